From an optimization exercise on the open Yosys and OpenROAD flow, aimed at small area and a short achievable clock period; shortcuts taken in it are not production practice.
Only simulation tests tie the RTL to the original design; equivalence was not proved.
Order is by start time. A run may have started before the one above it ended, and the first run may already hold edits.
The series may have gaps, and a smaller design here may also do less where the tests do not look.
Power figures rest on the tool's default switching activity, not on a simulated workload.

==> design.v <==
module id_decoder(
  instr,
  alu_op,
  imm,
  alu_a_src,
  alu_b_src,
  mem_op,
  branch_op,
  dest_src
);
  parameter INSTR_W = 32;
  parameter ALU_OP_W = (4);
  parameter WORD_W = 32;
  input [INSTR_W - 1:0] instr;
  output reg [ALU_OP_W - 1:0] alu_op;
  output reg [WORD_W - 1:0] imm;
  output reg [(2) - 1:0] alu_a_src;
  output reg [(2) - 1:0] alu_b_src;
  output reg [(4) - 1:0] mem_op;
  output reg branch_op;
  output reg [(2) - 1:0] dest_src;
  wire [6:0] opcode = (instr[6:0]);
  wire [2:0] funct3 = (instr[14:12]);
  wire [6:0] funct7 = (instr[31:25]);
  wire [16:0] opcode_rtype = 
({(instr[31:25]), (instr[14:12]), (instr[6:0])});
  wire [16:0] opcode_itype = 
({7'b0, (instr[14:12]), (instr[6:0])});
  wire [16:0] opcode_stype = 
({7'b0, (instr[14:12]), (instr[6:0])});
  wire [16:0] opcode_btype = 
({7'b0, (instr[14:12]), (instr[6:0])});
  reg [16:0] opcode_complete;
  wire [11:0] itype_imm12 = (instr[31:20]);
  wire [11:0] stype_imm12 = ({instr[31:25], instr[11:7]});
  wire [11:0] btype_imm12 = 
({instr[31], instr[7], instr[30:25], instr[11:8], 1'b0});
  always@(*) begin
    case(opcode)
      (7'b0110011): opcode_complete = opcode_rtype;
      (7'b0010011): opcode_complete = opcode_itype;
      (7'b0000011): opcode_complete = opcode_stype;
      (7'b0100011): opcode_complete = opcode_stype;
      (7'b1100011): opcode_complete = opcode_btype;
      (7'b0110111): opcode_complete = ({10'b0, (7'b0110111)});
      (7'b0010111): opcode_complete = ({10'b0, (7'b0010111)});
      (7'b1101111): opcode_complete = ({10'b0, (7'b1101111)});
      (7'b1100111): opcode_complete = ({10'b0, (7'b1100111)});
      default: opcode_complete = 0;
    endcase
  end
  always@(*) begin
    mem_op = (0);
    branch_op = 0;
    case(opcode)
      (7'b0110011): begin
        imm = {32{1'b0}};
        alu_a_src = (0);
        alu_b_src = (0);
        dest_src = (1);
      end
      (7'b0010011): begin
        imm = $signed(itype_imm12);
        alu_a_src = (0);
        alu_b_src = (1);
        dest_src = (1);
      end
      (7'b0000011): begin
        imm = $signed(itype_imm12);
        alu_a_src = (0);
        alu_b_src = (1);
        dest_src = (2);
        case(funct3)
          (3'b000): mem_op = (6);
          (3'b001): mem_op = (5);
          (3'b010): mem_op = (4);
          (3'b100): mem_op = (7);
          (3'b101): mem_op = (8);
          default: mem_op = (0);
        endcase
      end
      (7'b0100011): begin
        imm = $signed(stype_imm12);
        alu_a_src = (0);
        alu_b_src = (0);
        dest_src = (0);
        case(funct3)
          (3'b000): mem_op = (3);
          (3'b001): mem_op = (2);
          (3'b010): mem_op = (1);
          default: mem_op = (0);
        endcase
      end
      (7'b1100011): begin
        imm = $signed(btype_imm12);
        alu_a_src = (0);
        alu_b_src = (0);
        dest_src = (0);
        branch_op = 1;
      end
      (7'b0110111): begin
        imm = ({instr[31:12], 12'b0});
        alu_a_src = (2);
        alu_b_src = (1);
        dest_src = (1);
      end
      (7'b0010111): begin
        imm = ({instr[31:12], 12'b0});
        alu_a_src = (1);
        alu_b_src = (1);
        dest_src = (1);
      end
      (7'b1101111): begin
        imm = ({instr[31], instr[19:12], instr[20], instr[30:21], 
12'b0});
        alu_a_src = (2);
        alu_b_src = (3);
        dest_src = (0);
        branch_op = 1;
      end
      (7'b1100111): begin
        imm = ($signed(instr[31:20]));
        alu_a_src = (2);
        alu_b_src = (3);
        dest_src = (3);
        branch_op = 1;
      end
      default: begin
        imm = 0;
        alu_a_src = (0);
        alu_b_src = (0);
        dest_src = (0);
      end
    endcase
  end
  always@(*) begin
    case(opcode_complete)
      ({(7'b0000000), (3'b000), (7'b0110011)}), ({7'b0000000, (3'b000), (7'b0010011)}): alu_op = (0);
      ({(7'b0100000), (3'b000), (7'b0110011)}): alu_op = (6);
      ({(7'b0000000), (3'b010), (7'b0110011)}), ({7'b0000000, (3'b010), (7'b0010011)}): alu_op = (4);
      ({(7'b0000000), (3'b010), (7'b0110011)}), ({7'b0000000, (3'b011), (7'b0010011)}): alu_op = (5);
      ({(7'b0000000), (3'b100), (7'b0110011)}), ({7'b0000000, (3'b100), (7'b0010011)}): alu_op = (3);
      ({(7'b0000000), (3'b110), (7'b0110011)}), ({7'b0000000, (3'b110), (7'b0010011)}): alu_op = (2);
      ({(7'b0000000), (3'b111), (7'b0110011)}), ({7'b0000000, (3'b111), (7'b0010011)}): alu_op = (1);
      ({7'h00, (3'b000), (7'b1100011)}): alu_op = (3);
      ({7'h00, (3'b001), (7'b1100011)}): alu_op = (12);
      ({7'h00, (3'b100), (7'b1100011)}): alu_op = (10);
      ({7'h00, (3'b101), (7'b1100011)}): alu_op = (4);
      ({7'h00, (3'b110), (7'b1100011)}): alu_op = (10);
      ({7'h00, (3'b111), (7'b1100011)}): alu_op = (11);
      ({10'b0, (7'b0110111)}): alu_op = (0);
      ({10'b0, (7'b0010111)}): alu_op = (0);
      ({10'b0, (7'b1101111)}): alu_op = (0);
      ({10'b0, (7'b1100111)}): alu_op = (0);
      default: alu_op = (0);
    endcase
  end
endmodule
module alu(
  opp_a,
  opp_b,
  op,
  eval,
  zero
);
  parameter DATA_W = 32;
  localparam ALU_OP_W = (4);
  input [DATA_W - 1:0] opp_a;
  input [DATA_W - 1:0] opp_b;
  input [ALU_OP_W - 1:0] op;
  output reg [DATA_W - 1:0] eval;
  output zero;
  assign zero = (eval == 0);
  always@(*) begin
    case(op)
      (0): eval = opp_a + opp_b;
      (6): eval = opp_a - opp_b;
      (1): eval = opp_a & opp_b;
      (2): eval = opp_a | opp_b;
      (3): eval = opp_a ^ opp_b;
      (4): eval = $signed(opp_a) < $signed(opp_b);
      (5): eval = opp_a < opp_b;
      (10): eval = $signed(opp_a) >= $signed(opp_b);
      (11): eval = opp_a >= opp_b;
      (12): eval = opp_a != opp_b;
      default: eval = 0;
    endcase
  end
endmodule
module register_file(
  clk,
  aresetn,
  rd_reg_a,
  rd_reg_b,
  rd_data_a,
  rd_data_b,
  wr_en,
  wr_reg,
  wr_data
);
  parameter REG_COUNT = 32;
  parameter REG_W = 32;
  parameter REG_IDX_W = $clog2(REG_COUNT);
  input clk;
  input aresetn;
  input [REG_IDX_W - 1:0] rd_reg_a;
  input [REG_IDX_W - 1:0] rd_reg_b;
  output [REG_W - 1:0] rd_data_a;
  output [REG_W - 1:0] rd_data_b;
  input wr_en;
  input [REG_IDX_W - 1:0] wr_reg;
  input [REG_W - 1:0] wr_data;
  reg [REG_W - 1:0] registers [0:REG_COUNT - 1];
  integer i;
  always@(posedge clk) begin
    if(aresetn == 0) begin
      for(i = 0; i < REG_COUNT; i = i + 1) begin
        registers[i] <= 0;
      end
    end else if(wr_en == 1 && wr_reg != 0) begin
      registers[wr_reg] <= wr_data;
    end
  end
  assign rd_data_a = registers[rd_reg_a];
  assign rd_data_b = registers[rd_reg_b];
endmodule
module fe(
  clk,
  clr,
  stall,
  i_branch,
  i_branch_addr,
  o_pc,
  o_instr_req
);
  input clk;
  input clr;
  input stall;
  input i_branch;
  input [32 - 1:0] i_branch_addr;
  output [32 -1:0] o_pc;
  output o_instr_req;
  reg [32 - 1:0] r_pc;
  always@(posedge clk) begin
    if(clr == 1) begin
      r_pc <= 0;
    end else if(stall == 0) begin
      if (i_branch == 1) begin
        r_pc <= i_branch_addr + 32 / 8;
      end else begin
        r_pc <= r_pc + 32 / 8;
      end
    end
  end
  assign o_pc = i_branch ? i_branch_addr : r_pc;
  assign o_instr_req = ~clr;
endmodule
module id(
  clk,
  clr,
  stall,
  rf_reset,
  i_pc,
  i_instr,
  i_ex_alu_eval,
  i_ex_dest_reg,
  i_ex_dest_src,
  i_me_dest_reg,
  i_me_dest_src,
  i_me_dest_data,
  i_wb_dest_en,
  i_wb_dest_reg,
  i_wb_dest_data,
  o_pc,
  o_instr,
  o_alu_op,
  o_alu_data_a,
  o_alu_data_b,
  o_imm,
  o_mem_op,
  o_dest_src,
  o_dest_reg,
  o_branch_op,
  o_mem_hazard
);
  input clk;
  input clr;
  input stall;
  input rf_reset;
  input [32 - 1:0] i_pc;
  input [32 - 1:0] i_instr;
  wire [32 - 1:0] s_instr;
  input [$clog2(32) - 1:0] i_ex_dest_reg;
  input [(2) - 1:0] i_ex_dest_src;
  input [32 - 1:0] i_ex_alu_eval;
  input [$clog2(32) - 1:0] i_me_dest_reg;
  input [(2) - 1:0] i_me_dest_src;
  input [32 - 1:0] i_me_dest_data;
  input i_wb_dest_en;
  input [$clog2(32) - 1:0] i_wb_dest_reg;
  input [32 - 1:0] i_wb_dest_data;
  output [32 - 1:0] o_pc;
  output [32 - 1:0] o_instr;
  reg [32 - 1:0] r_pc;
  reg [32 - 1:0] r_instr;
  output [(4) - 1:0] o_alu_op;
  output reg[32 - 1:0] o_alu_data_a;
  output reg[32 - 1:0] o_alu_data_b;
  output [32 - 1:0] o_imm;
  output [(4) - 1:0] o_mem_op;
  output o_branch_op;
  output [(2) - 1:0] o_dest_src;
  output [$clog2(32) - 1:0] o_dest_reg;
  assign o_dest_reg = (s_instr[11:7]);
  output o_mem_hazard;
  wire [(2) - 1:0] s_alu_src_a;
  wire [(2) - 1:0] s_alu_src_b;
  wire [(4) - 1:0] s_mem_op;
  wire [(2) - 1:0] s_dest_src;
  wire s_branch_op;
  wire [$clog2(32) - 1:0] s_reg_a = (s_instr[19:15]);
  wire [32 - 1:0] s_reg_data_a;
  wire [$clog2(32) - 1:0] s_reg_b = (s_instr[24:20]);
  wire [32 - 1:0] s_reg_data_b;
  reg s_mem_hazard_reg_a;
  reg s_mem_hazard_reg_b;
  reg [32 - 1:0] r_temp_pc;
  reg [32 - 1:0] r_temp_instr;
  reg r_temp_valid;
  always@(posedge clk) begin
    if(clr == 1) begin
      r_pc <= 0;
      r_instr <= 0;
      r_temp_valid <= 0;
    end else begin
      if(r_temp_valid == 0) begin
        r_pc <= i_pc;
        r_instr <= i_instr;
      end
      if(stall == 1) begin
        r_temp_pc <= r_pc;
        r_temp_instr <= r_instr;
      end
      r_temp_valid <= stall;
    end
  end
  assign o_pc = r_temp_valid ? r_temp_pc : r_pc;
  assign o_instr = r_temp_valid ? r_temp_instr : r_instr;
  assign s_instr = o_instr;
  assign o_mem_hazard = s_mem_hazard_reg_a | s_mem_hazard_reg_b;
  assign o_mem_op = stall ? (0) : s_mem_op;
  assign o_dest_src = stall ? (0) : s_dest_src;
  assign o_branch_op = ~stall & s_branch_op;
  id_decoder dec(
    .instr(s_instr),
    .alu_op(o_alu_op),
    .imm(o_imm),
    .mem_op(s_mem_op),
    .alu_a_src(s_alu_src_a),
    .alu_b_src(s_alu_src_b),
    .dest_src(s_dest_src),
    .branch_op(s_branch_op)
  );
  register_file rf(
    .clk(clk),
    .aresetn(rf_reset),
    .rd_reg_a(s_reg_a),
    .rd_reg_b(s_reg_b),
    .rd_data_a(s_reg_data_a),
    .rd_data_b(s_reg_data_b),
    .wr_en(i_wb_dest_en),
    .wr_reg(i_wb_dest_reg),
    .wr_data(i_wb_dest_data)
  );
  function [32 - 1:0] fwd_alu_data;
    input [$clog2(32) - 1:0] reg_num;
    input [32 - 1:0] reg_data;
  begin
    if(reg_num != 0 && reg_num == i_ex_dest_reg &&
      i_ex_dest_src == (1)) begin
      fwd_alu_data = i_ex_alu_eval;
    end else if(reg_num != 0 && reg_num == i_me_dest_reg &&
      i_me_dest_src != (0)) begin
      fwd_alu_data = i_me_dest_data;
    end else if(reg_num != 0 && reg_num == i_wb_dest_reg &&
      i_wb_dest_en == 1) begin
      fwd_alu_data = i_wb_dest_data;
    end else begin
      fwd_alu_data = reg_data;
    end
  end
  endfunction
  function mem_hazard_stall;
    input [$clog2(32) - 1:0] reg_num;
  begin
    if(reg_num != 0 && reg_num == i_ex_dest_reg &&
      i_ex_dest_src == (2)) begin
      mem_hazard_stall = 1;
    end else begin
      mem_hazard_stall = 0;
    end
  end
  endfunction
  always@(*) begin
    s_mem_hazard_reg_a = 0;
    case(s_alu_src_a)
      (0): begin
        o_alu_data_a = fwd_alu_data(s_reg_a, s_reg_data_a);
        s_mem_hazard_reg_a = mem_hazard_stall(s_reg_a);
      end
      (1): o_alu_data_a = r_pc;
      (2): o_alu_data_a = 0;
      default: o_alu_data_a = 0;
    endcase
    s_mem_hazard_reg_b = 0;
    case(s_alu_src_b)
      (0): begin
        o_alu_data_b = fwd_alu_data(s_reg_b, s_reg_data_b);
        s_mem_hazard_reg_b = mem_hazard_stall(s_reg_b);
      end
      (1): o_alu_data_b = o_imm;
      (2): o_alu_data_b = 32 / 8;
      (3): o_alu_data_b = 0;
      default: o_alu_data_b = 0;
    endcase
  end
endmodule
module ex(
  clk,
  clr,
  stall,
  i_pc,
  i_instr,
  i_alu_op,
  i_alu_data_a,
  i_alu_data_b,
  i_imm,
  i_mem_op,
  i_dest_src,
  i_dest_reg,
  i_branch_op,
  o_pc,
  o_instr,
  o_dest_src,
  o_dest_reg,
  o_alu_eval,
  o_mem_op,
  o_mem_req_addr,
  o_mem_req_wr_data,
  o_mem_req_wr_en,
  o_mem_req_count,
  o_branch,
  o_branch_addr
);
  input clk;
  input clr;
  input stall;
  input [32 - 1:0] i_pc;
  input [32 - 1:0] i_instr;
  input [(4) - 1:0] i_alu_op;
  input [32 - 1:0] i_alu_data_a;
  input [32 - 1:0] i_alu_data_b;
  input [32 - 1:0] i_imm;
  input [(4) - 1:0] i_mem_op;
  input [(2) - 1:0] i_dest_src;
  input [$clog2(32) - 1:0] i_dest_reg;
  input i_branch_op;
  reg [32 - 1:0] r_pc;
  reg [32 - 1:0] r_instr;
  reg [(4) - 1:0] r_alu_op;
  reg [32 - 1:0] r_alu_data_a;
  reg [32 - 1:0] r_alu_data_b;
  reg [32 - 1:0] r_imm;
  reg [(4) - 1:0] r_mem_op;
  reg [(2) - 1:0] r_dest_src;
  reg [$clog2(32) - 1:0] r_dest_reg;
  reg r_branch_op;
  wire [32 - 1:0] s_alu_eval;
  wire s_alu_zero;
  output [32 - 1:0] o_pc;
  output [32 - 1:0] o_instr;
  output [(2) - 1:0] o_dest_src;
  output [$clog2(32) - 1:0] o_dest_reg;
  output [32 - 1:0] o_alu_eval;
  output [(4) - 1:0] o_mem_op;
  output [32 - 1:0] o_mem_req_addr;
  output [32 - 1:0] o_mem_req_wr_data;
  output reg o_mem_req_wr_en;
  output reg [(2) - 1:0] o_mem_req_count;
  output o_branch;
  output [32 - 1:0] o_branch_addr;
  assign o_pc = r_pc;
  assign o_instr = r_instr;
  assign o_dest_src = r_dest_src;
  assign o_dest_reg = r_dest_reg;
  assign o_alu_eval = s_alu_eval;
  assign o_mem_op = r_mem_op;
  assign o_branch = s_alu_zero & r_branch_op;
  assign o_branch_addr = r_pc + r_imm;
  always@(posedge clk) begin
    if(clr == 1) begin
      r_pc <= 0;
      r_instr <= 0;
      r_alu_op <= (0);
      r_alu_data_a <= 0;
      r_alu_data_b <= 0;
      r_imm <= 0;
      r_mem_op <= (0);
      r_dest_src <= (0);
      r_dest_reg <= 0;
      r_branch_op <= 0;
    end else if(stall == 0) begin
      r_pc <= i_pc;
      r_instr <= i_instr;
      r_alu_op <= i_alu_op;
      r_mem_op <= i_mem_op;
      r_alu_data_a <= i_alu_data_a;
      r_alu_data_b <= i_alu_data_b;
      r_imm <= i_imm;
      r_dest_src <= i_dest_src;
      r_dest_reg <= i_dest_reg;
      r_branch_op <= i_branch_op;
    end
  end
  alu comp(
    .opp_a(r_alu_data_a),
    .opp_b(r_alu_data_b),
    .op(r_alu_op),
    .eval(s_alu_eval),
    .zero(s_alu_zero)
  );
  assign o_mem_req_addr = r_imm + r_alu_data_a;
  assign o_mem_req_wr_data = r_alu_data_b;
  always@(*) begin
    case(r_mem_op)
      (1): begin
        o_mem_req_count = (3);
        o_mem_req_wr_en = 1;
      end
      (2): begin
        o_mem_req_count = (2);
        o_mem_req_wr_en = 1;
      end
      (3): begin
        o_mem_req_count = (1);
        o_mem_req_wr_en = 1;
      end
      (4): begin
        o_mem_req_count = (3);
        o_mem_req_wr_en = 0;
      end
      (5): begin
        o_mem_req_count = (2);
        o_mem_req_wr_en = 0;
      end
      (6): begin
        o_mem_req_count = (1);
        o_mem_req_wr_en = 0;
      end
      (8): begin
        o_mem_req_count = (2);
        o_mem_req_wr_en = 0;
      end
      (7): begin
        o_mem_req_count = (1);
        o_mem_req_wr_en = 0;
      end
      default: begin
        o_mem_req_count = (0);
        o_mem_req_wr_en = 0;
      end
    endcase
  end
endmodule
module me(
  clk,
  clr,
  stall,
  i_pc,
  i_instr,
  i_dest_src,
  i_dest_reg,
  i_alu_eval,
  i_mem_read,
  i_mem_op,
  o_pc,
  o_instr,
  o_dest_src,
  o_dest_reg,
  o_dest_data
);
  input clk;
  input clr;
  input stall;
  input [32 - 1:0] i_pc;
  input [32 - 1:0] i_instr;
  input [(2) - 1:0] i_dest_src;
  input [$clog2(32) - 1:0] i_dest_reg;
  input [32 - 1:0] i_alu_eval;
  input [32 - 1:0] i_mem_read;
  input [(4) -1:0] i_mem_op;
  reg [32 - 1:0] r_pc;
  reg [32 - 1:0] r_instr;
  reg [(2) - 1:0] r_dest_src;
  reg [$clog2(32) - 1:0] r_dest_reg;
  reg [32 - 1:0] r_alu_eval;
  reg [32 - 1:0] r_mem_read;
  reg [32 - 1:0] s_final_mem_read;
  output [32 - 1:0] o_pc;
  output [32 - 1:0] o_instr;
  output [(2) - 1:0] o_dest_src;
  output [$clog2(32) - 1:0] o_dest_reg;
  output reg [32 - 1:0] o_dest_data;
  assign o_pc = r_pc;
  assign o_instr = r_instr;
  assign o_dest_src = r_dest_src;
  assign o_dest_reg = r_dest_reg;
  always@(posedge clk) begin
    if(clr == 1) begin
      r_pc <= 0;
      r_instr <= 0;
      r_dest_src <= 0;
      r_dest_reg <= 0;
      r_alu_eval <= 0;
      r_mem_read <= 0;
    end else if(stall == 0) begin
      r_pc <= i_pc;
      r_instr <= i_instr;
      r_dest_src <= i_dest_src;
      r_dest_reg <= i_dest_reg;
      r_alu_eval <= i_alu_eval;
      r_mem_read <= i_mem_read;
    end
  end
  always@(*) begin
    if(i_mem_op == (7) || i_mem_op == (8)) begin
      s_final_mem_read = i_mem_read;
    end else begin
      s_final_mem_read = $signed(i_mem_read);
    end
    case(r_dest_src)
      (0): o_dest_data = 0;
      (1): o_dest_data = r_alu_eval;
      (2): o_dest_data = s_final_mem_read;
      (3): o_dest_data = r_pc + 32 / 8;
      default: o_dest_data = 0;
    endcase
  end
endmodule
module wb(
  clk,
  clr,
  i_pc,
  i_instr,
  i_dest_src,
  i_dest_reg,
  i_dest_data,
  o_pc,
  o_instr,
  o_dest_en,
  o_dest_reg,
  o_dest_data
);
  input clk;
  input clr;
  input [32 - 1:0] i_pc;
  input [32 - 1:0] i_instr;
  input [(2) - 1:0] i_dest_src;
  input [$clog2(32) - 1:0] i_dest_reg;
  input [32 - 1:0] i_dest_data;
  reg [32 - 1:0] r_pc;
  reg [32 - 1:0] r_instr;
  reg [(2) - 1:0] r_dest_src;
  reg [$clog2(32) - 1:0] r_dest_reg;
  reg [32 - 1:0] r_dest_data;
  output [32 - 1:0] o_pc;
  output [32 - 1:0] o_instr;
  output o_dest_en;
  output [$clog2(32) - 1:0] o_dest_reg;
  output [32 - 1:0] o_dest_data;
  assign o_pc = r_pc;
  assign o_instr = r_instr;
  assign o_dest_en = r_dest_src != (0);
  assign o_dest_reg = r_dest_reg;
  assign o_dest_data = r_dest_data;
  always@(posedge clk) begin
    if(clr == 1) begin
      r_pc <= 0;
      r_instr <= 0;
      r_dest_src <= (0);
      r_dest_reg <= 0;
      r_dest_data <= 0;
    end else begin
      r_pc <= i_pc;
      r_instr <= i_instr;
      r_dest_src <= i_dest_src;
      r_dest_reg <= i_dest_reg;
      r_dest_data <= i_dest_data;
    end
  end
endmodule
module pipeline(
  clk,
  resetn,
  o_instr_req_addr,
  o_instr_req_en,
  i_instr_res_data,
  o_mem_req_addr,
  o_mem_req_wr_data,
  o_mem_req_wr_en,
  o_mem_req_count,
  i_mem_res_rd_data,
  i_mem_res_code
);
  input clk;
  input resetn;
  output [32 - 1:0] o_instr_req_addr;
  output o_instr_req_en;
  input [32 - 1:0] i_instr_res_data;
  output [32 - 1:0] o_mem_req_addr;
  output [32 - 1:0] o_mem_req_wr_data;
  output o_mem_req_wr_en;
  output [(2) - 1:0] o_mem_req_count;
  input [32 - 1:0] i_mem_res_rd_data;
  input [(3) - 1:0] i_mem_res_code;
  wire fe_clr;
  wire fe_stall;
  wire fe_branch;
  wire [32 - 1:0] fe_branch_addr;
  wire [32 - 1:0] fe_pc;
  wire id_clr;
  wire id_stall;
  wire [32 - 1:0] id_pc;
  wire [32 - 1:0] id_instr;
  wire [(4) - 1:0] id_alu_op;
  wire [32 - 1:0] id_alu_data_a;
  wire [32 - 1:0] id_alu_data_b;
  wire [32 - 1:0] id_imm;
  wire [(4) - 1:0] id_mem_op;
  wire [(2) - 1:0] id_dest_src;
  wire [$clog2(32) - 1:0] id_dest_reg;
  wire id_branch_op;
  wire id_mem_hazard;
  wire ex_clr;
  wire ex_stall;
  wire [32 - 1:0] ex_pc;
  wire [32 - 1:0] ex_instr;
  wire [32 - 1:0] ex_alu_eval;
  wire [(2) - 1:0] ex_dest_src;
  wire [$clog2(32) - 1:0] ex_dest_reg;
  wire [(4) - 1:0] ex_mem_op;
  wire me_clr;
  wire me_stall;
  wire [32 - 1:0] me_pc;
  wire [32 - 1:0] me_instr;
  wire [(2) - 1:0] me_dest_src;
  wire [$clog2(32) - 1:0] me_dest_reg;
  wire [32 - 1:0] me_dest_data;
  wire wb_clr;
  wire wb_stall;
  wire wb_dest_en;
  wire [$clog2(32) - 1:0] wb_dest_reg;
  wire [32 - 1:0] wb_dest_data;
  assign fe_clr = ~resetn;
  assign id_clr = ~resetn | fe_branch;
  assign ex_clr = ~resetn | fe_branch;
  assign me_clr = ~resetn;
  assign wb_clr = ~resetn;
  assign fe_stall = id_mem_hazard;
  assign id_stall = id_mem_hazard;
  assign ex_stall = 0;
  assign me_stall = 0;
  assign wb_stall = 0;
  assign o_instr_req_addr = fe_pc;
  fe p0(
    .clk(clk),
    .clr(fe_clr),
    .stall(fe_stall),
    .i_branch(fe_branch),
    .i_branch_addr(fe_branch_addr),
    .o_pc(fe_pc),
    .o_instr_req(o_instr_req_en)
  );
  reg [32 - 1:0] fe_pc_delay;
  always@(posedge clk) begin
    fe_pc_delay <= fe_pc;
  end
  id p1(
    .clk(clk),
    .clr(id_clr),
    .stall(id_stall),
    .rf_reset(resetn),
    .i_pc(fe_pc_delay),
    .i_instr(i_instr_res_data),
    .i_ex_dest_reg(ex_dest_reg),
    .i_ex_dest_src(ex_dest_src),
    .i_ex_alu_eval(ex_alu_eval),
    .i_me_dest_reg(me_dest_reg),
    .i_me_dest_src(me_dest_src),
    .i_me_dest_data(me_dest_data),
    .i_wb_dest_en(wb_dest_en),
    .i_wb_dest_reg(wb_dest_reg),
    .i_wb_dest_data(wb_dest_data),
    .o_pc(id_pc),
    .o_instr(id_instr),
    .o_alu_op(id_alu_op),
    .o_alu_data_a(id_alu_data_a),
    .o_alu_data_b(id_alu_data_b),
    .o_imm(id_imm),
    .o_mem_op(id_mem_op),
    .o_dest_src(id_dest_src),
    .o_dest_reg(id_dest_reg),
    .o_branch_op(id_branch_op),
    .o_mem_hazard(id_mem_hazard)
  );
  ex p2(
    .clk(clk),
    .clr(ex_clr),
    .stall(ex_stall),
    .i_pc(id_pc),
    .i_instr(id_instr),
    .i_alu_op(id_alu_op),
    .i_alu_data_a(id_alu_data_a),
    .i_alu_data_b(id_alu_data_b),
    .i_imm(id_imm),
    .i_mem_op(id_mem_op),
    .i_dest_src(id_dest_src),
    .i_dest_reg(id_dest_reg),
    .i_branch_op(id_branch_op),
    .o_pc(ex_pc),
    .o_instr(ex_instr),
    .o_dest_src(ex_dest_src),
    .o_dest_reg(ex_dest_reg),
    .o_alu_eval(ex_alu_eval),
    .o_mem_op(ex_mem_op),
    .o_mem_req_addr(o_mem_req_addr),
    .o_mem_req_wr_data(o_mem_req_wr_data),
    .o_mem_req_wr_en(o_mem_req_wr_en),
    .o_mem_req_count(o_mem_req_count),
    .o_branch(fe_branch),
    .o_branch_addr(fe_branch_addr)
  );
  me p3(
    .clk(clk),
    .clr(me_clr),
    .stall(me_stall),
    .i_pc(ex_pc),
    .i_instr(ex_instr),
    .i_dest_src(ex_dest_src),
    .i_dest_reg(ex_dest_reg),
    .i_alu_eval(ex_alu_eval),
    .i_mem_read(i_mem_res_rd_data),
    .i_mem_op(ex_mem_op),
    .o_pc(me_pc),
    .o_instr(me_instr),
    .o_dest_src(me_dest_src),
    .o_dest_reg(me_dest_reg),
    .o_dest_data(me_dest_data)
  );
  wb p4(
    .clk(clk),
    .clr(wb_clr),
    .i_pc(me_pc),
    .i_instr(me_instr),
    .i_dest_src(me_dest_src),
    .i_dest_reg(me_dest_reg),
    .i_dest_data(me_dest_data),
    .o_dest_en(wb_dest_en),
    .o_dest_reg(wb_dest_reg),
    .o_dest_data(wb_dest_data)
  );
endmodule
==> run.sh <==
#!/bin/bash
# synth_recipe.tcl (not shown) runs the flow's synth.tcl, then flattens the netlist and writes it again
# the make line also repeats each setting of config.mk as NAME=value (left out here)
make -C /OpenROAD-flow-scripts/flow DESIGN_CONFIG=/design/flow/config.mk WORK_HOME=/design/flow/orfs CLKGATE_MAP_FILE= SYNTH_SCRIPT=/design/flow/synth_recipe.tcl finish
==> config.mk <==
export PLATFORM = sky130hd
export DESIGN_NAME = pipeline
export DESIGN_NICKNAME = pipeline
export VERILOG_FILES = /design/flow/design.v
export SDC_FILE = /design/flow/constraint.sdc
export NUM_CORES = 4
export LEC_CHECK = 0
export CAP_MARGIN = 20
export CORE_MARGIN = 2
export CORE_UTILIZATION = 40
export SLEW_MARGIN = 20
==> constraint.sdc <==
create_clock -name core_clock -period 10.5 [get_ports {clk}]
set_input_delay 2.1000 -clock core_clock [delete_from_list [all_inputs] [get_ports {clk}]]
set_output_delay 2.1000 -clock core_clock [all_outputs]
set_load 0.01 [all_outputs]
==> results.toml, run 1 <==
[job]
max-cap-violations = 0

[finish]
multi_input_area_um2 = 41830
fin_cells = 12430
largest_reg_flops = 1024
final_common_cell = "nand2_1"
post-route-util_pct = 44.87
final_cell_mix = "2337 x nand2_1, 1088 x edfxtp_1, 1058 x and2_1, 856 x nand3_1, 422 x nor2_1"
drive_gt1_share_pct = 6.286
fin_nets = 9691
fillers = 20090
syn_to_final_growth_pct = 11.76
seq_area_um2 = 40340
top_register = "p1.rf.registers"

[timing]
slew_viol_final = 0
slew_headroom_pct = 13.15
max_freq_mhz = 97.94
finalHoldViolations = 0
finalSetupTns_ps = 0
finalHoldWorstSlack_ps = 436.9
fin_crit_ps = 10210
clock-skew-final_ps = 46.58
period_share_pct = 97.24
rsz0062_at_grt = "no"
setup_viol = 0
worst-slew-pin-transition_ps = 1294

[clock_tree]
cts_setup_buffers = 0
clk_latency_ps = 860
clock_sinks = 1470
cts-buffers-inserted = 166
htree_levels = 4
clock_path_buffers = 3
cts_tree = "built"
root_buffer = "clkbuf_16"
holdBufCountCts = 0
cts_resized = 0
clkTransAtPathRegs_ps = 60

[power_and_ir_drop]
power_density_nw_per_um2 = 153.0
intPower_uw = 10300
switching_share_pct = 29.05
power_leakage_uw = 0.03483
share_seq_of_total_power_pct = 45.3
p_clk_share_pct = 39.9
peakVddDrop_uv = 111.8
power_frac_comb_pct = 14.8
switchingPower_uw = 4218

[synthesis]
synth_area_leaders = "edfxtp_1 38%, nand2_1 10%, dfxtp_1 9.0%"
synth_top_area_share_pct = 38.48
synth_compound_area_share_pct = 13.01
synth_top_flop_cell = "edfxtp_1"
synth_edf_count = 1088
syn_area_um2 = 84900
seq_area_frac_synth_pct = 47.49
synthCells = 9748
synth-simple-area-share_pct = 28.92
syn_avg_cell_area_um2 = 8.709
synth.distinct_cells = 88
synthXorXnorAreaFrac_pct = 1.444
synthAdderAreaFrac_pct = 2.482
synth_top_family_by_area = "simple AND/OR/NAND/NOR gates"
yosys_warnings = 9
synthMuxAreaShare_pct = 2.233
synth_seq_cells = 1470
async_flop_share_pct = 0
synth_area_leader_cell = "edfxtp_1"

[worst_setup_path]
worstPathMaxFanout = 35
crit_type = "register to output port"
start_kind = "register"
r2r_cells = 24
worstReg2RegEnd = "p0.r_pc[28]"
endpoint_kind = "output port"
ff2ff_setup_slack_ps = 1340
r2r-start = "p2.r_alu_data_a[8]"
arrival_ps = 8110
crit_required_ps = 8400

[floorplan]
initial_core_util_pct = 40.15
die_w_um = 464.7
die_h_um = 464.7
rows = 169
fp.dieArea_um2 = 215900
ioPinCount = 169
core_um2 = 211500

[global_route]
grt_overflow_total = 0
grt_pass1_wl_mm = 509.9
antenna_found_initial = 27
grt_max_degree = 168
grt_pass1_vias = 72030
globalRouteTotalUtil_pct = 32.07

[routing]
drc = 0
drtPass1Iterations = 9
ant_nets = 0
drt_iter0_markers = 12630
vias_per_cell = 6.247
wire_per_inst_um = 28.90
vias = 77620
drt-total-wl_mm = 359.1

[place]
gp_congestion = 0.9952
io_buffer_count = 165
dp_hpwl_mm = 218.0
dp_cells = 12110

[worst_hold_path]
hp-start = "p1.r_instr[28]"
whs_path_depth = 0
worstHoldEndpoint = "p1.r_temp_instr[28]"
hold_path_class = "register to register"

[run_status]
outcome = "finished clean"
power by group through the flow:
| stage | clock network, uW | logic [uW] | registers, uW |
|---|---|---|---|
| floorplan | 0 | 1220 | 6650 |
| global placement | 0 | 2050 | 6680 |
| detailed placement | 0 | 2070 | 6680 |
| CTS | 5830 | 2080 | 6560 |
| global route | 6050 | 2250 | 6590 |
| finish | 5790 | 2150 | 6570 |
layer usage:
layer	track usage (%)	share of wire, %	vias to the layer above
li1	-	-	33680
met1	41.51	38	37650
met5	0	0.029	-
met3	7.223	12	1076
met4	18.13	6.2	10
met2	49.37	44	5208
per-stage QoR:
step / total power (uW) / instance area, um2 / setup WS (ps)
6_report: 14520 / 94880 / 289.7
2_1_floorplan: 7869 / 85010 / 3333
4_1_cts: 14460 / 94840 / 531.1
3_3_place_gp: 8728 / 89500 / 1439
5_1_grt: 14890 / 94860 / 20.08
3_5_place_dp: 8753 / 89530 / 1492
critical path, cell delays in order (launching register included):
cell,delay (ps)
dfxtp_1,480
inv_1,80
ha_1,450
and2_1,230
o21ai_0,480
o21ai_0,160
a21oi_1,620
o21ai_0,570
a31oi_1,550
nor4_1,120
a311oi_1,830
nand4_2,690
nor2_4,970
buf_4,280
nand2_1,60
nand2_1,110
clkdlybuf4s50_1,540
cell type report:
type | count | share of cell area (%)
Antenna cell | 11 | 0.02901
Clock buffer | 219 | 4.776
Inverter | 135 | 0.5367
Timing Repair Buffer | 356 | 3.512
Sequential cell | 1470 | 42.52
Tap cell | 2821 | 3.720
Clock inverter | 86 | 0.8202
Multi-Input combinational cell | 7327 | 44.09
synth_stat cells (all sizes together), types with 7 or more instances:
master	n
o211ai	119
and2	1058
nor3	50
nor3b	9
a21boi	8
clkbuf	759
a221o	8
mux2	35
a311oi	356
edfxtp	1088
nor4	26
or4	7
nand3	857
o21bai	14
or2	13
nand2b	47
nand3b	9
o311ai	8
o2bb2ai	31
nand4	38
xnor2	91
inv	135
a22oi	70
a221oi	16
and3	222
o22ai	28
a31oi	120
o31ai	21
a211oi	63
nand2	2339
a211o	14
a21oi	357
buf	88
ha	162
o21ai	245
a21o	45
mux2i	150
o21a	23
and4	7
or3	11
xor2	49
dfxtp	382
nor2b	23
nor2	459
kinds of logic after synthesis:
family / count (synthesis)
mux: 185
other cells: 1
fa+ha+maj: 166
xor+xnor: 140
compound gates: 1605
simple gates: 5199
flops: 1470
buf+inv: 982
how the worst max path moves through the flow:
stage / startpoint / endpoint / slack, ps / depth (start not counted)
6_report: p2.r_alu_data_a[8] / o_instr_req_addr[9] / 290 / 16
5_1_grt: p2.r_alu_data_a[6] / o_instr_req_addr[19] / 20 / 15
3_3_place_gp: p2.r_alu_data_a[5] / o_instr_req_addr[28] / 1440 / 15
3_5_place_dp: p2.r_alu_data_a[6] / o_instr_req_addr[2] / 1490 / 14
4_1_cts: p2.r_alu_data_a[6] / o_instr_req_addr[9] / 530 / 16
2_1_floorplan: p2.r_alu_data_b[5] / p1.r_temp_instr[0] / 3330 / 19
==> run 2: changes to the inputs <==
==> design.v (replaced) <==
module pipeline(
  clk,
  resetn,
  o_instr_req_addr,
  o_instr_req_en,
  i_instr_res_data,
  o_mem_req_addr,
  o_mem_req_wr_data,
  o_mem_req_wr_en,
  o_mem_req_count,
  i_mem_res_rd_data,
  i_mem_res_code
);
  input clk;
  input resetn;
  output [31:0] o_instr_req_addr;
  output o_instr_req_en;
  input [31:0] i_instr_res_data;
  output [31:0] o_mem_req_addr;
  output [31:0] o_mem_req_wr_data;
  output o_mem_req_wr_en;
  output [1:0] o_mem_req_count;
  input [31:0] i_mem_res_rd_data;
  input [2:0] i_mem_res_code;
  wire rst = ~resetn;
  assign o_instr_req_en = resetn;
  reg [31:0] pcd;
  reg rst_q;
  reg stall_q;
  reg [31:0] id_instr;
  reg [31:0] id_pc;
  reg [31:0] hold_instr;    
  reg id_v;                 
  reg id_replay;            
  reg [31:0] ex_a;
  reg [31:0] ex_b;
  reg [31:0] ex_t;          
  reg ex_cin;
  reg ex_op_and, ex_op_or, ex_op_xor, ex_op_lts, ex_op_ltu;
  reg ex_wr_alu, ex_wr_pc4, ex_wr_mem;
  reg [4:0] ex_rd;
  reg [1:0] ex_cnt;
  reg ex_we;
  reg ex_jump, ex_beq, ex_bs0, ex_blt, ex_bge, ex_bltu;
  reg [31:0] me_res;
  reg me_wr;
  reg me_ld;
  reg [4:0] me_rd;
  wire [32:0] ex_sum = {1'b0, ex_a} + {1'b0, ex_b} + {32'd0, ex_cin};
  wire [31:0] sum = ex_sum[31:0];
  wire lt_u = ~ex_sum[32];
  wire lt_s = (ex_a[31] == ex_b[31]) ? ex_a[31] : lt_u;
  wire eq = &(ex_a ^ ex_b);
  wire s0 = ((ex_a ^ ex_b) == {ex_a[30:0] | ex_b[30:0], 1'b0});
  wire branch = ex_jump | (ex_beq & eq) | (ex_bs0 & s0) |
                (ex_blt & lt_s) | (ex_bge & ~lt_s) | (ex_bltu & lt_u);
  reg [31:0] ex_res;
  always @(*) begin
    if (ex_op_and) ex_res = ex_a & ex_b;
    else if (ex_op_or) ex_res = ex_a | ex_b;
    else if (ex_op_xor) ex_res = ex_a ^ ex_b;
    else if (ex_op_lts) ex_res = {31'd0, lt_s};
    else if (ex_op_ltu) ex_res = {31'd0, lt_u};
    else ex_res = sum;
  end
  assign o_mem_req_addr = sum;
  assign o_mem_req_wr_data = ex_t;
  assign o_mem_req_wr_en = ex_we;
  assign o_mem_req_count = ex_cnt;
  wire [31:0] f_pc = rst_q ? 32'd0 : stall_q ? pcd : pcd + 32'd4;
  wire [31:0] o_pc = branch ? ex_t : f_pc;
  assign o_instr_req_addr = o_pc;
  wire [31:0] me_data = me_ld ? i_mem_res_rd_data : me_res;
  wire [32*32-1:0] rf_flat;
  assign rf_flat[31:0] = 32'd0;
  genvar g;
  generate
    for (g = 1; g < 32; g = g + 1) begin : rf
      reg [31:0] q;
      always @(posedge clk) begin
        if (rst | (me_wr && me_rd == g)) q <= rst ? 32'd0 : me_data;
      end
      assign rf_flat[g*32 +: 32] = q;
    end
  endgenerate
  wire [6:0] opc = id_instr[6:0];
  wire [2:0] f3 = id_instr[14:12];
  wire [6:0] f7 = id_instr[31:25];
  wire [4:0] rs1 = id_instr[19:15];
  wire [4:0] rs2 = id_instr[24:20];
  wire [4:0] rd = id_instr[11:7];
  wire is_r = opc == 7'b0110011;
  wire is_i = opc == 7'b0010011;
  wire is_ld = opc == 7'b0000011;
  wire is_st = opc == 7'b0100011;
  wire is_br = opc == 7'b1100011;
  wire is_lui = opc == 7'b0110111;
  wire is_auipc = opc == 7'b0010111;
  wire is_jal = opc == 7'b1101111;
  wire is_jalr = opc == 7'b1100111;
  wire reads_a = ~(is_lui | is_auipc | is_jal | is_jalr);
  wire reads_b = ~(is_i | is_ld | is_lui | is_auipc | is_jal | is_jalr);
  reg [31:0] rf_a, rf_b;
  integer i;
  always @(*) begin
    rf_a = 32'd0;
    rf_b = 32'd0;
    for (i = 1; i < 32; i = i + 1) begin
      rf_a = rf_a | ({32{rs1 == i}} & rf_flat[i*32 +: 32]);
      rf_b = rf_b | ({32{rs2 == i}} & rf_flat[i*32 +: 32]);
    end
  end
  wire fa_ex = (rs1 != 5'd0) & (rs1 == ex_rd) & ex_wr_alu;
  wire fa_me = (rs1 != 5'd0) & (rs1 == me_rd) & me_wr;
  wire fb_ex = (rs2 != 5'd0) & (rs2 == ex_rd) & ex_wr_alu;
  wire fb_me = (rs2 != 5'd0) & (rs2 == me_rd) & me_wr;
  wire [31:0] va = fa_ex ? ex_res : fa_me ? me_data : rf_a;
  wire [31:0] vb = fb_ex ? ex_res : fb_me ? me_data : rf_b;
  wire haz_a = reads_a & (rs1 != 5'd0) & (rs1 == ex_rd) & ex_wr_mem;
  wire haz_b = reads_b & (rs2 != 5'd0) & (rs2 == ex_rd) & ex_wr_mem;
  wire stall = id_v & (haz_a | haz_b);
  wire [31:0] imm_i = {{20{id_instr[31]}}, id_instr[31:20]};
  wire [31:0] imm_s = {{20{id_instr[31]}}, id_instr[31:25], id_instr[11:7]};
  wire [31:0] imm_b = {{20{id_instr[7]}}, id_instr[7], id_instr[30:25],
                       id_instr[11:8], 1'b0};
  wire [31:0] imm_u = {id_instr[31:12], 12'd0};
  wire [31:0] imm_j = {id_instr[31], id_instr[19:12], id_instr[20],
                       id_instr[30:21], 12'd0};
  wire [31:0] target = id_pc + (is_br ? imm_b : is_jal ? imm_j : imm_i);
  wire f7z = f7 == 7'd0;
  wire r_sub = is_r & (f7 == 7'b0100000) & (f3 == 3'd0);
  wire r_lo = is_r & f7z;           
  wire op_and = (r_lo | is_i) & (f3 == 3'd7);
  wire op_or = (r_lo | is_i) & (f3 == 3'd6);
  wire op_xor = (r_lo | is_i) & (f3 == 3'd4);
  wire op_lts = (r_lo | is_i) & (f3 == 3'd2);
  wire op_ltu = is_i & (f3 == 3'd3);
  wire b_inv = r_sub | op_lts | op_ltu | (is_br & (f3[2:1] != 2'b01));
  wire [31:0] a_val = reads_a ? va : (is_auipc | is_jalr) ? id_pc : 32'd0;
  wire [31:0] b_sel = (is_i | is_ld) ? imm_i :
                      is_st ? imm_s :
                      (is_lui | is_auipc) ? imm_u :
                      is_jalr ? 32'd4 : vb;
  wire [31:0] b_val = b_inv ? ~b_sel : b_sel;
  reg [1:0] cnt;
  always @(*) begin
    cnt = 2'd0;
    if (is_ld) begin
      case (f3)
        3'd0, 3'd4: cnt = 2'd1;
        3'd1, 3'd5: cnt = 2'd2;
        3'd2: cnt = 2'd3;
        default: cnt = 2'd0;
      endcase
    end else if (is_st) begin
      case (f3)
        3'd0: cnt = 2'd1;
        3'd1: cnt = 2'd2;
        3'd2: cnt = 2'd3;
        default: cnt = 2'd0;
      endcase
    end
  end
  wire flush = rst | branch;
  wire ok = id_v & ~stall & ~flush;
  always @(posedge clk) begin
    pcd <= o_pc;
    rst_q <= rst;
    stall_q <= stall;
    id_v <= ~flush;
    id_replay <= ~flush & stall;
    if (stall) begin
      hold_instr <= i_instr_res_data;
    end else begin
      id_instr <= id_replay ? hold_instr : i_instr_res_data;
      id_pc <= id_replay ? pcd - 32'd4 : pcd;
    end
    ex_a <= a_val;
    ex_b <= b_val;
    ex_t <= is_st ? vb : target;
    ex_cin <= b_inv;
    ex_op_and <= op_and;
    ex_op_or <= op_or;
    ex_op_xor <= op_xor;
    ex_op_lts <= op_lts;
    ex_op_ltu <= op_ltu;
    ex_rd <= rd;
    ex_we <= is_st;
    ex_wr_alu <= ok & (is_r | is_i | is_lui | is_auipc);
    ex_wr_pc4 <= ok & is_jalr;
    ex_wr_mem <= ok & is_ld;
    ex_cnt <= ok ? cnt : 2'd0;
    ex_jump <= ok & (is_jal | is_jalr);
    ex_beq <= ok & is_br & (f3[2:1] == 2'b00);
    ex_bs0 <= ok & is_br & (f3[2:1] == 2'b01);
    ex_blt <= ok & is_br & ((f3 == 3'd4) | (f3 == 3'd6));
    ex_bge <= ok & is_br & (f3 == 3'd5);
    ex_bltu <= ok & is_br & (f3 == 3'd7);
    me_res <= ex_res;
    me_wr <= ~rst & (ex_wr_alu | ex_wr_pc4 | ex_wr_mem);
    me_ld <= ex_wr_mem;
    me_rd <= ex_rd;
  end
endmodule
==> run 2 against run 1 <==
  * Still clean
  * Worst setup slack improved by 3000 ps
  * Flip-flop and latch count fell by 188
  * Area after synthesis down 30%
  * Core utilization is 1.6 points higher
  * Wire length decreased by 21%
  * Power up 4.4%
  * Clock skew is 1.5 ps higher
  * Clock power is 17% lower
==> results.toml, run 2 <==
[routing]
drt_iter0_markers = 11620
drc = 0
drt-total-wl_mm = 285.3
drtPass1Iterations = 10
highest_layer = "met5"
ant_nets = 0
wire_per_inst_um = 40.37
met2_length_mm = 117.0
wl_met1_mm = 96.67
met3_length_mm = 46.53
vias_per_cell = 7.200
vias = 50890

[power_and_ir_drop]
power_leakage_uw = 0.02486
peakVddDrop_uv = 170.3
p_total_uw = 15160
power_density_nw_per_um2 = 220.2

[finish]
final_common_cell = "edfxtp_1"
syn_to_final_growth_pct = 15.22
largest_reg_flops = 992
fin_cells = 7068
fin_nets = 5193
top_register = "rf.q"
drive_gt1_share_pct = 11.48
final_cell_mix = "1088 x edfxtp_1, 893 x a22oi_1, 353 x nand2_1, 192 x dfxtp_1, 190 x nor2_1"

[worst_setup_path]
r2r-start = "id_instr[23]"
crit_required_ps = 8400
endpoint_kind = "output port"
ff2ff_setup_slack_ps = 4510
crit_type = "register to output port"
arrival_ps = 5060
start_kind = "register"
r2r_cells = 10
worstReg2RegEnd = "ex_b[7]"
worstPathMaxFanout = 36

[clock_tree]
holdBufCountCts = 0
root_buffer = "clkbuf_16"
cts_tree = "built"
htree_levels = 4
clock_sinks = 1282
clock_path_buffers = 3
cts_setup_buffers = 0
clk_latency_ps = 800
cts_resized = 0
clkTransAtPathRegs_ps = 60
cts-buffers-inserted = 136

[timing]
setup_viol = 0
worst-slew-pin-transition_ps = 1268
fin_crit_ps = 7161
finalSetupTns_ps = 0
max_freq_mhz = 139.7
rsz0062_at_grt = "no"
slew_viol_final = 0
finalHoldViolations = 0
slew_headroom_pct = 15.23
period_share_pct = 68.20
clock-skew-final_ps = 48.12

[floorplan]
die_w_um = 390.5
core_um2 = 148000
rows = 141
initial_core_util_pct = 40.37
ioPinCount = 169
fp.dieArea_um2 = 152500
die_h_um = 390.5

[synthesis]
synthCells = 4908
yosys_warnings = 1
async_flop_share_pct = 0
synth_area_leaders = "edfxtp_1 55%, a22oi_1 11%, dfxtp_1 6.5%"
synth_area_leader_cell = "edfxtp_1"
seq_area_frac_synth_pct = 61.18
syn_area_um2 = 59750
synth_commonest_cells = "1088 x edfxtp_1, 893 x a22oi_1, 355 x nand2_1"
synth_seq_cells = 1282
syn_avg_cell_area_um2 = 12.17
synth_top_area_share_pct = 54.68
synth.distinct_cells = 88
yosysMostFrequentCell = "edfxtp_1"
synth_top_flop_cell = "edfxtp_1"
synth_edf_count = 1088

[global_route]
grt_pass1_vias = 46630
globalRouteTotalUtil_pct = 36.08
antenna_found_initial = 11
grt_overflow_total = 0
grt_pass1_wl_mm = 380.3
grt_max_degree = 66

[worst_hold_path]
whs_path_depth = 0
worstHoldEndpoint = "me_ld"
hp-start = "ex_wr_mem"
hold_path_class = "register to register"

[place]
io_buffer_count = 165
dp_hpwl_mm = 164.9
dp_cells = 6813
gp_congestion = 0.9697

[run_status]
outcome = "finished clean"

[job]
max-cap-violations = 0
## run 2: cell count changes in the layout (fill, tap and decap cells not counted), sizes merged, moves of 96 or more
cell and delta:
a21oi -227, a22oi +823, a311oi -356, a31oi -100
and2 -1005, and3 -187, dfxtp -188, mux2i -121
nand2 -1984, nand3 -712, nor2 -225, nor3 +96
o211ai -97
## run 2: worst max path at each step
| stage | cells past startpoint | slack (ps) | startpoint | to |
|---|---|---|---|---|
| after floorplan | 12 | 5040 | ex_a[0] | o_instr_req_addr[10] |
| after global placement | 13 | 4190 | ex_a[0] | o_instr_req_addr[12] |
| after detailed placement | 13 | 4140 | ex_a[0] | o_instr_req_addr[12] |
| after CTS | 13 | 3300 | ex_b[0] | o_instr_req_addr[13] |
| after global routing | 13 | 3150 | ex_a[0] | o_instr_req_addr[12] |
| final | 13 | 3340 | ex_b[0] | o_instr_req_addr[12] |
## run 2: cell type report
class	count	area [um2]
Antenna cell	9	22.52
Inverter	113	424.2
Timing Repair Buffer	330	2898
Fill cell	13200	79180
Tap cell	1930	2415
Clock buffer	167	3603
Multi-Input combinational cell	3161	22160
Sequential cell	1282	36560
Clock inverter	76	763.2
## run 2: worst max-delay path: stages, from the launching register on
cell and delay [ps]:
dfxtp_1 390, fa_1 250, inv_1 70, fa_1 440, nand2b_1 230, a21oi_4 220, o21ba_4 230, o21ai_2 120
o211a_4 330, mux2_4 320, a221oi_4 230, buf_4 470, mux2_2 420, clkdlybuf4s50_1 500
## run 2: cells by family (layout without fill, tap and decap cells)
family,after synthesis,in the layout,synth area share (%)
AOI/OAI and AO/OA,1548,1548,18.95
xor gates and xnor gates,188,188,2.756
adders and majority gates,100,100,2.132
buffers and inverters,465,686,3.024
DFF,1282,1282,61.18
muxes,119,119,2.188
other,0,9,0
and+or+nand+nor,1206,1206,9.769
## run 2: report_power, final
group / internal (uW) / switching (uW) / total, uW
registers: 6710 / 515 / 7230
clock network: 2690 / 2130 / 4810
logic: 967 / 2150 / 3120
total: 10400 / 4790 / 15200
## run 2: metrics by stage
step           setup WS (ps)  cell area, um2  hold slack, ps  util (%)
2_1_floorplan           5040           59750           351.3         -
3_3_place_gp            4187           64410           357.0     43.52
3_5_place_dp            4139           64410           359.8     43.52
4_1_cts                 3302           68780           365.3     46.47
5_1_grt                 3154           68820           375.9     46.49
6_report                3339           68840           366.4     46.51
## run 2: layer usage
layer / GRT usage, % / up-vias
met5: 0.3190 / -
met4: 24.18 / 16
met3: 15.21 / 1489
met2: 51.67 / 5208
met1: 44.15 / 24500
li1: - / 19670
==> run 3: changes to the inputs <==
--- a/design.v
+++ b/design.v
@@ -24,52 +24,30 @@
   input [2:0] i_mem_res_code;
   wire rst = ~resetn;
   assign o_instr_req_en = resetn;
-  reg [31:0] pcd;
-  reg rst_q;
-  reg stall_q;
+  reg [31:0] f_pc;          
+  reg [31:0] pcd;           
   reg [31:0] id_instr;
   reg [31:0] id_pc;
   reg [31:0] hold_instr;    
   reg id_v;                 
   reg id_replay;            
-  reg [31:0] ex_a;
-  reg [31:0] ex_b;
+  reg [31:0] ex_res;        
   reg [31:0] ex_t;          
-  reg ex_cin;
-  reg ex_op_and, ex_op_or, ex_op_xor, ex_op_lts, ex_op_ltu;
+  reg ex_br;                
   reg ex_wr_alu, ex_wr_pc4, ex_wr_mem;
   reg [4:0] ex_rd;
   reg [1:0] ex_cnt;
   reg ex_we;
-  reg ex_jump, ex_beq, ex_bs0, ex_blt, ex_bge, ex_bltu;
   reg [31:0] me_res;
   reg me_wr;
   reg me_ld;
   reg [4:0] me_rd;
-  wire [32:0] ex_sum = {1'b0, ex_a} + {1'b0, ex_b} + {32'd0, ex_cin};
-  wire [31:0] sum = ex_sum[31:0];
-  wire lt_u = ~ex_sum[32];
-  wire lt_s = (ex_a[31] == ex_b[31]) ? ex_a[31] : lt_u;
-  wire eq = &(ex_a ^ ex_b);
-  wire s0 = ((ex_a ^ ex_b) == {ex_a[30:0] | ex_b[30:0], 1'b0});
-  wire branch = ex_jump | (ex_beq & eq) | (ex_bs0 & s0) |
-                (ex_blt & lt_s) | (ex_bge & ~lt_s) | (ex_bltu & lt_u);
-  reg [31:0] ex_res;
-  always @(*) begin
-    if (ex_op_and) ex_res = ex_a & ex_b;
-    else if (ex_op_or) ex_res = ex_a | ex_b;
-    else if (ex_op_xor) ex_res = ex_a ^ ex_b;
-    else if (ex_op_lts) ex_res = {31'd0, lt_s};
-    else if (ex_op_ltu) ex_res = {31'd0, lt_u};
-    else ex_res = sum;
-  end
-  assign o_mem_req_addr = sum;
+  wire [31:0] o_pc = ex_br ? ex_t : f_pc;
+  assign o_instr_req_addr = o_pc;
+  assign o_mem_req_addr = ex_res;
   assign o_mem_req_wr_data = ex_t;
   assign o_mem_req_wr_en = ex_we;
   assign o_mem_req_count = ex_cnt;
-  wire [31:0] f_pc = rst_q ? 32'd0 : stall_q ? pcd : pcd + 32'd4;
-  wire [31:0] o_pc = branch ? ex_t : f_pc;
-  assign o_instr_req_addr = o_pc;
   wire [31:0] me_data = me_ld ? i_mem_res_rd_data : me_res;
   wire [32*32-1:0] rf_flat;
   assign rf_flat[31:0] = 32'd0;
@@ -114,8 +92,12 @@
   wire fa_me = (rs1 != 5'd0) & (rs1 == me_rd) & me_wr;
   wire fb_ex = (rs2 != 5'd0) & (rs2 == ex_rd) & ex_wr_alu;
   wire fb_me = (rs2 != 5'd0) & (rs2 == me_rd) & me_wr;
-  wire [31:0] va = fa_ex ? ex_res : fa_me ? me_data : rf_a;
-  wire [31:0] vb = fb_ex ? ex_res : fb_me ? me_data : rf_b;
+  wire fa_ld = ~fa_ex & fa_me & me_ld;
+  wire fb_ld = ~fb_ex & fb_me & me_ld;
+  wire [31:0] va_r = fa_ex ? ex_res : fa_me ? me_res : rf_a;
+  wire [31:0] vb_r = fb_ex ? ex_res : fb_me ? me_res : rf_b;
+  wire [31:0] va = fa_ld ? i_mem_res_rd_data : va_r;
+  wire [31:0] vb = fb_ld ? i_mem_res_rd_data : vb_r;
   wire haz_a = reads_a & (rs1 != 5'd0) & (rs1 == ex_rd) & ex_wr_mem;
   wire haz_b = reads_b & (rs2 != 5'd0) & (rs2 == ex_rd) & ex_wr_mem;
   wire stall = id_v & (haz_a | haz_b);
@@ -127,21 +109,48 @@
   wire [31:0] imm_j = {id_instr[31], id_instr[19:12], id_instr[20],
                        id_instr[30:21], 12'd0};
   wire [31:0] target = id_pc + (is_br ? imm_b : is_jal ? imm_j : imm_i);
-  wire f7z = f7 == 7'd0;
   wire r_sub = is_r & (f7 == 7'b0100000) & (f3 == 3'd0);
-  wire r_lo = is_r & f7z;           
+  wire r_lo = is_r & (f7 == 7'd0);   
   wire op_and = (r_lo | is_i) & (f3 == 3'd7);
   wire op_or = (r_lo | is_i) & (f3 == 3'd6);
   wire op_xor = (r_lo | is_i) & (f3 == 3'd4);
   wire op_lts = (r_lo | is_i) & (f3 == 3'd2);
   wire op_ltu = is_i & (f3 == 3'd3);
-  wire b_inv = r_sub | op_lts | op_ltu | (is_br & (f3[2:1] != 2'b01));
-  wire [31:0] a_val = reads_a ? va : (is_auipc | is_jalr) ? id_pc : 32'd0;
-  wire [31:0] b_sel = (is_i | is_ld) ? imm_i :
+  wire [31:0] a_oth = (is_auipc | is_jalr) ? id_pc : 32'd0;
+  wire [31:0] b_oth = (is_i | is_ld) ? imm_i :
                       is_st ? imm_s :
-                      (is_lui | is_auipc) ? imm_u :
-                      is_jalr ? 32'd4 : vb;
-  wire [31:0] b_val = b_inv ? ~b_sel : b_sel;
+                      (is_lui | is_auipc) ? imm_u : 32'd4;
+  wire [31:0] a_val = ~reads_a ? a_oth : fa_ld ? i_mem_res_rd_data : va_r;
+  wire [31:0] b_val = (~reads_b | is_st) ? b_oth : fb_ld ? i_mem_res_rd_data : vb_r;
+  wire sub = r_sub | op_lts | op_ltu | (is_br & (f3[2:1] != 2'b01));
+  wire sflip = op_lts | (is_br & f3[2] & (f3 != 3'd7));
+  wire [31:0] a_op = a_val ^ {sflip, 31'd0};
+  wire [31:0] b_op = b_val ^ {32{sub}} ^ {sflip, 31'd0};
+  wire [33:0] add = {1'b0, a_op, 1'b1} + {1'b0, b_op, sub};
+  wire [31:0] sum = add[32:1];
+  wire lt = ~add[33];
+  wire [31:0] p = a_op ^ b_op;
+  wire eq = &p;
+  wire s0 = (p == {p[30:0] | (a_op[30:0] & b_op[30:0]), 1'b0});
+  reg [31:0] result;
+  always @(*) begin
+    if (op_and) result = a_val & b_val;
+    else if (op_or) result = a_val | b_val;
+    else if (op_xor) result = a_val ^ b_val;
+    else if (op_lts | op_ltu) result = {31'd0, lt};
+    else result = sum;
+  end
+  reg taken;
+  always @(*) begin
+    case (f3)
+      3'd0, 3'd1: taken = eq;
+      3'd2, 3'd3: taken = s0;
+      3'd5: taken = ~lt;
+      default: taken = lt;
+    endcase
+    if (is_jal | is_jalr) taken = 1'b1;
+    else if (~is_br) taken = 1'b0;
+  end
   reg [1:0] cnt;
   always @(*) begin
     cnt = 2'd0;
@@ -161,12 +170,11 @@
       endcase
     end
   end
-  wire flush = rst | branch;
+  wire flush = rst | ex_br;
   wire ok = id_v & ~stall & ~flush;
   always @(posedge clk) begin
+    f_pc <= rst ? 32'd0 : stall ? f_pc : o_pc + 32'd4;
     pcd <= o_pc;
-    rst_q <= rst;
-    stall_q <= stall;
     id_v <= ~flush;
     id_replay <= ~flush & stall;
     if (stall) begin
@@ -175,27 +183,15 @@
       id_instr <= id_replay ? hold_instr : i_instr_res_data;
       id_pc <= id_replay ? pcd - 32'd4 : pcd;
     end
-    ex_a <= a_val;
-    ex_b <= b_val;
+    ex_res <= result;
     ex_t <= is_st ? vb : target;
-    ex_cin <= b_inv;
-    ex_op_and <= op_and;
-    ex_op_or <= op_or;
-    ex_op_xor <= op_xor;
-    ex_op_lts <= op_lts;
-    ex_op_ltu <= op_ltu;
+    ex_br <= ok & taken;
     ex_rd <= rd;
     ex_we <= is_st;
     ex_wr_alu <= ok & (is_r | is_i | is_lui | is_auipc);
     ex_wr_pc4 <= ok & is_jalr;
     ex_wr_mem <= ok & is_ld;
     ex_cnt <= ok ? cnt : 2'd0;
-    ex_jump <= ok & (is_jal | is_jalr);
-    ex_beq <= ok & is_br & (f3[2:1] == 2'b00);
-    ex_bs0 <= ok & is_br & (f3[2:1] == 2'b01);
-    ex_blt <= ok & is_br & ((f3 == 3'd4) | (f3 == 3'd6));
-    ex_bge <= ok & is_br & (f3 == 3'd5);
-    ex_bltu <= ok & is_br & (f3 == 3'd7);
     me_res <= ex_res;
     me_wr <= ~rst & (ex_wr_alu | ex_wr_pc4 | ex_wr_mem);
     me_ld <= ex_wr_mem;
==> run 3 against run 2 <==
  * Combinational power down 3%
  * Global-route usage down 0.13 points
  * Worst setup slack worse by 1000 ps
  * Power about the same
  * Non-clock buffer count up 27
  * Count of clock-buffer cells in the layout down 15
  * First-iteration DRC count up 3.0%
==> results.toml, run 3 <==
[run_status]
outcome = "finished clean"

[timing]
max_freq_mhz = 122.0
fin_ws_ps = 2302
finalHoldWorstSlack_ps = 367.4
slew_headroom_pct = 5.278
clock-skew-final_ps = 96.41
slew_viol_final = 0
rsz0062_at_grt = "no"
worst-slew-pin-transition_ps = 1417
finalHoldViolations = 0
setup_viol = 0
fin_crit_ps = 8198
period_share_pct = 78.08
finalSetupTns_ps = 0

[floorplan]
fp.dieArea_um2 = 156700
die_h_um = 395.9
rows = 143
ioPinCount = 169
initial_core_util_pct = 40.34
core_um2 = 152300
die_w_um = 395.9

[synthesis]
synth.distinct_cells = 101
synth_top_flop_cell = "edfxtp_1"
yosysMostFrequentCell = "edfxtp_1"
syn_avg_cell_area_um2 = 11.88
synth_commonest_cells = "1088 x edfxtp_1, 700 x a22oi_1, 486 x nand2_1"
synthCells = 5172
synth_area_leader_cell = "edfxtp_1"
yosys_warnings = 1
synth_top_area_share_pct = 53.19
seq_area_frac_synth_pct = 59.09
synth_edf_count = 1088
syn_area_um2 = 61420
synth_area_leaders = "edfxtp_1 53%, a22oi_1 8.6%, dfxtp_1 5.9%"
synth_seq_cells = 1269
async_flop_share_pct = 0

[power_and_ir_drop]
power_density_nw_per_um2 = 212.9
power_leakage_uw = 0.02625
peakVddDrop_uv = 139.1
p_total_uw = 15150

[worst_setup_path]
arrival_ps = 8880
crit_required_ps = 11180
endpoint_kind = "register"
crit_type = "register to register"
start_kind = "register"
worstPathMaxFanout = 21

[place]
dp_hpwl_mm = 173.5
place_ws_ps = 2668
gp_congestion = 1.016
place_area_um2 = 66610
io_buffer_count = 165

[finish]
seq_area_um2 = 36300
fin_nets = 5530
syn_to_final_growth_pct = 15.82
multi_input_area_um2 = 24070
fillers = 13680
top_register = "rf.q"
fin_area_um2 = 71130
drive_gt1_share_pct = 11.42
final_cell_mix = "1088 x edfxtp_1, 700 x a22oi_1, 485 x nand2_1, 184 x buf_4, 178 x dfxtp_1"
largest_reg_flops = 992
final_common_cell = "edfxtp_1"

[clock_tree]
holdBufCountCts = 0
clock_sinks = 1269
clkTransAtPathRegs_ps = 60
root_buffer = "clkbuf_16"
cts_tree = "built"
cts_resized = 0
cts-buffers-inserted = 131
cts_setup_buffers = 0
clock_path_buffers = 3
clk_latency_ps = 850
htree_levels = 4

[routing]
drtPass1Iterations = 11
vias_per_cell = 7.158
ant_nets = 0
drt-total-wl_mm = 291.6
drt_iter0_markers = 11960
vias = 53400
drc = 0
wire_per_inst_um = 39.09

[global_route]
grt_overflow_total = 0
grt_pass1_vias = 49460
grt_max_degree = 83
globalRouteTotalUtil_pct = 35.95
grt_pass1_wl_mm = 393.8
busiest_layer = "met2"
met1_usage_pct = 44.44
met2_usage_pct = 50.64
antenna_found_initial = 10
use_met3_pct = 15.26

[job]
max-cap-violations = 0

[worst_hold_path]
hold_path_class = "register to register"
[run 3: worst paths after layout]
kind                            slack, ps  depth (start not counted)          to    startpoint
worst max-delay path                 2300                         26  ex_res[25]  id_instr[21]
worst min-delay path                  370                          0       me_ld     ex_wr_mem
worst max register to register       2300                         26  ex_res[25]  id_instr[21]
worst min register to register        370                          0       me_ld     ex_wr_mem
[run 3: layout make-up]
| type | count | area share, % |
|---|---|---|
| Clock buffer | 152 | 4.763 |
| Inverter | 157 | 0.8285 |
| Multi-Input combinational cell | 3387 | 33.83 |
| Clock inverter | 88 | 1.391 |
| Antenna cell | 20 | 0.07036 |
| Tap cell | 2030 | 3.571 |
| Sequential cell | 1269 | 51.03 |
| Timing Repair Buffer | 357 | 4.513 |
[run 3: report_power, final]
part	internal (uW)	switching, uW	leakage, uW
sequential	6670	673	0.0126
clock	2560	2220	0.00213
combinational	931	2100	0.0115
total	10200	4990	0.0262
[run 3: logic make-up after synthesis]
family | Yosys count | synth area share, %
and+or+nand+nor | 1323 | 10.44
DFF | 1269 | 59.09
AOI/OAI and AO/OA | 1575 | 18.84
xor gates and xnor gates | 193 | 2.764
buffers and inverters | 516 | 3.243
adders and majority gates | 158 | 3.231
muxes | 138 | 2.388
[run 3: stage by stage]
stage               util (%)  instances
global route           46.69       7441
detailed placement     43.75       7197
global placement       43.74       7197
CTS                    46.62       7437
floorplan                  -       5172
finish                 46.72       7460
[run 3: worst max-delay path, stage by stage (launching register included)]
cell	delay [ps]
edfxtp_1	320
buf_4	330
nand2b_1	910
nor2_4	470
buf_4	490
a22oi_1	260
nand2_1	70
nor4_1	400
nand4_1	170
o21ai_0	880
nand2_1	120
o21ai_0	330
o21ai_1	310
xnor2_1	210
ha_1	410
a21o_1	190
a21o_1	180
a21oi_1	130
o21ai_0	220
a221o_1	450
a21oi_1	180
nor2_1	80
nor2_1	230
o32a_1	190
o211ai_1	120
xnor2_1	160
o21ai_0	290
[run 3: routing by layer]
metal  wire length [um]  vias to the layer above
li1                   -                    20470
met1              99030                    25620
met2             117100                     5650
met3              49120                     1645
met4              26220                       10
met5                146                        -
==> run 4: changes to the inputs <==
==> flow/run.sh (new file) <==
#!/bin/bash
set -euo pipefail
bash standard.sh ADDER_MAP_FILE= SETUP_SLACK_MARGIN=6 finish > standard.log 2>&1
==> standard.sh (new file) <==
#!/bin/bash
# synth_recipe.tcl (not shown) runs the flow's synth.tcl, then flattens the netlist and writes it again
# the make line also repeats each setting of config.mk as NAME=value (left out here)
make -C /OpenROAD-flow-scripts/flow DESIGN_CONFIG=/design/flow/config.mk WORK_HOME=/design/flow/orfs CLKGATE_MAP_FILE= SYNTH_SCRIPT=/design/flow/synth_recipe.tcl "${@:-finish}"
removed: run.sh
==> run 4 against run 3 <==
  * Critical path depth decreased by 6
  * Maximum frequency increased by 45%
  * Power increased by 5.3%
  * Clock power increased by 2%
  * Register-to-register slack improved by 2500 ps
  * Via count increased by 18%
  * Count of clock-buffer cells in the layout increased by 10
==> results.toml, run 4 <==
[run_status]
outcome = "finished clean"

[finish]
fin_area_um2 = 79710
syn_to_final_growth_pct = 25.71
fin_nets = 6136
final_cell_mix = "1088 x edfxtp_1, 558 x nand3_1, 452 x a22oi_1, 407 x buf_4, 334 x nand2_1"
final_common_cell = "edfxtp_1"
top_register = "rf.q"
fillers = 13730
drive_gt1_share_pct = 22.21
largest_reg_flops = 992

[timing]
finalHoldWorstSlack_ps = 372.0
clock-skew-final_ps = 47.58
max_freq_mhz = 176.7
worst-slew-pin-transition_ps = 1296
slew_headroom_pct = 13.60
period_share_pct = 53.90
setup_viol = 0
fin_crit_ps = 5660
rsz0062_at_grt = "yes"
finalSetupTns_ps = 0
slew_viol_final = 0
finalHoldViolations = 0

[floorplan]
core_um2 = 157800
die_w_um = 402.1
initial_core_util_pct = 40.17
fp.dieArea_um2 = 161700
ioPinCount = 169
die_h_um = 402.1
rows = 146

[routing]
ant_nets = 0
vias = 63210
drc = 0
drt_iter0_markers = 15050
drtPass1Iterations = 17
wire_per_inst_um = 42.98
vias_per_cell = 7.627
drt-total-wl_mm = 356.1

[worst_setup_path]
arrival_ps = 6330
ff2ff_setup_slack_ps = 4840
endpoint_kind = "register"
r2r_cells = 20
worstReg2RegEnd = "ex_res[16]"
r2r-start = "id_instr[24]"
crit_required_ps = 11170
crit_type = "register to register"
worstPathMaxFanout = 8
start_kind = "register"

[synthesis]
synth_area_leaders = "edfxtp_1 52%, dfxtp_1 5.7%, a22oi_1 5.4%"
seq_area_frac_synth_pct = 57.24
async_flop_share_pct = 0
synthCells = 5620
synth.distinct_cells = 115
synth_top_area_share_pct = 51.53
syn_avg_cell_area_um2 = 11.28
synth_seq_cells = 1269
syn_area_um2 = 63410
synth_edf_count = 1088
synth_commonest_cells = "1088 x edfxtp_1, 570 x nand3_1, 457 x a22oi_1"
yosysMostFrequentCell = "edfxtp_1"
synth_top_flop_cell = "edfxtp_1"
synth_area_leader_cell = "edfxtp_1"
yosys_warnings = 1

[global_route]
grt_pass1_wl_mm = 465.0
grt_max_degree = 87
globalRouteTotalUtil_pct = 41.66
antenna_found_initial = 32
grt_overflow_total = 0
grt_pass1_vias = 55900

[worst_hold_path]
whs_path_depth = 0
hold_path_class = "register to register"
worstHoldEndpoint = "me_ld"
hp-start = "ex_wr_mem"

[clock_tree]
clk_latency_ps = 830
holdBufCountCts = 0
htree_levels = 4
cts-buffers-inserted = 137
clock_path_buffers = 3
clock_sinks = 1269
root_buffer = "clkbuf_16"
clkTransAtPathRegs_ps = 70
cts_tree = "built"

[place]
place_area_um2 = 68320
io_buffer_count = 165
dp_hpwl_mm = 199.3
gp_congestion = 1.038

[power_and_ir_drop]
power_density_nw_per_um2 = 200.0
peakVddDrop_uv = 153.9
power_leakage_uw = 0.02925

[job]
max-cap-violations = 0
[run 4: changes by cell type in the layout (fill, tap and decap cells not counted), sizes merged, moves of 45 or more]
cell / change
a2111oi: +61
a221o: -79
a22oi: -243
a31oi: +52
and3: +190
buf: +355
ha: -157
inv: -98
nand2: -139
nand3: +464
nand4: +110
nor2: +45
xnor2: +45
[run 4: logic make-up after synthesis]
family | after synthesis | synth area share (%)
mux | 148 | 2.500
simple gates | 2072 | 17.25
compound gates | 1382 | 15.94
flops | 1269 | 57.24
fa+ha+maj | 21 | 0.3355
xor+xnor | 236 | 3.341
buf+inv | 492 | 3.392
[run 4: worst max path at each step]
stage / cells after the start / slack, ps / to / start
after floorplan: 14 / 5350 / ex_res[27] / i_mem_res_rd_data[1]
after global placement: 19 / 3020 / ex_res[0] / id_instr[15]
after global routing: 20 / 4900 / ex_res[16] / id_instr[24]
after detailed placement: 17 / 3170 / ex_res[27] / id_instr[21]
final: 20 / 4840 / ex_res[16] / id_instr[24]
after CTS: 21 / 5030 / ex_res[27] / id_instr[18]
[run 4: stage by stage]
step	std cells	utilization, %	setup WS [ps]	power (uW)
floorplan	5620	-	5353	8656
global placement	7655	43.27	3017	10230
detailed placement	7656	43.28	3170	10260
CTS	8120	48.94	5034	15370
global route	8256	50.46	4899	16150
finish	8287	50.50	4840	15940
[run 4: repair_timing]
action / in CTS / in global routing
gates resized for setup: 499 / 259
buffers inserted: 196 / 116
endpoints found under the setup margin: 109 / 62
gates cloned: 22 / 10
pin swaps: 88 / 87
[run 4: layout make-up]
class                   count  area, um2  area share [%]
multi-input cells        3864      28450           35.70
clock buffers             162       3553           4.458
flip-flops and latches   1269      36300           45.54
inverters                  60      225.2          0.2825
repair buffers            735       7675           9.628
diodes                     41      102.6          0.1287
clock inverters            84      805.8           1.011
well taps                2072       2592           3.252
[run 4: power breakdown]
| group | total [uW] | internal [uW] | switching (uW) | leakage, uW |
|---|---|---|---|---|
| sequential | 7330 | 6650 | 681 | 0.0126 |
| clock | 4870 | 2680 | 2180 | 0.00213 |
| combinational | 3740 | 1270 | 2470 | 0.0145 |
| total | 15900 | 10600 | 5340 | 0.0293 |
[run 4: critical path, cell delays in order, from the launching register on]
cell	delay [ps]
edfxtp_1	510
buf_6	200
buf_12	150
or3_4	260
buf_6	140
nor2_4	80
buf_12	180
a22o_1	240
a221oi_2	200
nand4_1	440
o31a_1	550
a21o_4	300
o311a_1	400
or4_1	410
o211a_1	180
o2111ai_2	120
nand2_1	130
maj3_2	350
maj3_2	330
xnor2_1	200
o22ai_1	100
[run 4: per-layer routing]
metal	vias up	track usage, %	share of wire [%]
met3	2526	22.87	18
met5	-	6.928	0.55
met2	7377	55.69	38
met1	30090	47.89	32
li1	23180	-	-
met4	36	34.14	12
==> run 5: changes to the inputs <==
--- a/design.v
+++ b/design.v
@@ -31,6 +31,8 @@
   reg [31:0] hold_instr;    
   reg id_v;                 
   reg id_replay;            
+  reg [31:0] id_rfa;        
+  reg [31:0] id_rfb;        
   reg [31:0] ex_res;        
   reg [31:0] ex_t;          
   reg ex_br;                
@@ -78,14 +80,17 @@
   wire is_jalr = opc == 7'b1100111;
   wire reads_a = ~(is_lui | is_auipc | is_jal | is_jalr);
   wire reads_b = ~(is_i | is_ld | is_lui | is_auipc | is_jal | is_jalr);
+  wire [31:0] nx_instr = id_replay ? hold_instr : i_instr_res_data;
+  wire [4:0] nx_rs1 = nx_instr[19:15];
+  wire [4:0] nx_rs2 = nx_instr[24:20];
   reg [31:0] rf_a, rf_b;
   integer i;
   always @(*) begin
     rf_a = 32'd0;
     rf_b = 32'd0;
     for (i = 1; i < 32; i = i + 1) begin
-      rf_a = rf_a | ({32{rs1 == i}} & rf_flat[i*32 +: 32]);
-      rf_b = rf_b | ({32{rs2 == i}} & rf_flat[i*32 +: 32]);
+      rf_a = rf_a | ({32{nx_rs1 == i}} & rf_flat[i*32 +: 32]);
+      rf_b = rf_b | ({32{nx_rs2 == i}} & rf_flat[i*32 +: 32]);
     end
   end
   wire fa_ex = (rs1 != 5'd0) & (rs1 == ex_rd) & ex_wr_alu;
@@ -94,8 +99,8 @@
   wire fb_me = (rs2 != 5'd0) & (rs2 == me_rd) & me_wr;
   wire fa_ld = ~fa_ex & fa_me & me_ld;
   wire fb_ld = ~fb_ex & fb_me & me_ld;
-  wire [31:0] va_r = fa_ex ? ex_res : fa_me ? me_res : rf_a;
-  wire [31:0] vb_r = fb_ex ? ex_res : fb_me ? me_res : rf_b;
+  wire [31:0] va_r = fa_ex ? ex_res : fa_me ? me_res : id_rfa;
+  wire [31:0] vb_r = fb_ex ? ex_res : fb_me ? me_res : id_rfb;
   wire [31:0] va = fa_ld ? i_mem_res_rd_data : va_r;
   wire [31:0] vb = fb_ld ? i_mem_res_rd_data : vb_r;
   wire haz_a = reads_a & (rs1 != 5'd0) & (rs1 == ex_rd) & ex_wr_mem;
@@ -170,6 +175,10 @@
       endcase
     end
   end
+  wire [4:0] pa = stall ? rs1 : nx_rs1;
+  wire [4:0] pb = stall ? rs2 : nx_rs2;
+  wire pa_me = (pa != 5'd0) & (pa == me_rd) & me_wr;
+  wire pb_me = (pb != 5'd0) & (pb == me_rd) & me_wr;
   wire flush = rst | ex_br;
   wire ok = id_v & ~stall & ~flush;
   always @(posedge clk) begin
@@ -177,9 +186,10 @@
     pcd <= o_pc;
     id_v <= ~flush;
     id_replay <= ~flush & stall;
-    if (stall) begin
-      hold_instr <= i_instr_res_data;
-    end else begin
+    hold_instr <= i_instr_res_data;
+    id_rfa <= pa_me ? me_data : stall ? id_rfa : rf_a;
+    id_rfb <= pb_me ? me_data : stall ? id_rfb : rf_b;
+    if (~stall) begin
       id_instr <= id_replay ? hold_instr : i_instr_res_data;
       id_pc <= id_replay ? pcd - 32'd4 : pcd;
     end
==> run 5 against run 4 <==
  * Via count shrank 7.2%
  * Global-route usage is 3.1 points lower
  * Power is 6.6% higher
==> results.toml, run 5 <==
[run_status]
outcome = "finished clean"

[finish]
fin_cells = 7999
post-route-util_pct = 51.33
final_cell_mix = "1120 x edfxtp_1, 429 x buf_4, 318 x a22o_1, 306 x a22oi_1, 300 x a221oi_1"
drive_gt1_share_pct = 24.84
fin_nets = 5871
fillers = 13470
final_common_cell = "edfxtp_1"
syn_to_final_growth_pct = 27.50
largest_reg_flops = 992
top_register = "rf.q"

[power_and_ir_drop]
peakVddDrop_uv = 129.0
power_density_nw_per_um2 = 209.1
switching_share_pct = 32.55
p_clk_share_pct = 30.8
share_seq_of_total_power_pct = 45.7
power_leakage_uw = 0.02856
switchingPower_uw = 5534
power_frac_comb_pct = 23.5
intPower_uw = 11470

[place]
dp_cells = 7385
gp_congestion = 1.028
io_buffer_count = 165
dp_hpwl_mm = 183.2

[floorplan]
rows = 146
die_h_um = 403.3
fp.dieArea_um2 = 162600
initial_core_util_pct = 40.26
die_w_um = 403.3
ioPinCount = 169
core_um2 = 158400

[clock_tree]
clock_sinks = 1333
clock_path_buffers = 3
cts-buffers-inserted = 141
holdBufCountCts = 0
clk_latency_ps = 830
root_buffer = "clkbuf_16"
htree_levels = 4
cts_tree = "built"
clkTransAtPathRegs_ps = 60

[synthesis]
yosysMostFrequentCell = "edfxtp_1"
synth_top_flop_cell = "edfxtp_1"
synth_commonest_cells = "1120 x edfxtp_1, 331 x nor2_1, 322 x a221oi_1, 322 x a22o_1, 320 x clkbuf_1"
synth.distinct_cells = 106
synth_top_area_share_pct = 52.74
async_flop_share_pct = 0
synthCells = 5314
synth_edf_count = 1120
seq_area_frac_synth_pct = 59.43
syn_avg_cell_area_um2 = 12.00
synth_seq_cells = 1333
synth_area_leader_cell = "edfxtp_1"
syn_area_um2 = 63770
yosys_warnings = 1
synth_area_leaders = "edfxtp_1 53%, dfxtp_1 6.7%, a221oi_1 4.4%"

[timing]
finalHoldWorstSlack_ps = 388.5
worst-slew-pin-transition_ps = 1186
max_freq_mhz = 192.7
slew_viol_final = 0
period_share_pct = 49.42
setup_viol = 0
finalHoldViolations = 0
rsz0062_at_grt = "yes"
slew_headroom_pct = 20.93
finalSetupTns_ps = 0
clock-skew-final_ps = 45.51
fin_crit_ps = 5190

[worst_setup_path]
crit_required_ps = 11170
start_kind = "primary input"
worstPathMaxFanout = 7
arrival_ps = 5860
crit_type = "primary input to register"
endpoint_kind = "register"

[routing]
vias = 58670
drt-total-wl_mm = 328.1
vias_per_cell = 7.334
drc = 0
drt_iter0_markers = 12630
ant_nets = 0
drtPass1Iterations = 11
wire_per_inst_um = 41.02

[global_route]
antenna_found_initial = 12
grt_max_degree = 49
grt_overflow_total = 0
grt_pass1_wl_mm = 437.7
globalRouteTotalUtil_pct = 38.57
grt_pass1_vias = 54400

[worst_hold_path]
hold_path_class = "register to register"

[job]
max-cap-violations = 0
==> run 5: cell types whose count changed in the layout (fill, tap and decap cells not counted), moves of 73 or more <==
| cell | delta |
|---|---|
| nand3_1 | -468 |
| a221oi_1 | +268 |
| a22o_1 | +263 |
| and3_1 | -222 |
| a22oi_1 | -146 |
| nand2_1 | -73 |
==> run 5: per-stage QoR <==
stage               worst slack (ps)  cell area (um2)  total power (uW)
global placement                3301            69540             10820
finish                          5310            81300             17000
CTS                             5291            78590             16430
detailed placement              3285            69570             10840
global route                    5179            81280             17320
floorplan                       4836            64210              9210
==> run 5: logic make-up after synthesis <==
family	synth area share, %
buffers and inverters	2.945
xor gates and xnor gates	3.324
adders and majority gates	0.5337
AOI/OAI and AO/OA	21.77
DFF	59.43
and+or+nand+nor	9.787
muxes	2.209
==> run 5: final timing paths <==
check               endpoint  slack [ps]                  start  depth (start not counted)
setup / recovery  ex_res[31]        5310  i_mem_res_rd_data[20]                         15
hold / removal      me_rd[4]         390               ex_rd[4]                          0
setup reg to reg  ex_res[31]        5360           id_instr[20]                         22
hold reg to reg     me_rd[4]         390               ex_rd[4]                          0
==> run 5: worst max-delay path, cell delays in order <==
cell	delay [ps]
dlygate4sd2_1	330
mux2i_1	390
a21oi_2	170
a222oi_1	440
buf_4	240
xnor2_2	160
nand3b_4	210
nor4b_4	280
o211ai_1	130
and3_4	220
o221a_1	250
a211oi_4	240
nand2_1	110
o2111ai_1	120
or4b_4	470
==> run 5: final cells by class <==
class / count / area, um2 / area share [%]
Tap cell: 2072 / 2592 / 3.189
Clock buffer: 170 / 3772 / 4.640
Sequential cell: 1333 / 37910 / 46.63
Inverter: 74 / 286.5 / 0.3524
Clock inverter: 85 / 1032 / 1.270
Timing Repair Buffer: 742 / 7154 / 8.800
Antenna cell: 13 / 32.53 / 0.04001
Multi-Input combinational cell: 3510 / 28520 / 35.08
==> run 5: power groups by stage <==
stage          Combinational, uW  Clock [uW]  Sequential (uW)
3_5_place_dp                3060           0             7780
6_report                    3990        5240             7770
3_3_place_gp                3040           0             7780
2_1_floorplan               1710           0             7500
5_1_grt                     4090        5430             7810
4_1_cts                     3500        5230             7700
==> run 5: routing by layer <==
metal | vias up | part of all wire (%) | track usage (%)
met5 | - | 0.031 | 0.2379
met2 | 6097 | 41 | 56.29
met3 | 1889 | 16 | 15.86
met4 | 10 | 11 | 30.22
met1 | 28100 | 32 | 44.87
li1 | 22570 | - | -
==> run 5: timing repair <==
item,CTS,global route
gates resized for setup,496,337
setup buffers,211,122
pin swaps,128,159
gates cloned,8,5
endpoints found under the hold margin,0,0
setup endpoints to repair,169,145
==> run 6: changes to the inputs <==
--- a/design.v
+++ b/design.v
@@ -1,3 +1,60 @@
+module alu(
+  input [31:0] rfa,
+  input [31:0] rfb,
+  input [31:0] ex_res,
+  input [31:0] me_res,
+  input [31:0] mem,
+  input fa_ex, fa_me, fa_ld,
+  input fb_ex, fb_me, fb_ld,
+  input a_imm,
+  input [31:0] a_oth,
+  input b_imm,
+  input [31:0] b_oth,
+  input sub,         
+  input sflip,       
+  input op_sum,      
+  input op_and,
+  input op_or,
+  input op_xor,
+  input op_lt,
+  input [2:0] f3,    
+  input is_br,
+  input is_jump,
+  output reg [31:0] result,
+  output [31:0] vb,  
+  output reg taken
+);
+  wire [31:0] va_r = fa_ex ? ex_res : fa_me ? me_res : rfa;
+  wire [31:0] vb_r = fb_ex ? ex_res : fb_me ? me_res : rfb;
+  assign vb = fb_ld ? mem : vb_r;
+  wire [31:0] a_val = a_imm ? a_oth : fa_ld ? mem : va_r;
+  wire [31:0] b_val = b_imm ? b_oth : vb;
+  wire [31:0] a_op = a_val ^ {sflip, 31'd0};
+  wire [31:0] b_op = b_val ^ {32{sub}} ^ {sflip, 31'd0};
+  wire [33:0] add = {1'b0, a_op, 1'b1} + {1'b0, b_op, sub};
+  wire [31:0] sum = add[32:1];
+  wire lt = ~add[33];
+  wire [31:0] p = a_op ^ b_op;
+  wire eq = &p;
+  wire s0 = (p == {p[30:0] | (a_op[30:0] & b_op[30:0]), 1'b0});
+  wire [31:0] lg = ({32{op_and}} & (a_val & b_val)) |
+                   ({32{op_or}} & (a_val | b_val)) |
+                   ({32{op_xor}} & (a_val ^ b_val));
+  always @(*) begin
+    if (op_sum) result = sum;
+    else result = {lg[31:1], lg[0] | (op_lt & lt)};
+  end
+  always @(*) begin
+    case (f3)
+      3'd0, 3'd1: taken = eq;
+      3'd2, 3'd3: taken = s0;
+      3'd5: taken = ~lt;
+      default: taken = lt;
+    endcase
+    if (is_jump) taken = 1'b1;
+    else if (~is_br) taken = 1'b0;
+  end
+endmodule
 module pipeline(
   clk,
   resetn,
@@ -31,8 +88,11 @@
   reg [31:0] hold_instr;    
   reg id_v;                 
   reg id_replay;            
+  reg stall;                
   reg [31:0] id_rfa;        
   reg [31:0] id_rfb;        
+  reg fa_ex, fa_me, fa_ld;  
+  reg fb_ex, fb_me, fb_ld;  
   reg [31:0] ex_res;        
   reg [31:0] ex_t;          
   reg ex_br;                
@@ -78,9 +138,10 @@
   wire is_auipc = opc == 7'b0010111;
   wire is_jal = opc == 7'b1101111;
   wire is_jalr = opc == 7'b1100111;
-  wire reads_a = ~(is_lui | is_auipc | is_jal | is_jalr);
-  wire reads_b = ~(is_i | is_ld | is_lui | is_auipc | is_jal | is_jalr);
+  wire flush = rst | ex_br;
+  wire ok = id_v & ~stall & ~flush;
   wire [31:0] nx_instr = id_replay ? hold_instr : i_instr_res_data;
+  wire [6:0] nx_opc = nx_instr[6:0];
   wire [4:0] nx_rs1 = nx_instr[19:15];
   wire [4:0] nx_rs2 = nx_instr[24:20];
   reg [31:0] rf_a, rf_b;
@@ -93,19 +154,22 @@
       rf_b = rf_b | ({32{nx_rs2 == i}} & rf_flat[i*32 +: 32]);
     end
   end
-  wire fa_ex = (rs1 != 5'd0) & (rs1 == ex_rd) & ex_wr_alu;
-  wire fa_me = (rs1 != 5'd0) & (rs1 == me_rd) & me_wr;
-  wire fb_ex = (rs2 != 5'd0) & (rs2 == ex_rd) & ex_wr_alu;
-  wire fb_me = (rs2 != 5'd0) & (rs2 == me_rd) & me_wr;
-  wire fa_ld = ~fa_ex & fa_me & me_ld;
-  wire fb_ld = ~fb_ex & fb_me & me_ld;
-  wire [31:0] va_r = fa_ex ? ex_res : fa_me ? me_res : id_rfa;
-  wire [31:0] vb_r = fb_ex ? ex_res : fb_me ? me_res : id_rfb;
-  wire [31:0] va = fa_ld ? i_mem_res_rd_data : va_r;
-  wire [31:0] vb = fb_ld ? i_mem_res_rd_data : vb_r;
-  wire haz_a = reads_a & (rs1 != 5'd0) & (rs1 == ex_rd) & ex_wr_mem;
-  wire haz_b = reads_b & (rs2 != 5'd0) & (rs2 == ex_rd) & ex_wr_mem;
-  wire stall = id_v & (haz_a | haz_b);
+  wire [4:0] pa = stall ? rs1 : nx_rs1;
+  wire [4:0] pb = stall ? rs2 : nx_rs2;
+  wire pa_me = (pa != 5'd0) & (pa == me_rd) & me_wr;
+  wire pb_me = (pb != 5'd0) & (pb == me_rd) & me_wr;
+  wire nx_reads_a = ~((nx_opc == 7'b0110111) | (nx_opc == 7'b0010111) |
+                      (nx_opc == 7'b1101111) | (nx_opc == 7'b1100111));
+  wire nx_reads_b = nx_reads_a & (nx_opc != 7'b0010011) &
+                    (nx_opc != 7'b0000011);
+  wire nx_haz = (nx_reads_a & (nx_rs1 != 5'd0) & (nx_rs1 == rd)) |
+                (nx_reads_b & (nx_rs2 != 5'd0) & (nx_rs2 == rd));
+  wire nx_wr_alu = ok & (is_r | is_i | is_lui | is_auipc);
+  wire nx_me_wr = ~rst & (ex_wr_alu | ex_wr_pc4 | ex_wr_mem);
+  wire na_ex = (pa != 5'd0) & (pa == rd) & nx_wr_alu;
+  wire na_me = (pa != 5'd0) & (pa == ex_rd) & nx_me_wr;
+  wire nb_ex = (pb != 5'd0) & (pb == rd) & nx_wr_alu;
+  wire nb_me = (pb != 5'd0) & (pb == ex_rd) & nx_me_wr;
   wire [31:0] imm_i = {{20{id_instr[31]}}, id_instr[31:20]};
   wire [31:0] imm_s = {{20{id_instr[31]}}, id_instr[31:25], id_instr[11:7]};
   wire [31:0] imm_b = {{20{id_instr[7]}}, id_instr[7], id_instr[30:25],
@@ -121,41 +185,29 @@
   wire op_xor = (r_lo | is_i) & (f3 == 3'd4);
   wire op_lts = (r_lo | is_i) & (f3 == 3'd2);
   wire op_ltu = is_i & (f3 == 3'd3);
+  wire sub = r_sub | op_lts | op_ltu | (is_br & (f3[2:1] != 2'b01));
+  wire sflip = op_lts | (is_br & f3[2] & (f3 != 3'd7));
+  wire a_imm = is_lui | is_auipc | is_jal | is_jalr;
+  wire b_imm = a_imm | is_i | is_ld | is_st;
   wire [31:0] a_oth = (is_auipc | is_jalr) ? id_pc : 32'd0;
   wire [31:0] b_oth = (is_i | is_ld) ? imm_i :
                       is_st ? imm_s :
                       (is_lui | is_auipc) ? imm_u : 32'd4;
-  wire [31:0] a_val = ~reads_a ? a_oth : fa_ld ? i_mem_res_rd_data : va_r;
-  wire [31:0] b_val = (~reads_b | is_st) ? b_oth : fb_ld ? i_mem_res_rd_data : vb_r;
-  wire sub = r_sub | op_lts | op_ltu | (is_br & (f3[2:1] != 2'b01));
-  wire sflip = op_lts | (is_br & f3[2] & (f3 != 3'd7));
-  wire [31:0] a_op = a_val ^ {sflip, 31'd0};
-  wire [31:0] b_op = b_val ^ {32{sub}} ^ {sflip, 31'd0};
-  wire [33:0] add = {1'b0, a_op, 1'b1} + {1'b0, b_op, sub};
-  wire [31:0] sum = add[32:1];
-  wire lt = ~add[33];
-  wire [31:0] p = a_op ^ b_op;
-  wire eq = &p;
-  wire s0 = (p == {p[30:0] | (a_op[30:0] & b_op[30:0]), 1'b0});
-  reg [31:0] result;
-  always @(*) begin
-    if (op_and) result = a_val & b_val;
-    else if (op_or) result = a_val | b_val;
-    else if (op_xor) result = a_val ^ b_val;
-    else if (op_lts | op_ltu) result = {31'd0, lt};
-    else result = sum;
-  end
-  reg taken;
-  always @(*) begin
-    case (f3)
-      3'd0, 3'd1: taken = eq;
-      3'd2, 3'd3: taken = s0;
-      3'd5: taken = ~lt;
-      default: taken = lt;
-    endcase
-    if (is_jal | is_jalr) taken = 1'b1;
-    else if (~is_br) taken = 1'b0;
-  end
+  wire [31:0] result;
+  wire [31:0] vb;
+  wire taken;
+  alu u_alu(
+    .rfa(id_rfa), .rfb(id_rfb), .ex_res(ex_res), .me_res(me_res),
+    .mem(i_mem_res_rd_data),
+    .fa_ex(fa_ex), .fa_me(fa_me), .fa_ld(fa_ld),
+    .fb_ex(fb_ex), .fb_me(fb_me), .fb_ld(fb_ld),
+    .a_imm(a_imm), .a_oth(a_oth), .b_imm(b_imm), .b_oth(b_oth),
+    .sub(sub), .sflip(sflip),
+    .op_sum(~(op_and | op_or | op_xor | op_lts | op_ltu)),
+    .op_and(op_and), .op_or(op_or), .op_xor(op_xor), .op_lt(op_lts | op_ltu),
+    .f3(f3), .is_br(is_br), .is_jump(is_jal | is_jalr),
+    .result(result), .vb(vb), .taken(taken)
+  );
   reg [1:0] cnt;
   always @(*) begin
     cnt = 2'd0;
@@ -175,22 +227,23 @@
       endcase
     end
   end
-  wire [4:0] pa = stall ? rs1 : nx_rs1;
-  wire [4:0] pb = stall ? rs2 : nx_rs2;
-  wire pa_me = (pa != 5'd0) & (pa == me_rd) & me_wr;
-  wire pb_me = (pb != 5'd0) & (pb == me_rd) & me_wr;
-  wire flush = rst | ex_br;
-  wire ok = id_v & ~stall & ~flush;
   always @(posedge clk) begin
     f_pc <= rst ? 32'd0 : stall ? f_pc : o_pc + 32'd4;
     pcd <= o_pc;
     id_v <= ~flush;
     id_replay <= ~flush & stall;
+    stall <= ok & is_ld & nx_haz;
+    fa_ex <= na_ex;
+    fa_me <= na_me;
+    fa_ld <= ~na_ex & na_me & ex_wr_mem;
+    fb_ex <= nb_ex;
+    fb_me <= nb_me;
+    fb_ld <= ~nb_ex & nb_me & ex_wr_mem;
     hold_instr <= i_instr_res_data;
     id_rfa <= pa_me ? me_data : stall ? id_rfa : rf_a;
     id_rfb <= pb_me ? me_data : stall ? id_rfb : rf_b;
     if (~stall) begin
-      id_instr <= id_replay ? hold_instr : i_instr_res_data;
+      id_instr <= nx_instr;
       id_pc <= id_replay ? pcd - 32'd4 : pcd;
     end
     ex_res <= result;
@@ -198,12 +251,12 @@
     ex_br <= ok & taken;
     ex_rd <= rd;
     ex_we <= is_st;
-    ex_wr_alu <= ok & (is_r | is_i | is_lui | is_auipc);
+    ex_wr_alu <= nx_wr_alu;
     ex_wr_pc4 <= ok & is_jalr;
     ex_wr_mem <= ok & is_ld;
     ex_cnt <= ok ? cnt : 2'd0;
     me_res <= ex_res;
-    me_wr <= ~rst & (ex_wr_alu | ex_wr_pc4 | ex_wr_mem);
+    me_wr <= nx_me_wr;
     me_ld <= ex_wr_mem;
     me_rd <= ex_rd;
   end
==> flow/run.sh (replaced) <==
#!/bin/bash
# Layout flow: the standard flow (standard.sh) with changes to how it
# optimises, not to what it builds or measures:
#  * ADDER_MAP_FILE is cleared, so synthesis skips the full/half adder
#    extraction and ABC maps the adders' logic together with the rest;
#  * port buffers are plain buffers (buf_2) rather than delay cells.
# Each make step writes its own log under orfs/logs/; the make output itself
# goes to standard.log here.
set -euo pipefail
export BUFFER_PORTS_ARGS="-buffer_cell sky130_fd_sc_hd__buf_2"
bash standard.sh ADDER_MAP_FILE= SETUP_SLACK_MARGIN=6 TNS_END_PERCENT=10 \
  "BUFFER_PORTS_ARGS=$BUFFER_PORTS_ARGS" finish > standard.log 2>&1
==> run 6 against run 5 <==
  * Still clean on timing, DRC and antenna
  * Register-to-register slack better by 290 ps
  * Final cell count is 2.4% lower
  * First-iteration DRC count is 3.9% lower
  * Sequential power is 0.6% lower
  * Worst setup slack better by 120 ps
==> results.toml, run 6 <==
[run_status]
outcome = "finished clean"

[synthesis]
seq_area_frac_synth_pct = 58.58
synth_area_leaders = "edfxtp_1 52%, dfxtp_1 6.8%, a221oi_1 5.3%"
synth.distinct_cells = 107
yosys_warnings = 2
yosysMostFrequentCell = "edfxtp_1"
synth_area_leader_cell = "edfxtp_1"
async_flop_share_pct = 0
synth_top_flop_cell = "edfxtp_1"
syn_area_um2 = 64930
synth_edf_count = 1120
synth_seq_cells = 1340
synth_commonest_cells = "1120 x edfxtp_1, 392 x a221oi_1, 383 x a22o_1"
synth_top_area_share_pct = 51.79
syn_avg_cell_area_um2 = 12.18
synthCells = 5330

[finish]
largest_reg_flops = 992
top_register = "rf.q"
post-route-util_pct = 47.31
syn_to_final_growth_pct = 17.24
final_cell_mix = "1120 x edfxtp_1, 384 x a221oi_1, 382 x a22o_1, 303 x nand2_1, 258 x buf_4"
fillers = 14260
final_common_cell = "edfxtp_1"
drive_gt1_share_pct = 19.13
fin_cells = 7811
fin_nets = 5587

[clock_tree]
cts_tree = "built"
clock_path_buffers = 3
cts-buffers-inserted = 141
htree_levels = 4
clock_sinks = 1340
clkTransAtPathRegs_ps = 70
root_buffer = "clkbuf_16"
clk_latency_ps = 840
holdBufCountCts = 0

[routing]
drt_iter0_markers = 12130
ant_nets = 0
wire_per_inst_um = 39.95
drtPass1Iterations = 14
vias_per_cell = 7.277
drt-total-wl_mm = 312.0
drc = 0
vias = 56840

[power_and_ir_drop]
peakVddDrop_uv = 139.9
power_leakage_uw = 0.02635
power_density_nw_per_um2 = 213.5

[timing]
slew_headroom_pct = 18.44
period_share_pct = 48.28
fin_crit_ps = 5070
finalHoldWorstSlack_ps = 388.8
setup_viol = 0
fin_ws_ps = 5430
worst-slew-pin-transition_ps = 1220
finalSetupTns_ps = 0
slew_viol_final = 0
finalHoldViolations = 0
max_freq_mhz = 197.2
clock-skew-final_ps = 71.73
rsz0062_at_grt = "yes"

[floorplan]
rows = 147
initial_core_util_pct = 40.35
core_um2 = 160900
die_w_um = 406.9
die_h_um = 406.9
ioPinCount = 169
fp.dieArea_um2 = 165600

[worst_hold_path]
whs_path_depth = 0
hold_path_class = "register to register"

[worst_setup_path]
cp_slowest_stage_delay_ps = 760
start_kind = "primary input"
path_buf_inv = 3
endpoint_kind = "register"
worstPathMaxFanout = 21
cp_top_family = "simple AND/OR/NAND/NOR gates"
r2r_cells = 16
cp_cell_sequence = "buf_2, mux2i_2, inv_1, nand2_1, nor2_4, buf_4, a22o_1, a221oi_1, nand4_1, nor3_1, a21oi_1"
crit_type = "primary input to register"
cp_slowest_cell = "nor3_1"
path_depth = 11
crit_required_ps = 11020
arrival_ps = 5590

[global_route]
grt_pass1_wl_mm = 420.7
use_met3_pct = 15.28
met1_usage_pct = 43.10
busiest_layer = "met2"
met2_usage_pct = 52.24
grt_max_degree = 70
globalRouteTotalUtil_pct = 36.54
grt_overflow_total = 0
antenna_found_initial = 17
grt_pass1_vias = 52390

[place]
gp_congestion = 1.025
place_ws_ps = 3861
io_buffer_count = 165
dp_cells = 7434
dp_hpwl_mm = 174.5

[job]
max-cap-violations = 0
==> run 6: final timing paths <==
kind	start	end	slack, ps
hold reg to reg	ex_wr_mem	me_ld	390
hold / removal	ex_wr_mem	me_ld	390
setup / recovery	i_instr_res_data[19]	id_rfa[29]	5430
setup reg to reg	id_instr[3]	ex_br	5650
==> run 6: area by class of cell <==
class / count / area [um2] / area share [%]
Clock inverter: 96 / 1215 / 1.596
Sequential cell: 1340 / 38050 / 49.98
Clock buffer: 163 / 3632 / 4.771
Inverter: 60 / 227.7 / 0.2991
Multi-Input combinational cell: 3528 / 27050 / 35.53
Tap cell: 2160 / 2703 / 3.550
Timing Repair Buffer: 447 / 3211 / 4.217
Antenna cell: 17 / 42.54 / 0.05588
==> run 6: cells by family after synthesis <==
logic type      count (synthesis)  share of synthesized area (%)
simple gates                 1197                          9.353
mux                           218                          3.524
flops                        1340                          58.58
xor+xnor                      268                          3.680
buf+inv                       464                          2.911
compound gates               1810                          21.45
fa+ha+maj                      33                         0.5087
==> run 6: metal layers <==
metal / share of wire, % / vias up
met5: 0.062 / -
met4: 10 / 18
met3: 16 / 1686
met2: 41 / 5703
met1: 33 / 27440
li1: - / 21990
==> run 6: stage by stage <==
step	total power (uW)	instance area, um2
after floorplan	9252	65020
after detailed placement	10650	69140
after global placement	10610	69140
final	16250	76130
after global routing	16610	76100
after CTS	15990	75640
==> run 6: what timing repair did <==
action	4_1_cts	5_1_grt
pin swaps	57	20
cloned	2	0
setup buffers	81	17
resized for setup	187	57
setup endpoints to repair	149	140
endpoints found under the hold margin	0	0
==> run 6: power breakdown <==
part           internal, uW  switching, uW  total (uW)
logic                  1060           2210        3270
clock network          2920           2340        5260
registers              7040            683        7720
==> run 7: changes to the inputs <==
==> flow/run.sh (replaced) <==
#!/bin/bash
# Layout flow: the standard flow (standard.sh) with changes to how it
# optimises, not to what it builds or measures:
#  * ADDER_MAP_FILE is cleared, so synthesis skips the full/half adder
#    extraction and ABC maps the adders' logic together with the rest;
#  * port buffers are plain buffers (buf_2) rather than delay cells;
#  * synthesis is hierarchical, so the ALU module is mapped on its own
#    (it holds no registers; the netlist is flattened after synthesis).
# Each make step writes its own log under orfs/logs/; the make output itself
# goes to standard.log here.
set -euo pipefail
export BUFFER_PORTS_ARGS="-buffer_cell sky130_fd_sc_hd__buf_2"
bash standard.sh ADDER_MAP_FILE= SETUP_SLACK_MARGIN=6 TNS_END_PERCENT=10 SYNTH_HIERARCHICAL=1 \
  "BUFFER_PORTS_ARGS=$BUFFER_PORTS_ARGS" finish > standard.log 2>&1
==> run 7 against run 6 <==
  * Combinational power shrank 7.6%
  * Largest cell class unchanged
  * Wire length is 2.0% lower
  * Worst hold slack about the same
  * Power is 2.7% lower
  * Count of clock-buffer cells in the layout is 4 higher
==> results.toml, run 7 <==
[synthesis]
syn_area_um2 = 64430
syn_avg_cell_area_um2 = 12.12
synth_area_leaders = "edfxtp_1 52%, dfxtp_1 6.8%, a221oi_1 5.5%"
synth_seq_cells = 1340
synth_commonest_cells = "1120 x edfxtp_1, 401 x a221oi_1, 400 x a22o_1"
yosys_warnings = 8
synth.distinct_cells = 105
seq_area_frac_synth_pct = 59.04
synth_top_area_share_pct = 52.20
synth_top_flop_cell = "edfxtp_1"
async_flop_share_pct = 0
synth_edf_count = 1120
synth_area_leader_cell = "edfxtp_1"
yosysMostFrequentCell = "edfxtp_1"
synthCells = 5317

[routing]
vias = 56270
ant_nets = 0
drt_iter0_markers = 11690
vias_per_cell = 7.157
drc = 0
drtPass1Iterations = 13
drt-total-wl_mm = 305.6
wire_per_inst_um = 38.87

[clock_tree]
cts_tree = "built"
clock_path_buffers = 3
cts-buffers-inserted = 140
clk_latency_ps = 830
clkTransAtPathRegs_ps = 70
root_buffer = "clkbuf_16"
holdBufCountCts = 0
clock_sinks = 1340
htree_levels = 4

[timing]
finalSetupTns_ps = 0
clock-skew-final_ps = 64.18
worst-slew-pin-transition_ps = 1214
slew_headroom_pct = 18.31
slew_viol_final = 0
finalHoldViolations = 0
fin_ws_ps = 5433
max_freq_mhz = 197.3
period_share_pct = 48.26
fin_crit_ps = 5067
setup_viol = 0
rsz0062_at_grt = "yes"

[global_route]
grt_overflow_total = 0
busiest_layer = "met2"
grt_max_degree = 60
use_met3_pct = 15.34
grt_pass1_wl_mm = 412.2
antenna_found_initial = 14
grt_pass1_vias = 51860
globalRouteTotalUtil_pct = 35.98
met1_usage_pct = 42.76
met2_usage_pct = 51.82

[floorplan]
ioPinCount = 169
die_w_um = 405.3
rows = 147
initial_core_util_pct = 40.22
fp.dieArea_um2 = 164300
die_h_um = 405.3
core_um2 = 160200

[job]
max-cap-violations = 0

[finish]
final_common_cell = "edfxtp_1"
syn_to_final_growth_pct = 18.23
multi_input_area_um2 = 26620
seq_area_um2 = 38050
final_cell_mix = "1120 x edfxtp_1, 400 x a221oi_1, 399 x a22o_1, 314 x buf_4, 285 x nand2_1"
fin_cells = 7862
largest_reg_flops = 992
fillers = 14130
drive_gt1_share_pct = 20.00
fin_nets = 5645
top_register = "rf.q"

[power_and_ir_drop]
power_density_nw_per_um2 = 207.6
power_leakage_uw = 0.02677
peakVddDrop_uv = 195.7

[worst_setup_path]
worstPathMaxFanout = 25
cp_slowest_stage_delay_ps = 630
crit_type = "primary input to register"
arrival_ps = 5610
start_kind = "primary input"
crit_required_ps = 11050
cp_slowest_cell = "nor3_2"
endpoint_kind = "register"
cp_cell_sequence = "buf_2, mux2i_2, inv_1, nand3_1, nor2_4, buf_4, a22o_1, a221oi_1, nand4_1, nor3_2, a21oi_1"

[place]
place_ws_ps = 3144
io_buffer_count = 165
dp_cells = 7439
gp_congestion = 1.014
dp_hpwl_mm = 171.7

[worst_hold_path]
hold_path_class = "register to register"

[run_status]
outcome = "finished clean"
run 7: cell count changes in the layout (fill, tap and decap cells not counted), sizes merged, moves of 23 or more:
cell,previous run,this run
a211oi,36,13
inv,67,95
o22ai,51,20
nor2,241,278
a22oi,170,113
o21ai,236,293
buf,447,511
run 7: area by class of cell:
cell class                 instances  area share [%]
antenna                           13         0.04271
inverter                          87          0.4599
timing repair buffer             514           4.970
clock inverter                    88           1.304
clock buffer                     167           4.772
tap                             2160           3.548
multi-input combinational       3492           34.95
timing repair inverter             1        0.006570
sequential                      1340           49.95
run 7: per-stage QoR:
step	power, uW	util (%)	area (um2)	hold slack [ps]
6_report	15810	47.55	76170	388.7
3_5_place_dp	10320	42.92	68760	383.4
3_3_place_gp	10300	42.92	68750	379.0
2_1_floorplan	9009	-	64470	346.2
5_1_grt	16160	47.53	76150	406.1
4_1_cts	15530	47.13	75500	390.0
run 7: power breakdown:
group | switching [uW] | internal [uW] | total (uW)
Sequential | 679 | 7030 | 7710
Combinational | 2050 | 969 | 3020
Clock | 2300 | 2780 | 5080
Total | 5030 | 10800 | 15800
run 7: worst max-delay path: cells and delay by family:
kind                   cells  cell delay [ps]
AOI/OAI and AO/OA          3              750
muxes                      1              400
buffers and inverters      3              800
and+or+nand+nor            4             1540
run 7: modules after synthesis, one instance, submodules excluded:
| module | cell area [um2] | cells inside | flops+latches | copies in the design |
|---|---|---|---|---|
| pipeline | 56880 | 4148 | 1340 | 1 |
| alu | 7543 | 1169 | 0 | 1 |
run 7: path summary, 6_finish.rpt:
path                                            from    endpoint  slack (ps)  cells after the start
worst max-delay path            i_instr_res_data[23]  id_rfb[16]        5430                     11
worst min-delay path                       ex_wr_mem       me_ld         390                      0
worst max register to register           id_instr[2]  ex_res[31]        5590                     20
worst min register to register             ex_wr_mem       me_ld         390                      0
run 7: cell families after synthesis:
group / Yosys count / synth area share, %
AOI/OAI and AO/OA: 1789 / 21.01
DFF: 1340 / 59.04
and+or+nand+nor: 1200 / 9.458
buffers and inverters: 486 / 2.993
xor gates and xnor gates: 238 / 3.247
muxes: 225 / 3.647
adders and majority gates: 39 / 0.6098
run 7: what timing repair did:
action / in CTS / in global routing
pin swaps: 61 / 34
setup buffers: 114 / 32
setup endpoints to repair: 181 / 211
cloned: 9 / 0
gates resized for setup: 219 / 77
run 7: metal layers:
layer | routed length (um) | up-vias
li1 | - | 21930
met1 | 101400 | 27030
met2 | 125300 | 5613
met3 | 49210 | 1676
met4 | 29580 | 16
met5 | 148 | -
==> run 8: changes to the inputs <==
--- a/design.v
+++ b/design.v
@@ -84,6 +84,7 @@
   reg [31:0] f_pc;          
   reg [31:0] pcd;           
   reg [31:0] id_instr;
+  reg [17:0] id_dec;        
   reg [31:0] id_pc;
   reg [31:0] hold_instr;    
   reg id_v;                 
@@ -129,33 +130,64 @@
   wire [4:0] rs1 = id_instr[19:15];
   wire [4:0] rs2 = id_instr[24:20];
   wire [4:0] rd = id_instr[11:7];
-  wire is_r = opc == 7'b0110011;
-  wire is_i = opc == 7'b0010011;
-  wire is_ld = opc == 7'b0000011;
-  wire is_st = opc == 7'b0100011;
-  wire is_br = opc == 7'b1100011;
-  wire is_lui = opc == 7'b0110111;
-  wire is_auipc = opc == 7'b0010111;
-  wire is_jal = opc == 7'b1101111;
-  wire is_jalr = opc == 7'b1100111;
+  wire is_r, is_i, is_ld, is_st, is_br, is_lui, is_auipc, is_jal, is_jalr;
+  wire sub, sflip, op_sum, op_and, op_or, op_xor, op_lt, a_imm, b_imm;
+  assign {is_r, is_i, is_ld, is_st, is_br, is_lui, is_auipc, is_jal, is_jalr,
+          sub, sflip, op_sum, op_and, op_or, op_xor, op_lt, a_imm, b_imm} =
+         id_dec;
   wire flush = rst | ex_br;
   wire ok = id_v & ~stall & ~flush;
   wire [31:0] nx_instr = id_replay ? hold_instr : i_instr_res_data;
   wire [6:0] nx_opc = nx_instr[6:0];
+  function [17:0] decode;
+    input [31:0] w;
+    reg [6:0] o;
+    reg [2:0] f;
+    reg r, im, ld, st, br, lui, aui, jal, jalr, lo, lts, ltu, rsub;
+    begin
+      o = w[6:0];
+      f = w[14:12];
+      r = o == 7'b0110011;
+      im = o == 7'b0010011;
+      ld = o == 7'b0000011;
+      st = o == 7'b0100011;
+      br = o == 7'b1100011;
+      lui = o == 7'b0110111;
+      aui = o == 7'b0010111;
+      jal = o == 7'b1101111;
+      jalr = o == 7'b1100111;
+      rsub = r & (w[31:25] == 7'b0100000) & (f == 3'd0);
+      lo = (r & (w[31:25] == 7'd0)) | im;   
+      lts = lo & (f == 3'd2);
+      ltu = im & (f == 3'd3);
+      decode = {r, im, ld, st, br, lui, aui, jal, jalr,
+                rsub | lts | ltu | (br & (f[2:1] != 2'b01)),
+                lts | (br & f[2] & (f != 3'd7)),
+                ~((lo & ((f == 3'd7) | (f == 3'd6) | (f == 3'd4))) | lts | ltu),
+                lo & (f == 3'd7),
+                lo & (f == 3'd6),
+                lo & (f == 3'd4),
+                lts | ltu,
+                lui | aui | jal | jalr,
+                lui | aui | jal | jalr | im | ld | st};
+    end
+  endfunction
+  wire [17:0] nx_dec = decode(nx_instr);
   wire [4:0] nx_rs1 = nx_instr[19:15];
   wire [4:0] nx_rs2 = nx_instr[24:20];
+  wire nx_in = ~stall & ~id_replay;
+  wire [4:0] pa = nx_in ? i_instr_res_data[19:15] : stall ? rs1 : hold_instr[19:15];
+  wire [4:0] pb = nx_in ? i_instr_res_data[24:20] : stall ? rs2 : hold_instr[24:20];
   reg [31:0] rf_a, rf_b;
   integer i;
   always @(*) begin
     rf_a = 32'd0;
     rf_b = 32'd0;
     for (i = 1; i < 32; i = i + 1) begin
-      rf_a = rf_a | ({32{nx_rs1 == i}} & rf_flat[i*32 +: 32]);
-      rf_b = rf_b | ({32{nx_rs2 == i}} & rf_flat[i*32 +: 32]);
-    end
-  end
-  wire [4:0] pa = stall ? rs1 : nx_rs1;
-  wire [4:0] pb = stall ? rs2 : nx_rs2;
+      rf_a = rf_a | ({32{pa == i}} & rf_flat[i*32 +: 32]);
+      rf_b = rf_b | ({32{pb == i}} & rf_flat[i*32 +: 32]);
+    end
+  end
   wire pa_me = (pa != 5'd0) & (pa == me_rd) & me_wr;
   wire pb_me = (pb != 5'd0) & (pb == me_rd) & me_wr;
   wire nx_reads_a = ~((nx_opc == 7'b0110111) | (nx_opc == 7'b0010111) |
@@ -178,17 +210,6 @@
   wire [31:0] imm_j = {id_instr[31], id_instr[19:12], id_instr[20],
                        id_instr[30:21], 12'd0};
   wire [31:0] target = id_pc + (is_br ? imm_b : is_jal ? imm_j : imm_i);
-  wire r_sub = is_r & (f7 == 7'b0100000) & (f3 == 3'd0);
-  wire r_lo = is_r & (f7 == 7'd0);   
-  wire op_and = (r_lo | is_i) & (f3 == 3'd7);
-  wire op_or = (r_lo | is_i) & (f3 == 3'd6);
-  wire op_xor = (r_lo | is_i) & (f3 == 3'd4);
-  wire op_lts = (r_lo | is_i) & (f3 == 3'd2);
-  wire op_ltu = is_i & (f3 == 3'd3);
-  wire sub = r_sub | op_lts | op_ltu | (is_br & (f3[2:1] != 2'b01));
-  wire sflip = op_lts | (is_br & f3[2] & (f3 != 3'd7));
-  wire a_imm = is_lui | is_auipc | is_jal | is_jalr;
-  wire b_imm = a_imm | is_i | is_ld | is_st;
   wire [31:0] a_oth = (is_auipc | is_jalr) ? id_pc : 32'd0;
   wire [31:0] b_oth = (is_i | is_ld) ? imm_i :
                       is_st ? imm_s :
@@ -203,8 +224,8 @@
     .fb_ex(fb_ex), .fb_me(fb_me), .fb_ld(fb_ld),
     .a_imm(a_imm), .a_oth(a_oth), .b_imm(b_imm), .b_oth(b_oth),
     .sub(sub), .sflip(sflip),
-    .op_sum(~(op_and | op_or | op_xor | op_lts | op_ltu)),
-    .op_and(op_and), .op_or(op_or), .op_xor(op_xor), .op_lt(op_lts | op_ltu),
+    .op_sum(op_sum),
+    .op_and(op_and), .op_or(op_or), .op_xor(op_xor), .op_lt(op_lt),
     .f3(f3), .is_br(is_br), .is_jump(is_jal | is_jalr),
     .result(result), .vb(vb), .taken(taken)
   );
@@ -240,10 +261,11 @@
     fb_me <= nb_me;
     fb_ld <= ~nb_ex & nb_me & ex_wr_mem;
     hold_instr <= i_instr_res_data;
-    id_rfa <= pa_me ? me_data : stall ? id_rfa : rf_a;
-    id_rfb <= pb_me ? me_data : stall ? id_rfb : rf_b;
+    id_rfa <= pa_me ? me_data : rf_a;
+    id_rfb <= pb_me ? me_data : rf_b;
     if (~stall) begin
       id_instr <= nx_instr;
+      id_dec <= nx_dec;
       id_pc <= id_replay ? pcd - 32'd4 : pcd;
     end
     ex_res <= result;
==> flow/run.sh (replaced) <==
#!/bin/bash
# Layout flow: the standard flow (standard.sh) with changes to how it
# optimises, not to what it builds or measures:
#  * ADDER_MAP_FILE is cleared, so synthesis skips the full/half adder
#    extraction and ABC maps the adders' logic together with the rest;
#  * port buffers are plain buffers (buf_2) rather than delay cells.
# Each make step writes its own log under orfs/logs/; the make output itself
# goes to standard.log here.
set -euo pipefail
export BUFFER_PORTS_ARGS="-buffer_cell sky130_fd_sc_hd__buf_2"
bash standard.sh ADDER_MAP_FILE= SETUP_SLACK_MARGIN=6 TNS_END_PERCENT=10 \
  "BUFFER_PORTS_ARGS=$BUFFER_PORTS_ARGS" finish > standard.log 2>&1
==> run 8 against run 7 <==
  * Maximum frequency rose by 3.4%
  * Power increased by 2.9%
  * Flip-flop and latch count grew 11
  * Sequential power about the same
  * Synthesized cell count up 0.34%
  * Core utilization increased by 0.36 points
  * Count of clock-buffer cells in the layout rose by 6
  * Final cell count is 0.71% lower
  * Clock skew is 28 ps lower
  * Critical path depth is 7 higher
  * Die area shrank 0.74%
  * Largest cell class unchanged
  * Highest routed layer unchanged
==> results.toml, run 8 <==
[run_status]
outcome = "finished clean"

[floorplan]
initial_core_util_pct = 40.33
ioPinCount = 169
core_um2 = 158600
rows = 146
die_w_um = 403.8
fp.dieArea_um2 = 163100
die_h_um = 403.8

[timing]
period_share_pct = 46.68
worst-slew-pin-transition_ps = 1272
max_freq_mhz = 204.0
fin_ws_ps = 5598
rsz0062_at_grt = "yes"
setup_viol = 0
clock-skew-final_ps = 36.52
finalSetupTns_ps = 0
fin_crit_ps = 4902
finalHoldViolations = 0
slew_headroom_pct = 14.33
slew_viol_final = 0

[global_route]
grt_overflow_total = 0
grt_pass1_vias = 51850
grt_max_degree = 65
globalRouteTotalUtil_pct = 36.25
antenna_found_initial = 18
grt_pass1_wl_mm = 413.6

[clock_tree]
htree_levels = 4
root_buffer = "clkbuf_16"
clock_sinks = 1351
holdBufCountCts = 0
cts-buffers-inserted = 141
cts_tree = "built"
clock_path_buffers = 3
clk_latency_ps = 810
clkTransAtPathRegs_ps = 70

[finish]
final_cell_mix = "1067 x edfxtp_1, 386 x a22oi_1, 313 x buf_4, 276 x dfxtp_1, 269 x a22o_1"
top_register = "rf.q"
largest_reg_flops = 992
drive_gt1_share_pct = 20.35
fin_area_um2 = 75960
fin_nets = 5676
post-route-util_pct = 47.90
final_common_cell = "edfxtp_1"
syn_to_final_growth_pct = 18.78

[place]
dp_hpwl_mm = 170.6
place_area_um2 = 68440
gp_congestion = 0.9933
place_ws_ps = 4120
io_buffer_count = 165

[routing]
ant_nets = 0
vias_per_cell = 7.276
drc = 0
vias = 56800
drt_iter0_markers = 13020
wire_per_inst_um = 39.41
drt-total-wl_mm = 307.6
drtPass1Iterations = 14

[worst_hold_path]
hp-start = "ex_wr_mem"
worstHoldEndpoint = "me_ld"
hold_path_class = "register to register"
whs_path_depth = 0

[synthesis]
synth_top_area_share_pct = 50.11
syn_area_um2 = 63950
synth_seq_cells = 1351
synth_edf_count = 1067
synthCells = 5335
synth_area_leaders = "edfxtp_1 50%, dfxtp_1 8.9%, a22oi_1 4.6%"
yosys_warnings = 2
seq_area_frac_synth_pct = 59.00
synth_area_leader_cell = "edfxtp_1"
syn_avg_cell_area_um2 = 11.99
synth_top_flop_cell = "edfxtp_1"
async_flop_share_pct = 0
synth_commonest_cells = "1067 x edfxtp_1, 388 x a22oi_1, 332 x nor2_1"
yosysMostFrequentCell = "edfxtp_1"
synth.distinct_cells = 113

[worst_setup_path]
worstPathMaxFanout = 6
crit_required_ps = 11190
endpoint_kind = "register"
arrival_ps = 5590
crit_type = "primary input to register"
start_kind = "primary input"
worstReg2RegEnd = "ex_res[27]"
r2r-start = "id_dec[1]"
r2r_cells = 17
ff2ff_setup_slack_ps = 5640

[power_and_ir_drop]
power_leakage_uw = 0.02651
power_density_nw_per_um2 = 214.2
peakVddDrop_uv = 149.5

[job]
max-cap-violations = 0
run 8: changes by cell type after synthesis, moves of 58 or more:
cell | before | now
a21oi_1 | 220 | 278
a221oi_1 | 401 | 273
a22o_1 | 400 | 269
a22oi_1 | 113 | 388
dfxtp_1 | 220 | 284
nand3_1 | 41 | 124
run 8: what timing repair did:
item / 4_1_cts / 5_1_grt
setup endpoints to repair: 103 / 117
buffers inserted: 83 / 60
resized for setup: 165 / 135
cloned: 1 / 2
pin swaps: 75 / 51
run 8: cell families (layout without fill, tap and decap cells):
family,Yosys count,after routing,synth area share [%]
simple gates,1217,1219,9.564
compound gates,1816,1816,20.97
mux,220,220,3.594
flops,1351,1351,59.00
other cells,0,14,0
fa+ha+maj,44,44,0.6907
xor+xnor,243,243,3.399
buf+inv,444,827,2.788
run 8: power breakdown:
| part | switching, uW | total, uW | internal, uW |
|---|---|---|---|
| sequential | 703 | 7740 | 7030 |
| combinational | 2180 | 3230 | 1050 |
| clock | 2250 | 5300 | 3050 |
run 8: worst max-delay path, cell delays in order:
cell,delay (ps)
buf_4,130
nand2_1,80
a21oi_2,220
a221o_1,210
nor2_1,120
maj3_1,380
o41ai_2,240
a311oi_2,140
buf_4,180
o21ai_4,160
a31oi_4,180
buf_4,190
nand4_1,80
o311ai_1,100
a311o_1,390
o21a_2,250
o21a_1,190
a31o_2,220
run 8: cell type report:
class | count | area [um2]
well taps | 2072 | 2592
clock inverters | 83 | 1020
repair buffers | 519 | 3859
flip-flops and latches | 1351 | 37740
fillers | 14020 | 82600
clock buffers | 173 | 3797
inverters | 52 | 197.7
diodes | 14 | 35.03
multi-input cells | 3542 | 26720
run 8: routing by layer:
layer  up-vias  part of all wire [%]  global-route usage, %
met5         -                  0.15                  1.189
met4        21                   9.9                  27.49
met3      1760                    16                  15.96
met2      5836                    41                  51.18
met1     27160                    33                  43.21
li1      22030                     -                      -
run 8: per-stage QoR:
| stage | hold WS (ps) | power [uW] | std cells |
|---|---|---|---|
| floorplan | 346.2 | 9155 | 5335 |
| global placement | 376.3 | 10510 | 7389 |
| detailed placement | 382.4 | 10550 | 7390 |
| CTS | 384.6 | 15940 | 7730 |
| global route | 393.1 | 16610 | 7795 |
| finish | 382.1 | 16270 | 7806 |
run 8: worst max-delay path by stage:
stage,start,endpoint,slack [ps],cells past startpoint
after floorplan,i_mem_res_rd_data[16],ex_res[27],5290,16
after global placement,i_mem_res_rd_data[4],ex_res[27],4160,15
after detailed placement,i_mem_res_rd_data[4],ex_res[27],4120,15
after CTS,i_instr_res_data[18],id_rfa[18],5650,15
after global routing,i_mem_res_rd_data[0],ex_res[27],5530,17
final,i_mem_res_rd_data[5],ex_res[27],5600,18
==> run 9: changes to the inputs <==
--- a/design.v
+++ b/design.v
@@ -4,12 +4,14 @@
   input [31:0] ex_res,
   input [31:0] me_res,
   input [31:0] mem,
-  input fa_ex, fa_me, fa_ld,
+  input fa_ex, fa_me,
   input fb_ex, fb_me, fb_ld,
   input a_imm,
   input [31:0] a_oth,
   input b_imm,
   input [31:0] b_oth,
+  input a_mem,
+  input b_mem,
   input sub,         
   input sflip,       
   input op_sum,      
@@ -17,20 +19,25 @@
   input op_or,
   input op_xor,
   input op_lt,
-  input [2:0] f3,    
-  input is_br,
-  input is_jump,
+  input t_jump,
+  input t_eq,
+  input t_s0,
+  input t_lt,
+  input t_ge,
   output reg [31:0] result,
   output [31:0] vb,  
-  output reg taken
+  output taken
 );
   wire [31:0] va_r = fa_ex ? ex_res : fa_me ? me_res : rfa;
   wire [31:0] vb_r = fb_ex ? ex_res : fb_me ? me_res : rfb;
   assign vb = fb_ld ? mem : vb_r;
-  wire [31:0] a_val = a_imm ? a_oth : fa_ld ? mem : va_r;
-  wire [31:0] b_val = b_imm ? b_oth : vb;
+  wire [31:0] a_rest = a_imm ? a_oth : va_r;
+  wire [31:0] b_rest = b_imm ? b_oth : vb_r;
+  wire [31:0] a_val = a_mem ? mem : a_rest;
+  wire [31:0] b_val = b_mem ? mem : b_rest;
+  wire [31:0] bx = {32{sub}} ^ {sflip, 31'd0};
   wire [31:0] a_op = a_val ^ {sflip, 31'd0};
-  wire [31:0] b_op = b_val ^ {32{sub}} ^ {sflip, 31'd0};
+  wire [31:0] b_op = b_mem ? (mem ^ bx) : (b_rest ^ bx);
   wire [33:0] add = {1'b0, a_op, 1'b1} + {1'b0, b_op, sub};
   wire [31:0] sum = add[32:1];
   wire lt = ~add[33];
@@ -44,16 +51,8 @@
     if (op_sum) result = sum;
     else result = {lg[31:1], lg[0] | (op_lt & lt)};
   end
-  always @(*) begin
-    case (f3)
-      3'd0, 3'd1: taken = eq;
-      3'd2, 3'd3: taken = s0;
-      3'd5: taken = ~lt;
-      default: taken = lt;
-    endcase
-    if (is_jump) taken = 1'b1;
-    else if (~is_br) taken = 1'b0;
-  end
+  assign taken = t_jump | (t_eq & eq) | (t_s0 & s0) | (t_lt & lt) |
+                 (t_ge & ~lt);
 endmodule
 module pipeline(
   clk,
@@ -84,7 +83,7 @@
   reg [31:0] f_pc;          
   reg [31:0] pcd;           
   reg [31:0] id_instr;
-  reg [17:0] id_dec;        
+  reg [22:0] id_dec;        
   reg [31:0] id_pc;
   reg [31:0] hold_instr;    
   reg id_v;                 
@@ -92,8 +91,9 @@
   reg stall;                
   reg [31:0] id_rfa;        
   reg [31:0] id_rfb;        
-  reg fa_ex, fa_me, fa_ld;  
+  reg fa_ex, fa_me;         
   reg fb_ex, fb_me, fb_ld;  
+  reg a_mem, b_mem;         
   reg [31:0] ex_res;        
   reg [31:0] ex_t;          
   reg ex_br;                
@@ -132,14 +132,15 @@
   wire [4:0] rd = id_instr[11:7];
   wire is_r, is_i, is_ld, is_st, is_br, is_lui, is_auipc, is_jal, is_jalr;
   wire sub, sflip, op_sum, op_and, op_or, op_xor, op_lt, a_imm, b_imm;
+  wire t_jump, t_eq, t_s0, t_lt, t_ge;
   assign {is_r, is_i, is_ld, is_st, is_br, is_lui, is_auipc, is_jal, is_jalr,
-          sub, sflip, op_sum, op_and, op_or, op_xor, op_lt, a_imm, b_imm} =
-         id_dec;
+          sub, sflip, op_sum, op_and, op_or, op_xor, op_lt, a_imm, b_imm,
+          t_jump, t_eq, t_s0, t_lt, t_ge} = id_dec;
   wire flush = rst | ex_br;
   wire ok = id_v & ~stall & ~flush;
   wire [31:0] nx_instr = id_replay ? hold_instr : i_instr_res_data;
   wire [6:0] nx_opc = nx_instr[6:0];
-  function [17:0] decode;
+  function [22:0] decode;
     input [31:0] w;
     reg [6:0] o;
     reg [2:0] f;
@@ -169,10 +170,18 @@
                 lo & (f == 3'd4),
                 lts | ltu,
                 lui | aui | jal | jalr,
-                lui | aui | jal | jalr | im | ld | st};
+                lui | aui | jal | jalr | im | ld | st,
+                jal | jalr,
+                br & (f[2:1] == 2'b00),
+                br & (f[2:1] == 2'b01),
+                br & ((f == 3'd4) | (f == 3'd6) | (f == 3'd7)),
+                br & (f == 3'd5)};
     end
   endfunction
-  wire [17:0] nx_dec = decode(nx_instr);
+  wire [22:0] nx_dec = decode(nx_instr);
+  wire [22:0] nd = stall ? id_dec : nx_dec;
+  wire nd_a_imm = nd[6];
+  wire nd_b_imm = nd[5];
   wire [4:0] nx_rs1 = nx_instr[19:15];
   wire [4:0] nx_rs2 = nx_instr[24:20];
   wire nx_in = ~stall & ~id_replay;
@@ -220,13 +229,14 @@
   alu u_alu(
     .rfa(id_rfa), .rfb(id_rfb), .ex_res(ex_res), .me_res(me_res),
     .mem(i_mem_res_rd_data),
-    .fa_ex(fa_ex), .fa_me(fa_me), .fa_ld(fa_ld),
+    .fa_ex(fa_ex), .fa_me(fa_me),
     .fb_ex(fb_ex), .fb_me(fb_me), .fb_ld(fb_ld),
+    .a_mem(a_mem), .b_mem(b_mem),
     .a_imm(a_imm), .a_oth(a_oth), .b_imm(b_imm), .b_oth(b_oth),
     .sub(sub), .sflip(sflip),
     .op_sum(op_sum),
     .op_and(op_and), .op_or(op_or), .op_xor(op_xor), .op_lt(op_lt),
-    .f3(f3), .is_br(is_br), .is_jump(is_jal | is_jalr),
+    .t_jump(t_jump), .t_eq(t_eq), .t_s0(t_s0), .t_lt(t_lt), .t_ge(t_ge),
     .result(result), .vb(vb), .taken(taken)
   );
   reg [1:0] cnt;
@@ -256,7 +266,8 @@
     stall <= ok & is_ld & nx_haz;
     fa_ex <= na_ex;
     fa_me <= na_me;
-    fa_ld <= ~na_ex & na_me & ex_wr_mem;
+    a_mem <= ~nd_a_imm & ~na_ex & na_me & ex_wr_mem;
+    b_mem <= ~nd_b_imm & ~nb_ex & nb_me & ex_wr_mem;
     fb_ex <= nb_ex;
     fb_me <= nb_me;
     fb_ld <= ~nb_ex & nb_me & ex_wr_mem;
==> run 9 against run 8 <==
  * Still clean on timing, DRC and antenna
  * Sequential share of layout area grew 1.0 points
  * Core utilization shrank 0.67 points
  * Flip-flop and latch count grew 6
  * Final cell count shrank 1.7%
  * Power grew 2.8%
  * Count of clock-buffer cells in the layout grew 18
  * Wire length grew 1.0%
  * Largest cell class unchanged
  * Largest power group unchanged
==> results.toml, run 9 <==
[worst_hold_path]
hold_path_class = "register to register"

[routing]
drtPass1Iterations = 12
ant_nets = 0
wire_per_inst_um = 40.52
vias_per_cell = 7.307
drt_iter0_markers = 12720
drc = 0
drt-total-wl_mm = 310.8
vias = 56050

[finish]
fin_cells = 7670
fillers = 14050
final_common_cell = "edfxtp_1"
drive_gt1_share_pct = 19.00
final_cell_mix = "1070 x edfxtp_1, 344 x a22oi_1, 303 x nand2_1, 294 x a221oi_1, 287 x a22o_1"
largest_reg_flops = 992
syn_to_final_growth_pct = 17.39
top_register = "rf.q"
fin_nets = 5532
fin_area_um2 = 74730

[global_route]
grt_pass1_wl_mm = 419.0
grt_pass1_vias = 51320
antenna_found_initial = 12
grt_max_degree = 78
globalRouteTotalUtil_pct = 37.06
grt_overflow_total = 0

[synthesis]
synth_area_leader_cell = "edfxtp_1"
synth_compound_area_share_pct = 21.40
seq_area_frac_synth_pct = 59.50
synthAdderAreaFrac_pct = 0.3774
async_flop_share_pct = 0
synthMuxAreaShare_pct = 3.257
yosysMostFrequentCell = "edfxtp_1"
syn_avg_cell_area_um2 = 12.13
yosys_warnings = 2
synth_top_flop_cell = "edfxtp_1"
synth_top_area_share_pct = 50.48
synth_commonest_cells = "1070 x edfxtp_1, 345 x a22oi_1, 310 x nand2_1"
synthXorXnorAreaFrac_pct = 3.229
synth_seq_cells = 1357
synth_area_leaders = "edfxtp_1 50%, dfxtp_1 9.0%, a221oi_1 4.1%"
syn_area_um2 = 63660
synth-simple-area-share_pct = 9.372
synth_top_family_by_area = "compound AO/OA/AOI/OAI gates"
synthCells = 5248
synth.distinct_cells = 110
synth_edf_count = 1070

[place]
place_area_um2 = 67850
dp_cells = 7287
place_ws_ps = 3895
gp_congestion = 0.9810
io_buffer_count = 165
dp_hpwl_mm = 172.1

[clock_tree]
clock_path_buffers = 3
root_buffer = "clkbuf_16"
clk_latency_ps = 830
holdBufCountCts = 0
cts-buffers-inserted = 143
clock_sinks = 1357
clkTransAtPathRegs_ps = 60
cts_tree = "built"
htree_levels = 4

[timing]
fin_ws_ps = 5768
setup_viol = 0
rsz0062_at_grt = "yes"
max_freq_mhz = 211.3
fin_crit_ps = 4732
slew_viol_final = 0
finalHoldViolations = 0
slew_headroom_pct = 18.75
clock-skew-final_ps = 48.00
worst-slew-pin-transition_ps = 1219
finalHoldWorstSlack_ps = 375.2
finalSetupTns_ps = 0
period_share_pct = 45.06

[floorplan]
initial_core_util_pct = 40.24
core_um2 = 158200
ioPinCount = 169
die_w_um = 402.9
fp.dieArea_um2 = 162300
rows = 146
die_h_um = 402.9

[worst_setup_path]
worstPathMaxFanout = 22
endpoint_kind = "register"
start_kind = "primary input"
crit_type = "primary input to register"
crit_required_ps = 11150
arrival_ps = 5380

[power_and_ir_drop]
power_leakage_uw = 0.02594
power_density_nw_per_um2 = 223.8
peakVddDrop_uv = 190.8

[run_status]
outcome = "finished clean"

[job]
max-cap-violations = 0
[run 9: cell count changes in the layout (fill, tap and decap cells not counted), moves of 21 or more]
cell      previous run  this run
a221oi_1           267       294
a22oi_1            386       344
o22ai_1             21        43
nor2_1             265       176
buf_4              313       245
mux2i_1            138       117
nor2b_1             20        62
a31oi_1             25        49
nand3_1            116        89
nand2_1            238       303
a21oi_1            262       222
[run 9: cell type report]
class	count	area [um2]	area share, %
Clock buffer	191	4090	5.473
Sequential cell	1357	37890	50.71
Tap cell	2072	2592	3.469
Timing Repair inverter	1	7.507	0.01005
Multi-Input combinational cell	3443	25600	34.26
Clock inverter	75	933.4	1.249
Antenna cell	14	35.03	0.04688
Inverter	64	247.7	0.3315
Timing Repair Buffer	453	3329	4.455
[run 9: repair_timing]
item	in CTS	in global routing
pin swaps	29	19
setup buffers	67	31
gates resized for setup	106	81
gates cloned	3	1
setup endpoints to repair	93	104
[run 9: metrics by stage]
stage | power (uW) | util, %
after global routing | 17130 | 47.22
final | 16730 | 47.24
after global placement | 11020 | 42.88
after CTS | 16430 | 46.81
after detailed placement | 11040 | 42.89
after floorplan | 9481 | -
[run 9: metal layers]
layer	up-vias	GRT usage (%)	part of all wire, %	routed length [um]
met5	-	0.8029	0.086	267
met4	12	28.29	10	31470
met3	1765	16.04	16	50920
met2	5755	52.89	41	126700
met1	26930	43.85	33	101400
li1	21590	-	-	-
[run 9: report_power, final]
group	internal, uW	switching [uW]	total (uW)
registers	7160	850	8010
logic	1080	2230	3310
clock network	3120	2300	5420
[run 9: final timing paths]
check / from / end / slack (ps) / cells after the start
max: i_instr_res_data[22] / id_rfb[15] / 5770 / 10
min: ex_wr_mem / me_ld / 380 / 0
max reg2reg: id_dec[19] / ex_br / 5870 / 14
min reg2reg: ex_wr_mem / me_ld / 380 / 0
[run 9: cells by family (layout without fill, tap and decap cells)]
group,after synthesis,in the layout
compound gates,1818,1818
flops,1357,1357
simple gates,1175,1176
buf+inv,450,784
xor+xnor,227,227
mux,197,198
fa+ha+maj,24,24
other cells,0,14
[run 9: worst max-delay path, stage by stage]
cell and delay (ps):
buf_2 100, mux2_2 340, mux2i_1 530, nand2_8 230, nor2_4 640, buf_6 540, a22oi_1 130, nand4_1 160
nor4_2 80, a21oi_1 480
==> run 10: changes to the inputs <==
--- a/design.v
+++ b/design.v
@@ -89,6 +89,8 @@
   reg id_v;                 
   reg id_replay;            
   reg stall;                
+  reg nx_in;                
+  reg [4:0] alt_a, alt_b;   
   reg [31:0] id_rfa;        
   reg [31:0] id_rfb;        
   reg fa_ex, fa_me;         
@@ -138,6 +140,7 @@
           t_jump, t_eq, t_s0, t_lt, t_ge} = id_dec;
   wire flush = rst | ex_br;
   wire ok = id_v & ~stall & ~flush;
+  wire stall_nx;
   wire [31:0] nx_instr = id_replay ? hold_instr : i_instr_res_data;
   wire [6:0] nx_opc = nx_instr[6:0];
   function [22:0] decode;
@@ -184,9 +187,8 @@
   wire nd_b_imm = nd[5];
   wire [4:0] nx_rs1 = nx_instr[19:15];
   wire [4:0] nx_rs2 = nx_instr[24:20];
-  wire nx_in = ~stall & ~id_replay;
-  wire [4:0] pa = nx_in ? i_instr_res_data[19:15] : stall ? rs1 : hold_instr[19:15];
-  wire [4:0] pb = nx_in ? i_instr_res_data[24:20] : stall ? rs2 : hold_instr[24:20];
+  wire [4:0] pa = nx_in ? i_instr_res_data[19:15] : alt_a;
+  wire [4:0] pb = nx_in ? i_instr_res_data[24:20] : alt_b;
   reg [31:0] rf_a, rf_b;
   integer i;
   always @(*) begin
@@ -205,6 +207,7 @@
                     (nx_opc != 7'b0000011);
   wire nx_haz = (nx_reads_a & (nx_rs1 != 5'd0) & (nx_rs1 == rd)) |
                 (nx_reads_b & (nx_rs2 != 5'd0) & (nx_rs2 == rd));
+  assign stall_nx = ok & is_ld & nx_haz;
   wire nx_wr_alu = ok & (is_r | is_i | is_lui | is_auipc);
   wire nx_me_wr = ~rst & (ex_wr_alu | ex_wr_pc4 | ex_wr_mem);
   wire na_ex = (pa != 5'd0) & (pa == rd) & nx_wr_alu;
@@ -263,7 +266,10 @@
     pcd <= o_pc;
     id_v <= ~flush;
     id_replay <= ~flush & stall;
-    stall <= ok & is_ld & nx_haz;
+    stall <= stall_nx;
+    nx_in <= ~stall_nx & ~(~flush & stall);
+    alt_a <= stall_nx ? pa : i_instr_res_data[19:15];
+    alt_b <= stall_nx ? pb : i_instr_res_data[24:20];
     fa_ex <= na_ex;
     fa_me <= na_me;
     a_mem <= ~nd_a_imm & ~na_ex & na_me & ex_wr_mem;
==> run 10 against run 9 <==
  * Via count rose by 2.6%
  * Critical path depth rose by 1
  * Clock power fell by 0.7%
  * Die area rose by 2.3%
  * Maximum frequency fell by 5.3%
  * Clock skew rose by 1.5 ps
  * Flip-flop and latch count rose by 11
  * Final cell count rose by 2.6%
  * Critical path type unchanged
  * Largest power group unchanged
==> results.toml, run 10 <==
[run_status]
outcome = "finished clean"

[finish]
top_register = "rf.q"
drive_gt1_share_pct = 17.11
fin_cells = 7872
fin_area_um2 = 75440
multi_input_area_um2 = 26800
syn_to_final_growth_pct = 15.87
largest_reg_flops = 992
fin_nets = 5640
fillers = 14540
final_common_cell = "edfxtp_1"
final_cell_mix = "1070 x edfxtp_1, 337 x a22oi_1, 315 x nand2_1, 295 x a221oi_1, 291 x a22o_1"
seq_area_um2 = 38110

[global_route]
grt_max_degree = 75
grt_pass1_wl_mm = 424.2
grt_pass1_vias = 53210
antenna_found_initial = 24
globalRouteTotalUtil_pct = 36.29
grt_overflow_total = 0

[place]
gp_congestion = 1.017
dp_hpwl_mm = 181.0
dp_cells = 7575
place_area_um2 = 69650
io_buffer_count = 165

[clock_tree]
clock_path_buffers = 3
clk_latency_ps = 840
holdBufCountCts = 0
cts-buffers-inserted = 144
root_buffer = "clkbuf_16"
clock_sinks = 1368
clkTransAtPathRegs_ps = 70
htree_levels = 4
cts_tree = "built"

[power_and_ir_drop]
power_density_nw_per_um2 = 214.9
p_total_uw = 16210
peakVddDrop_uv = 165.2
power_leakage_uw = 0.02599

[synthesis]
synth_area_leaders = "edfxtp_1 49%, dfxtp_1 9.2%, a221oi_1 4.0%"
syn_area_um2 = 65110
async_flop_share_pct = 0
synth_area_leader_cell = "edfxtp_1"
synthCells = 5427
synth_edf_count = 1070
synth_commonest_cells = "1070 x edfxtp_1, 338 x clkbuf_1, 337 x a22oi_1"
yosys_warnings = 2
synth_top_flop_cell = "edfxtp_1"
seq_area_frac_synth_pct = 58.51
synth.distinct_cells = 90
synth_top_area_share_pct = 49.35
yosysMostFrequentCell = "edfxtp_1"
synth_seq_cells = 1368
syn_avg_cell_area_um2 = 12.00

[routing]
drc = 0
drt-total-wl_mm = 314.7
ant_nets = 0
wire_per_inst_um = 39.97
drtPass1Iterations = 14
vias = 57490
vias_per_cell = 7.303
drt_iter0_markers = 12710

[worst_setup_path]
startpoint = "i_instr_res_data[24]"
arrival_ps = 5650
ff2ff_setup_slack_ps = 5790
endpoint_kind = "register"
r2r_cells = 10
r2r-start = "nx_in"
crit_required_ps = 11160
worstReg2RegEnd = "id_rfb[12]"
start_kind = "primary input"
worstPathMaxFanout = 18
crit_type = "primary input to register"
endpoint = "id_rfb[12]"

[timing]
fin_crit_ps = 4995
finalSetupTns_ps = 0
setup_viol = 0
worst-slew-pin-transition_ps = 1249
slew_headroom_pct = 14.35
finalHoldViolations = 0
clock-skew-final_ps = 49.48
rsz0062_at_grt = "yes"
period_share_pct = 47.57
slew_viol_final = 0
max_freq_mhz = 200.2

[worst_hold_path]
hold_path_class = "register to register"
whs_path_depth = 0

[job]
max-cap-violations = 0

[floorplan]
fp.dieArea_um2 = 166000
rows = 148
core_um2 = 162200
ioPinCount = 169
initial_core_util_pct = 40.14
die_h_um = 407.4
die_w_um = 407.4
## run 10: cell types whose count changed after synthesis, moves of 16 or more
cell      change
and2_1       +18
o211ai_1     +26
mux2_2       +28
nor2_1       -18
a21oi_1      -16
o31ai_1      +18
nor3_1       +19
buf_2        -29
o21ai_0      -22
clkbuf_1     +42
o221ai_1     +17
## run 10: kinds of logic (layout without fill, tap and decap cells)
kind of cell             after synthesis  count (layout)  synth area share, %
buffers and inverters                453             714                2.625
other                                  0               9                    0
adder cells (fa/ha/maj)               34              34               0.5227
XOR/XNOR                             208             208                2.840
AND/OR/NAND/NOR                     1246            1246                9.836
AO/OA/AOI/OAI                       1881            1881                21.83
flip-flops                          1368            1368                58.51
multiplexers                         237             237                3.838
## run 10: critical path: stages
cell and delay, ps:
buf_2 100, mux2_2 360, nand3_1 390, nor2_4 1010, buf_4 600, a22o_1 200, a221oi_1 50, nand4_1 170
nor4_1 80, buf_4 210, a21oi_1 350
## run 10: cell type report
class	instances	area share (%)
clock buffer	170	5.001
inverter	56	0.2820
clock inverter	93	1.572
antenna	9	0.02985
sequential	1368	50.52
multi-input combinational	3606	35.53
timing repair buffer	395	3.453
tap	2175	3.607
## run 10: per-stage QoR
stage	hold WS [ps]	util (%)	setup WS (ps)
after floorplan	346.2	-	5902
after global placement	372.8	42.93	4715
after detailed placement	366.8	42.94	4711
after CTS	387.5	46.29	5787
after global routing	399.6	46.49	5706
final	385.2	46.51	5505
## run 10: routing by layer
metal  share of wire, %  up-vias  wire length (um)  GRT usage [%]
li1                   -    22320                 -              -
met5              0.077        -               243         0.2586
met2                 42     5725            131600          53.58
met4                9.4       28             29470          25.60
met1                 33    27760            103700          42.91
met3                 16     1655             49650          14.71
## run 10: worst min path at each step
stage               slack (ps)         end   startpoint
global placement           370   me_res[5]    ex_res[5]
global route               400   me_res[5]    ex_res[5]
detailed placement         370  me_res[10]   ex_res[10]
CTS                        390  me_res[10]   ex_res[10]
floorplan                  350    ex_rd[2]  id_instr[9]
finish                     390  me_res[10]   ex_res[10]
## run 10: report_power, final
part | internal (uW) | leakage [uW] | switching, uW
sequential | 7100 | 0.0135 | 708
combinational | 912 | 0.0101 | 2110
clock | 3060 | 0.00238 | 2320
## run 10: timing repair
action / 4_1_cts / 5_1_grt
endpoints found under the setup margin: 79 / 99
pin swaps: 7 / 2
resized for setup: 70 / 42
setup buffers: 12 / 13
==> run 11: changes to the inputs <==
--- a/design.v
+++ b/design.v
@@ -83,7 +83,7 @@
   reg [31:0] f_pc;          
   reg [31:0] pcd;           
   reg [31:0] id_instr;
-  reg [22:0] id_dec;        
+  reg [27:0] id_dec;        
   reg [31:0] id_pc;
   reg [31:0] hold_instr;    
   reg id_v;                 
@@ -135,15 +135,17 @@
   wire is_r, is_i, is_ld, is_st, is_br, is_lui, is_auipc, is_jal, is_jalr;
   wire sub, sflip, op_sum, op_and, op_or, op_xor, op_lt, a_imm, b_imm;
   wire t_jump, t_eq, t_s0, t_lt, t_ge;
+  wire s_apc, s_bi, s_bs, s_bu, s_b4;
   assign {is_r, is_i, is_ld, is_st, is_br, is_lui, is_auipc, is_jal, is_jalr,
           sub, sflip, op_sum, op_and, op_or, op_xor, op_lt, a_imm, b_imm,
-          t_jump, t_eq, t_s0, t_lt, t_ge} = id_dec;
+          t_jump, t_eq, t_s0, t_lt, t_ge,
+          s_apc, s_bi, s_bs, s_bu, s_b4} = id_dec;
   wire flush = rst | ex_br;
   wire ok = id_v & ~stall & ~flush;
   wire stall_nx;
   wire [31:0] nx_instr = id_replay ? hold_instr : i_instr_res_data;
   wire [6:0] nx_opc = nx_instr[6:0];
-  function [22:0] decode;
+  function [27:0] decode;
     input [31:0] w;
     reg [6:0] o;
     reg [2:0] f;
@@ -178,13 +180,18 @@
                 br & (f[2:1] == 2'b00),
                 br & (f[2:1] == 2'b01),
                 br & ((f == 3'd4) | (f == 3'd6) | (f == 3'd7)),
-                br & (f == 3'd5)};
+                br & (f == 3'd5),
+                aui | jalr,          
+                im | ld,             
+                st,                  
+                lui | aui,           
+                jalr};               
     end
   endfunction
-  wire [22:0] nx_dec = decode(nx_instr);
-  wire [22:0] nd = stall ? id_dec : nx_dec;
-  wire nd_a_imm = nd[6];
-  wire nd_b_imm = nd[5];
+  wire [27:0] nx_dec = decode(nx_instr);
+  wire [27:0] nd = stall ? id_dec : nx_dec;
+  wire nd_a_imm = nd[11];
+  wire nd_b_imm = nd[10];
   wire [4:0] nx_rs1 = nx_instr[19:15];
   wire [4:0] nx_rs2 = nx_instr[24:20];
   wire [4:0] pa = nx_in ? i_instr_res_data[19:15] : alt_a;
@@ -222,10 +229,9 @@
   wire [31:0] imm_j = {id_instr[31], id_instr[19:12], id_instr[20],
                        id_instr[30:21], 12'd0};
   wire [31:0] target = id_pc + (is_br ? imm_b : is_jal ? imm_j : imm_i);
-  wire [31:0] a_oth = (is_auipc | is_jalr) ? id_pc : 32'd0;
-  wire [31:0] b_oth = (is_i | is_ld) ? imm_i :
-                      is_st ? imm_s :
-                      (is_lui | is_auipc) ? imm_u : 32'd4;
+  wire [31:0] a_oth = {32{s_apc}} & id_pc;
+  wire [31:0] b_oth = ({32{s_bi}} & imm_i) | ({32{s_bs}} & imm_s) |
+                      ({32{s_bu}} & imm_u) | {29'd0, s_b4, 2'd0};
   wire [31:0] result;
   wire [31:0] vb;
   wire taken;
==> run 11 against run 10 <==
  * Still clean
  * Highest routed layer unchanged
  * Worst setup slack better by 320 ps
  * Via count is 5.0% lower
  * Sequential power is 1% higher
  * Core utilization is 0.61 points higher
==> results.toml, run 11 <==
[run_status]
outcome = "finished clean"

[synthesis]
syn_avg_cell_area_um2 = 12.18
yosysMostFrequentCell = "edfxtp_1"
synth.distinct_cells = 87
synth_top_flop_cell = "edfxtp_1"
yosys_warnings = 2
syn_area_um2 = 63030
synth_top_area_share_pct = 51.12
seq_area_frac_synth_pct = 60.58
synthCells = 5173
synth_seq_cells = 1371
synth_commonest_cells = "1073 x edfxtp_1, 464 x a22oi_1, 300 x nand2_1"
synth_area_leader_cell = "edfxtp_1"
synth_area_leaders = "edfxtp_1 51%, dfxtp_1 9.5%, a22oi_1 5.5%"
synth_edf_count = 1073
async_flop_share_pct = 0

[worst_setup_path]
ff2ff_setup_slack_ps = 5910
cp_cell_sequence = "buf_8, buf_2"
crit_type = "primary input to output port"
r2r-start = "fa_me"
cp_slowest_stage_delay_ps = 240
start_kind = "primary input"
endpoint_kind = "output port"
cp_top_family = "buffers and inverters"
cp_slowest_cell = "buf_8"
path_buf_inv = 2
worstPathMaxFanout = 18
crit_required_ps = 8400
worstReg2RegEnd = "ex_br"
r2r_cells = 15
arrival_ps = 2580

[routing]
vias_per_cell = 7.218
wire_per_inst_um = 39.89
drt_iter0_markers = 12510
drtPass1Iterations = 15
drt-total-wl_mm = 301.9
vias = 54630
drc = 0
ant_nets = 0

[clock_tree]
clk_latency_ps = 820
clkTransAtPathRegs_ps = 60
cts_tree = "built"
htree_levels = 4
holdBufCountCts = 0
clock_sinks = 1371
cts-buffers-inserted = 142
root_buffer = "clkbuf_16"
clock_path_buffers = 3

[timing]
clock-skew-final_ps = 43.33
finalSetupTns_ps = 0
worst-slew-pin-transition_ps = 1231
rsz0062_at_grt = "yes"
finalHoldViolations = 0
slew_viol_final = 0
fin_ws_ps = 5823
setup_viol = 0
period_share_pct = 44.54
fin_crit_ps = 4677
max_freq_mhz = 213.8
slew_headroom_pct = 15.60

[finish]
fin_nets = 5454
syn_to_final_growth_pct = 16.90
final_cell_mix = "1073 x edfxtp_1, 464 x a22oi_1, 289 x nand2_1, 288 x dfxtp_1, 236 x a221oi_1"
drive_gt1_share_pct = 17.35
fillers = 13890
largest_reg_flops = 992
final_common_cell = "edfxtp_1"
fin_area_um2 = 73690
top_register = "rf.q"

[power_and_ir_drop]
power_leakage_uw = 0.02556
switching_share_pct = 31.09
power_frac_comb_pct = 17.3
intPower_uw = 11150
power_density_nw_per_um2 = 219.6
share_seq_of_total_power_pct = 48.8
peakVddDrop_uv = 175.6
p_clk_share_pct = 33.9
switchingPower_uw = 5032

[global_route]
globalRouteTotalUtil_pct = 36.18
grt_max_degree = 74
grt_overflow_total = 0
grt_pass1_wl_mm = 408.3
grt_pass1_vias = 50680
antenna_found_initial = 15

[floorplan]
fp.dieArea_um2 = 160800
core_um2 = 156400
ioPinCount = 169
die_h_um = 401.0
rows = 145
die_w_um = 401.0
initial_core_util_pct = 40.31

[worst_hold_path]
whs_path_depth = 0
worstHoldEndpoint = "me_res[23]"
hold_path_class = "register to register"
hp-start = "ex_res[23]"

[place]
place_ws_ps = 4547
place_area_um2 = 67380
dp_hpwl_mm = 171.7
gp_congestion = 0.9871
io_buffer_count = 165

[job]
max-cap-violations = 0
[run 11: worst max-delay path by stage]
stage / from / to / slack (ps) / cells after the start
floorplan: i_mem_res_rd_data[12] / ex_res[25] / 5750 / 13
global route: i_mem_res_rd_data[0] / ex_br / 5820 / 14
global placement: i_mem_res_rd_data[8] / ex_br / 4530 / 14
CTS: i_instr_res_data[19] / id_rfa[26] / 5730 / 11
finish: resetn / o_instr_req_en / 5820 / 2
detailed placement: i_mem_res_rd_data[8] / ex_br / 4550 / 14
[run 11: layer usage]
layer  routed length, um  global-route usage [%]
met1              103300                   44.32
met3               49460                   15.50
met4               27000                   23.17
met5                 219                  0.8326
met2              121900                   52.03
[run 11: logic make-up (layout without fill, tap and decap cells)]
logic type	count (synthesis)	after routing	synth area share, %
AO/OA/AOI/OAI	1707	1707	19.89
XOR/XNOR	246	246	3.418
adder cells (fa/ha/maj)	49	49	0.7821
buffers and inverters	418	747	2.604
flip-flops	1371	1371	60.58
multiplexers	203	203	3.349
other	0	8	0
AND/OR/NAND/NOR	1179	1180	9.371
[run 11: layout make-up]
cell class | count | area [um2] | share of cell area, %
sequential | 1371 | 38200 | 51.84
timing repair inverter | 1 | 7.507 | 0.01019
clock buffer | 183 | 3902 | 5.296
inverter | 58 | 236.5 | 0.3209
multi-input combinational | 3385 | 24610 | 33.40
timing repair buffer | 426 | 3009 | 4.084
antenna | 8 | 20.02 | 0.02717
tap | 2058 | 2575 | 3.494
clock inverter | 79 | 1129 | 1.532
[run 11: per-stage QoR]
stage	hold WS [ps]	power [uW]	std cells	util, %
after detailed placement	379.8	10470	7216	43.09
final	390.7	16180	7569	47.12
after global routing	391.0	16530	7564	47.11
after CTS	390.9	15930	7510	46.65
after floorplan	342.7	9099	5173	-
after global placement	384.8	10450	7214	43.06
[run 11: what timing repair did]
action	in CTS	in global routing
resized for setup	48	56
endpoints found under the setup margin	113	116
gates cloned	1	1
pin swaps	10	26
setup buffers	31	49
[run 11: power groups by stage]
stage | Combinational [uW] | Sequential (uW) | Clock, uW
after floorplan | 1470 | 7620 | 0
after CTS | 2620 | 7820 | 5490
final | 2800 | 7900 | 5490
after global routing | 2900 | 7930 | 5700
after global placement | 2540 | 7910 | 0
after detailed placement | 2550 | 7920 | 0
==> run 12: changes to the inputs <==
==> flow/run.sh (replaced) <==
#!/bin/bash
# Layout flow: the standard flow (standard.sh) with changes to how it
# optimises, not to what it builds or measures:
#  * ADDER_MAP_FILE is cleared, so synthesis skips the full/half adder
#    extraction and ABC maps the adders' logic together with the rest;
#  * port buffers are plain buffers (buf_2) rather than delay cells;
#  * the clock tree is built of clkbuf_8 cells, which are smaller.
# Each make step writes its own log under orfs/logs/; the make output itself
# goes to standard.log here.
set -euo pipefail
export BUFFER_PORTS_ARGS="-buffer_cell sky130_fd_sc_hd__buf_2"
bash standard.sh ADDER_MAP_FILE= SETUP_SLACK_MARGIN=6 TNS_END_PERCENT=10 CTS_BUF_LIST=sky130_fd_sc_hd__clkbuf_8 \
  "BUFFER_PORTS_ARGS=$BUFFER_PORTS_ARGS" finish > standard.log 2>&1
==> run 12 against run 11 <==
  * Cell area is 0.93% lower
  * First-iteration DRC count is 2.6% lower
  * Non-clock buffer count is 14 lower
  * Critical endpoint is now id_rfb[4]
  * Largest cell class unchanged
  * Largest power group unchanged
==> results.toml, run 12 <==
[run_status]
outcome = "finished clean"

[global_route]
antenna_found_initial = 16
grt_pass1_wl_mm = 407.0
grt_overflow_total = 0
globalRouteTotalUtil_pct = 35.99
grt_max_degree = 74
grt_pass1_vias = 50980

[timing]
finalHoldWorstSlack_ps = 390.3
slew_viol_final = 0
period_share_pct = 46.66
rsz0062_at_grt = "yes"
finalSetupTns_ps = 0
fin_crit_ps = 4900
clock-skew-final_ps = 84.89
max_freq_mhz = 204.1
finalHoldViolations = 0
setup_viol = 0
slew_headroom_pct = 14.60
worst-slew-pin-transition_ps = 1245

[power_and_ir_drop]
switchingPower_uw = 5010
p_clk_share_pct = 31.1
power_density_nw_per_um2 = 212.8
power_leakage_uw = 0.02561
switching_share_pct = 32.26
peakVddDrop_uv = 142.2
share_seq_of_total_power_pct = 50.8
intPower_uw = 10520
power_frac_comb_pct = 18.0
p_total_uw = 15530

[routing]
drt_iter0_markers = 12180
vias_per_cell = 7.183
ant_nets = 0
wire_per_inst_um = 39.13
drc = 0
drtPass1Iterations = 22
drt-total-wl_mm = 301.4
vias = 55330

[clock_tree]
cts-buffers-inserted = 217
clock_sinks = 1371
root_buffer = "clkbuf_8"
clk_latency_ps = 1030
clkTransAtPathRegs_ps = 70
htree_levels = 4
cts_tree = "built"
clock_path_buffers = 3
holdBufCountCts = 0

[synthesis]
synth_commonest_cells = "1073 x edfxtp_1, 464 x a22oi_1, 300 x nand2_1"
synth_area_leaders = "edfxtp_1 51%, dfxtp_1 9.5%, a22oi_1 5.5%"
seq_area_frac_synth_pct = 60.58
syn_avg_cell_area_um2 = 12.18
yosys_warnings = 2
yosysMostFrequentCell = "edfxtp_1"
synth_area_leader_cell = "edfxtp_1"
synth_seq_cells = 1371
synth_top_area_share_pct = 51.12
synthCells = 5173
synth.distinct_cells = 87
synth_top_flop_cell = "edfxtp_1"
async_flop_share_pct = 0
synth_edf_count = 1073
syn_area_um2 = 63030

[worst_setup_path]
worstPathMaxFanout = 16
start_kind = "primary input"
crit_type = "primary input to register"
startpoint = "i_instr_res_data[22]"
endpoint_kind = "register"
crit_required_ps = 11290
r2r-start = "nx_in"
arrival_ps = 5690

[finish]
syn_to_final_growth_pct = 15.82
final_common_cell = "edfxtp_1"
seq_area_um2 = 38200
post-route-util_pct = 46.68
fin_cells = 7703
multi_input_area_um2 = 24590
top_register = "rf.q"
fin_nets = 5514
largest_reg_flops = 992
final_cell_mix = "1073 x edfxtp_1, 464 x a22oi_1, 295 x nand2_1, 288 x dfxtp_1, 236 x a221oi_1"
fillers = 14050
drive_gt1_share_pct = 17.96

[worst_hold_path]
hold_path_class = "register to register"
hp-start = "ex_res[29]"

[job]
max-cap-violations = 0

[floorplan]
fp.dieArea_um2 = 160800
initial_core_util_pct = 40.31
die_w_um = 401.0
rows = 145
ioPinCount = 169
core_um2 = 156400
die_h_um = 401.0

[place]
gp_congestion = 0.9871
dp_cells = 7216
io_buffer_count = 165
dp_hpwl_mm = 171.7
[run 12: routing by layer]
| metal | track usage, % | vias to the layer above | share of wire [%] |
|---|---|---|---|
| li1 | - | 21360 | - |
| met1 | 44.07 | 26540 | 34 |
| met2 | 51.56 | 5660 | 41 |
| met3 | 15.25 | 1753 | 16 |
| met4 | 23.86 | 18 | 9.0 |
| met5 | 0.7136 | - | 0.10 |
[run 12: metrics by stage]
stage,cell area (um2),setup slack (ps)
floorplan,63130,5747
global placement,67340,4533
detailed placement,67380,4547
CTS,72180,5741
global route,72980,5728
finish,73000,5600
[run 12: final timing paths]
check	end	slack [ps]	cells after the start
setup / recovery	id_rfb[4]	5600	9
hold / removal	me_res[29]	390	0
setup reg to reg	id_rfb[4]	5760	8
hold reg to reg	me_res[29]	390	0
[run 12: layout make-up]
cell class                      instances  area share, %
Antenna cell                           15        0.05142
Clock buffer                          232          4.374
Clock inverter                        172          1.839
Inverter                               58         0.3154
Multi-Input combinational cell       3384          33.69
Sequential cell                      1371          52.33
Tap cell                             2058          3.527
Timing Repair Buffer                  412          3.867
Timing Repair inverter                  1        0.01028
[run 12: logic make-up after synthesis]
kind of cell             count (synthesis)  share of synthesized area (%)
XOR/XNOR                               246                          3.418
AO/OA/AOI/OAI                         1707                          19.89
AND/OR/NAND/NOR                       1179                          9.371
adder cells (fa/ha/maj)                 49                         0.7821
buffers and inverters                  418                          2.604
multiplexers                           203                          3.349
flip-flops                            1371                          60.58
[run 12: timing repair]
item | CTS | global route
pin swaps | 0 | 29
gates cloned | 1 | 0
setup buffers | 11 | 55
setup endpoints to repair | 84 | 110
resized for setup | 33 | 65
[run 12: critical path, stage by stage]
cell and delay, ps:
buf_2 140, mux2i_1 380, nand2_1 580, nor2_4 950
buf_4 580, a221oi_1 170, nand4_1 160, nor4_1 70
a21oi_1 470
[run 12: power groups by stage]
stage	clock, uW	sequential [uW]	combinational (uW)
2_1_floorplan	0	7620	1470
3_3_place_gp	0	7910	2540
3_5_place_dp	0	7920	2550
4_1_cts	4830	7820	2570
5_1_grt	5060	7940	2900
6_report	4840	7890	2800
==> run 13: changes to the inputs <==
==> flow/run.sh (replaced) <==
#!/bin/bash
# Layout flow: the standard flow (standard.sh) with changes to how it
# optimises, not to what it builds or measures:
#  * ADDER_MAP_FILE is cleared, so synthesis skips the full/half adder
#    extraction and ABC maps the adders' logic together with the rest;
#  * port buffers are plain buffers (buf_2) rather than delay cells;
set -euo pipefail
export BUFFER_PORTS_ARGS="-buffer_cell sky130_fd_sc_hd__buf_2"
bash standard.sh ADDER_MAP_FILE= SETUP_SLACK_MARGIN=6 TNS_END_PERCENT=10 \
  "BUFFER_PORTS_ARGS=$BUFFER_PORTS_ARGS" finish > standard.log 2>&1
--- a/config.mk
+++ b/config.mk
@@ -7,5 +7,6 @@
 export LEC_CHECK = 0
 export CAP_MARGIN = 20
 export CORE_MARGIN = 2
-export CORE_UTILIZATION = 40
+export CORE_UTILIZATION = 55
+export PLACE_DENSITY = 0.75
 export SLEW_MARGIN = 20
==> run 13 against run 12 <==
  * First-iteration DRC count is 20% higher
  * Highest routed layer unchanged
  * Critical path depth stayed put
  * Non-clock buffer count is 4 higher
  * Critical path type unchanged
==> results.toml, run 13 <==
[synthesis]
synth_edf_count = 1073
yosysMostFrequentCell = "edfxtp_1"
synth_commonest_cells = "1073 x edfxtp_1, 464 x a22oi_1, 300 x nand2_1"
synth_top_area_share_pct = 51.12
synth_area_leader_cell = "edfxtp_1"
syn_area_um2 = 63030
synth_seq_cells = 1371
synth.distinct_cells = 87
yosys_warnings = 2
synthCells = 5173
syn_avg_cell_area_um2 = 12.18
synth_top_flop_cell = "edfxtp_1"
async_flop_share_pct = 0
synth_area_leaders = "edfxtp_1 51%, dfxtp_1 9.5%, a22oi_1 5.5%"
seq_area_frac_synth_pct = 60.58

[clock_tree]
clkTransAtPathRegs_ps = 60
root_buffer = "clkbuf_16"
htree_levels = 4
cts-buffers-inserted = 141
clock_path_buffers = 3
clk_latency_ps = 810
cts_tree = "built"
clock_sinks = 1371
holdBufCountCts = 0

[routing]
drtPass1Iterations = 15
drt_iter0_markers = 14660
drt-total-wl_mm = 288.5
drc = 0
wire_per_inst_um = 41.08
vias_per_cell = 8.077
vias = 56710
ant_nets = 0

[worst_setup_path]
path_buf_inv = 2
start_kind = "primary input"
cp_cell_sequence = "buf_2, mux2i_2, nand2_2, nor2_4, buf_4, a22oi_1, nand4_1, nor4_1, a21oi_1"
cp_slowest_cell = "nor2_4"
cp_top_family = "simple AND/OR/NAND/NOR gates"
arrival_ps = 5490
cp_slowest_stage_delay_ps = 800
worstPathMaxFanout = 18
endpoint_kind = "register"
crit_required_ps = 11140
crit_type = "primary input to register"

[place]
dp_hpwl_mm = 159.9
place_area_um2 = 66640
io_buffer_count = 165
gp_congestion = 1.029

[floorplan]
die_w_um = 342.5
ioPinCount = 169
core_um2 = 114000
die_h_um = 342.5
rows = 124
initial_core_util_pct = 55.28
fp.dieArea_um2 = 117300

[finish]
fin_area_um2 = 72730
drive_gt1_share_pct = 16.81
final_cell_mix = "1073 x edfxtp_1, 464 x a22oi_1, 293 x nand2_1, 288 x dfxtp_1, 235 x a221oi_1"
fin_nets = 5441
final_common_cell = "edfxtp_1"
largest_reg_flops = 992
top_register = "rf.q"
post-route-util_pct = 63.78
syn_to_final_growth_pct = 15.39

[worst_hold_path]
hold_path_class = "register to register"

[timing]
worst-slew-pin-transition_ps = 1334
finalSetupTns_ps = 0
slew_viol_final = 0
max_freq_mhz = 206.4
rsz0062_at_grt = "yes"
finalHoldViolations = 0
fin_crit_ps = 4844
setup_viol = 0
period_share_pct = 46.13
slew_headroom_pct = 10.10
clock-skew-final_ps = 77.02

[global_route]
grt_max_degree = 73
grt_pass1_vias = 51900
antenna_found_initial = 17
grt_overflow_total = 0
globalRouteTotalUtil_pct = 47.77
grt_pass1_wl_mm = 392.0

[job]
max-cap-violations = 0

[power_and_ir_drop]
peakVddDrop_uv = 190.4
power_leakage_uw = 0.02543
power_density_nw_per_um2 = 220.2

[run_status]
outcome = "finished clean"
==> run 13: cell counts after synthesis <==
No cell type changed its count.
==> run 13: worst paths after layout <==
check	from	end	slack [ps]	cells past startpoint
max	i_instr_res_data[23]	id_rfb[24]	5660	9
min	pcd[1]	id_pc[1]	400	0
max reg2reg	id_dec[24]	ex_br	5920	15
min reg2reg	pcd[1]	id_pc[1]	400	0
==> run 13: cell type report <==
type,count,area (um2)
Fill cell,8424,41300
Clock buffer,192,3944
Multi-Input combinational cell,3384,24610
Tap cell,1512,1892
Clock inverter,70,920.9
Sequential cell,1371,38200
Antenna cell,18,45.04
Inverter,58,224.0
Timing Repair Buffer,416,2894
==> run 13: kinds of logic (layout without fill, tap and decap cells) <==
family	count (synthesis)	after routing	share of synthesized area, %
muxes	203	203	3.349
other	0	18	0
DFF	1371	1371	60.58
buffers and inverters	418	736	2.604
adders and majority gates	49	49	0.7821
xor gates and xnor gates	246	246	3.418
and+or+nand+nor	1179	1179	9.371
AOI/OAI and AO/OA	1707	1707	19.89
==> run 13: stage by stage <==
step                      hold WS [ps]  worst slack [ps]  total power [uW]  instances
final                            405.0              5656             16020       7021
after global routing             406.2              5839             16280       7008
after CTS                        402.7              5829             15660       6957
after detailed placement         387.7              4310             10420       6671
after global placement           385.2              4347             10350       6671
after floorplan                  342.7              5747              9099       5173
==> run 13: worst reg2reg max path, cell delays in order (launching register included) <==
cell and delay, ps:
edfxtp_1 420, buf_6 300, or2_2 380, a21oi_2 330, a221oi_1 200, a21oi_1 450, xnor2_1 200, nor2b_1 200
maj3_1 410, a21oi_1 350, maj3_1 230, a21oi_1 110, a21o_1 220, a31oi_4 310, mux2i_1 250, a21oi_1 80
==> run 13: what timing repair did <==
item	CTS	global route
cloned	2	0
endpoints found under the setup margin	91	73
pin swaps	16	24
resized for setup	57	49
buffers inserted	22	45
==> run 13: power by group <==
part / switching [uW] / internal [uW] / total, uW
clock: 2290 / 3020 / 5310
combinational: 1930 / 877 / 2810
sequential: 775 / 7120 / 7900
==> run 13: per-layer routing <==
layer	routed length, um	part of all wire (%)	GRT usage [%]
met2	112100	39	64.94
met5	1369	0.47	7.612
met1	88130	31	54.28
met3	53690	19	26.79
met4	33200	12	38.36
==> run 14: changes to the inputs <==
--- a/design.v
+++ b/design.v
@@ -79,6 +79,7 @@
   input [31:0] i_mem_res_rd_data;
   input [2:0] i_mem_res_code;
   wire rst = ~resetn;
+  reg rst_q;
   assign o_instr_req_en = resetn;
   reg [31:0] f_pc;          
   reg [31:0] pcd;           
@@ -107,7 +108,7 @@
   reg me_wr;
   reg me_ld;
   reg [4:0] me_rd;
-  wire [31:0] o_pc = ex_br ? ex_t : f_pc;
+  wire [31:0] o_pc = ex_br ? ex_t : rst_q ? 32'd0 : f_pc;
   assign o_instr_req_addr = o_pc;
   assign o_mem_req_addr = ex_res;
   assign o_mem_req_wr_data = ex_t;
@@ -121,7 +122,7 @@
     for (g = 1; g < 32; g = g + 1) begin : rf
       reg [31:0] q;
       always @(posedge clk) begin
-        if (rst | (me_wr && me_rd == g)) q <= rst ? 32'd0 : me_data;
+        if (rst_q | (me_wr && me_rd == g)) q <= rst_q ? 32'd0 : me_data;
       end
       assign rf_flat[g*32 +: 32] = q;
     end
@@ -268,7 +269,8 @@
     end
   end
   always @(posedge clk) begin
-    f_pc <= rst ? 32'd0 : stall ? f_pc : o_pc + 32'd4;
+    rst_q <= rst;
+    f_pc <= stall ? f_pc : o_pc + 32'd4;
     pcd <= o_pc;
     id_v <= ~flush;
     id_replay <= ~flush & stall;
@@ -284,8 +286,8 @@
     fb_me <= nb_me;
     fb_ld <= ~nb_ex & nb_me & ex_wr_mem;
     hold_instr <= i_instr_res_data;
-    id_rfa <= pa_me ? me_data : rf_a;
-    id_rfb <= pb_me ? me_data : rf_b;
+    id_rfa <= pa_me ? me_data : rst_q ? 32'd0 : rf_a;
+    id_rfb <= pb_me ? me_data : rst_q ? 32'd0 : rf_b;
     if (~stall) begin
       id_instr <= nx_instr;
       id_dec <= nx_dec;
==> flow/run.sh (replaced) <==
#!/bin/bash
# Layout flow: the standard flow (standard.sh) with changes to how it
# optimises, not to what it builds or measures:
#  * ADDER_MAP_FILE is cleared, so synthesis skips the full/half adder
#    extraction and ABC maps the adders' logic together with the rest;
#  * port buffers are plain buffers (buf_2) rather than delay cells.
# Each make step writes its own log under orfs/logs/; the make output itself
# goes to standard.log here.
set -euo pipefail
export BUFFER_PORTS_ARGS="-buffer_cell sky130_fd_sc_hd__buf_2"
bash standard.sh ADDER_MAP_FILE= SETUP_SLACK_MARGIN=6.3 TNS_END_PERCENT=30 \
  "BUFFER_PORTS_ARGS=$BUFFER_PORTS_ARGS" finish > standard.log 2>&1
--- a/config.mk
+++ b/config.mk
@@ -7,6 +7,5 @@
 export LEC_CHECK = 0
 export CAP_MARGIN = 20
 export CORE_MARGIN = 2
-export CORE_UTILIZATION = 55
-export PLACE_DENSITY = 0.75
+export CORE_UTILIZATION = 40
 export SLEW_MARGIN = 20
==> run 14 against run 13 <==
  * Area after synthesis up 0.57%
  * Critical path depth decreased by 7
  * Core utilization fell by 15 points
  * Worst setup slack better by 440 ps
  * Largest power group unchanged
==> results.toml, run 14 <==
[global_route]
use_met3_pct = 14.63
globalRouteTotalUtil_pct = 36.22
grt_pass1_vias = 51560
grt_overflow_total = 0
grt_pass1_wl_mm = 410.9
grt_max_degree = 64
antenna_found_initial = 13
met1_usage_pct = 43.47
met2_usage_pct = 52.57
busiest_layer = "met2"

[worst_setup_path]
cp_top_family = "buffers and inverters"
worstReg2RegEnd = "ex_br"
ff2ff_setup_slack_ps = 6200
arrival_ps = 2300
crit_top_cell = "buf_6"
cp_cell_sequence = "buf_6, buf_6"
worstPathMaxFanout = 2
r2r_cells = 14
crit_type = "primary input to output port"
cp_slowest_stage_delay_ps = 110
cp_slowest_cell = "buf_6"
start_kind = "primary input"
r2r-start = "id_dec[3]"
crit_required_ps = 8400
endpoint_kind = "output port"
path_buf_inv = 2

[synthesis]
synth_top_flop_cell = "edfxtp_1"
synth_commonest_cells = "1105 x edfxtp_1, 370 x a22o_1, 363 x a221oi_1"
synth_top_area_share_pct = 52.35
yosysMostFrequentCell = "edfxtp_1"
yosys_warnings = 2
synth_area_leader_cell = "edfxtp_1"
seq_area_frac_synth_pct = 60.78
syn_avg_cell_area_um2 = 12.33
synth_seq_cells = 1372
synth.distinct_cells = 91
async_flop_share_pct = 0
syn_area_um2 = 63390
synth_edf_count = 1105
synthCells = 5143
synth_area_leaders = "edfxtp_1 52%, dfxtp_1 8.4%, a22o_1 5.1%"

[routing]
wire_per_inst_um = 40.01
drtPass1Iterations = 10
vias_per_cell = 7.301
drt-total-wl_mm = 306.8
ant_nets = 0
drc = 0
vias = 55980
drt_iter0_markers = 11400

[finish]
final_common_cell = "edfxtp_1"
syn_to_final_growth_pct = 21.01
fin_area_um2 = 76710
final_cell_mix = "1105 x edfxtp_1, 368 x a22o_1, 340 x a221oi_1, 297 x buf_4, 256 x nand2_1"
top_register = "rf.q"
fin_nets = 5538
drive_gt1_share_pct = 21.74
fin_cells = 7667
largest_reg_flops = 992
post-route-util_pct = 48.60

[timing]
finalHoldViolations = 0
setup_viol = 0
period_share_pct = 41.92
clock-skew-final_ps = 49.00
rsz0062_at_grt = "yes"
worst-slew-pin-transition_ps = 1331
slew_headroom_pct = 11.24
max_freq_mhz = 227.2
finalSetupTns_ps = 0
fin_crit_ps = 4402
slew_viol_final = 0

[power_and_ir_drop]
switching_share_pct = 29.83
switchingPower_uw = 4484
share_seq_of_total_power_pct = 50.3
p_clk_share_pct = 34.8
p_total_uw = 15030
power_density_nw_per_um2 = 196.0
power_leakage_uw = 0.02688
peakVddDrop_uv = 144.0
power_frac_comb_pct = 14.9
intPower_uw = 10550

[place]
dp_hpwl_mm = 166.1
io_buffer_count = 165
place_area_um2 = 67630
dp_cells = 7179
gp_congestion = 1.005

[clock_tree]
root_buffer = "clkbuf_16"
cts_tree = "built"
clock_path_buffers = 3
clkTransAtPathRegs_ps = 60
holdBufCountCts = 0
clk_latency_ps = 840
htree_levels = 4
clock_sinks = 1372
cts-buffers-inserted = 143

[run_status]
outcome = "finished clean"

[floorplan]
die_w_um = 402.1
rows = 146
core_um2 = 157800
ioPinCount = 169
die_h_um = 402.1
initial_core_util_pct = 40.16
fp.dieArea_um2 = 161700

[worst_hold_path]
worstHoldEndpoint = "me_ld"
whs_path_depth = 0
hold_path_class = "register to register"
hp-start = "ex_wr_mem"

[job]
max-cap-violations = 0
## run 14: kinds of logic after synthesis
logic type	after synthesis	synth area share, %
AOI/OAI and AO/OA	1798	21.52
DFF	1372	60.78
adders and majority gates	43	0.6790
and+or+nand+nor	1067	8.164
xor gates and xnor gates	241	3.330
buffers and inverters	450	2.734
muxes	172	2.791
## run 14: cell type report
class | instances | area (um2)
multi-input cells | 3324 | 25850
clock buffers | 179 | 3836
clock inverters | 86 | 959.7
fillers | 13770 | 81130
inverters | 72 | 295.3
flip-flops and latches | 1372 | 38550
diodes | 6 | 15.01
well taps | 2072 | 2592
repair buffers | 556 | 4602
## run 14: how the worst max path moves through the flow
stage,start,to,cells after the start
global placement,i_instr_res_data[16],id_rfa[29],12
global route,rst_q,o_instr_req_addr[26],6
CTS,resetn,o_instr_req_en,2
floorplan,i_mem_res_rd_data[1],ex_res[31],14
finish,resetn,o_instr_req_en,2
detailed placement,i_instr_res_data[17],id_rfa[29],10
## run 14: metrics by stage
stage	worst slack [ps]	hold WS (ps)
finish	6098	376.5
global placement	4523	366.1
global route	6058	398.8
CTS	6101	377.3
detailed placement	4544	367.6
floorplan	5645	342.7
## run 14: per-layer routing
metal	vias to the layer above	wire [um]
met5	-	322
met1	26820	101500
met2	5808	127100
met4	18	29450
li1	21500	-
met3	1829	48440
## run 14: what timing repair did
item / 4_1_cts / 5_1_grt
endpoints found under the hold margin: 0 / 0
cloned: 3 / 6
buffers inserted: 121 / 87
pin swaps: 73 / 85
gates resized for setup: 253 / 256
setup endpoints to repair: 147 / 112
## run 14: power groups by stage
stage	clock network, uW	logic (uW)	registers, uW
floorplan	0	1030	7420
global placement	0	1870	7620
detailed placement	0	1890	7630
CTS	5240	2010	7510
global route	5440	2280	7610
finish	5230	2230	7570
==> run 15: changes to the inputs <==
--- a/flow/run.sh
+++ b/flow/run.sh
@@ -8,5 +8,5 @@
 # goes to standard.log here.
 set -euo pipefail
 export BUFFER_PORTS_ARGS="-buffer_cell sky130_fd_sc_hd__buf_2"
-bash standard.sh ADDER_MAP_FILE= SETUP_SLACK_MARGIN=6.3 TNS_END_PERCENT=30 \
+bash standard.sh ADDER_MAP_FILE= SETUP_SLACK_MARGIN=6.1 TNS_END_PERCENT=30 \
   "BUFFER_PORTS_ARGS=$BUFFER_PORTS_ARGS" finish > standard.log 2>&1
==> run 15 against run 14 <==
  * Worst hold slack gained 7.0 ps
  * Non-clock buffer count shrank 77
  * Worst setup slack worse by 310 ps
  * Final cell count down 1.1%
  * Die area unchanged
  * Largest cell class unchanged
  * Synthesized cell count is the same
==> results.toml, run 15 <==
[run_status]
outcome = "finished clean"

[worst_hold_path]
hold_path_class = "register to register"
worstHoldEndpoint = "me_ld"
whs_path_depth = 0
hp-start = "ex_wr_mem"

[finish]
syn_to_final_growth_pct = 18.02
largest_reg_flops = 992
final_cell_mix = "1105 x edfxtp_1, 370 x a22o_1, 357 x a221oi_1, 280 x buf_4, 261 x nand2_1"
fin_cells = 7583
multi_input_area_um2 = 25200
drive_gt1_share_pct = 19.02
final_common_cell = "edfxtp_1"
post-route-util_pct = 47.40
seq_area_um2 = 38540
top_register = "rf.q"
fin_nets = 5459
fillers = 13930

[timing]
slew_headroom_pct = 6.450
clock-skew-final_ps = 34.38
fin_crit_ps = 4711
setup_viol = 0
max_freq_mhz = 212.3
fin_ws_ps = 5789
period_share_pct = 44.86
finalHoldWorstSlack_ps = 383.5
worst-slew-pin-transition_ps = 1403
slew_viol_final = 0
finalHoldViolations = 0
rsz0062_at_grt = "yes"
finalSetupTns_ps = 0

[clock_tree]
clock_sinks = 1372
clock_path_buffers = 3
root_buffer = "clkbuf_16"
cts-buffers-inserted = 142
clkTransAtPathRegs_ps = 60
clk_latency_ps = 820
cts_tree = "built"
htree_levels = 4

[worst_setup_path]
worstPathMaxFanout = 18
endpoint_kind = "register"
start_kind = "primary input"
crit_required_ps = 11130
worstReg2RegEnd = "ex_res[31]"
arrival_ps = 5340
r2r-start = "id_dec[11]"
ff2ff_setup_slack_ps = 6140
crit_type = "primary input to register"
r2r_cells = 16

[floorplan]
core_um2 = 157800
initial_core_util_pct = 40.16
die_h_um = 402.1
rows = 146
fp.dieArea_um2 = 161700
die_w_um = 402.1
ioPinCount = 169

[power_and_ir_drop]
power_leakage_uw = 0.02610
power_density_nw_per_um2 = 199.4
peakVddDrop_uv = 137.7

[routing]
vias_per_cell = 7.203
drc = 0
wire_per_inst_um = 39.20
drt-total-wl_mm = 297.3
drt_iter0_markers = 11640
ant_nets = 0
drtPass1Iterations = 12
vias = 54620

[synthesis]
syn_avg_cell_area_um2 = 12.33
synth_seq_cells = 1372
synth.distinct_cells = 91
yosysMostFrequentCell = "edfxtp_1"
synth_area_leader_cell = "edfxtp_1"
syn_area_um2 = 63390
synth_commonest_cells = "1105 x edfxtp_1, 370 x a22o_1, 363 x a221oi_1"
async_flop_share_pct = 0
synth_area_leaders = "edfxtp_1 52%, dfxtp_1 8.4%, a22o_1 5.1%"
yosys_warnings = 2
synth_top_flop_cell = "edfxtp_1"
synthCells = 5143
seq_area_frac_synth_pct = 60.78
synth_top_area_share_pct = 52.35
synth_edf_count = 1105

[place]
dp_hpwl_mm = 167.4
place_ws_ps = 4512
io_buffer_count = 165
gp_congestion = 0.9973
dp_cells = 7189

[global_route]
grt_pass1_vias = 50780
globalRouteTotalUtil_pct = 35.30
grt_max_degree = 65
grt_pass1_wl_mm = 401.1
antenna_found_initial = 13
grt_overflow_total = 0

[job]
max-cap-violations = 0
[run 15: cell counts after synthesis]
Identical to the previous run, type by type.
[run 15: layout make-up]
| class | count | area share (%) |
|---|---|---|
| Tap cell | 2072 | 3.465 |
| Antenna cell | 6 | 0.02007 |
| Sequential cell | 1372 | 51.52 |
| Clock buffer | 177 | 5.189 |
| Multi-Input combinational cell | 3323 | 33.69 |
| Timing Repair Buffer | 479 | 4.552 |
| Inverter | 72 | 0.3947 |
| Clock inverter | 82 | 1.171 |
[run 15: layer usage]
metal  wire length [um]  GRT usage, %  vias to the layer above
met1              99580         41.85                    26230
met2             125600         52.35                     5444
met4              25840         23.68                       18
li1                   -             -                    21340
met3              45760         14.47                     1592
met5                460         1.219                        -
[run 15: how the worst max path moves through the flow]
| stage | cells past startpoint | endpoint | startpoint |
|---|---|---|---|
| 3_5_place_dp | 10 | id_rfa[21] | i_instr_res_data[17] |
| 6_report | 10 | id_rfa[4] | i_instr_res_data[18] |
| 4_1_cts | 5 | o_instr_req_addr[9] | ex_br |
| 3_3_place_gp | 12 | id_rfa[31] | i_instr_res_data[16] |
| 2_1_floorplan | 14 | ex_res[31] | i_mem_res_rd_data[1] |
| 5_1_grt | 12 | id_rfa[10] | i_instr_res_data[17] |
[run 15: cell families after synthesis]
kind of cell             Yosys count  synth area share (%)
AND/OR/NAND/NOR                 1067                 8.164
AO/OA/AOI/OAI                   1798                 21.52
XOR/XNOR                         241                 3.330
multiplexers                     172                 2.791
adder cells (fa/ha/maj)           43                0.6790
buffers and inverters            450                 2.734
flip-flops                      1372                 60.78
[run 15: what timing repair did]
item                                    4_1_cts  5_1_grt
pin swaps                                    40       42
hold endpoints to repair                      0        0
hold buffers                                  0        0
endpoints found under the setup margin      139       96
gates resized for setup                     125      149
gates cloned                                  0        2
setup buffers                                70       57
[run 15: critical path, stage by stage]
cell      delay [ps]
buf_2            130
mux2_2           330
nand2_2          360
nor2_4            60
buf_4            320
buf_4            370
a22oi_1          250
nand4_1          130
o311ai_1         990
o21ai_0          210
[run 15: through the flow]
step           area [um2]  power, uW
2_1_floorplan       63610       8451
3_3_place_gp        67700       9491
3_5_place_dp        67700       9515
4_1_cts             73660      14710
5_1_grt             74810      15250
6_report            74820      14920
[run 15: where the power goes]
group          switching (uW)  internal [uW]  leakage, uW  total (uW)
logic                    1490            631       0.0101        2120
registers                 599           6970       0.0137        7570
clock network            2240           2990      0.00231        5230
total                    4330          10600       0.0261       14900
==> run 16: changes to the inputs <==
--- a/design.v
+++ b/design.v
@@ -38,9 +38,30 @@
   wire [31:0] bx = {32{sub}} ^ {sflip, 31'd0};
   wire [31:0] a_op = a_val ^ {sflip, 31'd0};
   wire [31:0] b_op = b_mem ? (mem ^ bx) : (b_rest ^ bx);
-  wire [33:0] add = {1'b0, a_op, 1'b1} + {1'b0, b_op, sub};
-  wire [31:0] sum = add[32:1];
-  wire lt = ~add[33];
+  wire [31:0] pg_p = a_op ^ b_op;
+  wire [31:0] pg_g = a_op & b_op;
+  wire [31:0] gp [0:5];
+  wire [31:0] pp [0:5];
+  assign gp[0] = {pg_g[31:1], pg_g[0] | (pg_p[0] & sub)};
+  assign pp[0] = pg_p;
+  genvar l, k;
+  generate
+    for (l = 0; l < 5; l = l + 1) begin : lv
+      for (k = 0; k < 32; k = k + 1) begin : bt
+        if (k & (1 << l)) begin
+          assign gp[l+1][k] = gp[l][k] |
+                              (pp[l][k] & gp[l][(k >> l << l) - 1]);
+          assign pp[l+1][k] = pp[l][k] & pp[l][(k >> l << l) - 1];
+        end else begin
+          assign gp[l+1][k] = gp[l][k];
+          assign pp[l+1][k] = pp[l][k];
+        end
+      end
+    end
+  endgenerate
+  wire [31:0] cy = {gp[5][30:0], sub};
+  wire [31:0] sum = pg_p ^ cy;
+  wire lt = ~gp[5][31];
   wire [31:0] p = a_op ^ b_op;
   wire eq = &p;
   wire s0 = (p == {p[30:0] | (a_op[30:0] & b_op[30:0]), 1'b0});
--- a/flow/run.sh
+++ b/flow/run.sh
@@ -8,5 +8,5 @@
 # goes to standard.log here.
 set -euo pipefail
 export BUFFER_PORTS_ARGS="-buffer_cell sky130_fd_sc_hd__buf_2"
-bash standard.sh ADDER_MAP_FILE= SETUP_SLACK_MARGIN=6.1 TNS_END_PERCENT=30 \
+bash standard.sh ADDER_MAP_FILE= SETUP_SLACK_MARGIN=6.3 TNS_END_PERCENT=30 \
   "BUFFER_PORTS_ARGS=$BUFFER_PORTS_ARGS" finish > standard.log 2>&1
==> run 16 against run 15 <==
  * Die area grew 1.8%
  * Sequential power decreased by 1%
  * Worst setup slack gained 310 ps
  * Area after synthesis is 1.8% higher
  * Core utilization grew 0.82 points
  * Worst hold slack worse by 2.5 ps
  * Wire length is 5.7% higher
  * Power is 2.7% higher
  * Flip-flop and latch count unchanged
==> results.toml, run 16 <==
[worst_setup_path]
crit_type = "primary input to output port"
cp_slowest_cell = "buf_6"
crit_required_ps = 8400
arrival_ps = 2300
endpoint_kind = "output port"
worstPathMaxFanout = 2
ff2ff_setup_slack_ps = 6200
path_depth = 2
cp_slowest_stage_delay_ps = 110
cp_top_family = "buffers and inverters"
r2r_cells = 10
cp_cell_sequence = "buf_8, buf_6"
path_buf_inv = 2
start_kind = "primary input"

[timing]
rsz0062_at_grt = "yes"
worst-slew-pin-transition_ps = 1274
period_share_pct = 41.94
fin_ws_ps = 6097
slew_viol_final = 0
finalHoldViolations = 0
setup_viol = 0
finalSetupTns_ps = 0
fin_crit_ps = 4403
clock-skew-final_ps = 87.05
max_freq_mhz = 227.1
slew_headroom_pct = 14.17

[synthesis]
synth_seq_cells = 1372
synth_top_flop_cell = "edfxtp_1"
async_flop_share_pct = 0
synth_area_leader_cell = "edfxtp_1"
synth_top_area_share_pct = 51.42
syn_avg_cell_area_um2 = 12.09
synth_compound_area_share_pct = 21.35
synth_area_leaders = "edfxtp_1 51%, dfxtp_1 8.3%, a22oi_1 4.8%"
synthMuxAreaShare_pct = 2.707
synth_edf_count = 1105
synthXorXnorAreaFrac_pct = 3.213
syn_area_um2 = 64530
yosys_warnings = 2
synth_commonest_cells = "1105 x edfxtp_1, 411 x a22oi_1, 303 x clkbuf_1"
synth-simple-area-share_pct = 9.829
yosysMostFrequentCell = "edfxtp_1"
synth_top_family_by_area = "compound AO/OA/AOI/OAI gates"
synth.distinct_cells = 111
synthCells = 5339
synthAdderAreaFrac_pct = 0.3296
seq_area_frac_synth_pct = 59.71

[finish]
top_register = "rf.q"
drive_gt1_share_pct = 20.67
syn_to_final_growth_pct = 19.85
fin_cells = 7912
final_common_cell = "edfxtp_1"
largest_reg_flops = 992
final_cell_mix = "1105 x edfxtp_1, 392 x a22oi_1, 301 x buf_4, 277 x a22o_1, 265 x a221oi_1"
fin_nets = 5688
post-route-util_pct = 48.22

[routing]
vias_per_cell = 7.239
vias = 57280
wire_per_inst_um = 39.70
ant_nets = 0
drc = 0
drt_iter0_markers = 12120
drtPass1Iterations = 17
drt-total-wl_mm = 314.1

[global_route]
grt_max_degree = 103
globalRouteTotalUtil_pct = 36.73
grt_pass1_wl_mm = 419.4
grt_overflow_total = 0
antenna_found_initial = 34
grt_pass1_vias = 52140

[clock_tree]
cts_tree = "built"
htree_levels = 4
clock_sinks = 1372
clock_path_buffers = 3
clk_latency_ps = 830
clkTransAtPathRegs_ps = 60
root_buffer = "clkbuf_16"
cts-buffers-inserted = 143

[floorplan]
die_w_um = 405.6
core_um2 = 160400
die_h_um = 405.6
initial_core_util_pct = 40.23
fp.dieArea_um2 = 164500
rows = 147
ioPinCount = 169

[power_and_ir_drop]
power_leakage_uw = 0.02724
peakVddDrop_uv = 165.2
p_total_uw = 15320
power_density_nw_per_um2 = 198.1

[place]
place_ws_ps = 4541
dp_hpwl_mm = 177.9
gp_congestion = 1.053
dp_cells = 7458
io_buffer_count = 165

[run_status]
outcome = "finished clean"

[worst_hold_path]
whs_path_depth = 0
hold_path_class = "register to register"

[job]
max-cap-violations = 0
-- run 16: cell count changes in the layout (fill, tap and decap cells not counted), sizes merged, moves of 18 or more --
cell,change
a22oi,+183
o21bai,+21
a21oi,-23
nor2,-18
o311ai,-31
nor3,+69
maj3,-22
or3,+55
a221oi,-91
buf,+51
a22o,-89
a31oi,+23
xor2,-22
nand3,+57
-- run 16: metal layers --
metal  vias up  wire, um  track usage (%)
met5         -       487           0.5947
met4        44     29290            26.64
met3      1716     49990            15.36
met2      5788    130000            53.30
met1     27590    104400            43.57
li1      22140         -                -
-- run 16: cell type report --
class | count | area (um2)
flip-flops and latches | 1372 | 38550
fillers | 14110 | 83050
multi-input cells | 3497 | 26360
clock buffers | 171 | 3830
diodes | 15 | 37.54
clock inverters | 92 | 1395
well taps | 2160 | 2703
repair buffers | 535 | 4190
inverters | 70 | 280.3
-- run 16: cells by family after synthesis --
family	count (synthesis)
AO/OA/AOI/OAI	1828
flip-flops	1372
AND/OR/NAND/NOR	1248
buffers and inverters	470
XOR/XNOR	231
multiplexers	169
adder cells (fa/ha/maj)	21
-- run 16: path summary, 6_finish.rpt --
check / startpoint / end
hold / removal: ex_wr_mem / me_ld
setup / recovery: resetn / o_instr_req_en
hold reg to reg: ex_wr_mem / me_ld
setup reg to reg: fb_me / ex_br
-- run 16: what timing repair did --
item / 4_1_cts / 5_1_grt
endpoints found under the setup margin: 133 / 134
hold buffers: 0 / 0
buffers inserted: 99 / 73
gates cloned: 1 / 3
resized for setup: 157 / 212
pin swaps: 65 / 72
-- run 16: where the power goes --
part	internal, uW	total, uW	switching [uW]
registers	6890	7460	576
clock network	3260	5610	2350
logic	696	2250	1550
-- run 16: stage by stage --
stage / area (um2) / hold WS, ps
3_5_place_dp: 68830 / 377.8
5_1_grt: 77300 / 398.1
2_1_floorplan: 64720 / 346.2
4_1_cts: 75720 / 392.9
3_3_place_gp: 68830 / 383.6
6_report: 77340 / 380.9
==> run 17: changes to the inputs <==
--- a/design.v
+++ b/design.v
@@ -38,30 +38,9 @@
   wire [31:0] bx = {32{sub}} ^ {sflip, 31'd0};
   wire [31:0] a_op = a_val ^ {sflip, 31'd0};
   wire [31:0] b_op = b_mem ? (mem ^ bx) : (b_rest ^ bx);
-  wire [31:0] pg_p = a_op ^ b_op;
-  wire [31:0] pg_g = a_op & b_op;
-  wire [31:0] gp [0:5];
-  wire [31:0] pp [0:5];
-  assign gp[0] = {pg_g[31:1], pg_g[0] | (pg_p[0] & sub)};
-  assign pp[0] = pg_p;
-  genvar l, k;
-  generate
-    for (l = 0; l < 5; l = l + 1) begin : lv
-      for (k = 0; k < 32; k = k + 1) begin : bt
-        if (k & (1 << l)) begin
-          assign gp[l+1][k] = gp[l][k] |
-                              (pp[l][k] & gp[l][(k >> l << l) - 1]);
-          assign pp[l+1][k] = pp[l][k] & pp[l][(k >> l << l) - 1];
-        end else begin
-          assign gp[l+1][k] = gp[l][k];
-          assign pp[l+1][k] = pp[l][k];
-        end
-      end
-    end
-  endgenerate
-  wire [31:0] cy = {gp[5][30:0], sub};
-  wire [31:0] sum = pg_p ^ cy;
-  wire lt = ~gp[5][31];
+  wire [33:0] add = {1'b0, a_op, 1'b1} + {1'b0, b_op, sub};
+  wire [31:0] sum = add[32:1];
+  wire lt = ~add[33];
   wire [31:0] p = a_op ^ b_op;
   wire eq = &p;
   wire s0 = (p == {p[30:0] | (a_op[30:0] & b_op[30:0]), 1'b0});
--- a/flow/run.sh
+++ b/flow/run.sh
@@ -8,5 +8,5 @@
 # goes to standard.log here.
 set -euo pipefail
 export BUFFER_PORTS_ARGS="-buffer_cell sky130_fd_sc_hd__buf_2"
-bash standard.sh ADDER_MAP_FILE= SETUP_SLACK_MARGIN=6.3 TNS_END_PERCENT=30 \
+bash standard.sh ADDER_MAP_FILE= SETUP_SLACK_MARGIN=6.3 TNS_END_PERCENT=10 \
   "BUFFER_PORTS_ARGS=$BUFFER_PORTS_ARGS" finish > standard.log 2>&1
==> run 17 against run 16 <==
  * Combinational power is 4% lower
  * Clock power fell by 6.8%
  * Wire length fell by 3.0%
  * Synthesized cell count decreased by 3.7%
  * Register-to-register slack lost 30 ps
  * Die area decreased by 1.7%
  * Critical path type is now primary input to register
  * Cell area shrank 2.2%
  * Area after synthesis down 1.8%
  * Still clean
==> results.toml, run 17 <==
[run_status]
outcome = "finished clean"

[synthesis]
synth.distinct_cells = 91
synth_edf_count = 1105
synthCells = 5143
synth_top_flop_cell = "edfxtp_1"
synth_area_leader_cell = "edfxtp_1"
syn_area_um2 = 63390
synth_commonest_cells = "1105 x edfxtp_1, 370 x a22o_1, 363 x a221oi_1"
yosysMostFrequentCell = "edfxtp_1"
yosys_warnings = 2
syn_avg_cell_area_um2 = 12.33
synth_area_leaders = "edfxtp_1 52%, dfxtp_1 8.4%, a22o_1 5.1%"
synth_seq_cells = 1372
synth_top_area_share_pct = 52.35
async_flop_share_pct = 0
seq_area_frac_synth_pct = 60.78

[clock_tree]
cts-buffers-inserted = 143
clk_latency_ps = 840
holdBufCountCts = 0
clock_path_buffers = 3
cts_tree = "built"
root_buffer = "clkbuf_16"
clock_sinks = 1372
clkTransAtPathRegs_ps = 60
htree_levels = 4

[worst_hold_path]
worstHoldEndpoint = "me_ld"
whs_path_depth = 0
hold_path_class = "register to register"
hp-start = "ex_wr_mem"

[worst_setup_path]
start_kind = "primary input"
endpoint_kind = "register"
crit_type = "primary input to register"
worstPathMaxFanout = 17
arrival_ps = 5090
crit_required_ps = 11140
startpoint = "i_instr_res_data[15]"
r2r_cells = 14
ff2ff_setup_slack_ps = 6170
worstReg2RegEnd = "ex_br"
r2r-start = "id_dec[24]"

[finish]
final_cell_mix = "1105 x edfxtp_1, 368 x a22o_1, 347 x a221oi_1, 261 x buf_4"
post-route-util_pct = 47.92
drive_gt1_share_pct = 19.97
seq_area_um2 = 38550
top_register = "rf.q"
largest_reg_flops = 992
syn_to_final_growth_pct = 19.32
multi_input_area_um2 = 25500
fillers = 13840
final_common_cell = "edfxtp_1"
fin_nets = 5476

[place]
dp_hpwl_mm = 166.1
io_buffer_count = 165
gp_congestion = 1.005

[floorplan]
ioPinCount = 169
core_um2 = 157800
fp.dieArea_um2 = 161700
die_w_um = 402.1
die_h_um = 402.1
initial_core_util_pct = 40.16
rows = 146

[timing]
clock-skew-final_ps = 52.99
fin_crit_ps = 4455
slew_viol_final = 0
finalSetupTns_ps = 0
max_freq_mhz = 224.5
setup_viol = 0
period_share_pct = 42.43
finalHoldViolations = 0
rsz0062_at_grt = "yes"
worst-slew-pin-transition_ps = 1311
slew_headroom_pct = 12.63

[routing]
ant_nets = 0
drc = 0
met3_length_mm = 47.32
met2_length_mm = 125.7
drtPass1Iterations = 17
drt_iter0_markers = 11720
vias = 55780
wl_met1_mm = 102.1
wire_per_inst_um = 40.03
drt-total-wl_mm = 304.6
vias_per_cell = 7.331
highest_layer = "met5"

[global_route]
antenna_found_initial = 17
grt_pass1_vias = 51280
grt_max_degree = 64
grt_pass1_wl_mm = 410.3
globalRouteTotalUtil_pct = 36.17
grt_overflow_total = 0

[power_and_ir_drop]
power_leakage_uw = 0.02639
peakVddDrop_uv = 143.7
p_total_uw = 14960
power_density_nw_per_um2 = 197.8

[job]
max-cap-violations = 0
[run 17: logic make-up (layout without fill, tap and decap cells)]
logic type / after synthesis / in the layout / share of synthesized area, %
muxes: 172 / 172 / 2.791
buffers and inverters: 450 / 833 / 2.734
adders and majority gates: 43 / 43 / 0.6790
AOI/OAI and AO/OA: 1798 / 1798 / 21.52
other: 0 / 10 / 0
and+or+nand+nor: 1067 / 1068 / 8.164
DFF: 1372 / 1372 / 60.78
xor gates and xnor gates: 241 / 241 / 3.330
[run 17: per-stage QoR]
stage	setup slack (ps)	hold WS (ps)	area, um2	std cells
after global routing	6018	398.8	75610	7601
after floorplan	5645	342.7	63610	5143
after global placement	4523	366.1	67630	7179
after detailed placement	4544	367.6	67630	7179
after CTS	6101	377.3	74330	7549
final	6045	374.1	75630	7609
[run 17: how the worst max path moves through the flow]
stage / end / depth (start not counted)
after floorplan: ex_res[31] / 14
after global placement: id_rfa[29] / 12
after detailed placement: id_rfa[29] / 10
after CTS: o_instr_req_en / 2
after global routing: ex_res[31] / 13
final: id_rfa[24] / 12
[run 17: timing repair]
| item | CTS | global route |
|---|---|---|
| setup buffers | 102 | 50 |
| pin swaps | 50 | 58 |
| gates cloned | 3 | 0 |
| gates resized for setup | 188 | 191 |
| endpoints found under the setup margin | 147 | 116 |
[run 17: area by class of cell]
cell class                 count  area share (%)
antenna                       10         0.03309
clock buffer                 179           5.072
clock inverter                86           1.269
inverter                      72          0.3838
multi-input combinational   3322           33.72
sequential                  1372           50.98
tap                         2072           3.428
timing repair buffer         496           5.122
[run 17: critical path, cell delays in order]
cell	delay (ps)
buf_2	140
mux2i_2	290
nor2_1	150
nand2_2	200
nor2_4	40
buf_4	270
buf_4	350
a22o_1	260
a221oi_1	200
nand4_1	180
o311ai_4	610
o21ai_0	230
[run 17: power breakdown]
part	switching, uW	internal, uW
Combinational	1520	642
Clock	2340	2890
Sequential	597	6970
Total	4450	10500
[run 17: per-layer routing]
metal  vias to the layer above  track usage (%)
li1                      21370                -
met1                     26920            43.35
met2                      5678            52.55
met3                      1789            14.91
met4                        28            25.56
met5                         -           0.1189

port drivers added, routing unchanged:
The results above use ideal ports. As a check the final layouts listed here were re-extracted and re-timed, cells and wires unchanged.
Step 1 (the two cells are an assumption about what drives the block):
set clk [get_ports {clk}]
set_driving_cell -lib_cell sky130_fd_sc_hd__clkbuf_16 $clk
set_driving_cell -lib_cell sky130_fd_sc_hd__buf_2 [delete_from_list [all_inputs] $clk]
Step 2, shift: input delay + t, output delay - t, t = (earliest + latest rising clock arrival at the registers) / 2. This alone moves slack from input paths to output paths.
Three values: ideal ports, drivers, drivers and shift; two values: the first two.
| run | shift t [ns] | setup slack, ns | worst setup path after step 2 |
|---|---|---|---|
| run 1 | 0.924 | 0.290 / 0.199 / 1.123 | register to output |
| run 2 | 0.863 | 3.339 / 3.260 / 4.123 | register to output |
| run 3 | 0.883 | 2.302 / 2.302 / 2.302 | register to register |
| run 4 | 0.895 | 4.840 / 4.840 / 4.010 | input to register |
| run 5 | 0.891 | 5.310 / 5.358 / 4.469 | input to register |
| run 6 | 0.891 | 5.430 / 5.476 / 4.586 | input to register |
| run 7 | 0.897 | 5.433 / 5.509 / 4.612 | input to register |
| run 8 | 0.873 | 5.598 / 5.601 / 4.729 | input to register |
| run 9 | 0.895 | 5.768 / 5.739 / 4.940 | input to register |
| run 10 | 0.887 | 5.505 / 5.521 / 4.634 | input to register |
| run 11 | 0.881 | 5.823 / 5.773 / 4.957 | input to register |
| run 12 | 1.055 | 5.600 / 5.627 / 4.572 | input to register |
| run 13 | 0.847 | 5.656 / 5.660 / 4.813 | input to register |
| run 14 | 0.897 | 6.098 / 6.058 / 5.219 | input to register |
| run 15 | 0.880 | 5.789 / 5.853 / 4.973 | input to register |
| run 16 | 0.877 | 6.097 / 6.059 / 5.203 | input to register |
| run 17 | 0.901 | 6.045 / 6.043 / 5.207 | input to register |
After both steps every run listed still meets setup and hold. The setup slack of run 12, which loses most, moves by +0.027 ns with the drivers and by -1.028 ns with both steps.
